What follows belongs to an exercise in optimizing a design on an open flow for a short achievable clock period and few clock cycles; a production flow would make more cautious choices. Function was checked by simulation only, so behaviour that the tests miss may differ from the original. Runs are listed by start time; runs that overlapped did not see each other's results, and the first one shown may already differ from the original design. Not every run is shown, and edits may drop behaviour that the tests do not exercise. No activity file was given, so power comes from the tool's default toggle rates.

<file path="design.v">
`timescale 1ns / 1ps
module alu (
    input wire [31:0] a,
    input wire [31:0] b,
    input wire [3:0] alu_control,
    output reg [31:0] result,
    output wire zero
);
always @(*) begin
    case (alu_control)
        4'b0000:  result = a + b;
        4'b0001:  result = a - b;
        4'b1001:  result = a & b;
        4'b1000:   result = a | b;
        4'b0101:  result = a ^ b;
        4'b0010:  result = a << b[4:0];      
        4'b0110:  result = a >> b[4:0];      
        4'b0111:  result = $signed(a) >>> b[4:0];  
        4'b0011:  result = ($signed(a) < $signed(b)) ? 32'd1 : 32'd0;
        4'b0100: result = (a < b) ? 32'd1 : 32'd0;
        4'b1010:  result = b;                
        default:  result = 32'd0;
    endcase
end
assign zero = (result == 32'd0);
endmodule
`timescale 1ns / 1ps
module immediate_generator (
    input wire [31:0] instr,
    output reg [31:0] imm_out
);
    wire [6:0] opcode = instr[6:0];
    always @(*) begin
        case (opcode)
            7'b0010011, 7'b0000011, 7'b1100111:
                imm_out = {{20{instr[31]}}, instr[31:20]};   
            7'b0100011:
                imm_out = {{20{instr[31]}}, instr[31:25], instr[11:7]};   
            7'b1100011: 
                imm_out = {{20{instr[31]}}, instr[7], instr[30:25], instr[11:8], 1'b0};
            7'b0110111, 7'b0010111:
                imm_out = {instr[31:12], 12'b0};   
            7'b1101111:
                imm_out = {{11{instr[31]}}, instr[31], instr[19:12], instr[20], instr[30:21], 1'b0};
            default:
                imm_out = 32'b0;
        endcase
    end
endmodule
`timescale 1ns / 1ps
module control_unit (
    input wire [31:0] instruction,   
    output reg [20-1:0] control_signals
);
    wire [6:0] opcode = instruction[6:0];
    wire [2:0] funct3 = instruction[14:12];
    wire [6:0] funct7 = instruction[31:25];
    reg reg_write, mem_to_reg, mem_read, mem_write;
    reg branch, jump, alu_src;
    reg [3:0] alu_op;
    reg [2:0] imm_type;
    reg [1:0] pc_src;
    always @(*) begin
        reg_write = 0;
        mem_to_reg = 0;
        mem_read = 0;
        mem_write = 0;
        branch = 0;
        jump = 0;
        alu_src = 0;
        alu_op = 4'b0000;   
        imm_type = 3'b000;
        pc_src = 2'b00;
        case (opcode)
            7'b0110011: begin   
                reg_write = 1;
                alu_src = 0;
                case (funct3)
                    3'b000: alu_op = funct7[5] ? 4'b0001 : 4'b0000;
                    3'b001: alu_op = 4'b0010;
                    3'b010: alu_op = 4'b0011;
                    3'b011: alu_op = 4'b0100;
                    3'b100: alu_op = 4'b0101;
                    3'b101: alu_op = funct7[5] ? 4'b0111 : 4'b0110;
                    3'b110: alu_op = 4'b1000;
                    3'b111: alu_op = 4'b1001;
                endcase
            end
            7'b0010011: begin   
                reg_write = 1;
                alu_src = 1;
                imm_type = 3'b000;  
                case (funct3)
                    3'b000: alu_op = 4'b0000;   
                    3'b001: alu_op = 4'b0010;   
                    3'b010: alu_op = 4'b0011;   
                    3'b011: alu_op = 4'b0100;  
                    3'b100: alu_op = 4'b0101;   
                    3'b101: alu_op = funct7[5] ? 4'b0111 : 4'b0110;  
                    3'b110: alu_op = 4'b1000;    
                    3'b111: alu_op = 4'b1001;   
                endcase
            end
            7'b0000011: begin   
                reg_write = 1;
                mem_to_reg = 1;
                mem_read = 1;
                alu_src = 1;
                alu_op = 4'b0000;
                imm_type = 3'b000;  
            end
            7'b0100011: begin   
                mem_write = 1;
                alu_src = 1;
                alu_op = 4'b0000;
                imm_type = 3'b001;  
            end
            7'b1100011: begin   
                branch = 1;
                alu_op = 4'b0001;  
                imm_type = 3'b010;  
            end
            7'b1101111: begin   
                jump = 1;
                reg_write = 1;
                pc_src = 2'b01;  
                imm_type = 3'b011;  
            end
            7'b1100111: begin   
                jump = 1;
                reg_write = 1;
                alu_src = 1;
                pc_src = 2'b10;  
                imm_type = 3'b000;  
            end
            7'b0110111: begin   
                reg_write = 1;
                alu_src = 1;
                alu_op = 4'b1010;  
                imm_type = 3'b100;  
            end
            7'b0010111: begin   
                reg_write = 1;
                alu_src = 1;
                alu_op = 4'b0000;
                imm_type = 3'b100;  
                pc_src = 2'b11;  
            end
            default: begin
            end
        endcase
        control_signals = 0;
        control_signals[0] = reg_write;
        control_signals[1] = mem_to_reg;
        control_signals[2] = mem_read;
        control_signals[3] = mem_write;
        control_signals[4] = branch;
        control_signals[5] = jump;
        control_signals[6] = alu_src;
        control_signals[10:7] = alu_op;
        control_signals[13:11] = imm_type;
        control_signals[15:14] = pc_src;
        if (mem_read || mem_write)
            control_signals[14:12] = funct3;
    end
endmodule
`timescale 1ns / 1ps
module forwarding_unit (
    input wire [4:0] id_ex_rs1_addr,   
    input wire [4:0] id_ex_rs2_addr,   
    input wire [4:0] ex_mem_rd_addr,   
    input wire ex_mem_reg_write,       
    input wire [4:0] mem_wb_rd_addr,   
    input wire mem_wb_reg_write,       
    output reg [1:0] forward_a,        
    output reg [1:0] forward_b         
);
    localparam NO_FORWARD = 2'b00;
    localparam FORWARD_FROM_EX = 2'b01;
    localparam FORWARD_FROM_MEM = 2'b10;
    always @(*) begin
        forward_a = NO_FORWARD;
        forward_b = NO_FORWARD;
        if (ex_mem_reg_write && 
            (ex_mem_rd_addr != 5'b0) && 
            (ex_mem_rd_addr == id_ex_rs1_addr)) begin
            forward_a = FORWARD_FROM_EX;
        end
        else if (mem_wb_reg_write && 
                (mem_wb_rd_addr != 5'b0) && 
                (mem_wb_rd_addr == id_ex_rs1_addr)) begin
            forward_a = FORWARD_FROM_MEM;
        end
        if (ex_mem_reg_write && 
            (ex_mem_rd_addr != 5'b0) && 
            (ex_mem_rd_addr == id_ex_rs2_addr)) begin
            forward_b = FORWARD_FROM_EX;
        end
        else if (mem_wb_reg_write && 
                (mem_wb_rd_addr != 5'b0) && 
                (mem_wb_rd_addr == id_ex_rs2_addr)) begin
            forward_b = FORWARD_FROM_MEM;
        end
    end
endmodule
`timescale 1ns / 1ps
module hazard_detection (
    input wire [4:0] if_id_rs1_addr,   
    input wire [4:0] if_id_rs2_addr,   
    input wire [4:0] id_ex_rd_addr,    
    input wire id_ex_mem_read,         
    output reg stall                   
);
    always @(*) begin
        stall = id_ex_mem_read && 
               (id_ex_rd_addr != 5'b0) && 
               ((id_ex_rd_addr == if_id_rs1_addr) || (id_ex_rd_addr == if_id_rs2_addr));
    end
endmodule
`timescale 1ns / 1ps
module register_file #(
    parameter WIDTH = 32,
    parameter DEPTH = 16    
)(
    input wire clk,
    input wire reset,
    input wire [4:0] rs1_addr,
    input wire [4:0] rs2_addr,
    output reg [WIDTH-1:0] rs1_data,
    output reg [WIDTH-1:0] rs2_data,
    input wire [4:0] rd_addr,
    input wire [WIDTH-1:0] rd_data,
    input wire reg_write
);
    reg [WIDTH-1:0] regs [1:DEPTH-1];
    always @(posedge clk or posedge reset) begin
        if (reset) begin
            for (int i = 1; i < DEPTH; i++) begin
                regs[i] <= '0;
            end
        end else if (reg_write && rd_addr[3:0] != 4'd0) begin
            regs[rd_addr[3:0]] <= rd_data;
        end
    end
    always @(*) begin
        rs1_data = (rs1_addr[3:0] == 4'd0) ? '0 :
                  ((reg_write && (rs1_addr[3:0] == rd_addr[3:0])) ? rd_data :
                  regs[rs1_addr[3:0]]);
        rs2_data = (rs2_addr[3:0] == 4'd0) ? '0 :
                  ((reg_write && (rs2_addr[3:0] == rd_addr[3:0])) ? rd_data :
                  regs[rs2_addr[3:0]]);
    end
endmodule
`timescale 1ns / 1ps
module if_stage (
    input wire clk,
    input wire reset,
    input wire stall,
    input wire flush,
    input wire pc_src,       
    input wire [31:0] new_pc,      
    output wire [31:0] imem_addr,
    output wire imem_read,
    input wire [31:0] imem_data,
    output reg [31:0] if_id_pc,
    output reg [31:0] if_id_instruction,
    output reg if_id_valid
);
    reg [31:0] pc_reg;
    wire [31:0] pc_next;
    assign pc_next = pc_src ? new_pc : pc_reg + 4;
    wire [31:0] if_id_pc_next;
    wire [31:0] if_id_instruction_next;
    wire        if_id_valid_next;
    assign if_id_pc_next          = pc_reg;
    assign if_id_instruction_next = imem_data;
    assign if_id_valid_next       = 1'b1;
    always @(posedge clk or posedge reset) begin
        if (reset)
            pc_reg <= 32'h0;
        else if (!stall)
            pc_reg <= pc_next;
    end
    always @(posedge clk or posedge reset) begin
        if (reset) begin
            if_id_pc <= 32'h0;
            if_id_instruction <= 32'h13;
            if_id_valid <= 1'b0;
        end else if (flush) begin  
            if_id_pc <= 32'h0;
            if_id_instruction <= 32'h13;
            if_id_valid <= 1'b0;
        end else if (!stall) begin
            if_id_pc <= if_id_pc_next;
            if_id_instruction <= if_id_instruction_next;
            if_id_valid <= if_id_valid_next;
        end
    end
    assign imem_addr = pc_reg;
    assign imem_read = !stall;
endmodule
`timescale 1ns / 1ps
module id_stage (
    input wire clk,
    input wire reset,
    input wire stall,
    input wire flush,
    input wire if_id_valid,
    input wire [31:0] if_id_pc,
    input wire [31:0] if_id_instruction,
    output wire [4:0] rs1_addr,   
    output wire [4:0] rs2_addr,
    input wire [31:0] rs1_data,
    input wire [31:0] rs2_data,
    input wire [4:0] mem_wb_rd_addr,
    input wire [31:0] mem_wb_rd_data,
    input wire mem_wb_reg_write,
    output reg [31:0] id_ex_pc,
    output reg [31:0] id_ex_instruction,
    output reg [31:0] id_ex_rs1_data,
    output reg [31:0] id_ex_rs2_data,
    output reg [31:0] id_ex_immediate,
    output reg [4:0] id_ex_rd_addr,
    output reg [4:0] id_ex_rs1_addr,
    output reg [4:0] id_ex_rs2_addr,
    output reg [20-1:0] id_ex_control_signals,
    output reg id_ex_valid
);
    wire [4:0] rs1_addr_full = if_id_instruction[19:15];
    wire [4:0] rs2_addr_full = if_id_instruction[24:20];
    wire [4:0] rd_addr_full  = if_id_instruction[11:7];
    wire [20-1:0] control_signals;
    wire [31:0] immediate;
    control_unit ctrl_unit (
        .instruction(if_id_instruction),
        .control_signals(control_signals)
    );
    immediate_generator imm_gen (
        .instr(if_id_instruction),
        .imm_out(immediate)
    );
    wire [31:0] rs1_data_bypassed = (mem_wb_reg_write && mem_wb_rd_addr == rs1_addr_full && rs1_addr_full != 0) 
                                  ? mem_wb_rd_data : rs1_data;
    wire [31:0] rs2_data_bypassed = (mem_wb_reg_write && mem_wb_rd_addr == rs2_addr_full && rs2_addr_full != 0) 
                                  ? mem_wb_rd_data : rs2_data;
    assign rs1_addr = rs1_addr_full;
    assign rs2_addr = rs2_addr_full;
    always @(posedge clk or posedge reset) begin
        if (reset) begin
            id_ex_pc <= 0;
            id_ex_instruction <= 32'h00000013;  
            id_ex_rs1_data <= 0;
            id_ex_rs2_data <= 0;
            id_ex_immediate <= 0;
            id_ex_rd_addr <= 0;
            id_ex_rs1_addr <= 0;
            id_ex_rs2_addr <= 0;
            id_ex_control_signals <= 0;
            id_ex_valid <= 0;
        end else if (flush || stall) begin
            id_ex_pc <= 0;
            id_ex_instruction <= 32'h00000013;
            id_ex_rs1_data <= 0;
            id_ex_rs2_data <= 0;
            id_ex_immediate <= 0;
            id_ex_rd_addr <= 0;
            id_ex_rs1_addr <= 0;
            id_ex_rs2_addr <= 0;
            id_ex_control_signals <= 0;
            id_ex_valid <= 0;
        end else begin
            id_ex_pc <= if_id_pc;
            id_ex_instruction <= if_id_instruction;
            id_ex_rs1_data <= rs1_data_bypassed;
            id_ex_rs2_data <= rs2_data_bypassed;
            id_ex_immediate <= immediate;
            id_ex_rd_addr <= rd_addr_full;
            id_ex_rs1_addr <= rs1_addr_full;
            id_ex_rs2_addr <= rs2_addr_full;
            id_ex_control_signals <= control_signals;
            id_ex_valid <= if_id_valid;
        end
    end
endmodule
`timescale 1ns / 1ps
module ex_stage (
    input wire clk,
    input wire reset,
    input wire [31:0] id_ex_pc,
    input wire [31:0] id_ex_instruction,
    input wire [31:0] id_ex_rs1_data,
    input wire [31:0] id_ex_rs2_data,
    input wire [31:0] id_ex_immediate,
    input wire [4:0] id_ex_rd_addr,
    input wire [4:0] id_ex_rs1_addr,
    input wire [4:0] id_ex_rs2_addr,
    input wire [20-1:0] id_ex_control_signals,
    input wire id_ex_valid,
    input wire [1:0] forward_a,
    input wire [1:0] forward_b,
    input wire [31:0] wb_data,             
    output reg [31:0] ex_mem_pc,
    output reg [31:0] ex_mem_alu_result,
    output reg [31:0] ex_mem_rs2_data,
    output reg [4:0] ex_mem_rd_addr,
    output reg [20-1:0] ex_mem_control_signals,
    output reg ex_mem_valid,
    output wire [31:0] ex_mem_alu_result_fwd,  
    output wire branch_taken,                  
    output wire [31:0] branch_target           
);
    wire reg_write = id_ex_control_signals[0];
    wire mem_to_reg = id_ex_control_signals[1];
    wire mem_read = id_ex_control_signals[2];
    wire mem_write = id_ex_control_signals[3];
    wire branch = id_ex_control_signals[4];
    wire jump = id_ex_control_signals[5];
    wire alu_src = id_ex_control_signals[6];
    wire [3:0] alu_op = id_ex_control_signals[10:7];
    wire [31:0] alu_input_a, alu_input_b;
    reg [31:0] forwarded_rs1, forwarded_rs2;
    wire alu_zero;
    wire [31:0] pc_plus4 = id_ex_pc + 32'd4;
    wire [2:0] branch_type = id_ex_instruction[14:12];  
    reg branch_condition_met;
    always @(*) begin
        case (forward_a)
            2'b00: forwarded_rs1 = id_ex_rs1_data;        
            2'b01: forwarded_rs1 = ex_mem_alu_result;     
            2'b10: forwarded_rs1 = wb_data;               
            default: forwarded_rs1 = id_ex_rs1_data;
        endcase
        case (forward_b)
            2'b00: forwarded_rs2 = id_ex_rs2_data;        
            2'b01: forwarded_rs2 = ex_mem_alu_result;     
            2'b10: forwarded_rs2 = wb_data;               
            default: forwarded_rs2 = id_ex_rs2_data;
        endcase
    end
    wire [1:0] pc_src_sel = id_ex_control_signals[15:14];
    wire is_auipc = (pc_src_sel == 2'b11);
    wire is_jalr  = (pc_src_sel == 2'b10);
    assign alu_input_a = is_auipc ? id_ex_pc : forwarded_rs1;
    assign alu_input_b = alu_src ? id_ex_immediate : forwarded_rs2;
    wire [31:0] alu_result;
    alu alu_unit (
        .a(alu_input_a),
        .b(alu_input_b),
        .alu_control(alu_op),
        .result(alu_result),
        .zero(alu_zero)
    );
    always @(*) begin
        branch_condition_met = 1'b0;
        if (branch) begin
            case (branch_type)
                3'b000: branch_condition_met = (forwarded_rs1 == forwarded_rs2);  
                3'b001: branch_condition_met = (forwarded_rs1 != forwarded_rs2);  
                3'b100: branch_condition_met = ($signed(forwarded_rs1) < $signed(forwarded_rs2));  
                3'b101: branch_condition_met = ($signed(forwarded_rs1) >= $signed(forwarded_rs2));  
                3'b110: branch_condition_met = (forwarded_rs1 < forwarded_rs2);  
                3'b111: branch_condition_met = (forwarded_rs1 >= forwarded_rs2);  
                default: branch_condition_met = 1'b0;
            endcase
        end
    end
    assign branch_taken = (branch_condition_met || jump);
    wire [31:0] jalr_sum = forwarded_rs1 + id_ex_immediate;
    assign branch_target = is_jalr ? {jalr_sum[31:1], 1'b0} : (id_ex_pc + id_ex_immediate);
    always @(posedge clk or posedge reset) begin
        if (reset) begin
            ex_mem_pc <= 0;
            ex_mem_alu_result <= 0;
            ex_mem_rs2_data <= 0;
            ex_mem_rd_addr <= 0;
            ex_mem_control_signals <= 0;
            ex_mem_valid <= 0;
        end else begin
            ex_mem_pc <= id_ex_pc;
            ex_mem_alu_result <= jump ? pc_plus4 : alu_result;    
            ex_mem_rs2_data <= forwarded_rs2;
            ex_mem_rd_addr <= id_ex_rd_addr;
            ex_mem_control_signals <= id_ex_control_signals;
            ex_mem_valid <= id_ex_valid;
        end
    end
    assign ex_mem_alu_result_fwd = alu_result;
endmodule
`timescale 1ns / 1ps
module mem_stage (
    input wire clk,
    input wire reset,
    input wire [31:0] ex_mem_pc,
    input wire [31:0] ex_mem_alu_result,
    input wire [31:0] ex_mem_rs2_data,
    input wire [4:0] ex_mem_rd_addr,
    input wire [20-1:0] ex_mem_control_signals,
    input wire ex_mem_valid,
    output reg [31:0] dmem_addr,
    input wire [31:0] dmem_data_in,
    output reg [31:0] dmem_data_out,
    output reg dmem_read,
    output reg dmem_write,
    output reg [3:0] dmem_byte_enable,
    output reg [31:0] mem_wb_pc,
    output reg [31:0] mem_wb_alu_result,
    output reg [31:0] mem_wb_mem_data,
    output reg [4:0] mem_wb_rd_addr,
    output reg [20-1:0] mem_wb_control_signals,
    output reg mem_wb_valid
);
    wire mem_read_en = ex_mem_control_signals[2];
    wire mem_write_en = ex_mem_control_signals[3];
    wire [2:0] mem_width = ex_mem_control_signals[14:12];
    wire mem_unsigned = ex_mem_control_signals[14];
    always @(*) begin
        dmem_addr = ex_mem_alu_result;
        dmem_read = mem_read_en;
        dmem_write = mem_write_en;
        case (mem_width[1:0])
            2'b00: begin
                dmem_data_out = {4{ex_mem_rs2_data[7:0]}};
                case (ex_mem_alu_result[1:0])
                    2'b00: dmem_byte_enable = 4'b0001;
                    2'b01: dmem_byte_enable = 4'b0010;
                    2'b10: dmem_byte_enable = 4'b0100;
                    2'b11: dmem_byte_enable = 4'b1000;
                endcase
            end
            2'b01: begin
                dmem_data_out = {2{ex_mem_rs2_data[15:0]}};
                case (ex_mem_alu_result[1])
                    1'b0: dmem_byte_enable = 4'b0011;
                    1'b1: dmem_byte_enable = 4'b1100;
                endcase
            end
            default: begin
                dmem_data_out = ex_mem_rs2_data;
                dmem_byte_enable = 4'b1111;  
            end
        endcase
    end
    reg [31:0] read_data;
    always @(*) begin
        if (mem_read_en) begin
            case (mem_width[1:0])
                2'b00: begin
                    case (dmem_addr[1:0])
                        2'b00: read_data = mem_unsigned ? {24'b0, dmem_data_in[7:0]} : {{24{dmem_data_in[7]}}, dmem_data_in[7:0]};
                        2'b01: read_data = mem_unsigned ? {24'b0, dmem_data_in[15:8]} : {{24{dmem_data_in[15]}}, dmem_data_in[15:8]};
                        2'b10: read_data = mem_unsigned ? {24'b0, dmem_data_in[23:16]} : {{24{dmem_data_in[23]}}, dmem_data_in[23:16]};
                        2'b11: read_data = mem_unsigned ? {24'b0, dmem_data_in[31:24]} : {{24{dmem_data_in[31]}}, dmem_data_in[31:24]};
                    endcase
                end
                2'b01: begin
                    case (dmem_addr[1])
                        1'b0: read_data = mem_unsigned ? {16'b0, dmem_data_in[15:0]} : {{16{dmem_data_in[15]}}, dmem_data_in[15:0]};
                        1'b1: read_data = mem_unsigned ? {16'b0, dmem_data_in[31:16]} : {{16{dmem_data_in[31]}}, dmem_data_in[31:16]};
                    endcase
                end
                default: begin  
                    read_data = dmem_data_in;
                end
            endcase
        end else begin
            read_data = 32'b0;
        end
    end
    always @(posedge clk or posedge reset) begin
        if (reset) begin
            mem_wb_pc <= 32'h0;
            mem_wb_alu_result <= 32'h0;
            mem_wb_mem_data <= 32'h0;
            mem_wb_rd_addr <= 5'h0;
            mem_wb_control_signals <= {20{1'b0}};
            mem_wb_valid <= 1'b0;
        end else begin
            mem_wb_pc <= ex_mem_pc;
            mem_wb_alu_result <= ex_mem_alu_result;
            mem_wb_mem_data <= read_data;
            mem_wb_rd_addr <= ex_mem_rd_addr;
            mem_wb_control_signals <= ex_mem_control_signals;
            mem_wb_valid <= ex_mem_valid;
        end
    end
endmodule
`timescale 1ns / 1ps
module rv32i_cpu (
    input wire clk,
    input wire reset,
    output wire [31:0] imem_addr,
    input  wire [31:0] imem_rdata,
    output wire [31:0] dmem_addr,
    output wire [31:0] dmem_wdata,
    output wire        dmem_we,
    output wire [3:0]  dmem_be,
    input  wire [31:0] dmem_rdata
);
    wire [31:0] if_id_pc;
    wire [31:0] if_id_instruction;
    wire if_id_valid;
    wire [31:0] id_ex_pc;
    wire [31:0] id_ex_instruction;
    wire [31:0] id_ex_rs1_data;
    wire [31:0] id_ex_rs2_data;
    wire [31:0] id_ex_immediate;
    wire [4:0] id_ex_rd_addr;
    wire [4:0] id_ex_rs1_addr;
    wire [4:0] id_ex_rs2_addr;
    wire [20-1:0] id_ex_control_signals;
    wire id_ex_valid;
    wire [31:0] ex_mem_pc;
    wire [31:0] ex_mem_alu_result;
    wire [31:0] ex_mem_rs2_data;
    wire [4:0] ex_mem_rd_addr;
    wire [20-1:0] ex_mem_control_signals;
    wire ex_mem_valid;
    wire [31:0] mem_wb_pc;
    wire [31:0] mem_wb_alu_result;
    wire [31:0] mem_wb_mem_data;
    wire [4:0] mem_wb_rd_addr;
    wire [20-1:0] mem_wb_control_signals;
    wire mem_wb_valid;
    wire stall;
    wire [31:0] new_pc;
    wire pc_src;
    wire flush = pc_src;    
    wire [1:0] forward_a;
    wire [1:0] forward_b;
    wire [31:0] rs1_data;
    wire [31:0] rs2_data;
    wire [4:0] rs1_addr;
    wire [4:0] rs2_addr;
    wire [31:0] wb_data;
    wire imem_read;
    wire [31:0] dmem_data_in;
    wire [31:0] dmem_data_out;
    wire dmem_read;
    wire dmem_write;
    wire [3:0] dmem_byte_enable;
    wire [31:0] imem_data = imem_rdata;
    wire [31:0] dmem_addr_int;
    assign dmem_addr = dmem_addr_int;
    assign dmem_wdata = dmem_data_out;
    assign dmem_we = dmem_write;
    assign dmem_be = dmem_byte_enable;
    assign dmem_data_in = dmem_rdata;
    if_stage instruction_fetch (
        .clk(clk),
        .reset(reset),
        .stall(stall),
        .flush(flush),
        .pc_src(pc_src),
        .new_pc(new_pc),
        .imem_addr(imem_addr),
        .imem_data(imem_data),
        .imem_read(imem_read),
        .if_id_pc(if_id_pc),
        .if_id_instruction(if_id_instruction),
        .if_id_valid(if_id_valid)
    );
    id_stage instruction_decode (
        .clk(clk),
        .reset(reset),
        .stall(stall),
        .flush(flush),
        .if_id_pc(if_id_pc),
        .if_id_instruction(if_id_instruction),
        .if_id_valid(if_id_valid),
        .mem_wb_rd_addr(mem_wb_rd_addr),
        .mem_wb_rd_data(wb_data),
        .mem_wb_reg_write(mem_wb_control_signals[0]),
        .id_ex_pc(id_ex_pc),
        .id_ex_instruction(id_ex_instruction),
        .id_ex_rs1_data(id_ex_rs1_data),
        .id_ex_rs2_data(id_ex_rs2_data),
        .id_ex_immediate(id_ex_immediate),
        .id_ex_rd_addr(id_ex_rd_addr),
        .id_ex_rs1_addr(id_ex_rs1_addr),
        .id_ex_rs2_addr(id_ex_rs2_addr),
        .id_ex_control_signals(id_ex_control_signals),
        .id_ex_valid(id_ex_valid),
        .rs1_addr(rs1_addr),
        .rs2_addr(rs2_addr),
        .rs1_data(rs1_data),
        .rs2_data(rs2_data)
    );
    ex_stage execute (
        .clk(clk),
        .reset(reset),
        .id_ex_pc(id_ex_pc),
        .id_ex_instruction(id_ex_instruction),
        .id_ex_rs1_data(id_ex_rs1_data),
        .id_ex_rs2_data(id_ex_rs2_data),
        .id_ex_immediate(id_ex_immediate),
        .id_ex_rd_addr(id_ex_rd_addr),
        .id_ex_rs1_addr(id_ex_rs1_addr),
        .id_ex_rs2_addr(id_ex_rs2_addr),
        .id_ex_control_signals(id_ex_control_signals),
        .id_ex_valid(id_ex_valid),
        .ex_mem_pc(ex_mem_pc),
        .ex_mem_alu_result(ex_mem_alu_result),
        .ex_mem_rs2_data(ex_mem_rs2_data),
        .ex_mem_rd_addr(ex_mem_rd_addr),
        .ex_mem_control_signals(ex_mem_control_signals),
        .ex_mem_valid(ex_mem_valid),
        .forward_a(forward_a),
        .forward_b(forward_b),
        .wb_data(wb_data),
        .branch_taken(pc_src),   
        .branch_target(new_pc)
    );
    mem_stage memory_access (
        .clk(clk),
        .reset(reset),
        .ex_mem_pc(ex_mem_pc),
        .ex_mem_alu_result(ex_mem_alu_result),
        .ex_mem_rs2_data(ex_mem_rs2_data),
        .ex_mem_rd_addr(ex_mem_rd_addr),
        .ex_mem_control_signals(ex_mem_control_signals),
        .ex_mem_valid(ex_mem_valid),
        .dmem_addr(dmem_addr_int),
        .dmem_data_in(dmem_data_in),
        .dmem_data_out(dmem_data_out),
        .dmem_read(dmem_read),
        .dmem_write(dmem_write),
        .dmem_byte_enable(dmem_byte_enable),
        .mem_wb_pc(mem_wb_pc),
        .mem_wb_alu_result(mem_wb_alu_result),
        .mem_wb_mem_data(mem_wb_mem_data),
        .mem_wb_rd_addr(mem_wb_rd_addr),
        .mem_wb_control_signals(mem_wb_control_signals),
        .mem_wb_valid(mem_wb_valid)
    );
    assign wb_data = mem_wb_control_signals[1] ? mem_wb_mem_data : mem_wb_alu_result;
    hazard_detection hazard_detection (
        .id_ex_rd_addr(id_ex_rd_addr),
        .id_ex_mem_read(id_ex_control_signals[2]),
        .if_id_rs1_addr(rs1_addr),
        .if_id_rs2_addr(rs2_addr),
        .stall(stall)
    );
    forwarding_unit forwarding_unit (
        .id_ex_rs1_addr(id_ex_rs1_addr),
        .id_ex_rs2_addr(id_ex_rs2_addr),
        .ex_mem_rd_addr(ex_mem_rd_addr),
        .ex_mem_reg_write(ex_mem_control_signals[0]),
        .mem_wb_rd_addr(mem_wb_rd_addr),
        .mem_wb_reg_write(mem_wb_control_signals[0]),
        .forward_a(forward_a),
        .forward_b(forward_b)
    );
    register_file #(
        .WIDTH(32),
        .DEPTH(16)   
    ) reg_file (
        .clk(clk),
        .reset(reset),
        .rs1_addr(rs1_addr),
        .rs2_addr(rs2_addr),
        .rd_addr(mem_wb_rd_addr),
        .rd_data(wb_data),
        .reg_write(mem_wb_control_signals[0]),
        .rs1_data(rs1_data),
        .rs2_data(rs2_data)
    );
endmodule
</file>
<file path="constraint.sdc">
create_clock -name core_clock -period 8.0 [get_ports {clk}]
set_input_delay 1.6000 -clock core_clock [delete_from_list [all_inputs] [get_ports {clk}]]
set_output_delay 1.6000 -clock core_clock [all_outputs]
set_load 0.01 [all_outputs]
</file>
<file path="run.sh">
#!/bin/bash
# synth_recipe.tcl (not shown) runs the flow's synth.tcl, then flattens the netlist and writes it again
# the make line also repeats each setting of config.mk as NAME=value (left out here)
make -C /OpenROAD-flow-scripts/flow DESIGN_CONFIG=/design/flow/config.mk WORK_HOME=/design/flow/orfs CLKGATE_MAP_FILE= SYNTH_SCRIPT=/design/flow/synth_recipe.tcl finish
</file>
<file path="config.mk">
export PLATFORM = sky130hd
export DESIGN_NAME = rv32i_cpu
export DESIGN_NICKNAME = rv32i_cpu
export VERILOG_FILES = /design/flow/design.v
export SDC_FILE = /design/flow/constraint.sdc
export NUM_CORES = 4
export LEC_CHECK = 0
export CAP_MARGIN = 20
export CORE_MARGIN = 2
export CORE_UTILIZATION = 40
export SLEW_MARGIN = 20
</file>
==> impl_metrics.json, run 1 <==
{
  "clock_path_buffers": 3,
  "crit_slowest_cell": "or4_4",
  "totalPowerFinal_mw": 16.9,
  "fmax_mhz": 144,
  "fin_crit_ns": 6.95,
  "synth.distinct_cells": 94,
  "drv_slew": 0,
  "vias_per_cell": 6.74,
  "synthFlopType": "dfrtp_1",
  "synth_xor_area_share_pct": 1.98,
  "ir_worst_vdd_mv": 0.194,
  "critPathArrivalTime_ns": 7.57,
  "place_ws_ns": 1.20,
  "die_area_mm2": 0.140,
  "dr.pass1.iters": 8,
  "h-tree-depth": 3,
  "synth_edf_count": 0,
  "status": "no timing/DRC/antenna violations",
  "cts_resized": 0,
  "clk_latency_ns": 0.75,
  "tritoncts": "done",
  "layout_common_cells": "dfrtp_1 (877), a21oi_1 (771), nor2_1 (652), nand2_1 (567), o21ai_0 (391)",
  "muxShareOfSynthArea_pct": 6.53,
  "worst_pin_slew_ns": 1.27,
  "wl_per_cell_um": 34.9,
  "postRouteAntennaNets": 0,
  "timing.final.ws_setup_ns": 1.05,
  "antenna_found_initial": 31,
  "port_buffers": 166,
  "synth_seq_cells": 882,
  "drv_cap": 0,
  "io_pins": 167,
  "synth_simple_gate_area_share_pct": 15.3,
  "cts.sink_count": 882,
  "min_period_over_period_pct": 86.9,
  "holdCritPathClass": "register to register",
  "setup_viol": 0,
  "rsz0062_at_grt": "no",
  "core_mm2": 0.136,
  "synth-compound-area-share_pct": 26.4,
  "async_flop_share_pct": 100,
  "grt_max_degree": 143,
  "grt_pass1_wl_um": 399000,
  "crit_type": "register to register",
  "largest-register": "reg_file.regs",
  "p_leak_nw": 27.5,
  "ys_seq_area_share_pct": 40.3,
  "max_stage_delay_ns": 0.62,
  "grt_pass1_vias": 51900,
  "rows": 135,
  "synth.avg_cell_area_um2": 8.70,
  "synth_area_mm2": 0.0547,
  "synth_top_family_by_area": "compound AO/OA/AOI/OAI gates",
  "yosys.area_share.adder_pct": 4.53,
  "route.detailed.drc": 0,
  "hold_start": "instruction_decode.id_ex_control_signals[12]",
  "final_common_cell": "dfrtp_1",
  "yosysWarnings": 11,
  "clock_tree.root_cell": "clkbuf_16",
  "wl_um": 285000,
  "critPathLaunch": "memory_access.mem_wb_rd_addr[1]",
  "cp_cell_sequence": "or4_4 -> o211a_4 -> a21oi_1 -> o31ai_1 -> buf_4 -> mux2i_1 -> inv_1 -> ha_1 -> inv_1 -> fa_1 -> nor2_1 -> o311a_1 -> o41ai_1 -> a21oi_1 -> a41oi_1 -> a21oi_1 -> a31o_2 -> o21ai_0 -> nor2b_1 -> mux2_2 -> o32a_1",
  "ctsHoldBuffers": 0,
  "synth_cells": 6294,
  "area_growth_pct": 13.9,
  "postCtsSetupBuffers": 0,
  "crit_required_ns": 8.62,
  "numCtsBuffers": 99,
  "cp-start-kind": "register",
  "gp_congestion": 1.10,
  "fin_nets": 6542,
  "grt_overflow": 0,
  "crit_path_frequent_cell": "a21oi_1",
  "max_slew_margin_pct": 13.2,
  "hpwl_um": 194000,
  "clkTransAtPathRegs_ns": 0.07,
  "vias": 54900,
  "initial_core_util_pct": 40.4,
  "r2r-start": "memory_access.mem_wb_rd_addr[1]",
  "hold_violations": 0,
  "worstPathMaxFanout": 32,
  "end_kind": "register",
  "power_density_mw_per_mm2": 271,
  "drive_gt1_share_pct": 10.6,
  "fin_util_pct": 46.0,
  "grtUsageTotal_pct": 39.6,
  "fin_worst_skew_ns": 0.0389,
  "largest_reg_flops": 480,
  "dieHeight_um": 374,
  "fp.dieW_um": 374,
  "drt_iter0_drc": 8944
}
## through the flow
stage               hold WS [ns]  TNS (ns)  cells  area (um^2)
floorplan                  0.331  -5039.28   6294        54800
global placement           0.338         0   7959        58700
detailed placement         0.337         0   7960        58800
CTS                        0.354         0   8141        62300
global route               0.363         0   8143        62300
finish                     0.352         0   8156        62300
## worst max-delay path, delay by kind of cell (launching register included)
kind                       cells  cell delay [ns]
AOI/OAI and AO/OA             11             3.65
adders and majority gates      2             0.55
buffers and inverters          3             0.47
DFF                            1             0.53
muxes                          2             0.76
and+or+nand+nor                3             0.89
## kinds of logic after synthesis
group           after synthesis
compound gates             2214
simple gates               1873
flops                       882
buf+inv                     677
mux                         328
fa+ha+maj                   196
xor+xnor                    124
## synthesized netlist by cell type (26+ instances only)
| master | n | area, um^2 |
|---|---|---|
| o21ai_0 | 395 | 1980 |
| buf_1 | 28 | 105 |
| nor3_1 | 72 | 360 |
| nand3_1 | 178 | 891 |
| o211ai_1 | 46 | 345 |
| a211oi_1 | 65 | 488 |
| a31oi_1 | 33 | 206 |
| a21o_1 | 67 | 503 |
| xor2_1 | 52 | 455 |
| a221o_1 | 26 | 260 |
| a22oi_1 | 262 | 1970 |
| mux2i_1 | 195 | 1950 |
| a22o_1 | 47 | 412 |
| nand4_1 | 61 | 382 |
| o22ai_1 | 105 | 657 |
| a222oi_1 | 65 | 651 |
| a221oi_1 | 76 | 666 |
| and3_1 | 113 | 707 |
| a21oi_1 | 771 | 3860 |
| buf_2 | 35 | 175 |
| nand2_1 | 569 | 2140 |
| nor2_1 | 683 | 2560 |
| xnor2_1 | 72 | 631 |
| ha_1 | 192 | 2400 |
| o21a_1 | 27 | 203 |
| nor2b_1 | 28 | 175 |
| clkbuf_1 | 415 | 1560 |
| inv_1 | 164 | 616 |
| mux2_2 | 122 | 1370 |
| nand2b_1 | 48 | 300 |
| dfrtp_1 | 879 | 22000 |
## routing by layer
layer	vias up	global-route usage, %	part of all wire [%]
met5	-	0.240	0.071
met1	27100	54.5	41
met4	22	22.0	6.7
li1	23100	-	-
met2	3776	54.4	40
met3	919	13.0	12
## final cells by class
| cell class | count | area (um^2) |
|---|---|---|
| Fill cell | 13200 | 73300 |
| Sequential cell | 882 | 22100 |
| Tap cell | 1781 | 2230 |
| Clock inverter | 46 | 706 |
| Multi-Input combinational cell | 4735 | 30400 |
| Clock buffer | 135 | 2830 |
| Antenna cell | 15 | 37.5 |
| Inverter | 175 | 671 |
| Timing Repair Buffer | 387 | 3400 |
## power breakdown
group / leakage, nW / switching [mW] / internal (mW)
sequential: 11.7 / 1.13 / 5.18
clock: 1.72 / 2.09 / 2.94
combinational: 14.1 / 3.64 / 1.92
total: 27.5 / 6.86 / 10.0
## final timing paths
check	endpoint	slack, ns	cells after the start
max	execute.ex_mem_alu_result[28]	1.05	21
min	execute.ex_mem_control_signals[12]	0.35	0
max reg2reg	execute.ex_mem_alu_result[28]	1.05	21
min reg2reg	execute.ex_mem_control_signals[12]	0.35	0
max in group asynchronous	reg_file.regs[14][14]	4.82	4
min in group asynchronous	reg_file.regs[8][24]	1.34	2
Testbench counts, summed over its fixed seeds: cycles 64,675.
==> run 2, diff against run 1 <==
==> design.v (replaced) <==
`timescale 1ns / 1ps
module rv32i_cpu (
    input  wire        clk,
    input  wire        reset,
    output wire [31:0] imem_addr,
    input  wire [31:0] imem_rdata,
    output wire [31:0] dmem_addr,
    output wire [31:0] dmem_wdata,
    output wire        dmem_we,
    output wire [3:0]  dmem_be,
    input  wire [31:0] dmem_rdata
);
    reg  [29:0] pc;             
    reg         f_valid;
    reg  [29:0] f_pc;
    reg  [31:0] f_ins;
    reg         e_wr, e_ld, e_st, e_br, e_jalr;    
    reg  [3:0]  e_rd;
    reg  [31:0] e_a, e_b, e_sd, e_pass;
    reg         e_a_m, e_a_w;                      
    reg         e_b_m, e_b_w;                      
    reg         e_d_m, e_d_w;                      
    reg         r_sum, r_xor, r_or, r_and, r_sll, r_sr, r_slt, r_sltu, r_pass;
    reg         e_sub, e_sra;
    reg  [2:0]  e_f3;
    reg         e_pred;                            
    reg  [29:0] e_alt;                             
    reg         m_wr, m_we;
    reg         m_ld;
    reg  [3:0]  m_rd;
    reg  [31:0] m_res;
    reg  [2:0]  m_f3;
    reg  [3:0]  m_be;
    reg  [31:0] m_wdata;
    reg         w_wr;
    reg  [3:0]  w_rd;
    reg  [31:0] w_val;
    reg  [31:0] rf [1:15];
    reg  [15:1] rfv;
    wire        stall;
    wire        ex_redirect;
    wire [29:0] ex_target;
    wire [31:0] fi = imem_rdata;
    wire fi_jal = (fi[6:0] == 7'b1101111);
    wire fi_bbk = (fi[6:0] == 7'b1100011) & fi[31];
    wire [29:0] fi_jimm = {{12{fi[31]}}, fi[19:12], fi[20], fi[30:22]};
    wire [29:0] fi_bimm = {{20{fi[31]}}, fi[7], fi[30:25], fi[11:9]};
    wire [29:0] pc_jal  = pc + fi_jimm;
    wire [29:0] pc_br   = pc + fi_bimm;
    wire [29:0] pc_inc  = pc + 30'd1;
    wire [29:0] pc_pred = fi_jal ? pc_jal : (fi_bbk ? pc_br : pc_inc);
    assign imem_addr = {pc, 2'b00};
    always @(posedge clk or posedge reset) begin
        if (reset)
            pc <= 30'd0;
        else if (ex_redirect)
            pc <= ex_target;
        else if (!stall)
            pc <= pc_pred;
    end
    always @(posedge clk or posedge reset) begin
        if (reset)
            f_valid <= 1'b0;
        else if (ex_redirect)
            f_valid <= 1'b0;
        else if (!stall)
            f_valid <= 1'b1;
    end
    always @(posedge clk) begin
        if (!stall) begin
            f_pc  <= pc;
            f_ins <= fi;
        end
    end
    wire [6:0] op  = f_ins[6:0];
    wire [2:0] f3  = f_ins[14:12];
    wire [3:0] rd  = f_ins[10:7];
    wire [3:0] rs1 = f_ins[18:15];
    wire [3:0] rs2 = f_ins[23:20];
    wire d_r     = (op == 7'b0110011);
    wire d_i     = (op == 7'b0010011);
    wire d_ld    = (op == 7'b0000011);
    wire d_st    = (op == 7'b0100011);
    wire d_br    = (op == 7'b1100011);
    wire d_jal   = (op == 7'b1101111);
    wire d_jalr  = (op == 7'b1100111);
    wire d_lui   = (op == 7'b0110111);
    wire d_auipc = (op == 7'b0010111);
    wire d_wr  = (d_r | d_i | d_ld | d_jal | d_jalr | d_lui | d_auipc) & (rd != 4'd0);
    wire use1  = d_r | d_i | d_ld | d_st | d_br | d_jalr;
    wire use2  = d_r | d_st | d_br;
    wire b_rs2 = d_r | d_br;                  
    wire [31:0] imm_i = {{20{f_ins[31]}}, f_ins[31:20]};
    wire [31:0] imm_s = {{20{f_ins[31]}}, f_ins[31:25], f_ins[11:7]};
    wire [31:0] imm_u = {f_ins[31:12], 12'b0};
    wire [29:0] imm_b = {{20{f_ins[31]}}, f_ins[7], f_ins[30:25], f_ins[11:9]};
    wire [31:0] pc32   = {f_pc, 2'b00};
    wire [31:0] d_pass = d_lui ? imm_u : (d_auipc ? (pc32 + imm_u) : (pc32 + 32'd4));
    wire [29:0] d_alt  = f_ins[31] ? (f_pc + 30'd1) : (f_pc + imm_b);
    wire [31:0] rf1 = (rs1 != 4'd0 && rfv[rs1]) ? rf[rs1] : 32'd0;
    wire [31:0] rf2 = (rs2 != 4'd0 && rfv[rs2]) ? rf[rs2] : 32'd0;
    wire [31:0] d_v1 = (w_wr && w_rd == rs1) ? w_val : rf1;
    wire [31:0] d_v2 = (w_wr && w_rd == rs2) ? w_val : rf2;
    wire a_m = e_wr & (e_rd == rs1);
    wire a_w = ~a_m & m_wr & (m_rd == rs1);
    wire s_m = e_wr & (e_rd == rs2);
    wire s_w = ~s_m & m_wr & (m_rd == rs2);
    assign stall = f_valid & e_ld & ((use1 & (e_rd == rs1)) | (use2 & (e_rd == rs2)));
    wire kill = ex_redirect | stall | ~f_valid;
    always @(posedge clk or posedge reset) begin
        if (reset) begin
            e_wr   <= 1'b0;
            e_ld   <= 1'b0;
            e_st   <= 1'b0;
            e_br   <= 1'b0;
            e_jalr <= 1'b0;
        end else begin
            e_wr   <= d_wr & ~kill;
            e_ld   <= d_ld & d_wr & ~kill;
            e_st   <= d_st & ~kill;
            e_br   <= d_br & ~kill;
            e_jalr <= d_jalr & ~kill;
        end
    end
    always @(posedge clk) begin
        e_rd   <= rd;
        e_a    <= d_v1;
        e_b    <= b_rs2 ? d_v2 : (d_st ? imm_s : imm_i);
        e_sd   <= d_v2;
        e_pass <= d_pass;
        e_a_m  <= a_m;
        e_a_w  <= a_w;
        e_b_m  <= s_m & b_rs2;
        e_b_w  <= s_w & b_rs2;
        e_d_m  <= s_m;
        e_d_w  <= s_w;
        r_sum  <= ((d_r | d_i) & f3 == 3'b000) | d_ld | d_st;
        r_sll  <= (d_r | d_i) & f3 == 3'b001;
        r_slt  <= (d_r | d_i) & f3 == 3'b010;
        r_sltu <= (d_r | d_i) & f3 == 3'b011;
        r_xor  <= (d_r | d_i) & f3 == 3'b100;
        r_sr   <= (d_r | d_i) & f3 == 3'b101;
        r_or   <= (d_r | d_i) & f3 == 3'b110;
        r_and  <= (d_r | d_i) & f3 == 3'b111;
        r_pass <= d_jal | d_jalr | d_lui | d_auipc;
        e_sub  <= d_r & f_ins[30];
        e_sra  <= f_ins[30];
        e_f3   <= f3;
        e_pred <= f_ins[31];
        e_alt  <= d_alt;
    end
    wire [31:0] A  = e_a_m ? m_res : (e_a_w ? w_val : e_a);
    wire [31:0] B  = e_b_m ? m_res : (e_b_w ? w_val : e_b);
    wire [31:0] SD = e_d_m ? m_res : (e_d_w ? w_val : e_sd);
    wire [31:0] sum  = e_sub ? (A - B) : (A + B);
    wire        eq   = (A == B);
    wire        lt   = ($signed(A) < $signed(B));
    wire        ltu  = (A < B);
    wire [4:0]  sh   = B[4:0];
    wire [31:0] sll  = A << sh;
    wire [32:0] sra_in = {e_sra & A[31], A};
    wire [32:0] sr33 = $signed(sra_in) >>> sh;
    wire [31:0] sr   = sr33[31:0];
    wire [31:0] res = ({32{r_sum}}  & sum)
                    | ({32{r_xor}}  & (A ^ B))
                    | ({32{r_or}}   & (A | B))
                    | ({32{r_and}}  & (A & B))
                    | ({32{r_sll}}  & sll)
                    | ({32{r_sr}}   & sr)
                    | ({32{r_slt}}  & {31'd0, lt})
                    | ({32{r_sltu}} & {31'd0, ltu})
                    | ({32{r_pass}} & e_pass);
    reg cond;
    always @(*) begin
        case (e_f3[2:1])
            2'b00:   cond = eq  ^ e_f3[0];
            2'b10:   cond = lt  ^ e_f3[0];
            2'b11:   cond = ltu ^ e_f3[0];
            default: cond = 1'b0;
        endcase
    end
    assign ex_redirect = e_jalr | (e_br & (cond ^ e_pred));
    assign ex_target   = e_jalr ? sum[31:2] : e_alt;
    reg [3:0]  st_be;
    reg [31:0] st_data;
    always @(*) begin
        case (e_f3[1:0])
            2'b00: begin
                st_data = {4{SD[7:0]}};
                st_be   = 4'b0001 << sum[1:0];
            end
            2'b01: begin
                st_data = {2{SD[15:0]}};
                st_be   = sum[1] ? 4'b1100 : 4'b0011;
            end
            default: begin
                st_data = SD;
                st_be   = 4'b1111;
            end
        endcase
    end
    always @(posedge clk or posedge reset) begin
        if (reset) begin
            m_wr <= 1'b0;
            m_we <= 1'b0;
        end else begin
            m_wr <= e_wr;
            m_we <= e_st;
        end
    end
    always @(posedge clk) begin
        m_ld    <= e_ld;
        m_rd    <= e_rd;
        m_res   <= res;
        m_f3    <= e_f3;
        m_be    <= st_be;
        m_wdata <= st_data;
    end
    assign dmem_addr  = m_res;
    assign dmem_wdata = m_wdata;
    assign dmem_we    = m_we;
    assign dmem_be    = m_be;
    reg [31:0] ld_val;
    always @(*) begin
        case (m_f3[1:0])
            2'b00: begin
                case (m_res[1:0])
                    2'b00: ld_val = {{24{~m_f3[2] & dmem_rdata[7]}},  dmem_rdata[7:0]};
                    2'b01: ld_val = {{24{~m_f3[2] & dmem_rdata[15]}}, dmem_rdata[15:8]};
                    2'b10: ld_val = {{24{~m_f3[2] & dmem_rdata[23]}}, dmem_rdata[23:16]};
                    default: ld_val = {{24{~m_f3[2] & dmem_rdata[31]}}, dmem_rdata[31:24]};
                endcase
            end
            2'b01: begin
                if (m_res[1])
                    ld_val = {{16{~m_f3[2] & dmem_rdata[31]}}, dmem_rdata[31:16]};
                else
                    ld_val = {{16{~m_f3[2] & dmem_rdata[15]}}, dmem_rdata[15:0]};
            end
            default: ld_val = dmem_rdata;
        endcase
    end
    always @(posedge clk or posedge reset) begin
        if (reset)
            w_wr <= 1'b0;
        else
            w_wr <= m_wr;
    end
    always @(posedge clk) begin
        w_rd  <= m_rd;
        w_val <= m_ld ? ld_val : m_res;
    end
    always @(posedge clk or posedge reset) begin
        if (reset)
            rfv <= 15'd0;
        else if (w_wr)
            rfv[w_rd] <= 1'b1;
    end
    always @(posedge clk) begin
        if (w_wr)
            rf[w_rd] <= w_val;
    end
endmodule
--- a/config.mk
+++ b/config.mk
@@ -6,6 +6,8 @@
 export NUM_CORES = 4
 export LEC_CHECK = 0
+export ABC_CLOCK_PERIOD_IN_PS = 2500
 export CAP_MARGIN = 20
 export CORE_MARGIN = 2
 export CORE_UTILIZATION = 40
+export SETUP_SLACK_MARGIN = 5
 export SLEW_MARGIN = 20
==> impl_metrics.json, run 2 <==
{
  "p_leak_nw": 24.4,
  "synth_top_cells_by_area": "edfxtp_1 (32%), dfxtp_1 (12%), mux4_2 (8.9%)",
  "timing.final.ws_setup_ns": 3.56,
  "clock_tree.root_cell": "clkbuf_16",
  "largest_reg_flops": 480,
  "h-tree-depth": 3,
  "grt_overflow": 0,
  "fin_setup_tns_ns": 0,
  "cp_num_buf_inv": 4,
  "synth.avg_cell_area_um2": 10.8,
  "postRouteAntennaNets": 0,
  "power_density_mw_per_mm2": 234,
  "max_stage_delay_ns": 0.42,
  "fin_nets": 5318,
  "synth_most_common_cell": "edfxtp_1",
  "yosysWarnings": 1,
  "initial_core_util_pct": 40.2,
  "final_cell_area_mm2": 0.0639,
  "synth_area_mm2": 0.0510,
  "layout_common_cells": "edfxtp_1 (542), nand2_1 (410), nor2_1 (347), mux2i_1 (303), a21oi_1 (284)",
  "drv_slew": 0,
  "synth_seq_cells": 897,
  "grt_pass1_vias": 40000,
  "antenna_found_initial": 9,
  "synth_edf_count": 542,
  "fp.dieW_um": 361,
  "holdPathEnd": "w_rd[1]",
  "status": "no timing/DRC/antenna violations",
  "synth_common_cells": "edfxtp_1 (542), nand2_1 (423), nor2_1 (371)",
  "gp_congestion": 1.02,
  "area_growth_pct": 25.3,
  "r2r-start": "e_a_w",
  "final_common_cell": "edfxtp_1",
  "finalNonFillerCells": 6808,
  "dr.pass1.iters": 6,
  "max_slew_margin_pct": 21.4,
  "min_period_over_period_pct": 55.4,
  "fin_worst_skew_ns": 0.0586,
  "place_area_mm2": 0.0546,
  "worstHoldPathCells": 0,
  "drv_cap": 0,
  "io_pins": 167,
  "drt_iter0_drc": 5638,
  "crit_slowest_cell": "nor4b_4",
  "worstPathMaxFanout": 5,
  "wl_um": 194000,
  "clk_latency_ns": 0.72,
  "grtUsageTotal_pct": 28.6,
  "die_area_mm2": 0.130,
  "fin_crit_ns": 4.44,
  "route.detailed.drc": 0,
  "rsz0062_at_grt": "yes",
  "port_buffers": 164,
  "wl_per_cell_um": 28.5,
  "async_flop_share_pct": 6.02,
  "totalPowerFinal_mw": 15.0,
  "holdCritPathClass": "register to register",
  "synth_cells": 4722,
  "critPathArrivalTime_ns": 4.99,
  "drive_gt1_share_pct": 27.0,
  "cp-start-kind": "register",
  "netlist.area_leader.share_pct": 31.9,
  "worst_pin_slew_ns": 1.18,
  "synthFlopType": "edfxtp_1",
  "yosys.area.top_type": "edfxtp_1",
  "crit_type": "register to register",
  "ys_seq_area_share_pct": 46.3,
  "cp_top_family": "compound AO/OA/AOI/OAI gates",
  "vias": 42200,
  "dpl.cell_count": 6303,
  "ir_worst_vdd_mv": 0.177,
  "worstReg2RegEnd": "pc[16]",
  "grt_pass1_wl_um": 276000,
  "tritoncts": "done",
  "end_kind": "register",
  "hpwl_um": 128000,
  "fmax_mhz": 225,
  "clkTransAtPathRegs_ns": 0.07,
  "r2r_slack_ns": 3.56,
  "setup_viol": 0,
  "hold_violations": 0,
  "cp_cell_sequence": "buf_4 -> buf_6 -> mux2i_2 -> o21a_2 -> ha_4 -> fa_2 -> o21bai_4 -> o211ai_1 -> a31oi_2 -> a311oi_2 -> nor4b_4 -> o31ai_4 -> o41ai_4 -> buf_6 -> mux2i_4 -> buf_6 -> mux2_4 -> mux2_4",
  "dieHeight_um": 361,
  "grt_max_degree": 77,
  "core_mm2": 0.127,
  "crit_path_frequent_cell": "buf_6",
  "largest-register": "rf",
  "numCtsBuffers": 98,
  "rows": 131,
  "crit_required_ns": 8.55,
  "clock_path_buffers": 3,
  "hold_start": "m_rd[1]",
  "vias_per_cell": 6.20,
  "r2r_cells": 18,
  "place_ws_ns": 1.62,
  "cts.sink_count": 897,
  "synth.distinct_cells": 86
}
[run 2: cell types whose count changed after synthesis, sizes merged, moves of 137 or more]
cell	before	now
dfrtp	879	54
edfxtp	0	542
a21oi	776	328
nor2	687	372
dfxtp	0	301
a22oi	262	19
mux4	11	202
clkbuf	415	229
nand2	571	423
a211oi	66	203
[run 2: stage by stage]
stage	hold WS, ns	util, %
6_report	0.387	50.3
5_1_grt	0.392	50.3
4_1_cts	0.387	49.0
3_5_place_dp	0.378	43.0
3_3_place_gp	0.383	43.0
2_1_floorplan	0.331	-
[run 2: layout make-up]
class | count | area [um^2]
clock buffer | 118 | 2640
antenna | 5 | 12.5
sequential | 897 | 23900
inverter | 159 | 609
fill | 11100 | 63100
tap | 1662 | 2080
clock inverter | 66 | 678
timing repair buffer | 560 | 5610
multi-input combinational | 3341 | 28400
[run 2: routing by layer]
layer	GRT usage (%)	vias to the layer above	routed length (um)
met5	0	-	29
met3	5.97	390	19600
met1	40.7	21100	81900
met4	11.1	4	8490
li1	-	18400	-
met2	42.6	2315	84300
[run 2: worst max path at each step]
stage,start,to,slack (ns),cells past startpoint
3_5_place_dp,imem_rdata[31],pc[28],1.62,18
4_1_cts,imem_rdata[1],pc[28],3.62,19
5_1_grt,e_a_w,m_res[21],3.49,20
2_1_floorplan,imem_rdata[3],pc[28],3.15,18
6_report,e_a_w,pc[16],3.56,18
3_3_place_gp,imem_rdata[31],pc[28],1.63,18
[run 2: report_power, final]
part / switching, mW / internal (mW) / total, mW / leakage [nW]
clock: 2.01 / 2.61 / 4.62 / 1.62
sequential: 0.518 / 5.34 / 5.86 / 8.32
combinational: 2.51 / 1.98 / 4.49 / 14.4
[run 2: logic make-up after synthesis]
kind of cell | share of synthesized area [%]
multiplexers | 15.7
other | 0.00735
adder cells (fa/ha/maj) | 4.85
AO/OA/AOI/OAI | 17.1
AND/OR/NAND/NOR | 9.63
buffers and inverters | 3.75
flip-flops | 46.3
XOR/XNOR | 2.61
[run 2: timing repair]
action,4_1_cts,5_1_grt
gates resized for setup,825,204
gates cloned,13,3
pin swaps,150,153
hold buffers,0,0
buffers inserted,209,91
endpoints found under the setup margin,333,238
Testbench counts for the RTL of run 2, summed over its fixed seeds: cycles 58,571.
==> run 3, diff against run 2 <==
--- a/design.v
+++ b/design.v
@@ -16,9 +16,10 @@
     reg  [31:0] f_ins;
     reg         e_wr, e_ld, e_st, e_br, e_jalr;    
+    reg         e_jal;                             
     reg  [3:0]  e_rd;
     reg  [31:0] e_a, e_b, e_sd, e_pass;
-    reg         e_a_m, e_a_w;                      
-    reg         e_b_m, e_b_w;                      
-    reg         e_d_m, e_d_w;                      
+    reg         e_a_m;                             
+    reg         e_b_m;                             
+    reg         e_d_m;                             
     reg         r_sum, r_xor, r_or, r_and, r_sll, r_sr, r_slt, r_sltu, r_pass;
     reg         e_sub, e_sra;
@@ -30,4 +31,5 @@
     reg  [3:0]  m_rd;
     reg  [31:0] m_res;
+    reg  [31:0] m_addr;
     reg  [2:0]  m_f3;
     reg  [3:0]  m_be;
@@ -43,11 +45,22 @@
     wire [31:0] fi = imem_rdata;
     wire fi_jal = (fi[6:0] == 7'b1101111);
-    wire fi_bbk = (fi[6:0] == 7'b1100011) & fi[31];
-    wire [29:0] fi_jimm = {{12{fi[31]}}, fi[19:12], fi[20], fi[30:22]};
-    wire [29:0] fi_bimm = {{20{fi[31]}}, fi[7], fi[30:25], fi[11:9]};
-    wire [29:0] pc_jal  = pc + fi_jimm;
-    wire [29:0] pc_br   = pc + fi_bimm;
+    wire fi_br  = (fi[6:0] == 7'b1100011);
+    wire j_short = (fi[30] == fi[31]) & (fi[20] == fi[31]) & (fi[19:12] == {8{fi[31]}});
+    wire b_short = fi[31] & fi[30] & fi[7];
+    wire [7:0]  jlo  = fi[29:22];
+    wire [7:0]  blo  = {fi[29:25], fi[11:9]};
+    wire [8:0]  jsum = {1'b0, pc[7:0]} + {1'b0, jlo};
+    wire [8:0]  bsum = {1'b0, pc[7:0]} + {1'b0, blo};
+    wire [21:0] pchi     = pc[29:8];
+    wire [21:0] pchi_inc = pc[29:8] + 22'd1;
+    wire [21:0] pchi_dec = pc[29:8] - 22'd1;
+    wire [21:0] j_hi = fi[31] ? (jsum[8] ? pchi : pchi_dec) : (jsum[8] ? pchi_inc : pchi);
+    wire [21:0] b_hi = bsum[8] ? pchi : pchi_dec;
+    wire [29:0] t_j  = {j_hi, jsum[7:0]};
+    wire [29:0] t_b  = {b_hi, bsum[7:0]};
+    wire take_j = fi_jal & j_short;
+    wire take_b = fi_br & b_short;
     wire [29:0] pc_inc  = pc + 30'd1;
-    wire [29:0] pc_pred = fi_jal ? pc_jal : (fi_bbk ? pc_br : pc_inc);
+    wire [29:0] pc_pred = take_j ? t_j : (take_b ? t_b : pc_inc);
     assign imem_addr = {pc, 2'b00};
     always @(posedge clk or posedge reset) begin
@@ -94,16 +107,25 @@
     wire [31:0] imm_s = {{20{f_ins[31]}}, f_ins[31:25], f_ins[11:7]};
     wire [31:0] imm_u = {f_ins[31:12], 12'b0};
-    wire [29:0] imm_b = {{20{f_ins[31]}}, f_ins[7], f_ins[30:25], f_ins[11:9]};
+    wire [29:0] imm_bw = {{20{f_ins[31]}}, f_ins[7], f_ins[30:25], f_ins[11:9]};
+    wire [29:0] imm_jw = {{12{f_ins[31]}}, f_ins[19:12], f_ins[20], f_ins[30:22]};
+    wire d_bpred  = f_ins[31] & f_ins[30] & f_ins[7];
+    wire d_jshort = (f_ins[30] == f_ins[31]) & (f_ins[20] == f_ins[31]) &
+                    (f_ins[19:12] == {8{f_ins[31]}});
     wire [31:0] pc32   = {f_pc, 2'b00};
     wire [31:0] d_pass = d_lui ? imm_u : (d_auipc ? (pc32 + imm_u) : (pc32 + 32'd4));
-    wire [29:0] d_alt  = f_ins[31] ? (f_pc + 30'd1) : (f_pc + imm_b);
+    wire [29:0] d_alt  = d_jal ? (f_pc + imm_jw) :
+                         (d_bpred ? (f_pc + 30'd1) : (f_pc + imm_bw));
+    reg  [31:0] ld_val;
+    wire [31:0] mem_val = m_ld ? ld_val : m_res;
     wire [31:0] rf1 = (rs1 != 4'd0 && rfv[rs1]) ? rf[rs1] : 32'd0;
     wire [31:0] rf2 = (rs2 != 4'd0 && rfv[rs2]) ? rf[rs2] : 32'd0;
-    wire [31:0] d_v1 = (w_wr && w_rd == rs1) ? w_val : rf1;
-    wire [31:0] d_v2 = (w_wr && w_rd == rs2) ? w_val : rf2;
-    wire a_m = e_wr & (e_rd == rs1);
-    wire a_w = ~a_m & m_wr & (m_rd == rs1);
-    wire s_m = e_wr & (e_rd == rs2);
-    wire s_w = ~s_m & m_wr & (m_rd == rs2);
+    wire a_mem = m_wr & (m_rd == rs1);
+    wire a_wb  = w_wr & (w_rd == rs1);
+    wire b_mem = m_wr & (m_rd == rs2);
+    wire b_wb  = w_wr & (w_rd == rs2);
+    wire [31:0] d_v1 = a_mem ? mem_val : (a_wb ? w_val : rf1);
+    wire [31:0] d_v2 = b_mem ? mem_val : (b_wb ? w_val : rf2);
+    wire a_ex = e_wr & (e_rd == rs1);
+    wire b_ex = e_wr & (e_rd == rs2);
     assign stall = f_valid & e_ld & ((use1 & (e_rd == rs1)) | (use2 & (e_rd == rs2)));
     wire kill = ex_redirect | stall | ~f_valid;
@@ -115,4 +137,5 @@
             e_br   <= 1'b0;
             e_jalr <= 1'b0;
+            e_jal  <= 1'b0;
         end else begin
             e_wr   <= d_wr & ~kill;
@@ -121,4 +144,5 @@
             e_br   <= d_br & ~kill;
             e_jalr <= d_jalr & ~kill;
+            e_jal  <= d_jal & ~d_jshort & ~kill;
         end
     end
@@ -129,10 +153,7 @@
         e_sd   <= d_v2;
         e_pass <= d_pass;
-        e_a_m  <= a_m;
-        e_a_w  <= a_w;
-        e_b_m  <= s_m & b_rs2;
-        e_b_w  <= s_w & b_rs2;
-        e_d_m  <= s_m;
-        e_d_w  <= s_w;
+        e_a_m  <= a_ex;
+        e_b_m  <= b_ex & b_rs2;
+        e_d_m  <= b_ex;
         r_sum  <= ((d_r | d_i) & f3 == 3'b000) | d_ld | d_st;
         r_sll  <= (d_r | d_i) & f3 == 3'b001;
@@ -147,11 +168,11 @@
         e_sra  <= f_ins[30];
         e_f3   <= f3;
-        e_pred <= f_ins[31];
+        e_pred <= d_bpred;
         e_alt  <= d_alt;
     end
-    wire [31:0] A  = e_a_m ? m_res : (e_a_w ? w_val : e_a);
-    wire [31:0] B  = e_b_m ? m_res : (e_b_w ? w_val : e_b);
-    wire [31:0] SD = e_d_m ? m_res : (e_d_w ? w_val : e_sd);
-    wire [31:0] sum  = e_sub ? (A - B) : (A + B);
+    wire [31:0] A  = e_a_m ? m_res : e_a;
+    wire [31:0] B  = e_b_m ? m_res : e_b;
+    wire [31:0] SD = e_d_m ? m_res : e_sd;
+    wire [31:0] sum  = A + (B ^ {32{e_sub}}) + {31'd0, e_sub};
     wire        eq   = (A == B);
     wire        lt   = ($signed(A) < $signed(B));
@@ -180,5 +201,5 @@
         endcase
     end
-    assign ex_redirect = e_jalr | (e_br & (cond ^ e_pred));
+    assign ex_redirect = e_jalr | e_jal | (e_br & (cond ^ e_pred));
     assign ex_target   = e_jalr ? sum[31:2] : e_alt;
     reg [3:0]  st_be;
@@ -213,17 +234,17 @@
         m_rd    <= e_rd;
         m_res   <= res;
+        m_addr  <= sum;
         m_f3    <= e_f3;
         m_be    <= st_be;
         m_wdata <= st_data;
     end
-    assign dmem_addr  = m_res;
+    assign dmem_addr  = m_addr;
     assign dmem_wdata = m_wdata;
     assign dmem_we    = m_we;
     assign dmem_be    = m_be;
-    reg [31:0] ld_val;
     always @(*) begin
         case (m_f3[1:0])
             2'b00: begin
-                case (m_res[1:0])
+                case (m_addr[1:0])
                     2'b00: ld_val = {{24{~m_f3[2] & dmem_rdata[7]}},  dmem_rdata[7:0]};
                     2'b01: ld_val = {{24{~m_f3[2] & dmem_rdata[15]}}, dmem_rdata[15:8]};
@@ -233,5 +254,5 @@
             end
             2'b01: begin
-                if (m_res[1])
+                if (m_addr[1])
                     ld_val = {{16{~m_f3[2] & dmem_rdata[31]}}, dmem_rdata[31:16]};
                 else
@@ -249,5 +270,5 @@
     always @(posedge clk) begin
         w_rd  <= m_rd;
-        w_val <= m_ld ? ld_val : m_res;
+        w_val <= mem_val;
     end
     always @(posedge clk or posedge reset) begin
==> impl_metrics.json, run 3 <==
{
  "status": "no timing/DRC/antenna violations",
  "async_flop_share_pct": 5.93,
  "clk_latency_ns": 0.79,
  "worstPathMaxFanout": 5,
  "antenna_found_initial": 13,
  "max_slew_margin_pct": 30.2,
  "synth.distinct_cells": 90,
  "holdCritPathClass": "register to register",
  "grt_pass1_wl_um": 298000,
  "clock_path_buffers": 3,
  "synth_cells": 4807,
  "timing.final.ws_setup_ns": 3.94,
  "crit_slowest_cell": "dfxtp_1",
  "vias": 44100,
  "crit_type": "register to register",
  "grt_max_degree": 65,
  "drv_slew": 0,
  "totalPowerFinal_mw": 15.8,
  "cts.sink_count": 927,
  "cp_top_family": "compound AO/OA/AOI/OAI gates",
  "area_growth_pct": 29.9,
  "ys_seq_area_share_pct": 46.4,
  "vias_per_cell": 6.22,
  "h-tree-depth": 3,
  "numCtsBuffers": 101,
  "largest_reg_flops": 480,
  "crit_required_ns": 8.58,
  "grtUsageTotal_pct": 30.9,
  "core_mm2": 0.129,
  "wl_um": 212000,
  "hold_violations": 0,
  "tritoncts": "done",
  "fin_worst_skew_ns": 0.0642,
  "fp.dieW_um": 365,
  "cp-start-kind": "register",
  "grt_overflow": 0,
  "initial_core_util_pct": 40.3,
  "clock_tree.root_cell": "clkbuf_16",
  "r2r_slack_ns": 3.94,
  "synth.avg_cell_area_um2": 10.9,
  "cp_cell_sequence": "mux2i_4 -> buf_12 -> xnor2_1 -> ha_4 -> a21oi_4 -> o2111ai_2 -> a211oi_4 -> o31ai_4 -> a31oi_4 -> o21ai_4 -> o21a_4 -> o41a_1 -> xnor2_4 -> mux2i_1",
  "synth_most_common_cell": "edfxtp_1",
  "synth_seq_cells": 927,
  "critPathArrivalTime_ns": 4.64,
  "synth_common_cells": "edfxtp_1 (542), nand2_1 (496), nor2_1 (354)",
  "max_stage_delay_ns": 0.73,
  "dr.pass1.iters": 6,
  "route.detailed.drc": 0,
  "fin_crit_ns": 4.06,
  "gp_congestion": 1.06,
  "end_kind": "register",
  "drive_gt1_share_pct": 29.8,
  "worst_pin_slew_ns": 1.05,
  "fin_setup_tns_ns": 0,
  "synth_top_cells_by_area": "edfxtp_1 (31%), dfxtp_1 (13%), mux4_2 (10%)",
  "die_area_mm2": 0.134,
  "wl_per_cell_um": 29.9,
  "ir_worst_vdd_mv": 0.170,
  "drv_cap": 0,
  "power_density_mw_per_mm2": 233,
  "cp_num_buf_inv": 1,
  "clkTransAtPathRegs_ns": 0.09,
  "rsz0062_at_grt": "yes",
  "dieHeight_um": 365,
  "fmax_mhz": 246,
  "synth_area_mm2": 0.0522,
  "setup_viol": 0,
  "postRouteAntennaNets": 0,
  "netlist.area_leader.share_pct": 31.2,
  "place_ws_ns": 2.27,
  "largest-register": "rf",
  "layout_common_cells": "edfxtp_1 (542), nand2_1 (474), buf_4 (325), nor2_1 (317), dfxtp_1 (307)",
  "yosysWarnings": 1,
  "hpwl_um": 137000,
  "ctsHoldBuffers": 0,
  "fin_nets": 5533,
  "drt_iter0_drc": 5488,
  "yosys.area.top_type": "edfxtp_1",
  "synthFlopType": "edfxtp_1",
  "port_buffers": 164,
  "final_common_cell": "edfxtp_1",
  "io_pins": 167,
  "grt_pass1_vias": 41900,
  "p_leak_nw": 25.6,
  "synth_edf_count": 542,
  "min_period_over_period_pct": 50.8,
  "rows": 132
}
## run 3: cell count changes after synthesis, moves of 32 or more
cell and delta:
a2bb2oi_1 +32, mux2i_1 -45, nand3_1 +35, o21ai_0 +75, mux4_2 +38, o21a_1 -71
a211oi_1 -115, nand2_1 +73, a21o_1 -43, a22oi_1 +36
## run 3: layer usage
metal,share of wire (%),vias to the layer above,track usage [%]
met4,5.4,4,14.6
met3,11,548,6.97
li1,-,19000,-
met2,45,2582,47.9
met1,39,22000,41.0
met5,0.011,-,0.0726
## run 3: area by class of cell
class	instances	area, um^2
fillers	11200	61600
clock buffers	135	2860
clock inverters	56	711
inverters	184	712
flip-flops and latches	927	24400
multi-input cells	3391	30400
repair buffers	645	6630
diodes	5	12.5
well taps	1742	2180
## run 3: what timing repair did
| action | CTS | global route |
|---|---|---|
| gates resized for setup | 806 | 298 |
| gates cloned | 21 | 2 |
| endpoints found under the setup margin | 339 | 268 |
| buffers inserted | 257 | 110 |
| pin swaps | 150 | 138 |
## run 3: cell families after synthesis
kind of cell | share of synthesized area, %
AOI/OAI and AO/OA | 14.8
xor gates and xnor gates | 3.07
adders and majority gates | 5.28
buffers and inverters | 3.64
DFF | 46.4
muxes | 16.2
other | 0.00718
and+or+nand+nor | 10.6
## run 3: path summary, 6_finish.rpt
kind | start | cells past startpoint | endpoint
worst min register to register | e_ld | 0 | m_ld
max in group asynchronous | reset | 3 | pc[26]
worst max-delay path | m_res[10] | 14 | pc[23]
min in group asynchronous | reset | 3 | rfv[3]
worst max register to register | m_res[10] | 14 | pc[23]
worst min-delay path | e_ld | 0 | m_ld
## run 3: power by group
part	internal (mW)	switching (mW)
sequential	5.47	0.446
combinational	2.13	2.81
clock	2.82	2.12
## run 3: stage by stage
stage                     utilization, %  instance area, um^2  cells  hold WS [ns]
final                               52.4                67800   7085         0.378
after global routing                52.4                67800   7082         0.388
after detailed placement            43.8                56700   6499         0.375
after CTS                           50.6                65600   6968         0.376
after floorplan                        -                53500   4808         0.331
after global placement              43.8                56700   6499         0.394
Testbench counts for the RTL of run 3, summed over its fixed seeds: cycles 58,571.
==> run 4, diff against run 3 <==
==> design.v (replaced) <==
`timescale 1ns / 1ps
module rv32i_cpu (
    input  wire        clk,
    input  wire        reset,
    output wire [31:0] imem_addr,
    input  wire [31:0] imem_rdata,
    output wire [31:0] dmem_addr,
    output wire [31:0] dmem_wdata,
    output wire        dmem_we,
    output wire [3:0]  dmem_be,
    input  wire [31:0] dmem_rdata
);
    reg  [29:0] pc;             
    reg         f_valid;
    reg  [29:0] f_pc;
    reg  [31:0] f_ins;
    reg         f_r, f_i, f_ld, f_st, f_br, f_jal, f_jalr, f_lui, f_auipc;
    reg         f_use1, f_use2, f_brs2, f_wr, f_bpred;
    reg         e_wr, e_ld, e_st;                  
    reg         e_beq;                             
    reg         e_blt;                             
    reg         e_jalr;                            
    reg  [3:0]  e_rd;
    reg  [31:0] e_a, e_b, e_bx, e_sd, e_pass;      
    reg         r_sum, r_xor, r_or, r_and, r_sll, r_sr, r_slt, r_sltu, r_pass;
    reg         e_sub, e_sra;
    reg  [2:0]  e_f3;
    reg         e_pred;                            
    reg  [29:0] e_alt;                             
    reg         m_wr, m_we, m_mis;                 
    reg         m_ld, m_jalr;
    reg  [3:0]  m_rd;
    reg  [31:0] m_res;
    reg  [31:0] m_addr;
    reg  [29:0] m_alt;
    reg  [2:0]  m_f3;
    reg  [3:0]  m_be;
    reg  [31:0] m_wdata;
    reg         w_wr;
    reg  [3:0]  w_rd;
    reg  [31:0] w_val;
    reg  [31:0] rf [0:15];
    reg  [15:0] rfv;
    wire        stall;
    wire        id_redirect;
    wire [29:0] id_target;
    wire        ex_redirect;
    wire [29:0] ex_target;
    wire        mem_redirect = m_mis;
    wire [29:0] mem_target   = m_jalr ? m_addr[31:2] : m_alt;
    wire [31:0] fi = imem_rdata;
    wire fi_br  = (fi[6:0] == 7'b1100011);
    wire [7:0]  blo  = {fi[29:25], fi[11:9]};
    wire [8:0]  bsum = {1'b0, pc[7:0]} + {1'b0, blo};
    wire take_b = fi_br & fi[31] & fi[30] & fi[7] & bsum[8];
    wire [29:0] pc_inc   = pc + 30'd1;
    wire [29:0] t_b      = {pc[29:8], bsum[7:0]};
    wire        use_pred = ~mem_redirect & ~ex_redirect & ~id_redirect & ~stall;
    wire [29:0] pc_other = mem_redirect ? mem_target :
                           ex_redirect  ? ex_target  :
                           id_redirect  ? id_target  : pc;
    wire [29:0] pc_next  = ({30{use_pred &  take_b}} & t_b) |
                           ({30{use_pred & ~take_b}} & pc_inc) |
                           ({30{~use_pred}} & pc_other);
    assign imem_addr = {pc, 2'b00};
    always @(posedge clk or posedge reset) begin
        if (reset)
            pc <= 30'd0;
        else
            pc <= pc_next;
    end
    always @(posedge clk or posedge reset) begin
        if (reset)
            f_valid <= 1'b0;
        else if (mem_redirect | ex_redirect | id_redirect)
            f_valid <= 1'b0;
        else if (!stall)
            f_valid <= 1'b1;
    end
    wire fd_r     = (fi[6:0] == 7'b0110011);
    wire fd_i     = (fi[6:0] == 7'b0010011);
    wire fd_ld    = (fi[6:0] == 7'b0000011);
    wire fd_st    = (fi[6:0] == 7'b0100011);
    wire fd_jal   = (fi[6:0] == 7'b1101111);
    wire fd_jalr  = (fi[6:0] == 7'b1100111);
    wire fd_lui   = (fi[6:0] == 7'b0110111);
    wire fd_auipc = (fi[6:0] == 7'b0010111);
    always @(posedge clk) begin
        if (!stall) begin
            f_pc     <= pc;
            f_ins    <= fi;
            f_r      <= fd_r;
            f_i      <= fd_i;
            f_ld     <= fd_ld;
            f_st     <= fd_st;
            f_br     <= fi_br;
            f_jal    <= fd_jal;
            f_jalr   <= fd_jalr;
            f_lui    <= fd_lui;
            f_auipc  <= fd_auipc;
            f_use1   <= fd_r | fd_i | fd_ld | fd_st | fi_br | fd_jalr;
            f_use2   <= fd_r | fd_st | fi_br;
            f_brs2   <= fd_r | fi_br;
            f_wr     <= (fd_r | fd_i | fd_ld | fd_jal | fd_jalr | fd_lui | fd_auipc) &
                        (fi[10:7] != 4'd0);
            f_bpred  <= take_b;
        end
    end
    wire [2:0] f3  = f_ins[14:12];
    wire [3:0] rd  = f_ins[10:7];
    wire [3:0] rs1 = f_ins[18:15];
    wire [3:0] rs2 = f_ins[23:20];
    wire [31:0] imm_i  = {{20{f_ins[31]}}, f_ins[31:20]};
    wire [31:0] imm_s  = {{20{f_ins[31]}}, f_ins[31:25], f_ins[11:7]};
    wire [29:0] imm_bw = {{20{f_ins[31]}}, f_ins[7], f_ins[30:25], f_ins[11:9]};
    wire [29:0] imm_jw = {{12{f_ins[31]}}, f_ins[19:12], f_ins[20], f_ins[30:22]};
    wire [29:0] pc_p1  = f_pc + 30'd1;
    wire [19:0] pc_up  = f_pc[29:10] + f_ins[31:12];
    wire [31:0] d_pass = f_lui   ? {f_ins[31:12], 12'b0} :
                         f_auipc ? {pc_up, f_pc[9:0], 2'b00} : {pc_p1, 2'b00};
    wire [29:0] alt_b  = f_pc + imm_bw;
    wire [29:0] d_alt  = f_bpred ? pc_p1 : alt_b;
    assign id_redirect = f_valid & f_jal & ~mem_redirect & ~ex_redirect;
    assign id_target   = f_pc + imm_jw;
    reg  [31:0] ld_val;
    wire [31:0] mem_val = m_ld ? ld_val : m_res;
    wire [31:0] rf1 = (rs1 != 4'd0 && rfv[rs1]) ? rf[rs1] : 32'd0;
    wire [31:0] rf2 = (rs2 != 4'd0 && rfv[rs2]) ? rf[rs2] : 32'd0;
    wire a_mem = m_wr & (m_rd == rs1);
    wire a_wb  = w_wr & (w_rd == rs1);
    wire b_mem = m_wr & (m_rd == rs2);
    wire b_wb  = w_wr & (w_rd == rs2);
    wire [31:0] d_v1 = a_mem ? mem_val : (a_wb ? w_val : rf1);
    wire [31:0] d_v2 = b_mem ? mem_val : (b_wb ? w_val : rf2);
    wire [31:0] d_b   = f_brs2 ? d_v2 : (f_st ? imm_s : imm_i);
    wire        d_sub = (f_r & f_ins[30] & f3 == 3'b000) |
                        ((f_r | f_i) & f3[2:1] == 2'b01) | f_br;
    wire a_ex = e_wr & (e_rd == rs1);
    wire b_ex = e_wr & (e_rd == rs2) & f_brs2;
    wire d_ex = e_wr & (e_rd == rs2);
    assign stall = f_valid & e_ld & ((f_use1 & (e_rd == rs1)) | (f_use2 & (e_rd == rs2)));
    wire kill = mem_redirect | ex_redirect | stall | ~f_valid;
    always @(posedge clk or posedge reset) begin
        if (reset) begin
            e_wr   <= 1'b0;
            e_ld   <= 1'b0;
            e_st   <= 1'b0;
            e_beq  <= 1'b0;
            e_blt  <= 1'b0;
            e_jalr <= 1'b0;
        end else begin
            e_wr   <= f_wr & ~kill;
            e_ld   <= f_ld & f_wr & ~kill;
            e_st   <= f_st & ~kill;
            e_beq  <= f_br & ~f3[2] & ~kill;
            e_blt  <= f_br & f3[2] & ~kill;
            e_jalr <= f_jalr & ~kill;
        end
    end
    wire [31:0] sum;
    wire [31:0] res_o;                             
    wire a_s  = a_ex & r_sum;
    wire a_o  = a_ex & ~r_sum;
    wire b_s  = b_ex & r_sum;
    wire b_o  = b_ex & ~r_sum;
    wire d_s  = d_ex & r_sum;
    wire d_o  = d_ex & ~r_sum;
    always @(posedge clk) begin
        e_rd   <= rd;
        e_a    <= ({32{a_s}} & sum) | ({32{a_o}} & res_o) | ({32{~a_ex}} & d_v1);
        e_b    <= ({32{b_s}} & sum) | ({32{b_o}} & res_o) | ({32{~b_ex}} & d_b);
        e_bx   <= ({32{b_s & ~d_sub}} & sum) | ({32{b_s & d_sub}} & ~sum) |
                  ({32{b_o}} & (res_o ^ {32{d_sub}})) |
                  ({32{~b_ex}} & (d_b ^ {32{d_sub}}));
        e_sd   <= ({32{d_s}} & sum) | ({32{d_o}} & res_o) | ({32{~d_ex}} & d_v2);
        e_pass <= d_pass;
        r_sum  <= ((f_r | f_i) & f3 == 3'b000) | f_ld | f_st;
        r_sll  <= (f_r | f_i) & f3 == 3'b001;
        r_slt  <= (f_r | f_i) & f3 == 3'b010;
        r_sltu <= (f_r | f_i) & f3 == 3'b011;
        r_xor  <= (f_r | f_i) & f3 == 3'b100;
        r_sr   <= (f_r | f_i) & f3 == 3'b101;
        r_or   <= (f_r | f_i) & f3 == 3'b110;
        r_and  <= (f_r | f_i) & f3 == 3'b111;
        r_pass <= f_jal | f_jalr | f_lui | f_auipc;
        e_sub  <= d_sub;
        e_sra  <= f_ins[30];
        e_f3   <= f3;
        e_pred <= f_bpred;
        e_alt  <= d_alt;
    end
    wire [31:0] A  = e_a;
    wire [31:0] B  = e_b;
    wire [31:0] SD = e_sd;
    wire [32:0] ad  = {1'b0, A} + {1'b0, e_bx} + {32'd0, e_sub};
    assign sum = ad[31:0];
    wire ltu = ~ad[32];
    wire lt  = (A[31] ^ B[31]) ? A[31] : ad[31];
    wire eq  = (A == B);
    wire [4:0]  sh   = B[4:0];
    wire [31:0] sll  = A << sh;
    wire [32:0] sra_in = {e_sra & A[31], A};
    wire [32:0] sr33 = $signed(sra_in) >>> sh;
    wire [31:0] sr   = sr33[31:0];
    assign res_o = ({32{r_xor}}  & (A ^ B))
                 | ({32{r_or}}   & (A | B))
                 | ({32{r_and}}  & (A & B))
                 | ({32{r_sll}}  & sll)
                 | ({32{r_sr}}   & sr)
                 | ({32{r_slt}}  & {31'd0, lt})
                 | ({32{r_sltu}} & {31'd0, ltu})
                 | ({32{r_pass}} & e_pass);
    wire beq_taken = eq ^ e_f3[0];
    assign ex_redirect = e_beq & (beq_taken ^ e_pred);
    assign ex_target   = e_alt;
    wire blt_taken = (e_f3[1] ? ltu : lt) ^ e_f3[0];
    wire ex_mis    = e_jalr | (e_blt & (blt_taken ^ e_pred));
    reg [3:0]  st_be;
    reg [31:0] st_data;
    always @(*) begin
        case (e_f3[1:0])
            2'b00: begin
                st_data = {4{SD[7:0]}};
                st_be   = 4'b0001 << sum[1:0];
            end
            2'b01: begin
                st_data = {2{SD[15:0]}};
                st_be   = sum[1] ? 4'b1100 : 4'b0011;
            end
            default: begin
                st_data = SD;
                st_be   = 4'b1111;
            end
        endcase
    end
    always @(posedge clk or posedge reset) begin
        if (reset) begin
            m_wr  <= 1'b0;
            m_we  <= 1'b0;
            m_mis <= 1'b0;
        end else begin
            m_wr  <= e_wr & ~mem_redirect;
            m_we  <= e_st & ~mem_redirect;
            m_mis <= ex_mis & ~mem_redirect;
        end
    end
    always @(posedge clk) begin
        m_ld    <= e_ld;
        m_jalr  <= e_jalr;
        m_rd    <= e_rd;
        m_res   <= r_sum ? sum : res_o;
        m_addr  <= sum;
        m_alt   <= e_alt;
        m_f3    <= e_f3;
        m_be    <= st_be;
        m_wdata <= st_data;
    end
    assign dmem_addr  = m_addr;
    assign dmem_wdata = m_wdata;
    assign dmem_we    = m_we;
    assign dmem_be    = m_be;
    always @(*) begin
        case (m_f3[1:0])
            2'b00: begin
                case (m_addr[1:0])
                    2'b00: ld_val = {{24{~m_f3[2] & dmem_rdata[7]}},  dmem_rdata[7:0]};
                    2'b01: ld_val = {{24{~m_f3[2] & dmem_rdata[15]}}, dmem_rdata[15:8]};
                    2'b10: ld_val = {{24{~m_f3[2] & dmem_rdata[23]}}, dmem_rdata[23:16]};
                    default: ld_val = {{24{~m_f3[2] & dmem_rdata[31]}}, dmem_rdata[31:24]};
                endcase
            end
            2'b01: begin
                if (m_addr[1])
                    ld_val = {{16{~m_f3[2] & dmem_rdata[31]}}, dmem_rdata[31:16]};
                else
                    ld_val = {{16{~m_f3[2] & dmem_rdata[15]}}, dmem_rdata[15:0]};
            end
            default: ld_val = dmem_rdata;
        endcase
    end
    always @(posedge clk or posedge reset) begin
        if (reset)
            w_wr <= 1'b0;
        else
            w_wr <= m_wr;
    end
    always @(posedge clk) begin
        w_rd  <= m_rd;
        w_val <= mem_val;
    end
    always @(posedge clk or posedge reset) begin
        if (reset)
            rfv <= 16'd0;
        else if (w_wr)
            rfv[w_rd] <= 1'b1;
    end
    always @(posedge clk) begin
        if (w_wr)
            rf[w_rd] <= w_val;
    end
endmodule
==> impl_metrics.json, run 4 <==
{
  "status": "no timing/DRC/antenna violations",
  "crit_path_frequent_cell": "buf_6",
  "largest-register": "rf",
  "synth.distinct_cells": 96,
  "cp_num_buf_inv": 3,
  "port_buffers": 164,
  "crit_required_ns": 8.59,
  "fp.dieW_um": 373,
  "clkTransAtPathRegs_ns": 0.06,
  "internal_power_mw": 11.0,
  "fin_nets": 5087,
  "area_growth_pct": 26.3,
  "grt_overflow": 0,
  "clock_tree.root_cell": "clkbuf_16",
  "worst_pin_slew_ns": 1.13,
  "dieHeight_um": 373,
  "fmax_mhz": 291,
  "grtUsageTotal_pct": 30.1,
  "totalPowerFinal_mw": 16.1,
  "synth_cells": 4435,
  "synth_common_cells": "edfxtp_1 (581), dfxtp_1 (390), mux4_2 (381)",
  "worstReg2RegEnd": "e_bx[10]",
  "fin_crit_ns": 3.44,
  "setup_viol": 0,
  "gp_congestion": 0.984,
  "core_mm2": 0.135,
  "switchingPower_mw": 5.16,
  "layout_common_cells": "edfxtp_1 (581), mux4_2 (382), dfxtp_1 (316), buf_4 (286), nand2_1 (279)",
  "h-tree-depth": 3,
  "cp-start-kind": "primary input",
  "max_stage_delay_ns": 0.56,
  "async_flop_share_pct": 5.45,
  "cp_top_family": "compound AO/OA/AOI/OAI gates",
  "drive_gt1_share_pct": 33.5,
  "drv_cap": 0,
  "vias": 42800,
  "synth_top_cells_by_area": "edfxtp_1 (32%), mux4_2 (16%), dfxtp_1 (14%)",
  "vias_per_cell": 6.35,
  "sw_frac_of_total_pct": 31.9,
  "clkPwrFrac_pct": 33.7,
  "r2r-start": "e_bx[0]",
  "postRouteAntennaNets": 0,
  "largest_reg_flops": 512,
  "synth.avg_cell_area_um2": 12.3,
  "synthFlopType": "edfxtp_1",
  "cts.sink_count": 1027,
  "hold_ws_ns": 0.346,
  "yosys.area.top_type": "edfxtp_1",
  "dr.pass1.iters": 7,
  "power_density_mw_per_mm2": 235,
  "critPathArrivalTime_ns": 4.03,
  "initial_core_util_pct": 40.3,
  "grt_pass1_vias": 41200,
  "hold_start": "e_alt[11]",
  "p_leak_nw": 25.5,
  "synth_seq_cells": 1027,
  "rsz0062_at_grt": "yes",
  "io_pins": 167,
  "max_slew_margin_pct": 24.6,
  "endpoint": "e_bx[27]",
  "r2r_cells": 14,
  "netlist.area_leader.share_pct": 32.0,
  "drt_iter0_drc": 5007,
  "rows": 135,
  "worstPathMaxFanout": 8,
  "ir_worst_vdd_mv": 0.289,
  "clock_path_buffers": 3,
  "route.detailed.drc": 0,
  "hold_violations": 0,
  "yosysWarnings": 1,
  "numCtsBuffers": 109,
  "synth_edf_count": 581,
  "grt_pass1_wl_um": 305000,
  "fin_worst_skew_ns": 0.0712,
  "synth_area_mm2": 0.0545,
  "fin_setup_tns_ns": 0,
  "crit_type": "primary input to register",
  "antenna_found_initial": 5,
  "crit_slowest_cell": "o211ai_1",
  "wl_um": 218000,
  "wl_per_cell_um": 32.3,
  "critPathLaunch": "dmem_rdata[31]",
  "cp_cell_sequence": "buf_8 -> mux4_2 -> nor4b_4 -> buf_6 -> nor3b_4 -> buf_6 -> nor2_4 -> o211ai_1 -> o41ai_4 -> o21a_1 -> xnor2_1",
  "die_area_mm2": 0.139,
  "grt_max_degree": 66,
  "combPwrFrac_pct": 25.5,
  "ys_seq_area_share_pct": 48.9,
  "holdCritPathClass": "register to register",
  "min_period_over_period_pct": 43.0,
  "final_common_cell": "edfxtp_1",
  "crit_cells": 11,
  "hpwl_um": 138000,
  "tritoncts": "done",
  "clk_latency_ns": 0.79,
  "r2r_slack_ns": 4.56,
  "p_seq_share_pct": 40.9,
  "drv_slew": 0,
  "synth_most_common_cell": "edfxtp_1",
  "end_kind": "register"
}
-- run 4: cell count changes after synthesis, sizes merged, moves of 60 or more --
cell,previous run,this run
nand2,496,293
o21ai,345,217
a21oi,338,273
dfxtp,330,390
nor2,354,246
mux2i,272,129
mux4,240,383
-- run 4: worst min-delay path by stage --
stage / end / slack (ns) / cells past startpoint
6_report: m_alt[11] / 0.35 / 0
5_1_grt: m_alt[5] / 0.35 / 0
4_1_cts: m_alt[8] / 0.35 / 0
3_5_place_dp: m_f3[2] / 0.32 / 0
3_3_place_gp: m_f3[2] / 0.31 / 0
2_1_floorplan: m_f3[2] / 0.31 / 0
-- run 4: final cells by class --
cell class / count / area [um^2]
Multi-Input combinational cell: 2916 / 28900
Timing Repair Buffer: 604 / 6130
Clock inverter: 70 / 845
Clock buffer: 137 / 2990
Tap cell: 1781 / 2230
Inverter: 194 / 787
Antenna cell: 3 / 7.51
Sequential cell: 1027 / 26900
Fill cell: 11600 / 66500
-- run 4: metrics by stage --
stage | setup WS, ns | area [um^2] | instances | utilization [%]
after global routing | 4.52 | 68800 | 6729 | 50.9
after global placement | 2.95 | 58300 | 6168 | 43.1
after detailed placement | 2.89 | 58300 | 6168 | 43.1
after CTS | 4.55 | 66400 | 6608 | 49.1
after floorplan | 4.06 | 54800 | 4436 | -
final | 4.56 | 68800 | 6732 | 50.9
-- run 4: power groups by stage --
stage | registers (mW) | logic, mW | clock network, mW
global placement | 6.80 | 3.17 | 0
detailed placement | 6.79 | 3.16 | 0
floorplan | 6.46 | 2.12 | 0
CTS | 6.60 | 3.72 | 5.48
finish | 6.60 | 4.11 | 5.43
global route | 6.62 | 4.35 | 5.67
-- run 4: routing by layer --
layer	routed length (um)	track usage [%]	share of wire, %
met1	82900	39.5	38
met2	99900	47.5	46
met3	22700	6.95	10
met4	12200	13.6	5.6
met5	16	0	0.0073
-- run 4: cell families (layout without fill, tap and decap cells) --
logic type | count (synthesis) | after routing | synth area share, %
xor+xnor | 206 | 206 | 3.34
buf+inv | 496 | 1005 | 3.61
other cells | 1 | 5 | 0.00688
mux | 580 | 580 | 19.6
compound gates | 1023 | 1024 | 12.4
flops | 1027 | 1027 | 48.9
simple gates | 933 | 935 | 8.13
fa+ha+maj | 169 | 169 | 3.96
-- run 4: worst reg2reg max path, cell delays in order, from the launching register on --
cell and delay [ns]:
dfxtp_2 0.34, fa_2 0.45, inv_2 0.08, fa_2 0.21, nor2b_2 0.05, o31a_1 0.32, buf_4 0.17, o221ai_4 0.25
buf_6 0.17, a211oi_4 0.06, or4_4 0.47, o221ai_4 0.14, o21ai_2 0.12, mux2_4 0.29, xnor2_1 0.12
-- run 4: repair_timing --
item                       CTS  global route
hold buffers                 0             0
buffers inserted           215           114
setup endpoints to repair  412           200
gates cloned                18             7
pin swaps                  103           145
resized for setup          888           301
Testbench counts for the RTL of run 4, summed over its fixed seeds: cycles 59,877.
==> run 5, diff against run 4 <==
--- a/design.v
+++ b/design.v
@@ -27,4 +27,7 @@
     reg  [2:0]  e_f3;
     reg         e_pred;                            
+    reg         e_d_m;                             
+    reg  [31:0] e_sa;                              
+    reg  [4:0]  e_sh;                              
     reg  [29:0] e_alt;                             
     reg         m_wr, m_we, m_mis;                 
@@ -32,6 +35,6 @@
     reg  [3:0]  m_rd;
     reg  [31:0] m_res;
-    reg  [31:0] m_addr;
     reg  [29:0] m_alt;
+    reg  [29:0] m_tgt;                             
     reg  [2:0]  m_f3;
     reg  [3:0]  m_be;
@@ -48,5 +51,5 @@
     wire [29:0] ex_target;
     wire        mem_redirect = m_mis;
-    wire [29:0] mem_target   = m_jalr ? m_addr[31:2] : m_alt;
+    wire [29:0] mem_target   = m_jalr ? m_tgt : m_alt;
     wire [31:0] fi = imem_rdata;
     wire fi_br  = (fi[6:0] == 7'b1100011);
@@ -136,4 +139,5 @@
     wire        d_sub = (f_r & f_ins[30] & f3 == 3'b000) |
                         ((f_r | f_i) & f3[2:1] == 2'b01) | f_br;
+    wire d_shift = (f_r | f_i) & (f3[1:0] == 2'b01);
     wire a_ex = e_wr & (e_rd == rs1);
     wire b_ex = e_wr & (e_rd == rs2) & f_brs2;
@@ -164,6 +168,4 @@
     wire b_s  = b_ex & r_sum;
     wire b_o  = b_ex & ~r_sum;
-    wire d_s  = d_ex & r_sum;
-    wire d_o  = d_ex & ~r_sum;
     always @(posedge clk) begin
         e_rd   <= rd;
@@ -173,5 +175,10 @@
                   ({32{b_o}} & (res_o ^ {32{d_sub}})) |
                   ({32{~b_ex}} & (d_b ^ {32{d_sub}}));
-        e_sd   <= ({32{d_s}} & sum) | ({32{d_o}} & res_o) | ({32{~d_ex}} & d_v2);
+        e_sd   <= d_v2;
+        if (d_shift) begin
+            e_sa <= ({32{a_s}} & sum) | ({32{a_o}} & res_o) | ({32{~a_ex}} & d_v1);
+            e_sh <= ({5{b_s}} & sum[4:0]) | ({5{b_o}} & res_o[4:0]) | ({5{~b_ex}} & d_b[4:0]);
+        end
+        e_d_m  <= d_ex;
         e_pass <= d_pass;
         r_sum  <= ((f_r | f_i) & f3 == 3'b000) | f_ld | f_st;
@@ -192,5 +199,5 @@
     wire [31:0] A  = e_a;
     wire [31:0] B  = e_b;
-    wire [31:0] SD = e_sd;
+    wire [31:0] SD = e_d_m ? m_res : e_sd;      
     wire [32:0] ad  = {1'b0, A} + {1'b0, e_bx} + {32'd0, e_sub};
     assign sum = ad[31:0];
@@ -198,7 +205,7 @@
     wire lt  = (A[31] ^ B[31]) ? A[31] : ad[31];
     wire eq  = (A == B);
-    wire [4:0]  sh   = B[4:0];
-    wire [31:0] sll  = A << sh;
-    wire [32:0] sra_in = {e_sra & A[31], A};
+    wire [4:0]  sh   = e_sh;
+    wire [31:0] sll  = e_sa << sh;
+    wire [32:0] sra_in = {e_sra & e_sa[31], e_sa};
     wire [32:0] sr33 = $signed(sra_in) >>> sh;
     wire [31:0] sr   = sr33[31:0];
@@ -250,11 +257,11 @@
         m_rd    <= e_rd;
         m_res   <= r_sum ? sum : res_o;
-        m_addr  <= sum;
         m_alt   <= e_alt;
+        m_tgt   <= sum[31:2];
         m_f3    <= e_f3;
         m_be    <= st_be;
         m_wdata <= st_data;
     end
-    assign dmem_addr  = m_addr;
+    assign dmem_addr  = m_res;
     assign dmem_wdata = m_wdata;
     assign dmem_we    = m_we;
@@ -263,5 +270,5 @@
         case (m_f3[1:0])
             2'b00: begin
-                case (m_addr[1:0])
+                case (m_res[1:0])
                     2'b00: ld_val = {{24{~m_f3[2] & dmem_rdata[7]}},  dmem_rdata[7:0]};
                     2'b01: ld_val = {{24{~m_f3[2] & dmem_rdata[15]}}, dmem_rdata[15:8]};
@@ -271,5 +278,5 @@
             end
             2'b01: begin
-                if (m_addr[1])
+                if (m_res[1])
                     ld_val = {{16{~m_f3[2] & dmem_rdata[31]}}, dmem_rdata[31:16]};
                 else
==> impl_metrics.json, run 5 <==
{
  "min_period_over_period_pct": 44.8,
  "clk_latency_ns": 0.77,
  "fin_nets": 5152,
  "r2r_cells": 16,
  "rsz0062_at_grt": "yes",
  "antenna_found_initial": 14,
  "synth_edf_count": 618,
  "core_mm2": 0.139,
  "r2r-start": "e_sub",
  "synth.distinct_cells": 97,
  "ys_seq_area_share_pct": 49.7,
  "drive_gt1_share_pct": 34.8,
  "grt_pass1_vias": 41400,
  "crit_slowest_cell": "and4b_2",
  "drv_slew": 0,
  "final_common_cell": "edfxtp_1",
  "route.detailed.drc": 0,
  "cts.sink_count": 1063,
  "die_area_mm2": 0.143,
  "async_flop_share_pct": 5.27,
  "finalNonFillerCells": 6896,
  "area_growth_pct": 25.9,
  "io_pins": 167,
  "final_cell_area_mm2": 0.0703,
  "dpl.cell_count": 6309,
  "yosys.area.top_type": "edfxtp_1",
  "status": "no timing/DRC/antenna violations",
  "synthFlopType": "edfxtp_1",
  "worstHoldPathCells": 0,
  "hold_start": "e_alt[3]",
  "grtUsageTotal_pct": 29.5,
  "wl_um": 216000,
  "dr_wl_met2_um": 99200,
  "ctsHoldBuffers": 0,
  "wl_met3_um": 21400,
  "wl_met1_um": 82600,
  "clkPwrFrac_pct": 31.9,
  "fmax_mhz": 279,
  "holdCritPathClass": "register to register",
  "cp_cell_sequence": "buf_8 -> ha_4 -> fa_2 -> a21o_1 -> a21oi_2 -> nor2b_2 -> o31ai_2 -> a21o_2 -> and4b_2 -> nand3_2 -> xor2_1 -> a221o_1 -> a21oi_1",
  "layout_common_cells": "edfxtp_1 (618), mux4_2 (390), dfxtp_1 (311), buf_4 (306), nor2_1 (266)",
  "place_area_mm2": 0.0595,
  "grt_max_degree": 65,
  "max_stage_delay_ns": 0.36,
  "fillerInstances": 12000,
  "dr.pass1.iters": 6,
  "clock_path_buffers": 3,
  "synth_seq_cells": 1063,
  "multiInputGateArea_mm2": 0.0293,
  "cp-start-kind": "primary input",
  "vias_per_cell": 6.21,
  "yosysWarnings": 1,
  "fin_util_pct": 50.6,
  "synth_top_cells_by_area": "edfxtp_1 (33%), mux4_2 (16%), dfxtp_1 (14%)",
  "top_layer": "met5",
  "sw_frac_of_total_pct": 31.9,
  "clkTransAtPathRegs_ns": 0.06,
  "p_seq_share_pct": 41.1,
  "vias": 42800,
  "p_leak_nw": 25.9,
  "fp.dieW_um": 378,
  "synth_common_cells": "edfxtp_1 (618), dfxtp_1 (389), mux4_2 (388)",
  "wl_per_cell_um": 31.3,
  "hold_violations": 0,
  "fin_worst_skew_ns": 0.0948,
  "setup_viol": 0,
  "grt_pass1_wl_um": 302000,
  "synth_most_common_cell": "edfxtp_1",
  "largest_reg_flops": 512,
  "holdPathEnd": "m_alt[3]",
  "internal_power_mw": 11.3,
  "synth_area_mm2": 0.0558,
  "ir_worst_vdd_mv": 0.159,
  "crit_type": "primary input to register",
  "fin_setup_tns_ns": 0,
  "initial_core_util_pct": 40.2,
  "postRouteAntennaNets": 0,
  "worstPathMaxFanout": 4,
  "port_buffers": 164,
  "drt_iter0_drc": 5640,
  "rows": 137,
  "hpwl_um": 141000,
  "crit_required_ns": 8.69,
  "worst_pin_slew_ns": 1.10,
  "power_density_mw_per_mm2": 236,
  "synth_cells": 4487,
  "fin_crit_ns": 3.58,
  "hold_ws_ns": 0.305,
  "tritoncts": "done",
  "end_kind": "register",
  "synth.avg_cell_area_um2": 12.4,
  "dieHeight_um": 378,
  "seqCellArea_mm2": 0.0280,
  "numCtsBuffers": 114,
  "grt_overflow": 0,
  "clock_tree.root_cell": "clkbuf_16",
  "combPwrFrac_pct": 27.1,
  "critPathArrivalTime_ns": 4.27,
  "drv_cap": 0,
  "gp_congestion": 1.02,
  "h-tree-depth": 3,
  "switchingPower_mw": 5.30,
  "r2r_slack_ns": 4.66,
  "netlist.area_leader.share_pct": 33.2,
  "largest-register": "rf",
  "worstReg2RegEnd": "e_sa[25]",
  "max_slew_margin_pct": 26.1
}
[run 5: cell count changes after synthesis, moves of 13 or more]
cell and change:
a21oi_1 +38, a221o_1 -15, clkbuf_1 -20, edfxtp_1 +37, nand2_1 -13, nand3_1 -14, nor2_1 +57, o211ai_1 -26
o21ai_1 -13, o22ai_1 -18
[run 5: timing repair]
item                                    4_1_cts  5_1_grt
resized for setup                           962      276
buffers inserted                            245       93
endpoints found under the setup margin      431      178
pin swaps                                   159      177
gates cloned                                 26        4
[run 5: layout make-up]
class,count,share of cell area [%]
clock inverters,55,0.806
well taps,1876,3.34
clock buffers,158,4.53
diodes,5,0.0178
inverters,181,1.02
repair buffers,612,8.76
multi-input cells,2944,41.7
flip-flops and latches,1063,39.8
repair inverters,2,0.0178
[run 5: worst max path at each step]
| stage | start | end | slack [ns] | depth (start not counted) |
|---|---|---|---|---|
| finish | imem_rdata[9] | pc[29] | 4.42 | 13 |
| global route | imem_rdata[9] | pc[24] | 4.35 | 14 |
| CTS | imem_rdata[9] | pc[29] | 4.53 | 13 |
| detailed placement | imem_rdata[9] | pc[29] | 2.92 | 13 |
| global placement | imem_rdata[9] | pc[29] | 2.98 | 13 |
| floorplan | imem_rdata[9] | pc[29] | 4.11 | 12 |
[run 5: per-layer routing]
metal  track usage, %  vias up
met2             46.3     2482
met3             5.62      512
met5                0        -
li1                 -    18200
met4             14.6        2
met1             39.3    21700
[run 5: kinds of logic (layout without fill, tap and decap cells)]
| kind of cell | Yosys count | in the layout | share of synthesized area [%] |
|---|---|---|---|
| other | 1 | 7 | 0.00672 |
| adders and majority gates | 168 | 168 | 3.85 |
| buffers and inverters | 482 | 1008 | 3.68 |
| AOI/OAI and AO/OA | 1031 | 1032 | 12.2 |
| muxes | 584 | 584 | 19.4 |
| DFF | 1063 | 1063 | 49.7 |
| xor gates and xnor gates | 210 | 210 | 3.29 |
| and+or+nand+nor | 948 | 948 | 7.92 |
[run 5: per-stage QoR]
step | setup slack (ns) | total power [mW]
global route | 4.35 | 17.2
global placement | 2.98 | 10.4
CTS | 4.53 | 16.2
detailed placement | 2.92 | 10.4
floorplan | 4.11 | 9.05
finish | 4.42 | 16.6
[run 5: power groups by stage]
stage,Combinational [mW],Sequential (mW),Clock [mW]
floorplan,2.28,6.77,0
finish,4.50,6.82,5.29
CTS,4.06,6.82,5.34
detailed placement,3.32,7.09,0
global placement,3.30,7.09,0
global route,4.79,6.85,5.56
[run 5: worst max-delay path: cells and delay by family]
family | cells | cell delay [ns]
compound gates | 6 | 1.36
xor+xnor | 1 | 0.17
simple gates | 3 | 0.53
fa+ha+maj | 2 | 0.50
buf+inv | 1 | 0.10
Testbench counts for the RTL of run 5, summed over its fixed seeds: cycles 59,877.
==> run 6, diff against run 5 <==
--- a/design.v
+++ b/design.v
@@ -11,5 +11,6 @@
     input  wire [31:0] dmem_rdata
 );
-    reg  [29:0] pc;             
+    reg  [29:0] pa, pt;
+    wire [29:0] pc = pa | pt;
     reg         f_valid;
     reg  [29:0] f_pc;
@@ -27,4 +28,6 @@
     reg  [2:0]  e_f3;
     reg         e_pred;                            
+    reg         e_addi;                            
+    reg  [31:0] e_nimm;                            
     reg         e_d_m;                             
     reg  [31:0] e_sa;                              
@@ -59,17 +62,19 @@
     wire [29:0] pc_inc   = pc + 30'd1;
     wire [29:0] t_b      = {pc[29:8], bsum[7:0]};
-    wire        use_pred = ~mem_redirect & ~ex_redirect & ~id_redirect & ~stall;
-    wire [29:0] pc_other = mem_redirect ? mem_target :
-                           ex_redirect  ? ex_target  :
-                           id_redirect  ? id_target  : pc;
-    wire [29:0] pc_next  = ({30{use_pred &  take_b}} & t_b) |
-                           ({30{use_pred & ~take_b}} & pc_inc) |
-                           ({30{~use_pred}} & pc_other);
+    wire        redirect = mem_redirect | ex_redirect | id_redirect;
+    wire [29:0] r_target = mem_redirect ? mem_target :
+                           ex_redirect  ? ex_target  : id_target;
     assign imem_addr = {pc, 2'b00};
     always @(posedge clk or posedge reset) begin
-        if (reset)
-            pc <= 30'd0;
-        else
-            pc <= pc_next;
+        if (reset) begin
+            pa <= 30'd0;
+            pt <= 30'd0;
+        end else if (redirect) begin
+            pa <= r_target;
+            pt <= 30'd0;
+        end else if (!stall) begin
+            pa <= take_b ? 30'd0 : pc_inc;
+            pt <= take_b ? t_b : 30'd0;
+        end
     end
     always @(posedge clk or posedge reset) begin
@@ -123,7 +128,16 @@
                          f_auipc ? {pc_up, f_pc[9:0], 2'b00} : {pc_p1, 2'b00};
     wire [29:0] alt_b  = f_pc + imm_bw;
-    wire [29:0] d_alt  = f_bpred ? pc_p1 : alt_b;
-    assign id_redirect = f_valid & f_jal & ~mem_redirect & ~ex_redirect;
-    assign id_target   = f_pc + imm_jw;
+    wire j_fuse = f_jalr & e_wr & (e_rd == rs1) & r_pass;
+    wire [31:0] j_sum = e_pass + imm_i;
+    wire z_fuse = f_br & ~f3[2] & (rs2 == 4'd0) & e_wr & (e_rd == rs1) & e_addi;
+    wire z_zero = (e_a == e_nimm);
+    wire z_taken = z_zero ^ f3[0];
+    wire z_mis  = z_fuse & (z_taken ^ f_bpred);
+    assign id_redirect = f_valid & (f_jal | j_fuse | z_mis) & ~mem_redirect & ~ex_redirect;
+    assign id_target   = f_jal  ? (f_pc + imm_jw) :
+                         j_fuse ? j_sum[31:2] :
+                         z_taken ? alt_b : pc_p1;
+    wire d_pred = z_fuse ? z_taken : f_bpred;
+    wire [29:0] d_alt  = d_pred ? pc_p1 : alt_b;
     reg  [31:0] ld_val;
     wire [31:0] mem_val = m_ld ? ld_val : m_res;
@@ -159,5 +173,5 @@
             e_beq  <= f_br & ~f3[2] & ~kill;
             e_blt  <= f_br & f3[2] & ~kill;
-            e_jalr <= f_jalr & ~kill;
+            e_jalr <= f_jalr & ~j_fuse & ~kill;
         end
     end
@@ -194,6 +208,8 @@
         e_sra  <= f_ins[30];
         e_f3   <= f3;
-        e_pred <= f_bpred;
+        e_pred <= d_pred;
         e_alt  <= d_alt;
+        e_addi <= f_i & (f3 == 3'b000);
+        e_nimm <= 32'd0 - imm_i;
     end
     wire [31:0] A  = e_a;
==> impl_metrics.json, run 6 <==
{
  "fin_crit_ns": 3.54,
  "worst_pin_slew_ns": 1.05,
  "combPwrFrac_pct": 33.6,
  "dpl.cell_count": 7116,
  "p_leak_nw": 30.2,
  "synth_area_mm2": 0.0603,
  "grt_max_degree": 65,
  "async_flop_share_pct": 7.85,
  "vias": 50000,
  "cp_num_buf_inv": 1,
  "tritoncts": "done",
  "yosysWarnings": 1,
  "fin_util_pct": 53.4,
  "clock_tree.root_cell": "clkbuf_16",
  "clk_latency_ns": 0.82,
  "seqCellArea_mm2": 0.0291,
  "fin_nets": 6105,
  "dieHeight_um": 392,
  "synth_most_common_cell": "edfxtp_1",
  "end_kind": "register",
  "numCtsBuffers": 118,
  "rsz0062_at_grt": "yes",
  "worstPathMaxFanout": 4,
  "largest-register": "rf",
  "place_area_mm2": 0.0643,
  "fin_setup_tns_ns": 0,
  "internal_power_mw": 13.0,
  "cts.sink_count": 1108,
  "p_seq_share_pct": 36.7,
  "finalNonFillerCells": 7961,
  "fp.dieW_um": 392,
  "fmax_mhz": 282,
  "final_common_cell": "edfxtp_1",
  "netlist.area_leader.share_pct": 30.8,
  "drive_gt1_share_pct": 38.3,
  "synth_cells": 5176,
  "cp_top_family": "compound AO/OA/AOI/OAI gates",
  "vias_per_cell": 6.28,
  "crit_required_ns": 8.68,
  "sw_frac_of_total_pct": 33.7,
  "synth_edf_count": 618,
  "synth.avg_cell_area_um2": 11.6,
  "layout_common_cells": "edfxtp_1 (618), buf_4 (483), mux4_2 (378), nor2_1 (344), nand2_1 (325)",
  "hpwl_um": 157000,
  "die_area_mm2": 0.154,
  "setup_viol": 0,
  "drt_iter0_drc": 6422,
  "min_period_over_period_pct": 44.3,
  "clock_path_buffers": 3,
  "cp_cell_sequence": "ha_4 -> fa_2 -> a211o_1 -> a2111oi_4 -> buf_4 -> nor3_2 -> or2_4 -> a221o_1 -> a21o_1 -> xnor2_2 -> o21ai_1 -> a22oi_1 -> o311ai_1",
  "synth.distinct_cells": 99,
  "wl_um": 248000,
  "route.detailed.drc": 0,
  "final_cell_area_mm2": 0.0799,
  "crit_type": "register to register",
  "rows": 142,
  "synthFlopType": "edfxtp_1",
  "largest_reg_flops": 512,
  "drv_slew": 0,
  "yosys.area.top_type": "edfxtp_1",
  "crit_slowest_cell": "edfxtp_1",
  "antenna_found_initial": 17,
  "io_pins": 167,
  "holdCritPathClass": "register to register",
  "power_density_mw_per_mm2": 245,
  "synth_seq_cells": 1108,
  "drv_cap": 0,
  "max_stage_delay_ns": 0.49,
  "initial_core_util_pct": 40.3,
  "hold_violations": 0,
  "ir_worst_vdd_mv": 0.207,
  "clkTransAtPathRegs_ns": 0.06,
  "synth_top_cells_by_area": "edfxtp_1 (31%), mux4_2 (14%), dfxtp_1 (13%)",
  "max_slew_margin_pct": 29.7,
  "grt_pass1_wl_um": 345000,
  "clkPwrFrac_pct": 29.7,
  "grt_overflow": 0,
  "fin_worst_skew_ns": 0.120,
  "cp-start-kind": "register",
  "status": "no timing/DRC/antenna violations",
  "area_growth_pct": 32.6,
  "fillerInstances": 12400,
  "h-tree-depth": 3,
  "port_buffers": 164,
  "core_mm2": 0.150,
  "critPathArrivalTime_ns": 4.22,
  "grt_pass1_vias": 47900,
  "wl_per_cell_um": 31.1,
  "postRouteAntennaNets": 0,
  "gp_congestion": 0.994,
  "ctsHoldBuffers": 0,
  "dr.pass1.iters": 8,
  "switchingPower_mw": 6.59,
  "ys_seq_area_share_pct": 47.8,
  "multiInputGateArea_mm2": 0.0346,
  "grtUsageTotal_pct": 31.1,
  "synth_common_cells": "edfxtp_1 (618), nor2_1 (405), dfxtp_1 (403)"
}
==> run 6: logic make-up after synthesis <==
| logic type | share of synthesized area [%] |
|---|---|
| xor+xnor | 3.49 |
| compound gates | 13.5 |
| mux | 17.5 |
| simple gates | 9.98 |
| fa+ha+maj | 4.22 |
| buf+inv | 3.56 |
| flops | 47.8 |
| other cells | 0.00622 |
==> run 6: path summary, 6_finish.rpt <==
check / startpoint / endpoint / slack [ns] / cells after the start
min reg2reg: e_f3[2] / m_f3[2] / 0.34 / 0
max in group asynchronous: reset / m_mis / 5.29 / 3
min: e_f3[2] / m_f3[2] / 0.34 / 0
min in group asynchronous: reset / pt[1] / 1.28 / 2
max reg2reg: f_ins[9] / pa[26] / 4.46 / 13
max: f_ins[9] / pa[26] / 4.46 / 13
==> run 6: cell type report <==
class / count / area share (%)
Multi-Input combinational cell: 3541 / 43.3
Sequential cell: 1108 / 36.4
Timing Repair Buffer: 874 / 11.0
Clock buffer: 157 / 4.12
Tap cell: 2016 / 3.16
Clock inverter: 65 / 1.03
Inverter: 195 / 0.980
Timing Repair inverter: 2 / 0.0235
Antenna cell: 3 / 0.00939
==> run 6: metrics by stage <==
step / hold WS, ns / setup slack (ns) / power, mW
4_1_cts: 0.340 / 4.41 / 18.8
3_3_place_gp: 0.312 / 2.95 / 11.9
3_5_place_dp: 0.326 / 2.80 / 11.9
2_1_floorplan: 0.310 / 4.35 / 10.2
5_1_grt: 0.356 / 4.35 / 20.3
6_report: 0.339 / 4.46 / 19.5
==> run 6: power groups by stage <==
stage / sequential [mW] / combinational (mW) / clock [mW]
after detailed placement: 7.36 / 4.51 / 0
final: 7.18 / 6.57 / 5.80
after floorplan: 6.99 / 3.23 / 0
after global placement: 7.37 / 4.50 / 0
after CTS: 7.16 / 5.78 / 5.83
after global routing: 7.20 / 6.97 / 6.08
==> run 6: metal layers <==
| layer | routed length, um | part of all wire, % | vias up | global-route usage, % |
|---|---|---|---|---|
| li1 | - | - | 21100 | - |
| met1 | 95200 | 38 | 25200 | 41.3 |
| met2 | 112000 | 45 | 2979 | 48.4 |
| met3 | 25500 | 10 | 675 | 6.31 |
| met4 | 15100 | 6.1 | 14 | 15.8 |
| met5 | 85 | 0.034 | - | 0 |
==> run 6: timing repair <==
action / CTS / global route
resized for setup: 1307 / 476
setup buffers: 412 / 174
setup endpoints to repair: 500 / 280
pin swaps: 232 / 261
gates cloned: 30 / 4
Testbench counts for the RTL of run 6, summed over its fixed seeds: cycles 57,312.
==> run 7, diff against run 6 <==
--- a/design.v
+++ b/design.v
@@ -17,5 +17,5 @@
     reg  [31:0] f_ins;
     reg         f_r, f_i, f_ld, f_st, f_br, f_jal, f_jalr, f_lui, f_auipc;
-    reg         f_use1, f_use2, f_brs2, f_wr, f_bpred;
+    reg         f_use1, f_use2, f_brs2, f_wr, f_bpred, f_jpred;
     reg         e_wr, e_ld, e_st;                  
     reg         e_beq;                             
@@ -57,9 +57,15 @@
     wire [31:0] fi = imem_rdata;
     wire fi_br  = (fi[6:0] == 7'b1100011);
+    wire fi_jal = (fi[6:0] == 7'b1101111);
     wire [7:0]  blo  = {fi[29:25], fi[11:9]};
     wire [8:0]  bsum = {1'b0, pc[7:0]} + {1'b0, blo};
     wire take_b = fi_br & fi[31] & fi[30] & fi[7] & bsum[8];
+    wire [7:0]  jlo  = fi[29:22];
+    wire [8:0]  jsum = {1'b0, pc[7:0]} + {1'b0, jlo};
+    wire j_short = (fi[30] == fi[31]) & (fi[20] == fi[31]) & (fi[19:12] == {8{fi[31]}});
+    wire take_j = fi_jal & j_short & (jsum[8] == fi[31]);
+    wire take   = take_b | take_j;
     wire [29:0] pc_inc   = pc + 30'd1;
-    wire [29:0] t_b      = {pc[29:8], bsum[7:0]};
+    wire [29:0] t_bj     = {pc[29:8], take_j ? jsum[7:0] : bsum[7:0]};
     wire        redirect = mem_redirect | ex_redirect | id_redirect;
     wire [29:0] r_target = mem_redirect ? mem_target :
@@ -74,6 +80,6 @@
             pt <= 30'd0;
         end else if (!stall) begin
-            pa <= take_b ? 30'd0 : pc_inc;
-            pt <= take_b ? t_b : 30'd0;
+            pa <= take ? 30'd0 : pc_inc;
+            pt <= take ? t_bj : 30'd0;
         end
     end
@@ -113,4 +119,5 @@
                         (fi[10:7] != 4'd0);
             f_bpred  <= take_b;
+            f_jpred  <= take_j;
         end
     end
@@ -134,6 +141,7 @@
     wire z_taken = z_zero ^ f3[0];
     wire z_mis  = z_fuse & (z_taken ^ f_bpred);
-    assign id_redirect = f_valid & (f_jal | j_fuse | z_mis) & ~mem_redirect & ~ex_redirect;
-    assign id_target   = f_jal  ? (f_pc + imm_jw) :
+    wire j_mis  = f_jal & ~f_jpred;
+    assign id_redirect = f_valid & (j_mis | j_fuse | z_mis) & ~mem_redirect & ~ex_redirect;
+    assign id_target   = j_mis  ? (f_pc + imm_jw) :
                          j_fuse ? j_sum[31:2] :
                          z_taken ? alt_b : pc_p1;
==> impl_metrics.json, run 7 <==
{
  "status": "no timing/DRC/antenna violations",
  "multiInputGateArea_mm2": 0.0337,
  "synth_edf_count": 619,
  "seqCellArea_mm2": 0.0291,
  "postRouteAntennaNets": 0,
  "holdCritPathClass": "register to register",
  "grt_pass1_vias": 47100,
  "fmax_mhz": 284,
  "min_period_over_period_pct": 44.0,
  "r2r_slack_ns": 4.48,
  "dieHeight_um": 391,
  "wl_per_cell_um": 31.2,
  "hold_start": "e_f3[2]",
  "clock_path_buffers": 3,
  "port_buffers": 164,
  "synth_most_common_cell": "edfxtp_1",
  "h-tree-depth": 3,
  "synth_area_mm2": 0.0600,
  "drv_cap": 0,
  "critPathArrivalTime_ns": 4.21,
  "largest-register": "rf",
  "rsz0062_at_grt": "yes",
  "r2r_cells": 15,
  "ir_worst_vdd_mv": 0.215,
  "vias": 49500,
  "synth.distinct_cells": 92,
  "ys_seq_area_share_pct": 48.0,
  "worstReg2RegEnd": "pa[21]",
  "die_area_mm2": 0.153,
  "synth_common_cells": "edfxtp_1 (619), dfxtp_1 (403), nand2_1 (390)",
  "fin_setup_tns_ns": 0,
  "drt_iter0_drc": 6089,
  "grt_pass1_wl_um": 340000,
  "tritoncts": "done",
  "end_kind": "register",
  "fin_worst_skew_ns": 0.0811,
  "worst_pin_slew_ns": 1.19,
  "worstPathMaxFanout": 15,
  "route.detailed.drc": 0,
  "vias_per_cell": 6.30,
  "wl_um": 245000,
  "clkTransAtPathRegs_ns": 0.06,
  "p_leak_nw": 29.6,
  "endpoint": "pa[21]",
  "grt_overflow": 0,
  "crit_type": "register to register",
  "synth_top_cells_by_area": "edfxtp_1 (31%), mux4_2 (14%), dfxtp_1 (13%)",
  "clock_tree.root_cell": "clkbuf_16",
  "area_growth_pct": 30.8,
  "hold_ws_ns": 0.336,
  "drive_gt1_share_pct": 36.3,
  "power_density_mw_per_mm2": 248,
  "grtUsageTotal_pct": 30.7,
  "largest_reg_flops": 512,
  "gp_congestion": 1.03,
  "max_slew_margin_pct": 20.8,
  "setup_viol": 0,
  "io_pins": 167,
  "cp-start-kind": "register",
  "totalPowerFinal_mw": 19.4,
  "critPathLaunch": "e_b[24]",
  "synth_seq_cells": 1109,
  "fin_crit_ns": 3.52,
  "crit_required_ns": 8.68,
  "cts.sink_count": 1109,
  "hpwl_um": 156000,
  "final_common_cell": "edfxtp_1",
  "layout_common_cells": "edfxtp_1 (619), buf_4 (431), mux4_2 (374), nand2_1 (363), dfxtp_1 (320)",
  "yosys.area.top_type": "edfxtp_1",
  "drv_slew": 0,
  "numCtsBuffers": 115,
  "initial_core_util_pct": 40.2,
  "hold_violations": 0,
  "grt_max_degree": 68,
  "synthFlopType": "edfxtp_1",
  "fp.dieW_um": 391,
  "r2r-start": "e_b[24]",
  "clk_latency_ns": 0.80,
  "async_flop_share_pct": 7.84,
  "rows": 142,
  "fillerInstances": 12600,
  "synth.avg_cell_area_um2": 11.7,
  "synth_cells": 5142,
  "fin_nets": 6003,
  "core_mm2": 0.149,
  "yosysWarnings": 1,
  "dr.pass1.iters": 8,
  "netlist.area_leader.share_pct": 31.0,
  "antenna_found_initial": 6
}
-- run 7: what timing repair did --
action | CTS | global route
setup endpoints to repair | 502 | 310
hold buffers | 0 | 0
gates cloned | 38 | 13
setup buffers | 308 | 183
hold endpoints to repair | 0 | 0
gates resized for setup | 1150 | 429
pin swaps | 198 | 214
-- run 7: per-layer routing --
metal	vias up	routed length [um]	GRT usage (%)
met5	-	0	0
met4	0	15800	16.7
met3	683	24200	5.81
met2	2981	113000	48.7
met1	25000	91700	39.9
li1	20800	-	-
-- run 7: kinds of logic after synthesis --
group / Yosys count / synth area share, %
AOI/OAI and AO/OA: 1257 / 13.6
and+or+nand+nor: 1187 / 9.16
DFF: 1109 / 48.0
muxes: 580 / 17.6
buffers and inverters: 560 / 3.65
xor gates and xnor gates: 245 / 3.58
adders and majority gates: 203 / 4.33
other: 1 / 0.00625
-- run 7: critical path: stages (launching register included) --
cell and delay [ns]:
dfxtp_4 0.38, inv_1 0.05, ha_1 0.30, nor4_2 0.31
nand4_1 0.29, nor2_4 0.25, xnor2_2 0.09, and2_4 0.17
buf_12 0.16, a211o_4 0.34, buf_6 0.14, buf_4 0.13
or3_4 0.45, o221ai_2 0.21, a21oi_1 0.07, o21ai_1 0.08
-- run 7: worst min path at each step --
stage / to / cells after the start
floorplan: m_f3[2] / 0
global placement: m_f3[2] / 0
detailed placement: m_f3[2] / 0
CTS: m_alt[1] / 0
global route: m_f3[2] / 0
finish: m_f3[2] / 0
-- run 7: cell type report --
type | count | area share (%)
multi-input cells | 3483 | 43.0
clock buffers | 147 | 3.96
repair buffers | 789 | 10.4
inverters | 234 | 1.23
repair inverters | 2 | 0.0494
clock inverters | 73 | 1.09
diodes | 3 | 0.00957
well taps | 2016 | 3.21
flip-flops and latches | 1109 | 37.0
-- run 7: power by group --
part	total, mW	internal [mW]	leakage [nW]	switching (mW)
clock	5.63	3.17	1.94	2.46
combinational	6.54	2.94	17.3	3.60
sequential	7.26	6.60	10.4	0.660
-- run 7: metrics by stage --
step | instance area (um^2) | instances | util (%) | setup slack, ns
4_1_cts | 74700 | 7657 | 50.0 | 4.56
2_1_floorplan | 60500 | 5143 | - | 3.83
5_1_grt | 78500 | 7854 | 52.5 | 4.39
3_3_place_gp | 64200 | 7091 | 42.9 | 2.78
3_5_place_dp | 64200 | 7091 | 42.9 | 2.74
6_report | 78500 | 7856 | 52.5 | 4.48
Testbench counts for the RTL of run 7, summed over its fixed seeds: cycles 56,829.
==> run 8, diff against run 7 <==
--- a/design.v
+++ b/design.v
@@ -1,3 +1,23 @@
 `timescale 1ns / 1ps
+module ex_adder (
+    input  wire [31:0] a,
+    input  wire [31:0] b,
+    input  wire        cin,
+    output wire [32:0] s
+);
+    assign s = {1'b0, a} + {1'b0, b} + {32'd0, cin};
+endmodule
+module fwd_sel #(
+    parameter W = 32
+) (
+    input  wire         s,
+    input  wire         x,
+    input  wire [W-1:0] a,
+    input  wire [W-1:0] b,
+    output wire [W-1:0] y
+);
+    assign y = s ? (a ^ {W{x}}) : b;
+endmodule
+`timescale 1ns / 1ps
 module rv32i_cpu (
     input  wire        clk,
@@ -190,15 +210,30 @@
     wire b_s  = b_ex & r_sum;
     wire b_o  = b_ex & ~r_sum;
+    wire [31:0] fa_o  = a_o ? res_o : d_v1;
+    wire [31:0] fb_o  = b_o ? res_o : d_b;
+    wire [31:0] fbx_o = fb_o ^ {32{d_sub}};
+    wire r_cmp = r_slt | r_sltu;
+    wire cmp   = r_slt ? lt : ltu;
+    wire [31:0] sum_c = {sum[31:1], r_sum ? sum[0] : cmp};
+    wire a_sc  = a_s | (a_ex & r_cmp);
+    wire b_sc  = b_s | (b_ex & r_cmp);
+    wire [31:0] fa_y, fb_y, fbx_y, fm_y;
+    fwd_sel #(.W(1))  fwd_a0  (.s(a_sc), .x(1'b0),  .a(sum_c[0]), .b(fa_o[0]),  .y(fa_y[0]));
+    fwd_sel #(.W(1))  fwd_b0  (.s(b_sc), .x(1'b0),  .a(sum_c[0]), .b(fb_o[0]),  .y(fb_y[0]));
+    fwd_sel #(.W(1))  fwd_bx0 (.s(b_sc), .x(d_sub), .a(sum_c[0]), .b(fbx_o[0]), .y(fbx_y[0]));
+    fwd_sel #(.W(1))  fwd_m0  (.s(r_sum | r_cmp), .x(1'b0), .a(sum_c[0]), .b(res_o[0]), .y(fm_y[0]));
+    fwd_sel #(.W(31)) fwd_a   (.s(a_s),   .x(1'b0),  .a(sum[31:1]), .b(fa_o[31:1]),  .y(fa_y[31:1]));
+    fwd_sel #(.W(31)) fwd_b   (.s(b_s),   .x(1'b0),  .a(sum[31:1]), .b(fb_o[31:1]),  .y(fb_y[31:1]));
+    fwd_sel #(.W(31)) fwd_bx  (.s(b_s),   .x(d_sub), .a(sum[31:1]), .b(fbx_o[31:1]), .y(fbx_y[31:1]));
+    fwd_sel #(.W(31)) fwd_m   (.s(r_sum), .x(1'b0),  .a(sum[31:1]), .b(res_o[31:1]), .y(fm_y[31:1]));
     always @(posedge clk) begin
         e_rd   <= rd;
-        e_a    <= ({32{a_s}} & sum) | ({32{a_o}} & res_o) | ({32{~a_ex}} & d_v1);
-        e_b    <= ({32{b_s}} & sum) | ({32{b_o}} & res_o) | ({32{~b_ex}} & d_b);
-        e_bx   <= ({32{b_s & ~d_sub}} & sum) | ({32{b_s & d_sub}} & ~sum) |
-                  ({32{b_o}} & (res_o ^ {32{d_sub}})) |
-                  ({32{~b_ex}} & (d_b ^ {32{d_sub}}));
+        e_a    <= fa_y;
+        e_b    <= fb_y;
+        e_bx   <= fbx_y;
         e_sd   <= d_v2;
         if (d_shift) begin
-            e_sa <= ({32{a_s}} & sum) | ({32{a_o}} & res_o) | ({32{~a_ex}} & d_v1);
-            e_sh <= ({5{b_s}} & sum[4:0]) | ({5{b_o}} & res_o[4:0]) | ({5{~b_ex}} & d_b[4:0]);
+            e_sa <= fa_y;
+            e_sh <= fb_y[4:0];
         end
         e_d_m  <= d_ex;
@@ -224,5 +259,6 @@
     wire [31:0] B  = e_b;
     wire [31:0] SD = e_d_m ? m_res : e_sd;      
-    wire [32:0] ad  = {1'b0, A} + {1'b0, e_bx} + {32'd0, e_sub};
+    wire [32:0] ad;
+    ex_adder adder (.a(A), .b(e_bx), .cin(e_sub), .s(ad));
     assign sum = ad[31:0];
     wire ltu = ~ad[32];
@@ -239,6 +275,4 @@
                  | ({32{r_sll}}  & sll)
                  | ({32{r_sr}}   & sr)
-                 | ({32{r_slt}}  & {31'd0, lt})
-                 | ({32{r_sltu}} & {31'd0, ltu})
                  | ({32{r_pass}} & e_pass);
     wire beq_taken = eq ^ e_f3[0];
@@ -280,5 +314,5 @@
         m_jalr  <= e_jalr;
         m_rd    <= e_rd;
-        m_res   <= r_sum ? sum : res_o;
+        m_res   <= fm_y;
         m_alt   <= e_alt;
         m_tgt   <= sum[31:2];
--- a/config.mk
+++ b/config.mk
@@ -6,5 +6,4 @@
 export NUM_CORES = 4
 export LEC_CHECK = 0
-export ABC_CLOCK_PERIOD_IN_PS = 2500
 export CAP_MARGIN = 20
 export CORE_MARGIN = 2
@@ -12,2 +11,4 @@
 export SETUP_SLACK_MARGIN = 5
 export SLEW_MARGIN = 20
+export SYNTH_HIERARCHICAL = 1
+export SYNTH_MINIMUM_KEEP_SIZE = 0
==> impl_metrics.json, run 8 <==
{
  "worst_pin_slew_ns": 1.10,
  "end_kind": "register",
  "synth_top_cells_by_area": "edfxtp_1 (29%), mux4_2 (14%), dfxtp_1 (13%)",
  "drv_slew": 0,
  "wl_per_cell_um": 30.7,
  "dieHeight_um": 405,
  "layout_common_cells": "edfxtp_1 (619), buf_4 (490), nor2_1 (399), mux4_2 (389), nand2_1 (364)",
  "p_leak_nw": 32.1,
  "rows": 146,
  "ctsHoldBuffers": 0,
  "io_pins": 167,
  "synth.distinct_cells": 108,
  "critPathArrivalTime_ns": 4.34,
  "numCtsBuffers": 119,
  "vias_per_cell": 6.28,
  "min_period_over_period_pct": 46.4,
  "power_density_mw_per_mm2": 225,
  "clkTransAtPathRegs_ns": 0.07,
  "dpl.cell_count": 7735,
  "cp-start-kind": "register",
  "fp.dieW_um": 405,
  "synth_edf_count": 619,
  "worstPathMaxFanout": 4,
  "largest-register": "rf",
  "clock_tree.root_cell": "clkbuf_16",
  "wl_um": 265000,
  "hpwl_um": 166000,
  "synth.avg_cell_area_um2": 11.1,
  "async_flop_share_pct": 7.84,
  "core_mm2": 0.159,
  "clk_latency_ns": 0.80,
  "drt_iter0_drc": 6745,
  "grt_overflow": 0,
  "fin_crit_ns": 3.72,
  "dr.pass1.iters": 8,
  "synthFlopType": "edfxtp_1",
  "ys_seq_area_share_pct": 44.9,
  "max_slew_margin_pct": 26.9,
  "clock_path_buffers": 3,
  "fin_worst_skew_ns": 0.117,
  "synth_most_common_cell": "edfxtp_1",
  "gp_congestion": 1.02,
  "cts.sink_count": 1109,
  "route.detailed.drc": 0,
  "netlist.area_leader.share_pct": 29.0,
  "largest_reg_flops": 512,
  "grt_pass1_wl_um": 365000,
  "hold_violations": 0,
  "area_growth_pct": 33.1,
  "vias": 54200,
  "grt_max_degree": 94,
  "drv_cap": 0,
  "yosysWarnings": 7,
  "grt_pass1_vias": 51000,
  "synth_area_mm2": 0.0642,
  "holdCritPathClass": "register to register",
  "port_buffers": 164,
  "synth_cells": 5757,
  "final_common_cell": "edfxtp_1",
  "crit_required_ns": 8.63,
  "synth_common_cells": "edfxtp_1 (619), nor2_1 (516), a21oi_1 (463)",
  "fmax_mhz": 269,
  "tritoncts": "done",
  "rsz0062_at_grt": "yes",
  "yosys.area.top_type": "edfxtp_1",
  "h-tree-depth": 3,
  "status": "no timing/DRC/antenna violations",
  "ir_worst_vdd_mv": 0.198,
  "grtUsageTotal_pct": 30.7,
  "die_area_mm2": 0.164,
  "postRouteAntennaNets": 0,
  "fin_nets": 6711,
  "fin_util_pct": 53.7,
  "finalNonFillerCells": 8626,
  "synth_seq_cells": 1109,
  "setup_viol": 0,
  "initial_core_util_pct": 40.4,
  "drive_gt1_share_pct": 38.2,
  "crit_type": "register to register",
  "fin_setup_tns_ns": 0,
  "antenna_found_initial": 14
}
-- run 8: metal layers --
layer / up-vias / track usage (%) / share of wire, %
li1: 23000 / - / -
met2: 3247 / 48.1 / 45
met5: - / 0 / 0.012
met1: 27200 / 40.0 / 38
met3: 745 / 5.46 / 9.7
met4: 4 / 17.6 / 7.1
-- run 8: power breakdown --
part	switching (mW)	internal (mW)	total, mW
combinational	3.39	2.84	6.23
sequential	0.633	6.53	7.16
clock	2.51	3.31	5.81
-- run 8: logic make-up after synthesis --
| group | after synthesis | share of synthesized area [%] |
|---|---|---|
| compound gates | 1384 | 13.6 |
| simple gates | 1412 | 10.3 |
| fa+ha+maj | 203 | 4.05 |
| buf+inv | 638 | 4.45 |
| other cells | 1 | 0.00584 |
| xor+xnor | 413 | 5.69 |
| mux | 597 | 17.0 |
| flops | 1109 | 44.9 |
-- run 8: worst paths after layout --
path / start / endpoint / slack, ns / cells after the start
max: e_a[0] / e_bx[0] / 4.28 / 15
min in group asynchronous: reset / f_valid / 1.29 / 2
max reg2reg: e_a[0] / e_bx[0] / 4.28 / 15
min reg2reg: e_alt[2] / m_alt[2] / 0.32 / 0
min: e_alt[2] / m_alt[2] / 0.32 / 0
max in group asynchronous: reset / pa[25] / 5.38 / 3
-- run 8: stage by stage --
stage | hold slack (ns) | power, mW | setup WS, ns | instance area [um^2]
finish | 0.323 | 19.2 | 4.28 | 85400
global route | 0.323 | 19.9 | 4.18 | 85400
global placement | 0.328 | 11.7 | 2.83 | 68000
CTS | 0.316 | 18.4 | 4.37 | 80300
floorplan | 0.310 | 10.1 | 4.13 | 64500
detailed placement | 0.324 | 11.7 | 2.73 | 68000
-- run 8: timing repair --
action,4_1_cts,5_1_grt
pin swaps,236,324
setup endpoints to repair,517,300
buffers inserted,413,195
gates resized for setup,1378,712
gates cloned,36,14
-- run 8: modules after synthesis (local to each module, per instance), excerpt --
| module | cells inside | cell area [um^2] | flip-flops and latches | copies in the design |
|---|---|---|---|---|
| ex_adder | 259 | 1850 | 0 | 1 |
| rv32i_cpu | 5070 | 59700 | 1109 | 1 |
-- run 8: area by class of cell --
type | count | area (um^2)
inverter | 255 | 1050
sequential | 1109 | 29100
timing repair inverter | 1 | 11.3
clock buffer | 163 | 3320
antenna | 9 | 22.5
timing repair buffer | 935 | 9830
tap | 2072 | 2590
fill | 13300 | 73500
multi-input combinational | 4021 | 38700
clock inverter | 61 | 785
-- run 8: worst max-delay path, stage by stage (launching register included) --
cell,delay (ns)
dfxtp_4,0.38
fa_2,0.38
fa_2,0.41
a21oi_4,0.18
o32ai_4,0.10
o211ai_2,0.22
a21o_1,0.20
o21ai_4,0.10
a21o_1,0.22
a211o_4,0.39
mux2_4,0.30
o21ai_4,0.26
buf_4,0.17
buf_6,0.09
xnor2_2,0.10
a21oi_1,0.08
Testbench counts for the RTL of run 8, summed over its fixed seeds: cycles 56,829.
==> run 9, diff against run 8 <==
--- a/design.v
+++ b/design.v
@@ -1,23 +1,3 @@
 `timescale 1ns / 1ps
-module ex_adder (
-    input  wire [31:0] a,
-    input  wire [31:0] b,
-    input  wire        cin,
-    output wire [32:0] s
-);
-    assign s = {1'b0, a} + {1'b0, b} + {32'd0, cin};
-endmodule
-module fwd_sel #(
-    parameter W = 32
-) (
-    input  wire         s,
-    input  wire         x,
-    input  wire [W-1:0] a,
-    input  wire [W-1:0] b,
-    output wire [W-1:0] y
-);
-    assign y = s ? (a ^ {W{x}}) : b;
-endmodule
-`timescale 1ns / 1ps
 module rv32i_cpu (
     input  wire        clk,
@@ -48,4 +28,5 @@
     reg  [2:0]  e_f3;
     reg         e_pred;                            
+    reg         e_k;                               
     reg         e_addi;                            
     reg  [31:0] e_nimm;                            
@@ -70,4 +51,5 @@
     wire        stall;
     wire        id_redirect;
+    wire        id_redir0;                         
     wire [29:0] id_target;
     wire        ex_redirect;
@@ -88,7 +70,12 @@
     wire [29:0] pc_inc   = pc + 30'd1;
     wire [29:0] t_bj     = {pc[29:8], take_j ? jsum[7:0] : bsum[7:0]};
-    wire        redirect = mem_redirect | ex_redirect | id_redirect;
-    wire [29:0] r_target = mem_redirect ? mem_target :
-                           ex_redirect  ? ex_target  : id_target;
+    wire        ex_go   = ex_redirect & ~mem_redirect;
+    wire [29:0] pa_rest = mem_redirect ? mem_target :
+                          id_redir0    ? id_target  :
+                          stall        ? pa         :
+                          take         ? 30'd0      : pc_inc;
+    wire [29:0] pt_rest = (mem_redirect | id_redir0) ? 30'd0 :
+                          stall        ? pt         :
+                          take         ? t_bj       : 30'd0;
     assign imem_addr = {pc, 2'b00};
     always @(posedge clk or posedge reset) begin
@@ -96,10 +83,7 @@
             pa <= 30'd0;
             pt <= 30'd0;
-        end else if (redirect) begin
-            pa <= r_target;
-            pt <= 30'd0;
-        end else if (!stall) begin
-            pa <= take ? 30'd0 : pc_inc;
-            pt <= take ? t_bj : 30'd0;
+        end else begin
+            pa <= ex_go ? ex_target : pa_rest;
+            pt <= ex_go ? 30'd0     : pt_rest;
         end
     end
@@ -107,8 +91,6 @@
         if (reset)
             f_valid <= 1'b0;
-        else if (mem_redirect | ex_redirect | id_redirect)
-            f_valid <= 1'b0;
-        else if (!stall)
-            f_valid <= 1'b1;
+        else
+            f_valid <= ~ex_go & ~mem_redirect & ~id_redir0 & (f_valid | ~stall);
     end
     wire fd_r     = (fi[6:0] == 7'b0110011);
@@ -162,5 +144,6 @@
     wire z_mis  = z_fuse & (z_taken ^ f_bpred);
     wire j_mis  = f_jal & ~f_jpred;
-    assign id_redirect = f_valid & (j_mis | j_fuse | z_mis) & ~mem_redirect & ~ex_redirect;
+    assign id_redir0   = f_valid & (j_mis | j_fuse | z_mis) & ~mem_redirect;
+    assign id_redirect = id_redir0 & ~ex_redirect;
     assign id_target   = j_mis  ? (f_pc + imm_jw) :
                          j_fuse ? j_sum[31:2] :
@@ -210,30 +193,15 @@
     wire b_s  = b_ex & r_sum;
     wire b_o  = b_ex & ~r_sum;
-    wire [31:0] fa_o  = a_o ? res_o : d_v1;
-    wire [31:0] fb_o  = b_o ? res_o : d_b;
-    wire [31:0] fbx_o = fb_o ^ {32{d_sub}};
-    wire r_cmp = r_slt | r_sltu;
-    wire cmp   = r_slt ? lt : ltu;
-    wire [31:0] sum_c = {sum[31:1], r_sum ? sum[0] : cmp};
-    wire a_sc  = a_s | (a_ex & r_cmp);
-    wire b_sc  = b_s | (b_ex & r_cmp);
-    wire [31:0] fa_y, fb_y, fbx_y, fm_y;
-    fwd_sel #(.W(1))  fwd_a0  (.s(a_sc), .x(1'b0),  .a(sum_c[0]), .b(fa_o[0]),  .y(fa_y[0]));
-    fwd_sel #(.W(1))  fwd_b0  (.s(b_sc), .x(1'b0),  .a(sum_c[0]), .b(fb_o[0]),  .y(fb_y[0]));
-    fwd_sel #(.W(1))  fwd_bx0 (.s(b_sc), .x(d_sub), .a(sum_c[0]), .b(fbx_o[0]), .y(fbx_y[0]));
-    fwd_sel #(.W(1))  fwd_m0  (.s(r_sum | r_cmp), .x(1'b0), .a(sum_c[0]), .b(res_o[0]), .y(fm_y[0]));
-    fwd_sel #(.W(31)) fwd_a   (.s(a_s),   .x(1'b0),  .a(sum[31:1]), .b(fa_o[31:1]),  .y(fa_y[31:1]));
-    fwd_sel #(.W(31)) fwd_b   (.s(b_s),   .x(1'b0),  .a(sum[31:1]), .b(fb_o[31:1]),  .y(fb_y[31:1]));
-    fwd_sel #(.W(31)) fwd_bx  (.s(b_s),   .x(d_sub), .a(sum[31:1]), .b(fbx_o[31:1]), .y(fbx_y[31:1]));
-    fwd_sel #(.W(31)) fwd_m   (.s(r_sum), .x(1'b0),  .a(sum[31:1]), .b(res_o[31:1]), .y(fm_y[31:1]));
     always @(posedge clk) begin
         e_rd   <= rd;
-        e_a    <= fa_y;
-        e_b    <= fb_y;
-        e_bx   <= fbx_y;
+        e_a    <= ({32{a_s}} & sum) | ({32{a_o}} & res_o) | ({32{~a_ex}} & d_v1);
+        e_b    <= ({32{b_s}} & sum) | ({32{b_o}} & res_o) | ({32{~b_ex}} & d_b);
+        e_bx   <= ({32{b_s & ~d_sub}} & sum) | ({32{b_s & d_sub}} & ~sum) |
+                  ({32{b_o}} & (res_o ^ {32{d_sub}})) |
+                  ({32{~b_ex}} & (d_b ^ {32{d_sub}}));
         e_sd   <= d_v2;
         if (d_shift) begin
-            e_sa <= fa_y;
-            e_sh <= fb_y[4:0];
+            e_sa <= ({32{a_s}} & sum) | ({32{a_o}} & res_o) | ({32{~a_ex}} & d_v1);
+            e_sh <= ({5{b_s}} & sum[4:0]) | ({5{b_o}} & res_o[4:0]) | ({5{~b_ex}} & d_b[4:0]);
         end
         e_d_m  <= d_ex;
@@ -252,4 +220,5 @@
         e_f3   <= f3;
         e_pred <= d_pred;
+        e_k    <= f3[0] ^ d_pred;
         e_alt  <= d_alt;
         e_addi <= f_i & (f3 == 3'b000);
@@ -259,6 +228,5 @@
     wire [31:0] B  = e_b;
     wire [31:0] SD = e_d_m ? m_res : e_sd;      
-    wire [32:0] ad;
-    ex_adder adder (.a(A), .b(e_bx), .cin(e_sub), .s(ad));
+    wire [32:0] ad  = {1'b0, A} + {1'b0, e_bx} + {32'd0, e_sub};
     assign sum = ad[31:0];
     wire ltu = ~ad[32];
@@ -275,7 +243,8 @@
                  | ({32{r_sll}}  & sll)
                  | ({32{r_sr}}   & sr)
+                 | ({32{r_slt}}  & {31'd0, lt})
+                 | ({32{r_sltu}} & {31'd0, ltu})
                  | ({32{r_pass}} & e_pass);
-    wire beq_taken = eq ^ e_f3[0];
-    assign ex_redirect = e_beq & (beq_taken ^ e_pred);
+    assign ex_redirect = e_beq & (eq ^ e_k);
     assign ex_target   = e_alt;
     wire blt_taken = (e_f3[1] ? ltu : lt) ^ e_f3[0];
@@ -314,5 +283,5 @@
         m_jalr  <= e_jalr;
         m_rd    <= e_rd;
-        m_res   <= fm_y;
+        m_res   <= r_sum ? sum : res_o;
         m_alt   <= e_alt;
         m_tgt   <= sum[31:2];
--- a/config.mk
+++ b/config.mk
@@ -6,4 +6,5 @@
 export NUM_CORES = 4
 export LEC_CHECK = 0
+export ABC_CLOCK_PERIOD_IN_PS = 2500
 export CAP_MARGIN = 20
 export CORE_MARGIN = 2
@@ -11,4 +12,2 @@
 export SETUP_SLACK_MARGIN = 5
 export SLEW_MARGIN = 20
-export SYNTH_HIERARCHICAL = 1
-export SYNTH_MINIMUM_KEEP_SIZE = 0
==> impl_metrics.json, run 9 <==
{
  "status": "no timing/DRC/antenna violations",
  "port_buffers": 164,
  "hold_ws_ns": 0.333,
  "fin_worst_skew_ns": 0.111,
  "ctsHoldBuffers": 0,
  "yosys.area_share.adder_pct": 4.25,
  "synth_cells": 5250,
  "rsz0062_at_grt": "yes",
  "fin_setup_tns_ns": 0,
  "async_flop_share_pct": 7.84,
  "ir_worst_vdd_mv": 0.215,
  "fin_nets": 6179,
  "wl_um": 256000,
  "dieHeight_um": 395,
  "grt_pass1_wl_um": 353000,
  "tritoncts": "done",
  "muxShareOfSynthArea_pct": 18.1,
  "grt_pass1_vias": 48800,
  "synth_top_family_by_area": "multiplexers",
  "cp_top_family": "compound AO/OA/AOI/OAI gates",
  "totalPowerFinal_mw": 19.3,
  "synthFlopType": "edfxtp_1",
  "synth_most_common_cell": "edfxtp_1",
  "netlist.area_leader.share_pct": 30.3,
  "drv_slew": 0,
  "place_area_mm2": 0.0656,
  "drv_cap": 0,
  "worstPathMaxFanout": 11,
  "clkTransAtPathRegs_ns": 0.07,
  "crit_type": "register to register",
  "h-tree-depth": 3,
  "clock_path_buffers": 3,
  "drive_gt1_share_pct": 39.9,
  "cp_cell_sequence": "buf_12 -> ha_4 -> and3_1 -> a221o_1 -> a221oi_2 -> nand3_2 -> a221o_1 -> a2111oi_2 -> a41o_1 -> a2111oi_2 -> a221o_1",
  "fin_util_pct": 53.8,
  "hold_violations": 0,
  "gp_congestion": 1.03,
  "seqCellArea_mm2": 0.0292,
  "min_period_over_period_pct": 42.6,
  "grt_max_degree": 65,
  "setup_viol": 0,
  "grt_overflow": 0,
  "fmax_mhz": 293,
  "synth_seq_cells": 1110,
  "initial_core_util_pct": 40.3,
  "multiInputGateArea_mm2": 0.0361,
  "yosysWarnings": 1,
  "fin_crit_ns": 3.41,
  "synth_simple_gate_area_share_pct": 9.69,
  "holdCritPathClass": "register to register",
  "synth_xor_area_share_pct": 3.48,
  "ys_seq_area_share_pct": 47.1,
  "clk_latency_ns": 0.84,
  "grtUsageTotal_pct": 31.2,
  "power_density_mw_per_mm2": 236,
  "largest-register": "rf",
  "synth_top_cells_by_area": "edfxtp_1 (30%), mux4_2 (14%), dfxtp_1 (13%)",
  "vias": 51300,
  "critPathArrivalTime_ns": 4.08,
  "core_mm2": 0.152,
  "die_area_mm2": 0.156,
  "final_common_cell": "edfxtp_1",
  "worst_pin_slew_ns": 1.07,
  "io_pins": 167,
  "fillerInstances": 12600,
  "dr.pass1.iters": 9,
  "drt_iter0_drc": 6472,
  "synth.distinct_cells": 96,
  "clock_tree.root_cell": "clkbuf_16",
  "synth_edf_count": 619,
  "yosys.area.top_type": "edfxtp_1",
  "wl_per_cell_um": 31.8,
  "synth_common_cells": "edfxtp_1 (619), nor2_1 (406), dfxtp_1 (404)",
  "area_growth_pct": 33.7,
  "rows": 143,
  "cp_num_buf_inv": 1,
  "numCtsBuffers": 118,
  "max_stage_delay_ns": 0.46,
  "route.detailed.drc": 0,
  "cp-start-kind": "register",
  "end_kind": "register",
  "layout_common_cells": "edfxtp_1 (619), buf_4 (488), mux4_2 (391), nor2_1 (319), nand2_1 (310)",
  "largest_reg_flops": 512,
  "hpwl_um": 163000,
  "synth_area_mm2": 0.0612,
  "final_cell_area_mm2": 0.0819,
  "p_leak_nw": 30.8,
  "cts.sink_count": 1110,
  "fp.dieW_um": 395,
  "synth-compound-area-share_pct": 13.6,
  "max_slew_margin_pct": 28.1,
  "vias_per_cell": 6.37,
  "crit_required_ns": 8.68,
  "postRouteAntennaNets": 0,
  "crit_path_frequent_cell": "a221o_1",
  "synth.avg_cell_area_um2": 11.7,
  "crit_slowest_cell": "edfxtp_1",
  "antenna_found_initial": 16
}
-- run 9: changes by cell type after synthesis, sizes merged, moves of 13 or more --
cell / change
a31oi: +22
mux2: +28
buf: -45
a221oi: -30
xor2: -13
and3: +21
inv: -24
mux2i: -14
nand2: -47
xnor2: -161
nor2: -111
a21oi: -132
a211oi: +35
o21ai: -77
-- run 9: routing by layer --
| metal | up-vias | part of all wire (%) | wire [um] | track usage, % |
|---|---|---|---|---|
| met3 | 804 | 11 | 28000 | 7.34 |
| met2 | 3146 | 45 | 114000 | 47.7 |
| met4 | 20 | 7.2 | 18300 | 17.7 |
| li1 | 21500 | - | - | - |
| met5 | - | 0.055 | 142 | 0 |
| met1 | 25800 | 37 | 95100 | 40.6 |
-- run 9: worst reg2reg max path: stages (launching register included) --
cell       delay (ns)
edfxtp_1         0.46
buf_12           0.20
ha_4             0.29
and3_1           0.24
a221o_1          0.39
a221oi_2         0.29
nand3_2          0.15
a221o_1          0.37
a2111oi_2        0.30
a41o_1           0.21
a2111oi_2        0.10
a221o_1          0.31
-- run 9: per-stage QoR --
stage / worst slack, ns / cells
global route: 4.51 / 8044
floorplan: 4.18 / 5251
finish: 4.59 / 8048
detailed placement: 2.41 / 7206
CTS: 4.64 / 7861
global placement: 2.51 / 7206
-- run 9: logic make-up after synthesis --
group,count (synthesis)
compound gates,1257
xor+xnor,240
fa+ha+maj,203
buf+inv,572
flops,1110
mux,613
other cells,1
simple gates,1254
-- run 9: final cells by class --
type,count,area share (%)
multi-input cells,3572,44.0
repair buffers,875,11.1
clock inverters,70,0.928
inverters,233,1.15
diodes,4,0.0122
well taps,2030,3.10
flip-flops and latches,1110,35.6
clock buffers,154,4.00
-- run 9: repair_timing --
action                                  4_1_cts  5_1_grt
gates resized for setup                    1453      467
gates cloned                                 35       11
pin swaps                                   238      274
endpoints found under the setup margin      522      260
setup buffers                               396      172
-- run 9: path summary, 6_finish.rpt --
kind	startpoint	to	slack [ns]	cells past startpoint
worst max-delay path	f_ins[31]	pa[26]	4.59	11
worst min-delay path	e_f3[2]	m_f3[2]	0.33	0
worst max register to register	f_ins[31]	pa[26]	4.59	11
worst min register to register	e_f3[2]	m_f3[2]	0.33	0
max in group asynchronous	reset	pa[28]	5.26	3
min in group asynchronous	reset	m_we	1.35	2
-- run 9: report_power, final --
part           total, mW  leakage [nW]  internal (mW)  switching (mW)
Sequential          7.20          10.4           6.56           0.645
Clock               5.72          1.95           3.20            2.53
Combinational       6.36          18.4           2.86            3.50
Total               19.3          30.8           12.6            6.67
Testbench counts for the RTL of run 9, summed over its fixed seeds: cycles 56,829.
==> run 10, diff against run 9 <==
--- a/design.v
+++ b/design.v
@@ -18,4 +18,6 @@
     reg         f_r, f_i, f_ld, f_st, f_br, f_jal, f_jalr, f_lui, f_auipc;
     reg         f_use1, f_use2, f_brs2, f_wr, f_bpred, f_jpred;
+    reg         lx_valid;
+    reg  [29:0] lx_pc;
     reg         e_wr, e_ld, e_st;                  
     reg         e_beq;                             
@@ -31,4 +33,5 @@
     reg         e_addi;                            
     reg  [31:0] e_nimm;                            
+    reg  [31:0] e_nimm2;                           
     reg         e_d_m;                             
     reg  [31:0] e_sa;                              
@@ -62,5 +65,10 @@
     wire [7:0]  blo  = {fi[29:25], fi[11:9]};
     wire [8:0]  bsum = {1'b0, pc[7:0]} + {1'b0, blo};
-    wire take_b = fi_br & fi[31] & fi[30] & fi[7] & bsum[8];
+    wire lx_hit = lx_valid & (pc == lx_pc);
+    wire take_bb = fi_br & fi[31] & fi[30] & fi[7] & bsum[8] & ~lx_hit;
+    wire same_rs = (fi[18:15] == fi[23:20]);
+    wire f3_eqge = (fi[14:12] == 3'b000) | (fi[14:12] == 3'b101) | (fi[14:12] == 3'b111);
+    wire take_bf = fi_br & ~fi[31] & ~fi[30] & ~fi[7] & ~bsum[8] & same_rs & f3_eqge;
+    wire take_b = take_bb | take_bf;
     wire [7:0]  jlo  = fi[29:22];
     wire [8:0]  jsum = {1'b0, pc[7:0]} + {1'b0, jlo};
@@ -150,4 +158,18 @@
                          z_taken ? alt_b : pc_p1;
     wire d_pred = z_fuse ? z_taken : f_bpred;
+    wire lx_set = f_valid & z_fuse & f3[0] & z_taken & (e_a == e_nimm2) &
+                  ~mem_redirect & ~ex_redirect;
+    always @(posedge clk or posedge reset) begin
+        if (reset)
+            lx_valid <= 1'b0;
+        else if (lx_set)
+            lx_valid <= 1'b1;
+        else if (lx_hit & ~stall)
+            lx_valid <= 1'b0;
+    end
+    always @(posedge clk) begin
+        if (lx_set)
+            lx_pc <= f_pc;
+    end
     wire [29:0] d_alt  = d_pred ? pc_p1 : alt_b;
     reg  [31:0] ld_val;
@@ -224,4 +246,5 @@
         e_addi <= f_i & (f3 == 3'b000);
         e_nimm <= 32'd0 - imm_i;
+        e_nimm2 <= 32'd0 - {imm_i[30:0], 1'b0};
     end
     wire [31:0] A  = e_a;
==> impl_metrics.json, run 10 <==
{
  "status": "no timing/DRC/antenna violations",
  "drv_slew": 0,
  "netlist.area_leader.share_pct": 30.9,
  "core_mm2": 0.156,
  "synth_area_mm2": 0.0631,
  "crit_type": "primary input to register",
  "holdCritPathClass": "register to register",
  "synth_top_cells_by_area": "edfxtp_1 (31%), mux4_2 (14%), dfxtp_1 (13%)",
  "numCtsBuffers": 130,
  "io_pins": 167,
  "critPathArrivalTime_ns": 4.30,
  "ctsHoldBuffers": 0,
  "worst_pin_slew_ns": 1.01,
  "cp_cell_sequence": "clkdlybuf4s50_1 -> nor2b_2 -> nand3_2 -> a2111oi_4 -> buf_4 -> a211oi_4 -> nand4_1 -> buf_6 -> buf_16 -> buf_6 -> o22ai_2 -> a22oi_1 -> o31ai_1",
  "ir_worst_vdd_mv": 0.182,
  "drt_iter0_drc": 6689,
  "route.detailed.drc": 0,
  "cts.sink_count": 1141,
  "crit_required_ns": 8.68,
  "h-tree-depth": 4,
  "largest-register": "rf",
  "layout_common_cells": "edfxtp_1 (649), buf_4 (446), mux4_2 (395), dfxtp_1 (321), nand2_1 (310)",
  "grt_max_degree": 65,
  "fp.dieW_um": 401,
  "max_slew_margin_pct": 32.4,
  "postRouteAntennaNets": 0,
  "largest_reg_flops": 512,
  "port_buffers": 164,
  "dr.pass1.iters": 6,
  "synth_edf_count": 649,
  "die_area_mm2": 0.161,
  "clock_tree.root_cell": "clkbuf_16",
  "antenna_found_initial": 10,
  "r2r_slack_ns": 4.47,
  "cp_num_buf_inv": 5,
  "crit_path_frequent_cell": "buf_6",
  "grt_overflow": 0,
  "dieHeight_um": 401,
  "hold_violations": 0,
  "fmax_mhz": 277,
  "rows": 145,
  "grt_pass1_vias": 51100,
  "synth.distinct_cells": 100,
  "worstPathMaxFanout": 7,
  "vias_per_cell": 6.44,
  "setup_viol": 0,
  "synth_cells": 5401,
  "vias": 53000,
  "tritoncts": "done",
  "area_growth_pct": 32.3,
  "synth.avg_cell_area_um2": 11.7,
  "drive_gt1_share_pct": 38.0,
  "fin_util_pct": 53.4,
  "final_common_cell": "edfxtp_1",
  "p_leak_nw": 31.1,
  "power_density_mw_per_mm2": 246,
  "rsz0062_at_grt": "yes",
  "async_flop_share_pct": 7.71,
  "synth_common_cells": "edfxtp_1 (649), dfxtp_1 (404), mux4_2 (395)",
  "synth_most_common_cell": "edfxtp_1",
  "crit_slowest_cell": "clkdlybuf4s50_1",
  "totalPowerFinal_mw": 20.5,
  "max_stage_delay_ns": 0.61,
  "ys_seq_area_share_pct": 47.2,
  "drv_cap": 0,
  "hpwl_um": 172000,
  "wl_per_cell_um": 32.4,
  "gp_congestion": 1.01,
  "fin_crit_ns": 3.61,
  "clk_latency_ns": 0.81,
  "yosysWarnings": 1,
  "grtUsageTotal_pct": 32.1,
  "end_kind": "register",
  "initial_core_util_pct": 40.4,
  "grt_pass1_wl_um": 375000,
  "clock_path_buffers": 3,
  "cp_top_family": "buffers and inverters",
  "clkTransAtPathRegs_ns": 0.06,
  "fin_nets": 6321,
  "synth_seq_cells": 1141,
  "yosys.area.top_type": "edfxtp_1",
  "cp-start-kind": "primary input",
  "fin_worst_skew_ns": 0.0631,
  "min_period_over_period_pct": 45.2,
  "fin_setup_tns_ns": 0,
  "fillerInstances": 13200,
  "wl_um": 266000,
  "synthFlopType": "edfxtp_1"
}
run 10: cells by family after synthesis:
group / synth area share [%]
simple gates: 9.96
other cells: 0.00594
xor+xnor: 3.59
fa+ha+maj: 4.12
buf+inv: 3.58
compound gates: 13.6
mux: 18.0
flops: 47.2
run 10: what timing repair did:
action,CTS,global route
buffers inserted,403,142
pin swaps,240,237
resized for setup,1413,430
gates cloned,35,6
setup endpoints to repair,544,311
run 10: power by group:
group | switching, mW | internal, mW
clock | 2.72 | 3.68
combinational | 3.76 | 2.90
sequential | 0.681 | 6.76
run 10: final cells by class:
cell class              instances  area, um^2  area share (%)
diodes                          2        5.00         0.00599
clock buffers                 157        3420            4.09
clock inverters                81        1170            1.40
inverters                     224         900            1.08
multi-input cells            3699       36400            43.6
flip-flops and latches       1141       30000            36.0
well taps                    2058        2570            3.08
repair buffers                856        8980            10.8
run 10: final timing paths:
path                               startpoint  cells past startpoint        to
worst max register to register         pa[14]                     13     pa[0]
worst min register to register       e_alt[5]                      0  m_alt[5]
worst max-delay path            imem_rdata[5]                     13    pa[17]
max in group asynchronous               reset                      4     pa[2]
worst min-delay path                 e_alt[5]                      0  m_alt[5]
min in group asynchronous               reset                      3      m_wr
run 10: worst reg2reg max path: cells and delay by family, from the launching register on:
family                 cells  cell delay, ns
and+or+nand+nor            4            1.42
buffers and inverters      4            0.69
DFF                        1            0.45
AOI/OAI and AO/OA          5            0.88
run 10: metal layers:
metal	vias to the layer above	GRT usage (%)	wire, um
li1	22100	-	-
met1	26700	42.2	101000
met2	3315	49.5	119000
met3	825	6.58	27000
met4	2	18.1	18900
met5	-	0	12
run 10: through the flow:
step                      std cells  setup WS (ns)  hold slack [ns]  area (um^2)
final                          8218           4.39            0.321        83500
after global routing           8216           4.32            0.340        83500
after CTS                      8068           4.52            0.315        80300
after detailed placement       7392           2.29            0.339        67600
after global placement         7392           2.33            0.337        67600
after floorplan                5402           3.68            0.310        63800
Testbench counts for the RTL of run 10, summed over its fixed seeds: cycles 55,044.
==> run 11, diff against run 10 <==
--- a/design.v
+++ b/design.v
@@ -16,4 +16,6 @@
     reg  [29:0] f_pc;
     reg  [31:0] f_ins;
+    reg  [29:0] f_pc1;                             
+    reg  [29:0] f_tb, f_tj;                        
     reg         f_r, f_i, f_ld, f_st, f_br, f_jal, f_jalr, f_lui, f_auipc;
     reg         f_use1, f_use2, f_brs2, f_wr, f_bpred, f_jpred;
@@ -77,4 +79,6 @@
     wire take   = take_b | take_j;
     wire [29:0] pc_inc   = pc + 30'd1;
+    wire [29:0] fi_bw    = {{20{fi[31]}}, fi[7], fi[30:25], fi[11:9]};
+    wire [29:0] fi_jw    = {{12{fi[31]}}, fi[19:12], fi[20], fi[30:22]};
     wire [29:0] t_bj     = {pc[29:8], take_j ? jsum[7:0] : bsum[7:0]};
     wire        ex_go   = ex_redirect & ~mem_redirect;
@@ -113,4 +117,7 @@
         if (!stall) begin
             f_pc     <= pc;
+            f_pc1    <= pc_inc;
+            f_tb     <= pc + fi_bw;
+            f_tj     <= pc + fi_jw;
             f_ins    <= fi;
             f_r      <= fd_r;
@@ -138,11 +145,9 @@
     wire [31:0] imm_i  = {{20{f_ins[31]}}, f_ins[31:20]};
     wire [31:0] imm_s  = {{20{f_ins[31]}}, f_ins[31:25], f_ins[11:7]};
-    wire [29:0] imm_bw = {{20{f_ins[31]}}, f_ins[7], f_ins[30:25], f_ins[11:9]};
-    wire [29:0] imm_jw = {{12{f_ins[31]}}, f_ins[19:12], f_ins[20], f_ins[30:22]};
-    wire [29:0] pc_p1  = f_pc + 30'd1;
+    wire [29:0] pc_p1  = f_pc1;
     wire [19:0] pc_up  = f_pc[29:10] + f_ins[31:12];
     wire [31:0] d_pass = f_lui   ? {f_ins[31:12], 12'b0} :
                          f_auipc ? {pc_up, f_pc[9:0], 2'b00} : {pc_p1, 2'b00};
-    wire [29:0] alt_b  = f_pc + imm_bw;
+    wire [29:0] alt_b  = f_tb;
     wire j_fuse = f_jalr & e_wr & (e_rd == rs1) & r_pass;
     wire [31:0] j_sum = e_pass + imm_i;
@@ -154,5 +159,5 @@
     assign id_redir0   = f_valid & (j_mis | j_fuse | z_mis) & ~mem_redirect;
     assign id_redirect = id_redir0 & ~ex_redirect;
-    assign id_target   = j_mis  ? (f_pc + imm_jw) :
+    assign id_target   = j_mis  ? f_tj :
                          j_fuse ? j_sum[31:2] :
                          z_taken ? alt_b : pc_p1;
==> impl_metrics.json, run 11 <==
{
  "status": "no timing/DRC/antenna violations",
  "die_area_mm2": 0.162,
  "final_common_cell": "edfxtp_1",
  "hold_start": "e_f3[2]",
  "synth_seq_cells": 1231,
  "layout_common_cells": "edfxtp_1 (739), buf_4 (435), mux4_2 (392), dfxtp_1 (326), nor2_1 (293)",
  "fin_worst_skew_ns": 0.0551,
  "largest_reg_flops": 512,
  "grtUsageTotal_pct": 30.6,
  "cts.sink_count": 1231,
  "r2r_cells": 13,
  "route.detailed.drc": 0,
  "synthFlopType": "edfxtp_1",
  "holdPathEnd": "m_f3[2]",
  "r2r-start": "e_a[0]",
  "port_buffers": 164,
  "clock_path_buffers": 3,
  "crit_type": "register to register",
  "dieHeight_um": 403,
  "drv_slew": 0,
  "clkTransAtPathRegs_ns": 0.06,
  "area_growth_pct": 31.4,
  "grt_max_degree": 74,
  "worstPathMaxFanout": 3,
  "largest-register": "rf",
  "fmax_mhz": 258,
  "dr.pass1.iters": 7,
  "synth.avg_cell_area_um2": 12.4,
  "grt.met1_usage_pct": 38.9,
  "core_mm2": 0.158,
  "grt_busiest_layer": "met2",
  "gp_congestion": 0.984,
  "ys_seq_area_share_pct": 51.1,
  "cp-start-kind": "register",
  "fillerInstances": 13100,
  "antenna_found_initial": 9,
  "drt_iter0_drc": 6705,
  "clock_tree.root_cell": "clkbuf_16",
  "clk_latency_ns": 0.79,
  "async_flop_share_pct": 7.15,
  "ir_worst_vdd_mv": 0.195,
  "holdCritPathClass": "register to register",
  "synth.distinct_cells": 97,
  "postRouteAntennaNets": 0,
  "hold_violations": 0,
  "synth_cells": 5130,
  "drive_gt1_share_pct": 38.4,
  "drv_cap": 0,
  "io_pins": 167,
  "netlist.area_leader.share_pct": 34.9,
  "dpl.cell_count": 7161,
  "wl_um": 257000,
  "worstHoldPathCells": 0,
  "use_met3_pct": 6.61,
  "grt_util_met2_pct": 48.7,
  "worstReg2RegEnd": "e_sa[30]",
  "fin_setup_tns_ns": 0,
  "grt_pass1_vias": 48600,
  "min_period_over_period_pct": 48.5,
  "rows": 146,
  "grt_overflow": 0,
  "yosys.area.top_type": "edfxtp_1",
  "max_slew_margin_pct": 23.8,
  "vias_per_cell": 6.34,
  "numCtsBuffers": 139,
  "setup_viol": 0,
  "synth_top_cells_by_area": "edfxtp_1 (35%), mux4_2 (14%), dfxtp_1 (13%)",
  "power_density_mw_per_mm2": 254,
  "h-tree-depth": 4,
  "r2r_slack_ns": 4.12,
  "rsz0062_at_grt": "yes",
  "finalNonFillerCells": 8002,
  "end_kind": "register",
  "yosysWarnings": 1,
  "wl_per_cell_um": 32.1,
  "vias": 50700,
  "synth_area_mm2": 0.0636,
  "crit_required_ns": 8.48,
  "synth_edf_count": 739,
  "synth_most_common_cell": "edfxtp_1",
  "totalPowerFinal_mw": 21.3,
  "grt_pass1_wl_um": 356000,
  "worst_pin_slew_ns": 1.14,
  "fin_crit_ns": 3.88,
  "fin_nets": 6075,
  "synth_common_cells": "edfxtp_1 (739), dfxtp_1 (404), mux4_2 (392)",
  "critPathArrivalTime_ns": 4.36,
  "fp.dieW_um": 403,
  "initial_core_util_pct": 40.2,
  "tritoncts": "done",
  "p_leak_nw": 31.5,
  "hpwl_um": 162000
}
run 11: cell type report:
class | count | area [um^2] | area share, %
well taps | 2072 | 2590 | 3.10
multi-input cells | 3363 | 33700 | 40.3
diodes | 2 | 5.00 | 0.00599
inverters | 221 | 938 | 1.12
repair buffers | 856 | 8880 | 10.6
clock buffers | 186 | 3860 | 4.62
flip-flops and latches | 1231 | 32800 | 39.2
clock inverters | 71 | 845 | 1.01
run 11: worst max path at each step:
stage | end | cells after the start | start | slack [ns]
after floorplan | pa[5] | 11 | imem_rdata[9] | 4.07
after global placement | pt[22] | 12 | imem_rdata[22] | 2.96
after detailed placement | f_tj[22] | 14 | imem_rdata[22] | 3.05
after CTS | e_bx[30] | 14 | e_a[0] | 4.18
after global routing | e_sa[30] | 13 | e_a[0] | 4.09
final | e_sa[30] | 13 | e_a[0] | 4.12
run 11: metal layers:
layer | wire, um | part of all wire (%)
met5 | 40 | 0.016
met4 | 16700 | 6.5
met3 | 27100 | 11
met2 | 118000 | 46
met1 | 94700 | 37
run 11: power breakdown:
part / internal (mW) / switching [mW] / total (mW) / leakage, nW
Sequential: 7.64 / 0.830 / 8.47 / 11.6
Combinational: 2.84 / 3.37 / 6.21 / 17.6
Clock: 3.79 / 2.79 / 6.58 / 2.29
Total: 14.3 / 6.99 / 21.3 / 31.5
run 11: per-stage QoR:
stage | hold WS (ns) | setup slack, ns | utilization [%] | instance area, um^2
final | 0.338 | 4.12 | 52.8 | 83600
after detailed placement | 0.321 | 3.05 | 43.2 | 68300
after global placement | 0.319 | 2.96 | 43.2 | 68300
after CTS | 0.337 | 4.18 | 50.8 | 80400
after floorplan | 0.310 | 4.07 | - | 64400
after global routing | 0.356 | 4.09 | 52.8 | 83600
run 11: worst max-delay path, cell delays in order, from the launching register on:
cell and delay (ns):
dfxtp_4 0.35, fa_2 0.37, inv_2 0.07, fa_2 0.21, nor2b_2 0.05, o31a_1 0.27, o211a_1 0.25, a221o_2 0.46
a2111oi_4 0.39, o31ai_2 0.12, a21oi_2 0.27, xor2_4 0.31, a21oi_4 0.11, a21o_4 0.31
run 11: cell families (layout without fill, tap and decap cells):
| kind of cell | after synthesis | count (layout) | synth area share, % |
|---|---|---|---|
| simple gates | 1086 | 1086 | 7.96 |
| compound gates | 1190 | 1191 | 12.2 |
| xor+xnor | 247 | 247 | 3.43 |
| buf+inv | 538 | 1334 | 3.39 |
| other cells | 1 | 4 | 0.00590 |
| mux | 640 | 640 | 17.9 |
| fa+ha+maj | 197 | 197 | 3.95 |
| flops | 1231 | 1231 | 51.1 |
run 11: repair_timing:
item / CTS / global route
setup endpoints to repair: 606 / 392
gates cloned: 27 / 10
pin swaps: 214 / 248
resized for setup: 1370 / 410
setup buffers: 391 / 153
hold buffers: 0 / 0
Testbench counts for the RTL of run 11, summed over its fixed seeds: cycles 55,044.
==> run 12, diff against run 11 <==
--- a/design.v
+++ b/design.v
@@ -21,5 +21,5 @@
     reg         f_use1, f_use2, f_brs2, f_wr, f_bpred, f_jpred;
     reg         lx_valid;
-    reg  [29:0] lx_pc;
+    reg  [7:0]  lx_pc;
     reg         e_wr, e_ld, e_st;                  
     reg         e_beq;                             
@@ -67,5 +67,5 @@
     wire [7:0]  blo  = {fi[29:25], fi[11:9]};
     wire [8:0]  bsum = {1'b0, pc[7:0]} + {1'b0, blo};
-    wire lx_hit = lx_valid & (pc == lx_pc);
+    wire lx_hit = lx_valid & (pc[7:0] == lx_pc);
     wire take_bb = fi_br & fi[31] & fi[30] & fi[7] & bsum[8] & ~lx_hit;
     wire same_rs = (fi[18:15] == fi[23:20]);
@@ -175,5 +175,5 @@
     always @(posedge clk) begin
         if (lx_set)
-            lx_pc <= f_pc;
+            lx_pc <= f_pc[7:0];
     end
     wire [29:0] d_alt  = d_pred ? pc_p1 : alt_b;
==> impl_metrics.json, run 12 <==
{
  "clk_latency_ns": 0.81,
  "wl_um": 244000,
  "fp.dieW_um": 401,
  "grt_pass1_vias": 47900,
  "r2r_slack_ns": 4.55,
  "min_period_over_period_pct": 45.6,
  "die_area_mm2": 0.161,
  "setup_viol": 0,
  "synth.distinct_cells": 99,
  "grtUsageTotal_pct": 29.0,
  "clkPwrFrac_pct": 30.8,
  "drv_slew": 0,
  "synth_seq_cells": 1209,
  "critPathArrivalTime_ns": 4.34,
  "p_leak_nw": 30.7,
  "netlist.area_leader.share_pct": 34.1,
  "fin_crit_ns": 3.65,
  "drt_iter0_drc": 5911,
  "drive_gt1_share_pct": 39.2,
  "synth_edf_count": 717,
  "fmax_mhz": 274,
  "r2r-start": "e_a[0]",
  "gp_congestion": 1.03,
  "worstHoldPathCells": 0,
  "h-tree-depth": 4,
  "area_growth_pct": 32.0,
  "clkTransAtPathRegs_ns": 0.06,
  "rows": 145,
  "vias_per_cell": 6.21,
  "cts.sink_count": 1209,
  "grt_pass1_wl_um": 339000,
  "yosysWarnings": 1,
  "ctsHoldBuffers": 0,
  "holdPathEnd": "m_f3[2]",
  "max_stage_delay_ns": 0.54,
  "crit_slowest_cell": "or4b_1",
  "cp-start-kind": "primary input",
  "largest_reg_flops": 512,
  "crit_type": "primary input to register",
  "grt_overflow": 0,
  "synth_most_common_cell": "edfxtp_1",
  "fin_worst_skew_ns": 0.0371,
  "largest-register": "rf",
  "yosys.area.top_type": "edfxtp_1",
  "io_pins": 167,
  "initial_core_util_pct": 40.3,
  "hold_violations": 0,
  "combPwrFrac_pct": 29.8,
  "synthFlopType": "edfxtp_1",
  "wl_per_cell_um": 30.5,
  "fin_setup_tns_ns": 0,
  "worstPathMaxFanout": 7,
  "internal_power_mw": 14.1,
  "power_density_mw_per_mm2": 249,
  "synth_area_mm2": 0.0631,
  "dr.pass1.iters": 6,
  "tritoncts": "done",
  "grt_max_degree": 117,
  "ys_seq_area_share_pct": 50.4,
  "worst_pin_slew_ns": 1.16,
  "clock_path_buffers": 3,
  "switchingPower_mw": 6.67,
  "hpwl_um": 152000,
  "async_flop_share_pct": 7.28,
  "status": "no timing/DRC/antenna violations",
  "rsz0062_at_grt": "yes",
  "worstReg2RegEnd": "e_sa[24]",
  "max_slew_margin_pct": 22.8,
  "fin_nets": 6081,
  "final_cell_area_mm2": 0.0833,
  "dieHeight_um": 401,
  "sw_frac_of_total_pct": 32.2,
  "route.detailed.drc": 0,
  "synth_top_cells_by_area": "edfxtp_1 (34%), mux4_2 (13%), dfxtp_1 (13%)",
  "synth.avg_cell_area_um2": 12.2,
  "vias": 49700,
  "end_kind": "register",
  "hold_start": "e_f3[2]",
  "synth_common_cells": "edfxtp_1 (717), dfxtp_1 (404), nor2_1 (392)",
  "core_mm2": 0.156,
  "crit_required_ns": 8.70,
  "r2r_cells": 16,
  "port_buffers": 164,
  "final_common_cell": "edfxtp_1",
  "synth_cells": 5191,
  "place_area_mm2": 0.0675,
  "numCtsBuffers": 136,
  "p_seq_share_pct": 39.4,
  "postRouteAntennaNets": 0,
  "antenna_found_initial": 14,
  "cp_cell_sequence": "clkdlybuf4s15_2 -> xnor2_1 -> nand2_1 -> or4b_1 -> or4_4 -> o221a_4 -> nor3b_4 -> buf_12 -> a221o_1 -> o21ai_1 -> a21oi_1",
  "drv_cap": 0,
  "layout_common_cells": "edfxtp_1 (717), buf_4 (437), mux4_2 (376), nor2_1 (315), dfxtp_1 (312)",
  "ir_worst_vdd_mv": 0.232,
  "fillerInstances": 12800,
  "clock_tree.root_cell": "clkbuf_16",
  "holdCritPathClass": "register to register"
}
-- run 12: cell type report --
class	instances	area [um^2]	area share, %
diodes	5	12.5	0.0150
clock buffers	194	3840	4.61
clock inverters	56	699	0.840
inverters	202	865	1.04
multi-input cells	3456	34800	41.8
flip-flops and latches	1209	32100	38.6
well taps	2058	2570	3.09
repair buffers	811	8350	10.0
repair inverters	2	16.3	0.0195
-- run 12: repair_timing --
item,CTS,global route
resized for setup,1496,420
endpoints found under the setup margin,631,368
buffers inserted,342,168
pin swaps,283,286
cloned,36,6
-- run 12: layer usage --
layer | wire length, um | vias up | track usage [%]
met5 | 50 | - | 0
met4 | 15700 | 8 | 15.7
met3 | 23000 | 702 | 5.89
met2 | 113000 | 2862 | 46.2
met1 | 92200 | 25100 | 37.0
li1 | - | 21000 | -
-- run 12: cell families after synthesis --
logic type / Yosys count / share of synthesized area, %
mux: 642 / 17.8
xor+xnor: 253 / 3.51
flops: 1209 / 50.4
other cells: 1 / 0.00594
compound gates: 1165 / 11.8
simple gates: 1195 / 9.05
fa+ha+maj: 197 / 3.98
buf+inv: 529 / 3.34
-- run 12: worst max path at each step --
| stage | startpoint | to | depth (start not counted) |
|---|---|---|---|
| floorplan | imem_rdata[3] | pa[1] | 11 |
| global placement | imem_rdata[6] | pt[8] | 12 |
| detailed placement | imem_rdata[6] | pt[12] | 12 |
| CTS | imem_rdata[3] | pa[14] | 12 |
| global route | imem_rdata[18] | pa[12] | 11 |
| finish | imem_rdata[18] | pa[27] | 11 |
-- run 12: stage by stage --
stage	std cells	hold WS [ns]	util (%)	total power, mW	worst slack, ns
after detailed placement	7186	0.314	43.2	12.5	2.12
after global routing	7988	0.347	53.2	21.4	4.28
after global placement	7186	0.314	43.2	12.5	2.27
after floorplan	5192	0.310	-	10.9	3.83
after CTS	7814	0.327	51.1	20.1	4.38
final	7993	0.332	53.2	20.7	4.35
-- run 12: power groups by stage --
stage / Clock (mW) / Combinational (mW) / Sequential (mW)
floorplan: 0 / 3.02 / 7.88
global placement: 0 / 4.23 / 8.26
detailed placement: 0 / 4.27 / 8.27
CTS: 6.43 / 5.57 / 8.15
global route: 6.68 / 6.52 / 8.20
finish: 6.38 / 6.18 / 8.17
-- run 12: critical path: cells and delay by family --
family	cells	cell delay, ns
and+or+nand+nor	4	1.37
xor gates and xnor gates	1	0.17
AOI/OAI and AO/OA	4	0.65
buffers and inverters	2	0.55
Testbench counts for the RTL of run 12, summed over its fixed seeds: cycles 55,044.
==> run 13, diff against run 12 <==
--- a/design.v
+++ b/design.v
@@ -69,8 +69,5 @@
     wire lx_hit = lx_valid & (pc[7:0] == lx_pc);
     wire take_bb = fi_br & fi[31] & fi[30] & fi[7] & bsum[8] & ~lx_hit;
-    wire same_rs = (fi[18:15] == fi[23:20]);
-    wire f3_eqge = (fi[14:12] == 3'b000) | (fi[14:12] == 3'b101) | (fi[14:12] == 3'b111);
-    wire take_bf = fi_br & ~fi[31] & ~fi[30] & ~fi[7] & ~bsum[8] & same_rs & f3_eqge;
-    wire take_b = take_bb | take_bf;
+    wire take_b = take_bb;
     wire [7:0]  jlo  = fi[29:22];
     wire [8:0]  jsum = {1'b0, pc[7:0]} + {1'b0, jlo};
@@ -81,13 +78,16 @@
     wire [29:0] fi_bw    = {{20{fi[31]}}, fi[7], fi[30:25], fi[11:9]};
     wire [29:0] fi_jw    = {{12{fi[31]}}, fi[19:12], fi[20], fi[30:22]};
-    wire [29:0] t_bj     = {pc[29:8], take_j ? jsum[7:0] : bsum[7:0]};
+    wire [29:0] t_bj     = {pc[29:8], fi_jal ? jsum[7:0] : bsum[7:0]};
     wire        ex_go   = ex_redirect & ~mem_redirect;
-    wire [29:0] pa_rest = mem_redirect ? mem_target :
-                          id_redir0    ? id_target  :
-                          stall        ? pa         :
-                          take         ? 30'd0      : pc_inc;
-    wire [29:0] pt_rest = (mem_redirect | id_redir0) ? 30'd0 :
-                          stall        ? pt         :
-                          take         ? t_bj       : 30'd0;
+    wire        seq      = ~mem_redirect & ~id_redir0 & ~stall;
+    wire        hold     = ~mem_redirect & ~id_redir0 & stall;
+    wire [29:0] pa_other = mem_redirect ? mem_target : id_redir0 ? id_target : pa;
+    wire        s_inc    = ~ex_go & seq & ~take;
+    wire        s_tgt    = ~ex_go & seq &  take;
+    wire        s_oth    = ~ex_go & ~seq;
+    wire        s_hold   = ~ex_go & hold;
+    wire [29:0] pa_next  = ({30{ex_go}} & ex_target) | ({30{s_inc}} & pc_inc) |
+                           ({30{s_oth}} & pa_other);
+    wire [29:0] pt_next  = ({30{s_tgt}} & t_bj) | ({30{s_hold}} & pt);
     assign imem_addr = {pc, 2'b00};
     always @(posedge clk or posedge reset) begin
@@ -96,6 +96,6 @@
             pt <= 30'd0;
         end else begin
-            pa <= ex_go ? ex_target : pa_rest;
-            pt <= ex_go ? 30'd0     : pt_rest;
+            pa <= pa_next;
+            pt <= pt_next;
         end
     end
==> impl_metrics.json, run 13 <==
{
  "status": "no timing/DRC/antenna violations",
  "clock_path_buffers": 3,
  "totalPowerFinal_mw": 19.3,
  "timing.final.ws_setup_ns": 4.37,
  "ctsHoldBuffers": 0,
  "netlist.area_leader.share_pct": 34.4,
  "end_kind": "register",
  "grt_max_degree": 79,
  "fp.dieW_um": 399,
  "wl_per_cell_um": 31.2,
  "holdPathEnd": "m_f3[2]",
  "grtUsageTotal_pct": 29.7,
  "drt_iter0_drc": 6771,
  "synth_most_common_cell": "edfxtp_1",
  "cp-start-kind": "register",
  "initial_core_util_pct": 40.1,
  "min_period_over_period_pct": 45.4,
  "fin_setup_tns_ns": 0,
  "tritoncts": "done",
  "r2r_slack_ns": 4.37,
  "layout_common_cells": "edfxtp_1 (717), buf_4 (398), mux4_2 (362), nand2_1 (340), dfxtp_1 (327)",
  "wl_um": 246000,
  "largest-register": "rf",
  "hold_violations": 0,
  "fin_util_pct": 52.7,
  "drive_gt1_share_pct": 37.7,
  "vias_per_cell": 6.30,
  "dr.pass1.iters": 6,
  "hpwl_um": 153000,
  "fin_crit_ns": 3.63,
  "clk_latency_ns": 0.80,
  "dpl.cell_count": 7107,
  "drv_cap": 0,
  "rows": 145,
  "crit_required_ns": 8.64,
  "max_slew_margin_pct": 24.6,
  "fin_worst_skew_ns": 0.0493,
  "power_density_mw_per_mm2": 235,
  "h-tree-depth": 4,
  "fillerInstances": 12700,
  "vias": 49800,
  "grt_overflow": 0,
  "r2r_cells": 14,
  "route.detailed.drc": 0,
  "io_pins": 167,
  "r2r-start": "e_sub",
  "antenna_found_initial": 13,
  "synth_seq_cells": 1209,
  "ys_seq_area_share_pct": 50.9,
  "critPathArrivalTime_ns": 4.27,
  "finalNonFillerCells": 7900,
  "rsz0062_at_grt": "yes",
  "cts.sink_count": 1209,
  "final_cell_area_mm2": 0.0822,
  "hold_start": "e_f3[2]",
  "worstPathMaxFanout": 5,
  "yosysWarnings": 1,
  "critPathLaunch": "e_sub",
  "holdCritPathClass": "register to register",
  "async_flop_share_pct": 7.28,
  "place_ws_ns": 2.45,
  "synthFlopType": "edfxtp_1",
  "hold_ws_ns": 0.341,
  "synth.avg_cell_area_um2": 12.2,
  "synth_top_cells_by_area": "edfxtp_1 (34%), mux4_2 (13%), dfxtp_1 (13%)",
  "place_area_mm2": 0.0668,
  "setup_viol": 0,
  "gp_congestion": 1.02,
  "dieHeight_um": 399,
  "drv_slew": 0,
  "core_mm2": 0.156,
  "grt_pass1_wl_um": 341000,
  "final_common_cell": "edfxtp_1",
  "largest_reg_flops": 512,
  "worstReg2RegEnd": "e_bx[0]",
  "die_area_mm2": 0.160,
  "clock_tree.root_cell": "clkbuf_16",
  "postRouteAntennaNets": 0,
  "synth_edf_count": 717,
  "synth_cells": 5118,
  "synth.distinct_cells": 92,
  "numCtsBuffers": 135,
  "fin_nets": 5993,
  "worstHoldPathCells": 0,
  "p_leak_nw": 30.8,
  "grt_pass1_vias": 47200,
  "synth_common_cells": "edfxtp_1 (717), dfxtp_1 (404), nand2_1 (382)",
  "fmax_mhz": 276,
  "synth_area_mm2": 0.0626,
  "worst_pin_slew_ns": 1.13,
  "ir_worst_vdd_mv": 0.236,
  "yosys.area.top_type": "edfxtp_1",
  "clkTransAtPathRegs_ns": 0.06,
  "area_growth_pct": 31.4,
  "port_buffers": 164,
  "crit_type": "register to register"
}
-- run 13: where the power goes --
group | internal [mW] | total [mW] | switching (mW)
Sequential | 7.35 | 8.01 | 0.662
Clock | 3.76 | 6.54 | 2.78
Combinational | 2.24 | 4.75 | 2.51
-- run 13: area by class of cell --
cell class                      count  area, um^2  share of cell area, %
Timing Repair Buffer              796        8540                   10.4
Multi-Input combinational cell   3398       33600                   40.9
Clock inverter                     74         967                   1.18
Clock buffer                      171        3670                   4.46
Inverter                          190         793                  0.965
Antenna cell                        4        10.0                 0.0122
Tap cell                         2058        2570                   3.13
Sequential cell                  1209       32000                   39.0
-- run 13: cells by family after synthesis --
logic type | share of synthesized area (%)
flip-flops | 50.9
AND/OR/NAND/NOR | 8.98
adder cells (fa/ha/maj) | 4.01
XOR/XNOR | 3.49
AO/OA/AOI/OAI | 11.8
other | 0.00600
multiplexers | 17.6
buffers and inverters | 3.24
-- run 13: worst max-delay path, cell delays in order (launching register included) --
cell      delay [ns]
dfxtp_2         0.32
fa_2            0.42
inv_2           0.08
fa_2            0.23
nand2b_4        0.15
a21oi_4         0.06
o31a_1          0.37
o211ai_1        0.26
o211ai_1        0.26
o31ai_4         0.39
a311oi_4        0.15
buf_6           0.17
o221a_4         0.30
o21ai_4         0.24
xnor2_1         0.09
-- run 13: per-layer routing --
layer	vias to the layer above	GRT usage (%)	wire length (um)
li1	20800	-	-
met1	25200	40.7	96500
met2	3267	44.4	108000
met3	579	8.01	29400
met4	10	12.6	11700
met5	-	0	58
-- run 13: worst max path at each step --
stage	to	slack, ns	cells past startpoint
after global placement	pa[16]	2.51	15
after floorplan	f_tb[28]	3.84	12
after global routing	e_bx[28]	4.32	14
final	e_bx[0]	4.37	14
after CTS	f_tj[23]	4.45	12
after detailed placement	pa[16]	2.45	15
-- run 13: what timing repair did --
action / 4_1_cts / 5_1_grt
resized for setup: 1376 / 405
cloned: 43 / 7
pin swaps: 253 / 229
setup endpoints to repair: 617 / 318
buffers inserted: 334 / 160
Testbench counts for the RTL of run 13, summed over its fixed seeds: cycles 55,422.
==> run 14, diff against run 13 <==
--- a/design.v
+++ b/design.v
@@ -17,11 +17,13 @@
     reg  [31:0] f_ins;
     reg  [29:0] f_pc1;                             
-    reg  [29:0] f_tb, f_tj;                        
+    reg  [10:0] f_tbl;                             
+    reg         f_lxhit;                           
     reg         f_r, f_i, f_ld, f_st, f_br, f_jal, f_jalr, f_lui, f_auipc;
-    reg         f_use1, f_use2, f_brs2, f_wr, f_bpred, f_jpred;
+    reg         f_use1, f_use2, f_brs2, f_wr;
     reg         lx_valid;
     reg  [7:0]  lx_pc;
     reg         e_wr, e_ld, e_st;                  
     reg         e_beq;                             
+    reg         e_jalu;                            
     reg         e_blt;                             
     reg         e_jalr;                            
@@ -69,5 +71,8 @@
     wire lx_hit = lx_valid & (pc[7:0] == lx_pc);
     wire take_bb = fi_br & fi[31] & fi[30] & fi[7] & bsum[8] & ~lx_hit;
-    wire take_b = take_bb;
+    wire same_rs = (fi[18:15] == fi[23:20]);
+    wire f3_eqge = (fi[14:12] == 3'b000) | (fi[14:12] == 3'b101) | (fi[14:12] == 3'b111);
+    wire take_bf = fi_br & ~fi[31] & ~fi[30] & ~fi[7] & ~bsum[8] & same_rs & f3_eqge;
+    wire take_b = take_bb | take_bf;
     wire [7:0]  jlo  = fi[29:22];
     wire [8:0]  jsum = {1'b0, pc[7:0]} + {1'b0, jlo};
@@ -118,6 +123,6 @@
             f_pc     <= pc;
             f_pc1    <= pc_inc;
-            f_tb     <= pc + fi_bw;
-            f_tj     <= pc + fi_jw;
+            f_tbl    <= {1'b0, pc[9:0]} + {1'b0, fi_bw[9:0]};
+            f_lxhit  <= lx_hit;
             f_ins    <= fi;
             f_r      <= fd_r;
@@ -135,6 +140,4 @@
             f_wr     <= (fd_r | fd_i | fd_ld | fd_jal | fd_jalr | fd_lui | fd_auipc) &
                         (fi[10:7] != 4'd0);
-            f_bpred  <= take_b;
-            f_jpred  <= take_j;
         end
     end
@@ -144,4 +147,5 @@
     wire [3:0] rs2 = f_ins[23:20];
     wire [31:0] imm_i  = {{20{f_ins[31]}}, f_ins[31:20]};
+    wire [29:0] imm_jw = {{12{f_ins[31]}}, f_ins[19:12], f_ins[20], f_ins[30:22]};
     wire [31:0] imm_s  = {{20{f_ins[31]}}, f_ins[31:25], f_ins[11:7]};
     wire [29:0] pc_p1  = f_pc1;
@@ -149,5 +153,16 @@
     wire [31:0] d_pass = f_lui   ? {f_ins[31:12], 12'b0} :
                          f_auipc ? {pc_up, f_pc[9:0], 2'b00} : {pc_p1, 2'b00};
-    wire [29:0] alt_b  = f_tb;
+    wire [8:0]  d_bsum  = {1'b0, f_pc[7:0]} + {1'b0, f_ins[29:25], f_ins[11:9]};
+    wire        f_bpred = (f_br & f_ins[31] & f_ins[30] & f_ins[7] & d_bsum[8] & ~f_lxhit) |
+                          (f_br & ~f_ins[31] & ~f_ins[30] & ~f_ins[7] & ~d_bsum[8] &
+                           (f_ins[18:15] == f_ins[23:20]) &
+                           ((f3 == 3'b000) | (f3 == 3'b101) | (f3 == 3'b111)));
+    wire [8:0]  d_jsum  = {1'b0, f_pc[7:0]} + {1'b0, f_ins[29:22]};
+    wire        d_jshort = (f_ins[30] == f_ins[31]) & (f_ins[20] == f_ins[31]) &
+                           (f_ins[19:12] == {8{f_ins[31]}});
+    wire        f_jpred = d_jshort & (d_jsum[8] == f_ins[31]);
+    wire [19:0] tb_hi  = (f_tbl[10] == f_ins[31]) ? f_pc[29:10] :
+                         f_tbl[10] ? (f_pc[29:10] + 20'd1) : (f_pc[29:10] - 20'd1);
+    wire [29:0] alt_b  = {tb_hi, f_tbl[9:0]};
     wire j_fuse = f_jalr & e_wr & (e_rd == rs1) & r_pass;
     wire [31:0] j_sum = e_pass + imm_i;
@@ -156,9 +171,8 @@
     wire z_taken = z_zero ^ f3[0];
     wire z_mis  = z_fuse & (z_taken ^ f_bpred);
-    wire j_mis  = f_jal & ~f_jpred;
-    assign id_redir0   = f_valid & (j_mis | j_fuse | z_mis) & ~mem_redirect;
+    wire j_mis  = f_jal & ~f_jpred;                
+    assign id_redir0   = f_valid & (j_fuse | z_mis) & ~mem_redirect;
     assign id_redirect = id_redir0 & ~ex_redirect;
-    assign id_target   = j_mis  ? f_tj :
-                         j_fuse ? j_sum[31:2] :
+    assign id_target   =                          j_fuse ? j_sum[31:2] :
                          z_taken ? alt_b : pc_p1;
     wire d_pred = z_fuse ? z_taken : f_bpred;
@@ -177,5 +191,5 @@
             lx_pc <= f_pc[7:0];
     end
-    wire [29:0] d_alt  = d_pred ? pc_p1 : alt_b;
+    wire [29:0] d_alt  = f_jal ? (f_pc + imm_jw) : d_pred ? pc_p1 : alt_b;
     reg  [31:0] ld_val;
     wire [31:0] mem_val = m_ld ? ld_val : m_res;
@@ -203,4 +217,5 @@
             e_st   <= 1'b0;
             e_beq  <= 1'b0;
+            e_jalu <= 1'b0;
             e_blt  <= 1'b0;
             e_jalr <= 1'b0;
@@ -210,4 +225,5 @@
             e_st   <= f_st & ~kill;
             e_beq  <= f_br & ~f3[2] & ~kill;
+            e_jalu <= j_mis & ~kill;
             e_blt  <= f_br & f3[2] & ~kill;
             e_jalr <= f_jalr & ~j_fuse & ~kill;
@@ -274,5 +290,5 @@
                  | ({32{r_sltu}} & {31'd0, ltu})
                  | ({32{r_pass}} & e_pass);
-    assign ex_redirect = e_beq & (eq ^ e_k);
+    assign ex_redirect = (e_beq & (eq ^ e_k)) | e_jalu;
     assign ex_target   = e_alt;
     wire blt_taken = (e_f3[1] ? ltu : lt) ^ e_f3[0];
==> impl_metrics.json, run 14 <==
{
  "fmax_mhz": 280,
  "io_pins": 167,
  "postRouteAntennaNets": 0,
  "end_kind": "register",
  "crit_type": "primary input to register",
  "largest_reg_flops": 512,
  "power_density_mw_per_mm2": 255,
  "drv_slew": 0,
  "worst_pin_slew_ns": 1.30,
  "setup_viol": 0,
  "tritoncts": "done",
  "wl_per_cell_um": 31.3,
  "place_ws_ns": 2.34,
  "grt_overflow": 0,
  "port_buffers": 164,
  "core_mm2": 0.154,
  "crit_slowest_cell": "a31o_4",
  "vias": 49800,
  "synth_edf_count": 667,
  "cp_cell_sequence": "clkdlybuf4s15_2 -> ha_4 -> a21o_1 -> a21oi_2 -> o21ai_2 -> a31o_4 -> nor3_2 -> o21ai_2 -> o211ai_1 -> buf_4 -> nor3_4 -> buf_6 -> buf_12 -> buf_16 -> a221oi_4 -> o21ai_1",
  "numCtsBuffers": 132,
  "cts.sink_count": 1160,
  "totalPowerFinal_mw": 20.5,
  "max_slew_margin_pct": 13.1,
  "dieHeight_um": 397,
  "synth_common_cells": "edfxtp_1 (667), dfxtp_1 (404), nand2_1 (386)",
  "status": "no timing/DRC/antenna violations",
  "cp_top_family": "compound AO/OA/AOI/OAI gates",
  "hold_violations": 0,
  "fin_crit_ns": 3.57,
  "drive_gt1_share_pct": 35.3,
  "synth_area_mm2": 0.0619,
  "yosys.area.top_type": "edfxtp_1",
  "vias_per_cell": 6.26,
  "cp-start-kind": "primary input",
  "rows": 144,
  "crit_path_frequent_cell": "o21ai_2",
  "synthFlopType": "edfxtp_1",
  "place_area_mm2": 0.0664,
  "grt_pass1_wl_um": 345000,
  "async_flop_share_pct": 7.67,
  "rsz0062_at_grt": "yes",
  "layout_common_cells": "edfxtp_1 (667), buf_4 (382), mux4_2 (363), nand2_1 (351), dfxtp_1 (334)",
  "drv_cap": 0,
  "synth.distinct_cells": 87,
  "min_period_over_period_pct": 44.6,
  "synth_top_cells_by_area": "edfxtp_1 (32%), mux4_2 (13%), dfxtp_1 (13%)",
  "initial_core_util_pct": 40.2,
  "timing.final.ws_setup_ns": 4.43,
  "synth.avg_cell_area_um2": 11.9,
  "critPathArrivalTime_ns": 4.23,
  "largest-register": "rf",
  "grt_pass1_vias": 47900,
  "gp_congestion": 1.03,
  "clock_path_buffers": 3,
  "h-tree-depth": 4,
  "fin_nets": 6070,
  "drt_iter0_drc": 6115,
  "netlist.area_leader.share_pct": 32.4,
  "ir_worst_vdd_mv": 0.227,
  "clkTransAtPathRegs_ns": 0.06,
  "p_leak_nw": 30.5,
  "hpwl_um": 158000,
  "fp.dieW_um": 397,
  "final_common_cell": "edfxtp_1",
  "crit_required_ns": 8.66,
  "wl_um": 248000,
  "yosysWarnings": 1,
  "cp_num_buf_inv": 5,
  "fin_setup_tns_ns": 0,
  "ys_seq_area_share_pct": 49.0,
  "synth_cells": 5211,
  "final_cell_area_mm2": 0.0806,
  "fin_worst_skew_ns": 0.0593,
  "grtUsageTotal_pct": 30.3,
  "worstPathMaxFanout": 7,
  "area_growth_pct": 30.2,
  "clk_latency_ns": 0.82,
  "holdCritPathClass": "register to register",
  "max_stage_delay_ns": 0.26,
  "die_area_mm2": 0.158,
  "dr.pass1.iters": 8,
  "synth_seq_cells": 1160,
  "clock_tree.root_cell": "clkbuf_16",
  "synth_most_common_cell": "edfxtp_1",
  "grt_max_degree": 65,
  "antenna_found_initial": 8,
  "route.detailed.drc": 0
}
-- run 14: cell types whose count changed in the layout (fill, tap and decap cells not counted), sizes merged, moves of 16 or more --
| cell | before | now |
|---|---|---|
| buf | 688 | 648 |
| mux2 | 97 | 81 |
| nand3 | 46 | 67 |
| edfxtp | 717 | 667 |
| nor3b | 69 | 20 |
| inv | 189 | 219 |
| mux2i | 177 | 206 |
| and3 | 30 | 61 |
| a21oi | 336 | 313 |
| o21ai | 233 | 289 |
| nor2 | 348 | 321 |
-- run 14: routing by layer --
metal | vias to the layer above | share of wire, % | global-route usage [%]
met1 | 24900 | 36 | 38.4
met2 | 3076 | 46 | 47.5
met5 | - | 0.0056 | 0
met3 | 765 | 11 | 7.00
met4 | 2 | 7.1 | 18.0
li1 | 21000 | - | -
-- run 14: logic make-up after synthesis --
| group | count (synthesis) | synth area share [%] |
|---|---|---|
| xor+xnor | 256 | 3.63 |
| compound gates | 1205 | 12.6 |
| mux | 648 | 17.9 |
| simple gates | 1184 | 8.97 |
| buf+inv | 544 | 3.39 |
| flops | 1160 | 49.0 |
| other cells | 1 | 0.00606 |
| fa+ha+maj | 213 | 4.40 |
-- run 14: worst paths after layout --
kind	from	end	slack, ns	cells past startpoint
worst max-delay path	imem_rdata[25]	pa[9]	4.43	16
worst min-delay path	e_f3[2]	m_f3[2]	0.34	0
worst max register to register	f_ins[29]	pa[9]	4.45	16
worst min register to register	e_f3[2]	m_f3[2]	0.34	0
max in group asynchronous	reset	pa[29]	5.33	3
min in group asynchronous	reset	pt[1]	1.25	2
-- run 14: area by class of cell --
cell class / instances / area [um^2]
Multi-Input combinational cell: 3513 / 34100
Fill cell: 12800 / 73300
Antenna cell: 7 / 17.5
Tap cell: 2044 / 2560
Clock buffer: 182 / 3640
Inverter: 227 / 938
Sequential cell: 1160 / 30500
Timing Repair Buffer: 757 / 8090
Clock inverter: 54 / 713
-- run 14: metrics by stage --
| stage | hold WS [ns] | utilization (%) | std cells |
|---|---|---|---|
| 3_3_place_gp | 0.320 | 43.2 | 7205 |
| 4_1_cts | 0.340 | 50.4 | 7794 |
| 6_report | 0.343 | 52.4 | 7944 |
| 2_1_floorplan | 0.310 | - | 5212 |
| 3_5_place_dp | 0.326 | 43.2 | 7205 |
| 5_1_grt | 0.339 | 52.4 | 7937 |
-- run 14: repair_timing --
item / 4_1_cts / 5_1_grt
cloned: 31 / 11
buffers inserted: 322 / 132
resized for setup: 1245 / 399
pin swaps: 223 / 169
setup endpoints to repair: 542 / 312
hold buffers: 0 / 0
-- run 14: power breakdown --
part / switching, mW / total, mW / internal, mW
clock network: 2.70 / 6.11 / 3.41
logic: 3.63 / 6.73 / 3.10
registers: 0.677 / 7.67 / 6.99
-- run 14: worst reg2reg max path, delay by kind of cell (launching register included) --
family          cells  cell delay, ns
fa+ha+maj           1            0.32
buf+inv             5            0.82
simple gates        4            0.80
compound gates      6            1.10
flops               1            0.36
Testbench counts for the RTL of run 14, summed over its fixed seeds: cycles 55,046.
==> run 15, diff against run 14 <==
--- a/design.v
+++ b/design.v
@@ -236,15 +236,35 @@
     wire b_s  = b_ex & r_sum;
     wire b_o  = b_ex & ~r_sum;
+    wire [31:0] A, B;                              
+    wire [32:0] ad;                                
+    wire [31:0] fa_d  = ({32{a_s}} & sum) | ({32{a_o}} & res_o) | ({32{~a_ex}} & d_v1);
+    wire [31:0] fb_d  = ({32{b_s}} & sum) | ({32{b_o}} & res_o) | ({32{~b_ex}} & d_b);
+    wire [31:0] fbx_d = ({32{b_s & ~d_sub}} & sum) | ({32{b_s & d_sub}} & ~sum) |
+                        ({32{b_o}} & (res_o ^ {32{d_sub}})) |
+                        ({32{~b_ex}} & (d_b ^ {32{d_sub}}));
+    wire [31:0] fm_d  = r_sum ? sum : res_o;
+    wire c_x   = A[31] ^ B[31];                    
+    wire c_lt  = r_slt & ~c_x;                     
+    wire c_lta = r_slt & c_x & A[31];              
+    wire c_o   = ~r_sum & ~r_slt & ~r_sltu;
+    wire fa0  = (a_ex & r_sum & ad[0]) | (a_ex & c_lt & ad[31]) | (a_ex & r_sltu & ~ad[32]) |
+                (a_ex & c_lta) | (a_ex & c_o & res_o[0]) | (~a_ex & d_v1[0]);
+    wire fb0  = (b_ex & r_sum & ad[0]) | (b_ex & c_lt & ad[31]) | (b_ex & r_sltu & ~ad[32]) |
+                (b_ex & c_lta) | (b_ex & c_o & res_o[0]) | (~b_ex & d_b[0]);
+    wire fbx0 = (b_ex & r_sum & ~d_sub & ad[0]) | (b_ex & r_sum & d_sub & ~ad[0]) |
+                (b_ex & c_lt & ~d_sub & ad[31]) | (b_ex & c_lt & d_sub & ~ad[31]) |
+                (b_ex & r_sltu & ~d_sub & ~ad[32]) | (b_ex & r_sltu & d_sub & ad[32]) |
+                (b_ex & r_slt & c_x & (A[31] ^ d_sub)) |
+                (b_ex & c_o & (res_o[0] ^ d_sub)) | (~b_ex & (d_b[0] ^ d_sub));
+    wire fm0  = (r_sum & ad[0]) | (c_lt & ad[31]) | (r_sltu & ~ad[32]) | c_lta | (c_o & res_o[0]);
     always @(posedge clk) begin
         e_rd   <= rd;
-        e_a    <= ({32{a_s}} & sum) | ({32{a_o}} & res_o) | ({32{~a_ex}} & d_v1);
-        e_b    <= ({32{b_s}} & sum) | ({32{b_o}} & res_o) | ({32{~b_ex}} & d_b);
-        e_bx   <= ({32{b_s & ~d_sub}} & sum) | ({32{b_s & d_sub}} & ~sum) |
-                  ({32{b_o}} & (res_o ^ {32{d_sub}})) |
-                  ({32{~b_ex}} & (d_b ^ {32{d_sub}}));
+        e_a    <= {fa_d[31:1], fa0};
+        e_b    <= {fb_d[31:1], fb0};
+        e_bx   <= {fbx_d[31:1], fbx0};
         e_sd   <= d_v2;
         if (d_shift) begin
-            e_sa <= ({32{a_s}} & sum) | ({32{a_o}} & res_o) | ({32{~a_ex}} & d_v1);
-            e_sh <= ({5{b_s}} & sum[4:0]) | ({5{b_o}} & res_o[4:0]) | ({5{~b_ex}} & d_b[4:0]);
+            e_sa <= {fa_d[31:1], fa0};
+            e_sh <= {fb_d[4:1], fb0};
         end
         e_d_m  <= d_ex;
@@ -269,8 +289,8 @@
         e_nimm2 <= 32'd0 - {imm_i[30:0], 1'b0};
     end
-    wire [31:0] A  = e_a;
-    wire [31:0] B  = e_b;
+    assign A = e_a;
+    assign B = e_b;
     wire [31:0] SD = e_d_m ? m_res : e_sd;      
-    wire [32:0] ad  = {1'b0, A} + {1'b0, e_bx} + {32'd0, e_sub};
+    assign ad = {1'b0, A} + {1'b0, e_bx} + {32'd0, e_sub};
     assign sum = ad[31:0];
     wire ltu = ~ad[32];
@@ -287,6 +307,4 @@
                  | ({32{r_sll}}  & sll)
                  | ({32{r_sr}}   & sr)
-                 | ({32{r_slt}}  & {31'd0, lt})
-                 | ({32{r_sltu}} & {31'd0, ltu})
                  | ({32{r_pass}} & e_pass);
     assign ex_redirect = (e_beq & (eq ^ e_k)) | e_jalu;
@@ -327,5 +345,5 @@
         m_jalr  <= e_jalr;
         m_rd    <= e_rd;
-        m_res   <= r_sum ? sum : res_o;
+        m_res   <= {fm_d[31:1], fm0};
         m_alt   <= e_alt;
         m_tgt   <= sum[31:2];
==> impl_metrics.json, run 15 <==
{
  "dieHeight_um": 398,
  "antenna_found_initial": 15,
  "worstPathMaxFanout": 5,
  "core_mm2": 0.154,
  "clkPwrFrac_pct": 29.6,
  "hold_ws_ns": 0.337,
  "largest-register": "rf",
  "drive_gt1_share_pct": 38.8,
  "yosys.area.top_type": "edfxtp_1",
  "fin_worst_skew_ns": 0.0401,
  "dpl.cell_count": 7121,
  "synth_most_common_cell": "edfxtp_1",
  "grt_max_degree": 73,
  "fin_util_pct": 53.7,
  "power_density_mw_per_mm2": 255,
  "timing.final.ws_setup_ns": 4.41,
  "end_kind": "register",
  "fin_setup_tns_ns": 0,
  "synth.distinct_cells": 95,
  "rows": 144,
  "p_leak_nw": 31.4,
  "tritoncts": "done",
  "async_flop_share_pct": 7.67,
  "netlist.area_leader.share_pct": 32.3,
  "p_seq_share_pct": 36.6,
  "die_area_mm2": 0.158,
  "critPathArrivalTime_ns": 4.30,
  "fin_nets": 6118,
  "synthFlopType": "edfxtp_1",
  "synth.avg_cell_area_um2": 12.1,
  "cp_cell_sequence": "buf_8 -> ha_4 -> inv_2 -> fa_2 -> nor2b_1 -> o21ai_1 -> a21boi_1 -> o21ai_1 -> a21oi_1 -> xnor2_1 -> a32oi_2 -> buf_4 -> nor4b_4 -> buf_6 -> buf_12 -> nor2_4 -> buf_6 -> buf_6 -> nor2_2",
  "synth_cells": 5143,
  "layout_common_cells": "edfxtp_1 (667), buf_4 (430), mux4_2 (399), dfxtp_1 (329), nand2_1 (327)",
  "crit_required_ns": 8.71,
  "io_pins": 167,
  "grt_overflow": 0,
  "grtUsageTotal_pct": 30.6,
  "synth_seq_cells": 1160,
  "crit_path_frequent_cell": "buf_6",
  "gp_congestion": 1.03,
  "final_common_cell": "edfxtp_1",
  "area_growth_pct": 33.5,
  "crit_type": "primary input to register",
  "drv_slew": 0,
  "cts.sink_count": 1160,
  "route.detailed.drc": 0,
  "synth_top_cells_by_area": "edfxtp_1 (32%), mux4_2 (14%), dfxtp_1 (13%)",
  "fin_crit_ns": 3.59,
  "cp-start-kind": "primary input",
  "place_ws_ns": 2.58,
  "switchingPower_mw": 7.18,
  "status": "no timing/DRC/antenna violations",
  "vias": 50200,
  "crit_slowest_cell": "fa_2",
  "rsz0062_at_grt": "yes",
  "worst_pin_slew_ns": 1.15,
  "sw_frac_of_total_pct": 34.0,
  "initial_core_util_pct": 40.3,
  "max_slew_margin_pct": 23.1,
  "combPwrFrac_pct": 33.8,
  "vias_per_cell": 6.28,
  "min_period_over_period_pct": 44.9,
  "ys_seq_area_share_pct": 48.9,
  "numCtsBuffers": 133,
  "clkTransAtPathRegs_ns": 0.06,
  "yosysWarnings": 1,
  "largest_reg_flops": 512,
  "fmax_mhz": 279,
  "synth_common_cells": "edfxtp_1 (667), dfxtp_1 (404), mux4_2 (399)",
  "grt_pass1_wl_um": 349000,
  "clock_tree.root_cell": "clkbuf_16",
  "grt_pass1_vias": 48700,
  "fp.dieW_um": 398,
  "clock_path_buffers": 3,
  "ir_worst_vdd_mv": 0.208,
  "postRouteAntennaNets": 0,
  "clk_latency_ns": 0.79,
  "drt_iter0_drc": 6682,
  "ctsHoldBuffers": 0,
  "internal_power_mw": 13.9,
  "synth_area_mm2": 0.0620,
  "wl_per_cell_um": 31.5,
  "h-tree-depth": 4,
  "setup_viol": 0,
  "hold_violations": 0,
  "synth_edf_count": 667,
  "finalNonFillerCells": 7991,
  "max_stage_delay_ns": 0.34,
  "holdCritPathClass": "register to register",
  "drv_cap": 0,
  "wl_um": 252000,
  "port_buffers": 164,
  "dr.pass1.iters": 9,
  "hpwl_um": 157000
}
run 15: cell count changes after synthesis, sizes merged, moves of 22 or more:
cell and change:
o21a -30, mux4 +38, a22o -22, a22oi +30
nand2 -36, clkbuf -24, mux2i -61, buf +36
and3 -33, nor2 +34
run 15: final timing paths:
check,startpoint,endpoint,slack [ns],cells past startpoint
max in group asynchronous,reset,pa[14],5.56,3
max,imem_rdata[22],pt[11],4.41,19
min,e_f3[2],m_f3[2],0.34,0
max reg2reg,pt[0],pt[11],4.45,21
min in group asynchronous,reset,rfv[3],1.23,2
min reg2reg,e_f3[2],m_f3[2],0.34,0
run 15: final cells by class:
class / instances / area, um^2
timing repair inverter: 3 / 20.0
timing repair buffer: 884 / 9630
multi-input combinational: 3432 / 34600
tap: 2044 / 2560
inverter: 225 / 928
clock buffer: 175 / 3660
sequential: 1160 / 30600
antenna: 3 / 7.51
fill: 12600 / 71300
clock inverter: 65 / 781
run 15: timing repair:
item | CTS | global route
resized for setup | 1383 | 425
cloned | 39 | 13
pin swaps | 290 | 231
setup endpoints to repair | 499 | 309
setup buffers | 423 | 152
run 15: kinds of logic after synthesis:
logic type / Yosys count / share of synthesized area, %
AOI/OAI and AO/OA: 1196 / 12.5
DFF: 1160 / 48.9
and+or+nand+nor: 1140 / 8.67
muxes: 615 / 18.1
buffers and inverters: 554 / 3.60
xor gates and xnor gates: 264 / 3.75
adders and majority gates: 213 / 4.39
other: 1 / 0.00605
run 15: stage by stage:
stage          total power [mW]  instance area [um^2]
2_1_floorplan              11.0                 62800
3_3_place_gp               12.8                 66400
3_5_place_dp               12.8                 66400
4_1_cts                    20.5                 79400
5_1_grt                    21.8                 82800
6_report                   21.1                 82800
run 15: metal layers:
| layer | track usage, % | wire length [um] |
|---|---|---|
| met5 | 0 | 103 |
| met1 | 38.8 | 93000 |
| met3 | 7.41 | 25500 |
| met2 | 47.7 | 115000 |
| met4 | 18.0 | 18500 |
run 15: critical path: cells and delay by family:
family / cells / cell delay, ns
AO/OA/AOI/OAI: 5 / 0.72
buffers and inverters: 7 / 0.81
XOR/XNOR: 1 / 0.18
adder cells (fa/ha/maj): 2 / 0.47
AND/OR/NAND/NOR: 4 / 0.53
run 15: power groups by stage:
stage / Combinational, mW / Sequential (mW) / Clock (mW)
after floorplan: 3.55 / 7.41 / 0
after global placement: 4.98 / 7.80 / 0
after detailed placement: 5.01 / 7.80 / 0
after CTS: 6.54 / 7.68 / 6.30
after global routing: 7.55 / 7.73 / 6.55
final: 7.13 / 7.72 / 6.26
Testbench counts for the RTL of run 15, summed over its fixed seeds: cycles 55,046.
==> run 16, diff against run 15 <==
--- a/design.v
+++ b/design.v
@@ -11,6 +11,8 @@
     input  wire [31:0] dmem_rdata
 );
-    reg  [29:0] pa, pt;
-    wire [29:0] pc = pa | pt;
+    reg  [29:0] pa;
+    reg  [7:0]  pt;
+    wire [29:0] pc = {pa[29:8], pa[7:0] | pt};
+    wire        c8 = &pc[7:0];
     reg         f_valid;
     reg  [29:0] f_pc;
@@ -79,25 +81,27 @@
     wire j_short = (fi[30] == fi[31]) & (fi[20] == fi[31]) & (fi[19:12] == {8{fi[31]}});
     wire take_j = fi_jal & j_short & (jsum[8] == fi[31]);
-    wire take   = take_b | take_j;
+    wire take   = (take_b | take_j) & ~c8;
     wire [29:0] pc_inc   = pc + 30'd1;
     wire [29:0] fi_bw    = {{20{fi[31]}}, fi[7], fi[30:25], fi[11:9]};
     wire [29:0] fi_jw    = {{12{fi[31]}}, fi[19:12], fi[20], fi[30:22]};
-    wire [29:0] t_bj     = {pc[29:8], fi_jal ? jsum[7:0] : bsum[7:0]};
+    wire [7:0]  t_lo     = fi_jal ? jsum[7:0] : bsum[7:0];
     wire        ex_go   = ex_redirect & ~mem_redirect;
     wire        seq      = ~mem_redirect & ~id_redir0 & ~stall;
     wire        hold     = ~mem_redirect & ~id_redir0 & stall;
     wire [29:0] pa_other = mem_redirect ? mem_target : id_redir0 ? id_target : pa;
-    wire        s_inc    = ~ex_go & seq & ~take;
+    wire        s_inc    = ~ex_go & seq & ~take;   
     wire        s_tgt    = ~ex_go & seq &  take;
     wire        s_oth    = ~ex_go & ~seq;
     wire        s_hold   = ~ex_go & hold;
-    wire [29:0] pa_next  = ({30{ex_go}} & ex_target) | ({30{s_inc}} & pc_inc) |
-                           ({30{s_oth}} & pa_other);
-    wire [29:0] pt_next  = ({30{s_tgt}} & t_bj) | ({30{s_hold}} & pt);
+    wire [21:0] pa_hi_next = ex_go ? ex_target[29:8] : seq ? pc_inc[29:8] : pa_other[29:8];
+    wire [7:0]  pa_lo_next = ({8{ex_go}} & ex_target[7:0]) | ({8{s_inc}} & pc_inc[7:0]) |
+                             ({8{s_oth}} & pa_other[7:0]);
+    wire [29:0] pa_next  = {pa_hi_next, pa_lo_next};
+    wire [7:0]  pt_next  = ({8{s_tgt}} & t_lo) | ({8{s_hold}} & pt);
     assign imem_addr = {pc, 2'b00};
     always @(posedge clk or posedge reset) begin
         if (reset) begin
             pa <= 30'd0;
-            pt <= 30'd0;
+            pt <= 8'd0;
         end else begin
             pa <= pa_next;
@@ -154,12 +158,13 @@
                          f_auipc ? {pc_up, f_pc[9:0], 2'b00} : {pc_p1, 2'b00};
     wire [8:0]  d_bsum  = {1'b0, f_pc[7:0]} + {1'b0, f_ins[29:25], f_ins[11:9]};
-    wire        f_bpred = (f_br & f_ins[31] & f_ins[30] & f_ins[7] & d_bsum[8] & ~f_lxhit) |
+    wire        f_c8    = &f_pc[7:0];
+    wire        f_bpred = ~f_c8 & ((f_br & f_ins[31] & f_ins[30] & f_ins[7] & d_bsum[8] & ~f_lxhit) |
                           (f_br & ~f_ins[31] & ~f_ins[30] & ~f_ins[7] & ~d_bsum[8] &
                            (f_ins[18:15] == f_ins[23:20]) &
-                           ((f3 == 3'b000) | (f3 == 3'b101) | (f3 == 3'b111)));
+                           ((f3 == 3'b000) | (f3 == 3'b101) | (f3 == 3'b111))));
     wire [8:0]  d_jsum  = {1'b0, f_pc[7:0]} + {1'b0, f_ins[29:22]};
     wire        d_jshort = (f_ins[30] == f_ins[31]) & (f_ins[20] == f_ins[31]) &
                            (f_ins[19:12] == {8{f_ins[31]}});
-    wire        f_jpred = d_jshort & (d_jsum[8] == f_ins[31]);
+    wire        f_jpred = ~f_c8 & d_jshort & (d_jsum[8] == f_ins[31]);
     wire [19:0] tb_hi  = (f_tbl[10] == f_ins[31]) ? f_pc[29:10] :
                          f_tbl[10] ? (f_pc[29:10] + 20'd1) : (f_pc[29:10] - 20'd1);
==> impl_metrics.json, run 16 <==
{
  "status": "no timing/DRC/antenna violations",
  "largest-register": "rf",
  "clkTransAtPathRegs_ns": 0.06,
  "dieHeight_um": 394,
  "initial_core_util_pct": 40.2,
  "dpl.cell_count": 6986,
  "wl_um": 237000,
  "fin_setup_tns_ns": 0,
  "clock_tree.root_cell": "clkbuf_16",
  "grt_pass1_wl_um": 332000,
  "dr.pass1.iters": 6,
  "clk_latency_ns": 0.80,
  "max_slew_margin_pct": 24.7,
  "yosys.area.top_type": "edfxtp_1",
  "hpwl_um": 156000,
  "rows": 143,
  "ys_seq_area_share_pct": 49.0,
  "synth.distinct_cells": 84,
  "grt_busiest_layer": "met2",
  "synth_most_common_cell": "edfxtp_1",
  "die_area_mm2": 0.155,
  "fmax_mhz": 276,
  "hold_start": "e_f3[2]",
  "synth_seq_cells": 1138,
  "max_stage_delay_ns": 0.42,
  "largest_reg_flops": 512,
  "fin_nets": 5775,
  "cts.sink_count": 1138,
  "synth_common_cells": "edfxtp_1 (667), dfxtp_1 (404), mux4_2 (399)",
  "fillerInstances": 12900,
  "finalNonFillerCells": 7640,
  "io_pins": 167,
  "core_mm2": 0.152,
  "numCtsBuffers": 121,
  "synth_cells": 5021,
  "worstHoldPathCells": 0,
  "worstReg2RegEnd": "e_sa[28]",
  "crit_required_ns": 8.50,
  "final_common_cell": "edfxtp_1",
  "drive_gt1_share_pct": 34.8,
  "postRouteAntennaNets": 0,
  "cp-start-kind": "register",
  "synthFlopType": "edfxtp_1",
  "critPathArrivalTime_ns": 4.12,
  "port_buffers": 164,
  "fin_util_pct": 51.2,
  "wl_per_cell_um": 31.0,
  "p_leak_nw": 28.8,
  "antenna_found_initial": 13,
  "multiInputGateArea_mm2": 0.0334,
  "synth_top_cells_by_area": "edfxtp_1 (33%), mux4_2 (15%), dfxtp_1 (13%)",
  "vias_per_cell": 6.28,
  "layout_common_cells": "edfxtp_1 (667), mux4_2 (399), buf_4 (358), nand2_1 (337), dfxtp_1 (322)",
  "cp_top_family": "compound AO/OA/AOI/OAI gates",
  "seqCellArea_mm2": 0.0301,
  "async_flop_share_pct": 5.89,
  "hold_violations": 0,
  "drv_cap": 0,
  "vias": 48000,
  "r2r-start": "e_sub",
  "grtUsageTotal_pct": 29.4,
  "h-tree-depth": 3,
  "route.detailed.drc": 0,
  "worstPathMaxFanout": 5,
  "area_growth_pct": 27.6,
  "fp.dieW_um": 394,
  "drv_slew": 0,
  "grt.met1_usage_pct": 37.7,
  "min_period_over_period_pct": 45.3,
  "power_density_mw_per_mm2": 262,
  "cp_num_buf_inv": 3,
  "ctsHoldBuffers": 0,
  "end_kind": "register",
  "fin_worst_skew_ns": 0.0761,
  "crit_type": "register to register",
  "grt_max_degree": 70,
  "use_met3_pct": 6.32,
  "synth.avg_cell_area_um2": 12.1,
  "holdPathEnd": "m_f3[2]",
  "drt_iter0_drc": 6112,
  "holdCritPathClass": "register to register",
  "netlist.area_leader.share_pct": 32.9,
  "grt_overflow": 0,
  "synth_area_mm2": 0.0609,
  "r2r_slack_ns": 4.38,
  "worst_pin_slew_ns": 1.13,
  "gp_congestion": 0.974,
  "fin_crit_ns": 3.62,
  "tritoncts": "done",
  "ir_worst_vdd_mv": 0.264,
  "grt_util_met2_pct": 46.5,
  "r2r_cells": 15,
  "yosysWarnings": 1,
  "clock_path_buffers": 3,
  "setup_viol": 0,
  "rsz0062_at_grt": "yes",
  "crit_slowest_cell": "fa_2",
  "cp_cell_sequence": "fa_2 -> buf_4 -> inv_2 -> fa_2 -> nor2b_2 -> o31a_1 -> o21ai_4 -> a21oi_4 -> o21ai_4 -> buf_6 -> o22ai_4 -> nor3_4 -> nor2_4 -> o21a_2 -> a21o_4",
  "synth_edf_count": 667,
  "grt_pass1_vias": 46400
}
## run 16: cell types whose count changed in the layout (fill, tap and decap cells not counted), sizes merged, moves of 16 or more
cell / before / now
a22oi: 60 / 29
dfrtp: 89 / 67
o211ai: 73 / 52
mux2: 72 / 44
a31oi: 44 / 73
inv: 224 / 188
o21ai: 282 / 244
nor2: 356 / 326
clkbuf: 191 / 170
buf: 768 / 568
a21oi: 324 / 303
mux2i: 145 / 161
## run 16: report_power, final
group | leakage [nW] | internal, mW | switching (mW) | total, mW
clock network | 2.05 | 3.36 | 2.54 | 5.90
registers | 10.6 | 6.87 | 0.718 | 7.59
logic | 16.1 | 3.12 | 3.69 | 6.81
total | 28.8 | 13.4 | 6.95 | 20.3
## run 16: metrics by stage
| step | hold WS (ns) | power, mW | worst slack [ns] | area [um^2] |
|---|---|---|---|---|
| 2_1_floorplan | 0.310 | 10.7 | 3.99 | 61700 |
| 3_3_place_gp | 0.314 | 12.5 | 2.97 | 65300 |
| 3_5_place_dp | 0.326 | 12.5 | 2.87 | 65300 |
| 4_1_cts | 0.334 | 19.6 | 4.56 | 75500 |
| 5_1_grt | 0.336 | 21.0 | 4.33 | 77600 |
| 6_report | 0.331 | 20.3 | 4.38 | 77600 |
## run 16: metal layers
layer	vias up	routed length (um)
met5	-	53
met4	8	15100
met3	625	23300
met2	2800	109000
met1	24300	89100
li1	20200	-
## run 16: worst max-delay path by stage
stage | cells past startpoint | to | from | slack (ns)
floorplan | 14 | pa[5] | imem_rdata[22] | 3.99
global placement | 10 | pa[5] | f_ins[15] | 2.97
detailed placement | 10 | pa[5] | f_ins[15] | 2.87
CTS | 11 | e_sa[27] | e_sub | 4.56
global route | 15 | e_sa[28] | e_sub | 4.33
finish | 15 | e_sa[28] | e_sub | 4.38
## run 16: cells by family after synthesis
logic type | count (synthesis) | synth area share (%)
AOI/OAI and AO/OA | 1136 | 12.2
xor gates and xnor gates | 263 | 3.79
adders and majority gates | 213 | 4.48
buffers and inverters | 516 | 3.39
DFF | 1138 | 49.0
muxes | 604 | 18.2
other | 1 | 0.00616
and+or+nand+nor | 1150 | 8.98
## run 16: timing repair
item,in CTS,in global routing
pin swaps,216,189
gates cloned,15,5
setup endpoints to repair,530,331
setup buffers,298,99
gates resized for setup,1165,267
## run 16: area by class of cell
type	count	share of cell area [%]
flip-flops and latches	1138	38.7
clock inverters	68	0.991
clock buffers	164	4.43
inverters	188	0.970
repair buffers	676	8.55
multi-input cells	3371	43.1
diodes	5	0.0161
well taps	2030	3.27
Testbench counts for the RTL of run 16, summed over its fixed seeds: cycles 55,047.
==> run 17, diff against run 16 <==
--- a/config.mk
+++ b/config.mk
@@ -10,4 +10,4 @@
 export CORE_MARGIN = 2
 export CORE_UTILIZATION = 40
-export SETUP_SLACK_MARGIN = 5
+export SETUP_SLACK_MARGIN = 4.6
 export SLEW_MARGIN = 20
==> impl_metrics.json, run 17 <==
{
  "clock_tree.root_cell": "clkbuf_16",
  "hold_violations": 0,
  "synth_top_cells_by_area": "edfxtp_1 (33%), mux4_2 (15%), dfxtp_1 (13%)",
  "h-tree-depth": 4,
  "numCtsBuffers": 132,
  "fp.dieW_um": 394,
  "final_common_cell": "edfxtp_1",
  "crit_type": "register to register",
  "async_flop_share_pct": 5.89,
  "wl_per_cell_um": 30.5,
  "rsz0062_at_grt": "yes",
  "max_stage_delay_ns": 0.65,
  "clock_path_buffers": 3,
  "vias": 46300,
  "gp_congestion": 1.03,
  "cp-start-kind": "register",
  "worstPathMaxFanout": 6,
  "initial_core_util_pct": 40.2,
  "postRouteAntennaNets": 0,
  "drv_slew": 0,
  "route.detailed.drc": 0,
  "port_buffers": 164,
  "p_leak_nw": 27.0,
  "cp_num_buf_inv": 3,
  "drv_cap": 0,
  "max_slew_margin_pct": 28.2,
  "clkTransAtPathRegs_ns": 0.06,
  "dpl.cell_count": 6993,
  "synth_edf_count": 667,
  "grt_max_degree": 72,
  "fin_worst_skew_ns": 0.0739,
  "synthFlopType": "edfxtp_1",
  "synth_top_family_by_area": "multiplexers",
  "synth_common_cells": "edfxtp_1 (667), dfxtp_1 (404), mux4_2 (399)",
  "ir_worst_vdd_mv": 0.223,
  "fin_crit_ns": 3.57,
  "totalPowerFinal_mw": 19.0,
  "io_pins": 167,
  "power_density_mw_per_mm2": 261,
  "grt_pass1_vias": 45300,
  "worst_pin_slew_ns": 1.08,
  "drt_iter0_drc": 6022,
  "fin_setup_tns_ns": 0,
  "min_period_over_period_pct": 44.6,
  "cp_top_family": "multiplexers",
  "clk_latency_ns": 0.81,
  "hpwl_um": 154000,
  "fmax_mhz": 280,
  "rows": 143,
  "netlist.area_leader.share_pct": 32.9,
  "grt.met1_usage_pct": 36.7,
  "yosysWarnings": 1,
  "grtUsageTotal_pct": 28.4,
  "end_kind": "register",
  "synth_most_common_cell": "edfxtp_1",
  "antenna_found_initial": 16,
  "ctsHoldBuffers": 0,
  "grt_busiest_layer": "met2",
  "setup_viol": 0,
  "grt_util_met2_pct": 45.2,
  "grt_pass1_wl_um": 322000,
  "largest-register": "rf",
  "drive_gt1_share_pct": 24.8,
  "core_mm2": 0.152,
  "synth_cells": 5021,
  "crit_slowest_cell": "o211ai_1",
  "use_met3_pct": 5.36,
  "cts.sink_count": 1138,
  "yosys.area_share.adder_pct": 4.48,
  "wl_um": 227000,
  "fin_nets": 5559,
  "dieHeight_um": 394,
  "place_area_mm2": 0.0647,
  "yosys.area.top_type": "edfxtp_1",
  "vias_per_cell": 6.24,
  "crit_required_ns": 8.65,
  "layout_common_cells": "edfxtp_1 (667), mux4_2 (399), nand2_1 (352), dfxtp_1 (339), nor2_1 (306)",
  "finalNonFillerCells": 7427,
  "synth-compound-area-share_pct": 12.2,
  "critPathArrivalTime_ns": 4.22,
  "muxShareOfSynthArea_pct": 18.2,
  "die_area_mm2": 0.155,
  "synth.distinct_cells": 84,
  "fin_util_pct": 48.0,
  "holdCritPathClass": "register to register",
  "synth_simple_gate_area_share_pct": 8.98,
  "status": "no timing/DRC/antenna violations",
  "dr.pass1.iters": 8,
  "tritoncts": "done",
  "ys_seq_area_share_pct": 49.0,
  "grt_overflow": 0,
  "synth_seq_cells": 1138,
  "area_growth_pct": 19.6,
  "synth_area_mm2": 0.0609,
  "largest_reg_flops": 512,
  "synth_xor_area_share_pct": 3.79,
  "cp_cell_sequence": "buf_12 -> buf_12 -> mux4_2 -> mux4_2 -> o211ai_1 -> o2bb2ai_2 -> inv_1 -> mux2_4 -> mux2_4 -> xnor2_1",
  "final_cell_area_mm2": 0.0728,
  "synth.avg_cell_area_um2": 12.1
}
==> run 17: cell count changes in the layout (fill, tap and decap cells not counted), moves of 32 or more <==
cell             change
a21oi_2             -42
ha_4                -41
buf_6               -76
dfxtp_4             -32
ha_1                +41
clkdlybuf4s50_1     +58
o21ai_1             -42
buf_2               -41
o21ai_0             +68
a21oi_1             +48
buf_4              -139
==> run 17: layer usage <==
metal,wire length (um),up-vias
met1,86100,23300
li1,-,19800
met4,13700,10
met2,105000,2608
met3,21300,602
met5,70,-
==> run 17: area by class of cell <==
cell class / instances / area, um^2
multi-input cells: 3368 / 30800
diodes: 8 / 20.0
clock inverters: 68 / 661
well taps: 2030 / 2540
clock buffers: 175 / 3670
inverters: 188 / 751
flip-flops and latches: 1138 / 29900
repair buffers: 452 / 4430
fillers: 13400 / 78700
==> run 17: worst paths after layout <==
check,endpoint,slack [ns],start,cells past startpoint
setup / recovery,e_bx[5],4.43,e_sh[0],10
hold / removal,m_f3[2],0.33,e_f3[2],0
setup reg to reg,e_bx[5],4.43,e_sh[0],10
hold reg to reg,m_f3[2],0.33,e_f3[2],0
max in group asynchronous,pa[24],5.71,reset,3
min in group asynchronous,rfv[13],1.11,reset,2
==> run 17: worst reg2reg max path: stages, from the launching register on <==
cell	delay (ns)
edfxtp_1	0.37
buf_12	0.16
buf_12	0.16
mux4_2	0.56
mux4_2	0.54
o211ai_1	0.65
o2bb2ai_2	0.24
inv_1	0.10
mux2_4	0.30
mux2_4	0.27
xnor2_1	0.12
==> run 17: cells by family (layout without fill, tap and decap cells) <==
family	count (synthesis)	after routing
DFF	1138	1138
other	1	10
muxes	604	604
AOI/OAI and AO/OA	1136	1136
buffers and inverters	516	883
adders and majority gates	213	213
xor gates and xnor gates	263	263
and+or+nand+nor	1150	1150
==> run 17: where the power goes <==
group,internal (mW),total (mW),switching [mW]
combinational,2.35,5.38,3.03
clock,3.39,6.03,2.64
sequential,6.88,7.57,0.688
total,12.6,19.0,6.36
==> run 17: through the flow <==
stage / hold WS (ns) / worst slack (ns)
after floorplan: 0.310 / 3.99
after global placement: 0.313 / 3.08
after detailed placement: 0.314 / 3.13
after CTS: 0.327 / 4.51
after global routing: 0.328 / 4.41
final: 0.329 / 4.43
==> run 17: what timing repair did <==
item                       4_1_cts  5_1_grt
buffers inserted               104       71
setup endpoints to repair      400      129
hold endpoints to repair         0        0
resized for setup              408      222
pin swaps                       53       95
gates cloned                     4        4
==> run 18, diff against run 17 <==
--- a/design.v
+++ b/design.v
@@ -269,8 +269,6 @@
         e_bx   <= {fbx_d[31:1], fbx0};
         e_sd   <= d_v2;
-        if (d_shift) begin
-            e_sa <= {fa_d[31:1], fa0};
-            e_sh <= {fb_d[4:1], fb0};
-        end
+        e_sa   <= {fa_d[31:1], fa0} & {32{d_shift}};
+        e_sh   <= {fb_d[4:1], fb0} & {5{d_shift}};
         e_d_m  <= d_ex;
         e_pass <= d_pass;
--- a/config.mk
+++ b/config.mk
@@ -10,4 +10,4 @@
 export CORE_MARGIN = 2
 export CORE_UTILIZATION = 40
-export SETUP_SLACK_MARGIN = 4.6
+export SETUP_SLACK_MARGIN = 5
 export SLEW_MARGIN = 20
==> impl_metrics.json, run 18 <==
{
  "status": "no timing/DRC/antenna violations",
  "vias": 49300,
  "rows": 143,
  "max_stage_delay_ns": 0.55,
  "wl_met1_um": 94800,
  "critPathArrivalTime_ns": 4.28,
  "crit_required_ns": 8.71,
  "timing.final.ws_setup_ns": 4.43,
  "drv_slew": 0,
  "max_slew_margin_pct": 14.6,
  "initial_core_util_pct": 40.1,
  "largest-register": "rf",
  "largest_reg_flops": 512,
  "min_period_over_period_pct": 44.6,
  "antenna_found_initial": 17,
  "fin_setup_tns_ns": 0,
  "wl_per_cell_um": 32.2,
  "synth_most_common_cell": "edfxtp_1",
  "drt_iter0_drc": 6744,
  "cts.sink_count": 1138,
  "clock_path_buffers": 3,
  "core_mm2": 0.151,
  "ctsHoldBuffers": 0,
  "dr_wl_met2_um": 114000,
  "synth_common_cells": "edfxtp_1 (630), dfxtp_1 (441), mux4_2 (390)",
  "synth_top_cells_by_area": "edfxtp_1 (31%), dfxtp_1 (15%), mux4_2 (14%)",
  "hpwl_um": 163000,
  "synthFlopType": "edfxtp_1",
  "cp_num_buf_inv": 2,
  "synth_area_mm2": 0.0607,
  "grt_max_degree": 126,
  "synth_seq_cells": 1138,
  "yosysWarnings": 1,
  "port_buffers": 164,
  "final_common_cell": "edfxtp_1",
  "cp_top_family": "simple AND/OR/NAND/NOR gates",
  "worstPathMaxFanout": 5,
  "wl_um": 252000,
  "rsz0062_at_grt": "yes",
  "setup_viol": 0,
  "hold_violations": 0,
  "hold_start": "e_f3[2]",
  "ir_worst_vdd_mv": 0.229,
  "fin_nets": 5964,
  "worst_pin_slew_ns": 1.27,
  "crit_type": "register to register",
  "die_area_mm2": 0.155,
  "area_growth_pct": 31.2,
  "power_density_mw_per_mm2": 239,
  "cp_cell_sequence": "buf_12 -> ha_4 -> nand4_1 -> a211oi_2 -> nor3_4 -> mux2i_4 -> or4b_4 -> a31o_4 -> nor2_4 -> buf_4 -> a21oi_2 -> o211ai_1 -> o21a_1",
  "grtUsageTotal_pct": 31.1,
  "seqCellArea_mm2": 0.0297,
  "place_ws_ns": 3.07,
  "clock_tree.root_cell": "clkbuf_16",
  "r2r-start": "f_ins[26]",
  "tritoncts": "done",
  "h-tree-depth": 3,
  "crit_slowest_cell": "or4b_4",
  "yosys.area.top_type": "edfxtp_1",
  "gp_congestion": 1.04,
  "holdCritPathClass": "register to register",
  "dr.pass1.iters": 5,
  "synth.distinct_cells": 91,
  "end_kind": "register",
  "grt_pass1_wl_um": 348000,
  "dieHeight_um": 394,
  "postRouteAntennaNets": 0,
  "fp.dieW_um": 394,
  "grt_overflow": 0,
  "clk_latency_ns": 0.83,
  "drv_cap": 0,
  "wl_met3_um": 25000,
  "vias_per_cell": 6.31,
  "route.detailed.drc": 0,
  "grt_pass1_vias": 46900,
  "top_layer": "met5",
  "numCtsBuffers": 121,
  "netlist.area_leader.share_pct": 31.1,
  "async_flop_share_pct": 5.89,
  "ys_seq_area_share_pct": 48.4,
  "clkTransAtPathRegs_ns": 0.06,
  "cp-start-kind": "register",
  "p_leak_nw": 29.3,
  "fin_crit_ns": 3.57,
  "synth_cells": 5150,
  "multiInputGateArea_mm2": 0.0342,
  "io_pins": 167,
  "fillerInstances": 12800,
  "synth.avg_cell_area_um2": 11.8,
  "critPathLaunch": "f_ins[26]",
  "fmax_mhz": 280,
  "layout_common_cells": "edfxtp_1 (630), mux4_2 (390), nand2_1 (356), dfxtp_1 (351), buf_4 (351)",
  "drive_gt1_share_pct": 36.9,
  "synth_edf_count": 630,
  "fin_worst_skew_ns": 0.128
}
## run 18: changes by cell type in the layout (fill, tap and decap cells not counted), moves of 41 or more
cell | before | now
buf_12 | 26 | 67
clkdlybuf4s50_1 | 110 | 38
a21oi_2 | 21 | 112
o21ai_2 | 22 | 68
buf_6 | 28 | 111
a21oi_1 | 274 | 215
buf_4 | 219 | 351
## run 18: through the flow
stage	area [um^2]	util, %	hold WS, ns	power (mW)	cells
global route	79700	52.6	0.337	19.7	7818
floorplan	61400	-	0.310	10.2	5151
CTS	76400	50.5	0.332	18.5	7684
finish	79700	52.6	0.333	19.0	7822
detailed placement	65000	42.9	0.317	11.7	7112
global placement	65000	42.9	0.324	11.7	7112
## run 18: power breakdown
group	total (mW)	leakage, nW	switching [mW]	internal, mW
clock	5.96	2.03	2.53	3.43
combinational	5.64	16.6	3.08	2.55
sequential	7.43	10.6	0.633	6.79
total	19.0	29.3	6.24	12.8
## run 18: metal layers
| metal | vias to the layer above | GRT usage (%) |
|---|---|---|
| met4 | 18 | 16.8 |
| met5 | - | 0 |
| met3 | 762 | 6.37 |
| li1 | 20700 | - |
| met2 | 2947 | 48.4 |
| met1 | 24900 | 40.7 |
## run 18: worst register-to-register path, cell delays in order (launching register included)
cell and delay, ns:
edfxtp_1 0.42, buf_12 0.15, ha_4 0.27, nand4_1 0.21, a211oi_2 0.40, nor3_4 0.10, mux2i_4 0.24, or4b_4 0.55
a31o_4 0.31, nor2_4 0.28, buf_4 0.18, a21oi_2 0.06, o211ai_1 0.16, o21a_1 0.15
## run 18: final cells by class
| type | instances | area share, % |
|---|---|---|
| tap | 2030 | 3.19 |
| antenna | 4 | 0.0126 |
| clock inverter | 64 | 1.08 |
| inverter | 183 | 0.970 |
| clock buffer | 162 | 4.20 |
| timing repair inverter | 2 | 0.0236 |
| timing repair buffer | 733 | 10.3 |
| multi-input combinational | 3506 | 42.9 |
| sequential | 1138 | 37.3 |
## run 18: cell families after synthesis
kind of cell,count (synthesis),share of synthesized area (%)
buffers and inverters,513,3.45
AND/OR/NAND/NOR,1251,9.82
other,1,0.00617
XOR/XNOR,263,3.79
flip-flops,1138,48.4
multiplexers,580,17.7
AO/OA/AOI/OAI,1191,12.3
adder cells (fa/ha/maj),213,4.49
## run 18: path summary, 6_finish.rpt
path	to	slack (ns)	cells after the start
max	pa[11]	4.43	13
min	m_f3[2]	0.33	0
max reg2reg	pa[11]	4.43	13
min reg2reg	m_f3[2]	0.33	0
max in group asynchronous	pa[25]	5.57	3
min in group asynchronous	lx_valid	1.23	2
## run 18: timing repair
action	CTS	global route
endpoints found under the setup margin	523	242
setup buffers	298	126
pin swaps	224	259
gates cloned	48	8
resized for setup	1297	452
Testbench counts for the RTL of run 18, summed over its fixed seeds: cycles 55,047.
==> run 19, diff against run 18 <==
--- a/config.mk
+++ b/config.mk
@@ -10,4 +10,4 @@
 export CORE_MARGIN = 2
 export CORE_UTILIZATION = 40
-export SETUP_SLACK_MARGIN = 5
+export SETUP_SLACK_MARGIN = 4.6
 export SLEW_MARGIN = 20
==> impl_metrics.json, run 19 <==
{
  "holdCritPathClass": "register to register",
  "grt_overflow": 0,
  "clock_tree.root_cell": "clkbuf_16",
  "synth_most_common_cell": "edfxtp_1",
  "synth_cells": 5150,
  "drv_cap": 0,
  "clock_path_buffers": 3,
  "vias_per_cell": 6.22,
  "sw_frac_of_total_pct": 32.7,
  "hold_start": "e_f3[2]",
  "rows": 143,
  "drt_iter0_drc": 5683,
  "fmax_mhz": 283,
  "max_slew_margin_pct": 23.7,
  "wl_per_cell_um": 31.5,
  "rsz0062_at_grt": "yes",
  "grt_pass1_vias": 45100,
  "fin_crit_ns": 3.53,
  "worst_pin_slew_ns": 1.14,
  "fin_worst_skew_ns": 0.102,
  "synthFlopType": "edfxtp_1",
  "hpwl_um": 163000,
  "hold_violations": 0,
  "ir_worst_vdd_mv": 0.220,
  "worstReg2RegEnd": "pa[5]",
  "grt_pass1_wl_um": 332000,
  "combPwrFrac_pct": 27.3,
  "synth_common_cells": "edfxtp_1 (630), dfxtp_1 (441), mux4_2 (390)",
  "synth_area_mm2": 0.0607,
  "worstHoldPathCells": 0,
  "tritoncts": "done",
  "fin_setup_tns_ns": 0,
  "vias": 47000,
  "synth_seq_cells": 1138,
  "power_density_mw_per_mm2": 254,
  "p_seq_share_pct": 40.2,
  "r2r_cells": 10,
  "yosysWarnings": 1,
  "ys_seq_area_share_pct": 48.4,
  "synth_top_cells_by_area": "edfxtp_1 (31%), dfxtp_1 (15%), mux4_2 (14%)",
  "layout_common_cells": "edfxtp_1 (630), mux4_2 (390), nand2_1 (377), dfxtp_1 (376), nor2_1 (349)",
  "crit_type": "register to register",
  "initial_core_util_pct": 40.1,
  "synth.avg_cell_area_um2": 11.8,
  "netlist.area_leader.share_pct": 31.1,
  "r2r_slack_ns": 4.47,
  "worstPathMaxFanout": 8,
  "fin_nets": 5678,
  "clkPwrFrac_pct": 32.5,
  "wl_um": 238000,
  "grt_max_degree": 68,
  "critPathArrivalTime_ns": 4.20,
  "end_kind": "register",
  "crit_required_ns": 8.67,
  "p_leak_nw": 26.6,
  "r2r-start": "f_pc[4]",
  "h-tree-depth": 3,
  "yosys.area.top_type": "edfxtp_1",
  "port_buffers": 164,
  "grtUsageTotal_pct": 29.5,
  "clk_latency_ns": 0.83,
  "drive_gt1_share_pct": 25.1,
  "cp-start-kind": "register",
  "postRouteAntennaNets": 0,
  "route.detailed.drc": 0,
  "largest_reg_flops": 512,
  "gp_congestion": 1.02,
  "area_growth_pct": 19.9,
  "switchingPower_mw": 6.05,
  "ctsHoldBuffers": 0,
  "largest-register": "rf",
  "io_pins": 167,
  "fp.dieW_um": 394,
  "cts.sink_count": 1138,
  "die_area_mm2": 0.155,
  "synth.distinct_cells": 91,
  "fin_util_pct": 48.1,
  "dieHeight_um": 394,
  "setup_viol": 0,
  "status": "no timing/DRC/antenna violations",
  "final_common_cell": "edfxtp_1",
  "internal_power_mw": 12.4,
  "clkTransAtPathRegs_ns": 0.06,
  "antenna_found_initial": 24,
  "async_flop_share_pct": 5.89,
  "min_period_over_period_pct": 44.2,
  "holdPathEnd": "m_f3[2]",
  "core_mm2": 0.151,
  "synth_edf_count": 630,
  "numCtsBuffers": 120,
  "drv_slew": 0,
  "dr.pass1.iters": 7
}
run 19: cell counts after synthesis:
No cell type changed its count.
run 19: final cells by class:
class / instances / area [um^2]
Clock inverter: 70 / 915
Timing Repair Buffer: 451 / 4260
Sequential cell: 1138 / 29600
Inverter: 183 / 732
Fill cell: 13400 / 78500
Multi-Input combinational cell: 3504 / 31400
Tap cell: 2030 / 2540
Clock buffer: 160 / 3340
Antenna cell: 7 / 17.5
Timing Repair inverter: 1 / 5.00
run 19: metal layers:
metal,GRT usage (%),wire (um),part of all wire (%)
met2,45.9,109000,46
met3,5.96,23100,9.7
met5,0,127,0.053
met1,39.1,92300,39
met4,14.9,13700,5.8
run 19: timing repair:
action	in CTS	in global routing
cloned	7	4
gates resized for setup	471	230
buffers inserted	120	57
pin swaps	71	106
setup endpoints to repair	461	153
run 19: per-stage QoR:
| step | setup slack, ns | hold slack (ns) | power [mW] | area, um^2 | std cells |
|---|---|---|---|---|---|
| 2_1_floorplan | 4.17 | 0.310 | 10.1 | 60800 | 5151 |
| 3_3_place_gp | 3.08 | 0.313 | 11.7 | 64500 | 7118 |
| 3_5_place_dp | 3.01 | 0.322 | 11.7 | 64500 | 7119 |
| 4_1_cts | 4.49 | 0.337 | 18.1 | 71400 | 7476 |
| 5_1_grt | 4.39 | 0.348 | 19.1 | 72800 | 7537 |
| 6_report | 4.47 | 0.336 | 18.5 | 72900 | 7544 |
run 19: power groups by stage:
stage               sequential [mW]  clock, mW  combinational [mW]
floorplan                      7.19          0                2.91
global placement               7.57          0                4.09
detailed placement             7.56          0                4.11
CTS                            7.42       6.06                4.61
global route                   7.47       6.29                5.38
finish                         7.44       6.01                5.04
run 19: how the worst max path moves through the flow:
stage,from,to,slack [ns],cells after the start
floorplan,imem_rdata[9],pt[1],4.17,14
global placement,dmem_rdata[23],e_sa[25],3.08,7
detailed placement,imem_rdata[22],pt[3],3.01,14
CTS,f_ins[13],pa[27],4.49,12
global route,f_ins[27],pa[10],4.39,12
finish,f_pc[4],pa[5],4.47,10
run 19: worst max-delay path, stage by stage, from the launching register on:
cell,delay [ns]
edfxtp_1,0.52
nand4_1,0.25
o21ai_0,0.24
nor4_2,0.48
mux2i_4,0.19
or4b_4,0.61
a31o_4,0.31
buf_12,0.16
a211oi_1,0.24
a21oi_1,0.07
a221o_1,0.33
run 19: logic make-up (layout without fill, tap and decap cells):
kind of cell	after synthesis	in the layout	share of synthesized area (%)
and+or+nand+nor	1251	1251	9.82
AOI/OAI and AO/OA	1191	1195	12.3
DFF	1138	1138	48.4
muxes	580	580	17.7
buffers and inverters	513	865	3.45
xor gates and xnor gates	263	263	3.79
adders and majority gates	213	213	4.49
other	1	9	0.00617
==> run 20, diff against run 19 <==
--- a/design.v
+++ b/design.v
@@ -11,21 +11,13 @@
     input  wire [31:0] dmem_rdata
 );
-    reg  [29:0] pa;
-    reg  [7:0]  pt;
-    wire [29:0] pc = {pa[29:8], pa[7:0] | pt};
-    wire        c8 = &pc[7:0];
+    reg  [29:0] pa, pt;
+    wire [29:0] pc = pa | pt;
     reg         f_valid;
     reg  [29:0] f_pc;
     reg  [31:0] f_ins;
-    reg  [29:0] f_pc1;                             
-    reg  [10:0] f_tbl;                             
-    reg         f_lxhit;                           
     reg         f_r, f_i, f_ld, f_st, f_br, f_jal, f_jalr, f_lui, f_auipc;
-    reg         f_use1, f_use2, f_brs2, f_wr;
-    reg         lx_valid;
-    reg  [7:0]  lx_pc;
+    reg         f_use1, f_use2, f_brs2, f_wr, f_bpred, f_jpred;
     reg         e_wr, e_ld, e_st;                  
     reg         e_beq;                             
-    reg         e_jalu;                            
     reg         e_blt;                             
     reg         e_jalr;                            
@@ -39,5 +31,4 @@
     reg         e_addi;                            
     reg  [31:0] e_nimm;                            
-    reg  [31:0] e_nimm2;                           
     reg         e_d_m;                             
     reg  [31:0] e_sa;                              
@@ -71,40 +62,28 @@
     wire [7:0]  blo  = {fi[29:25], fi[11:9]};
     wire [8:0]  bsum = {1'b0, pc[7:0]} + {1'b0, blo};
-    wire lx_hit = lx_valid & (pc[7:0] == lx_pc);
-    wire take_bb = fi_br & fi[31] & fi[30] & fi[7] & bsum[8] & ~lx_hit;
-    wire same_rs = (fi[18:15] == fi[23:20]);
-    wire f3_eqge = (fi[14:12] == 3'b000) | (fi[14:12] == 3'b101) | (fi[14:12] == 3'b111);
-    wire take_bf = fi_br & ~fi[31] & ~fi[30] & ~fi[7] & ~bsum[8] & same_rs & f3_eqge;
-    wire take_b = take_bb | take_bf;
+    wire take_b = fi_br & fi[31] & fi[30] & fi[7] & bsum[8];
     wire [7:0]  jlo  = fi[29:22];
     wire [8:0]  jsum = {1'b0, pc[7:0]} + {1'b0, jlo};
     wire j_short = (fi[30] == fi[31]) & (fi[20] == fi[31]) & (fi[19:12] == {8{fi[31]}});
     wire take_j = fi_jal & j_short & (jsum[8] == fi[31]);
-    wire take   = (take_b | take_j) & ~c8;
+    wire take   = take_b | take_j;
     wire [29:0] pc_inc   = pc + 30'd1;
-    wire [29:0] fi_bw    = {{20{fi[31]}}, fi[7], fi[30:25], fi[11:9]};
-    wire [29:0] fi_jw    = {{12{fi[31]}}, fi[19:12], fi[20], fi[30:22]};
-    wire [7:0]  t_lo     = fi_jal ? jsum[7:0] : bsum[7:0];
+    wire [29:0] t_bj     = {pc[29:8], take_j ? jsum[7:0] : bsum[7:0]};
     wire        ex_go   = ex_redirect & ~mem_redirect;
-    wire        seq      = ~mem_redirect & ~id_redir0 & ~stall;
-    wire        hold     = ~mem_redirect & ~id_redir0 & stall;
-    wire [29:0] pa_other = mem_redirect ? mem_target : id_redir0 ? id_target : pa;
-    wire        s_inc    = ~ex_go & seq & ~take;   
-    wire        s_tgt    = ~ex_go & seq &  take;
-    wire        s_oth    = ~ex_go & ~seq;
-    wire        s_hold   = ~ex_go & hold;
-    wire [21:0] pa_hi_next = ex_go ? ex_target[29:8] : seq ? pc_inc[29:8] : pa_other[29:8];
-    wire [7:0]  pa_lo_next = ({8{ex_go}} & ex_target[7:0]) | ({8{s_inc}} & pc_inc[7:0]) |
-                             ({8{s_oth}} & pa_other[7:0]);
-    wire [29:0] pa_next  = {pa_hi_next, pa_lo_next};
-    wire [7:0]  pt_next  = ({8{s_tgt}} & t_lo) | ({8{s_hold}} & pt);
+    wire [29:0] pa_rest = mem_redirect ? mem_target :
+                          id_redir0    ? id_target  :
+                          stall        ? pa         :
+                          take         ? 30'd0      : pc_inc;
+    wire [29:0] pt_rest = (mem_redirect | id_redir0) ? 30'd0 :
+                          stall        ? pt         :
+                          take         ? t_bj       : 30'd0;
     assign imem_addr = {pc, 2'b00};
     always @(posedge clk or posedge reset) begin
         if (reset) begin
             pa <= 30'd0;
-            pt <= 8'd0;
+            pt <= 30'd0;
         end else begin
-            pa <= pa_next;
-            pt <= pt_next;
+            pa <= ex_go ? ex_target : pa_rest;
+            pt <= ex_go ? 30'd0     : pt_rest;
         end
     end
@@ -126,7 +105,4 @@
         if (!stall) begin
             f_pc     <= pc;
-            f_pc1    <= pc_inc;
-            f_tbl    <= {1'b0, pc[9:0]} + {1'b0, fi_bw[9:0]};
-            f_lxhit  <= lx_hit;
             f_ins    <= fi;
             f_r      <= fd_r;
@@ -144,4 +120,6 @@
             f_wr     <= (fd_r | fd_i | fd_ld | fd_jal | fd_jalr | fd_lui | fd_auipc) &
                         (fi[10:7] != 4'd0);
+            f_bpred  <= take_b;
+            f_jpred  <= take_j;
         end
     end
@@ -151,23 +129,12 @@
     wire [3:0] rs2 = f_ins[23:20];
     wire [31:0] imm_i  = {{20{f_ins[31]}}, f_ins[31:20]};
-    wire [29:0] imm_jw = {{12{f_ins[31]}}, f_ins[19:12], f_ins[20], f_ins[30:22]};
     wire [31:0] imm_s  = {{20{f_ins[31]}}, f_ins[31:25], f_ins[11:7]};
-    wire [29:0] pc_p1  = f_pc1;
+    wire [29:0] imm_bw = {{20{f_ins[31]}}, f_ins[7], f_ins[30:25], f_ins[11:9]};
+    wire [29:0] imm_jw = {{12{f_ins[31]}}, f_ins[19:12], f_ins[20], f_ins[30:22]};
+    wire [29:0] pc_p1  = f_pc + 30'd1;
     wire [19:0] pc_up  = f_pc[29:10] + f_ins[31:12];
     wire [31:0] d_pass = f_lui   ? {f_ins[31:12], 12'b0} :
                          f_auipc ? {pc_up, f_pc[9:0], 2'b00} : {pc_p1, 2'b00};
-    wire [8:0]  d_bsum  = {1'b0, f_pc[7:0]} + {1'b0, f_ins[29:25], f_ins[11:9]};
-    wire        f_c8    = &f_pc[7:0];
-    wire        f_bpred = ~f_c8 & ((f_br & f_ins[31] & f_ins[30] & f_ins[7] & d_bsum[8] & ~f_lxhit) |
-                          (f_br & ~f_ins[31] & ~f_ins[30] & ~f_ins[7] & ~d_bsum[8] &
-                           (f_ins[18:15] == f_ins[23:20]) &
-                           ((f3 == 3'b000) | (f3 == 3'b101) | (f3 == 3'b111))));
-    wire [8:0]  d_jsum  = {1'b0, f_pc[7:0]} + {1'b0, f_ins[29:22]};
-    wire        d_jshort = (f_ins[30] == f_ins[31]) & (f_ins[20] == f_ins[31]) &
-                           (f_ins[19:12] == {8{f_ins[31]}});
-    wire        f_jpred = ~f_c8 & d_jshort & (d_jsum[8] == f_ins[31]);
-    wire [19:0] tb_hi  = (f_tbl[10] == f_ins[31]) ? f_pc[29:10] :
-                         f_tbl[10] ? (f_pc[29:10] + 20'd1) : (f_pc[29:10] - 20'd1);
-    wire [29:0] alt_b  = {tb_hi, f_tbl[9:0]};
+    wire [29:0] alt_b  = f_pc + imm_bw;
     wire j_fuse = f_jalr & e_wr & (e_rd == rs1) & r_pass;
     wire [31:0] j_sum = e_pass + imm_i;
@@ -176,25 +143,12 @@
     wire z_taken = z_zero ^ f3[0];
     wire z_mis  = z_fuse & (z_taken ^ f_bpred);
-    wire j_mis  = f_jal & ~f_jpred;                
-    assign id_redir0   = f_valid & (j_fuse | z_mis) & ~mem_redirect;
+    wire j_mis  = f_jal & ~f_jpred;
+    assign id_redir0   = f_valid & (j_mis | j_fuse | z_mis) & ~mem_redirect;
     assign id_redirect = id_redir0 & ~ex_redirect;
-    assign id_target   =                          j_fuse ? j_sum[31:2] :
+    assign id_target   = j_mis  ? (f_pc + imm_jw) :
+                         j_fuse ? j_sum[31:2] :
                          z_taken ? alt_b : pc_p1;
     wire d_pred = z_fuse ? z_taken : f_bpred;
-    wire lx_set = f_valid & z_fuse & f3[0] & z_taken & (e_a == e_nimm2) &
-                  ~mem_redirect & ~ex_redirect;
-    always @(posedge clk or posedge reset) begin
-        if (reset)
-            lx_valid <= 1'b0;
-        else if (lx_set)
-            lx_valid <= 1'b1;
-        else if (lx_hit & ~stall)
-            lx_valid <= 1'b0;
-    end
-    always @(posedge clk) begin
-        if (lx_set)
-            lx_pc <= f_pc[7:0];
-    end
-    wire [29:0] d_alt  = f_jal ? (f_pc + imm_jw) : d_pred ? pc_p1 : alt_b;
+    wire [29:0] d_alt  = d_pred ? pc_p1 : alt_b;
     reg  [31:0] ld_val;
     wire [31:0] mem_val = m_ld ? ld_val : m_res;
@@ -222,5 +176,4 @@
             e_st   <= 1'b0;
             e_beq  <= 1'b0;
-            e_jalu <= 1'b0;
             e_blt  <= 1'b0;
             e_jalr <= 1'b0;
@@ -230,5 +183,4 @@
             e_st   <= f_st & ~kill;
             e_beq  <= f_br & ~f3[2] & ~kill;
-            e_jalu <= j_mis & ~kill;
             e_blt  <= f_br & f3[2] & ~kill;
             e_jalr <= f_jalr & ~j_fuse & ~kill;
@@ -241,34 +193,14 @@
     wire b_s  = b_ex & r_sum;
     wire b_o  = b_ex & ~r_sum;
-    wire [31:0] A, B;                              
-    wire [32:0] ad;                                
-    wire [31:0] fa_d  = ({32{a_s}} & sum) | ({32{a_o}} & res_o) | ({32{~a_ex}} & d_v1);
-    wire [31:0] fb_d  = ({32{b_s}} & sum) | ({32{b_o}} & res_o) | ({32{~b_ex}} & d_b);
-    wire [31:0] fbx_d = ({32{b_s & ~d_sub}} & sum) | ({32{b_s & d_sub}} & ~sum) |
-                        ({32{b_o}} & (res_o ^ {32{d_sub}})) |
-                        ({32{~b_ex}} & (d_b ^ {32{d_sub}}));
-    wire [31:0] fm_d  = r_sum ? sum : res_o;
-    wire c_x   = A[31] ^ B[31];                    
-    wire c_lt  = r_slt & ~c_x;                     
-    wire c_lta = r_slt & c_x & A[31];              
-    wire c_o   = ~r_sum & ~r_slt & ~r_sltu;
-    wire fa0  = (a_ex & r_sum & ad[0]) | (a_ex & c_lt & ad[31]) | (a_ex & r_sltu & ~ad[32]) |
-                (a_ex & c_lta) | (a_ex & c_o & res_o[0]) | (~a_ex & d_v1[0]);
-    wire fb0  = (b_ex & r_sum & ad[0]) | (b_ex & c_lt & ad[31]) | (b_ex & r_sltu & ~ad[32]) |
-                (b_ex & c_lta) | (b_ex & c_o & res_o[0]) | (~b_ex & d_b[0]);
-    wire fbx0 = (b_ex & r_sum & ~d_sub & ad[0]) | (b_ex & r_sum & d_sub & ~ad[0]) |
-                (b_ex & c_lt & ~d_sub & ad[31]) | (b_ex & c_lt & d_sub & ~ad[31]) |
-                (b_ex & r_sltu & ~d_sub & ~ad[32]) | (b_ex & r_sltu & d_sub & ad[32]) |
-                (b_ex & r_slt & c_x & (A[31] ^ d_sub)) |
-                (b_ex & c_o & (res_o[0] ^ d_sub)) | (~b_ex & (d_b[0] ^ d_sub));
-    wire fm0  = (r_sum & ad[0]) | (c_lt & ad[31]) | (r_sltu & ~ad[32]) | c_lta | (c_o & res_o[0]);
     always @(posedge clk) begin
         e_rd   <= rd;
-        e_a    <= {fa_d[31:1], fa0};
-        e_b    <= {fb_d[31:1], fb0};
-        e_bx   <= {fbx_d[31:1], fbx0};
+        e_a    <= ({32{a_s}} & sum) | ({32{a_o}} & res_o) | ({32{~a_ex}} & d_v1);
+        e_b    <= ({32{b_s}} & sum) | ({32{b_o}} & res_o) | ({32{~b_ex}} & d_b);
+        e_bx   <= ({32{b_s & ~d_sub}} & sum) | ({32{b_s & d_sub}} & ~sum) |
+                  ({32{b_o}} & (res_o ^ {32{d_sub}})) |
+                  ({32{~b_ex}} & (d_b ^ {32{d_sub}}));
         e_sd   <= d_v2;
-        e_sa   <= {fa_d[31:1], fa0} & {32{d_shift}};
-        e_sh   <= {fb_d[4:1], fb0} & {5{d_shift}};
+        e_sa   <= (({32{a_s}} & sum) | ({32{a_o}} & res_o) | ({32{~a_ex}} & d_v1)) & {32{d_shift}};
+        e_sh   <= (({5{b_s}} & sum[4:0]) | ({5{b_o}} & res_o[4:0]) | ({5{~b_ex}} & d_b[4:0])) & {5{d_shift}};
         e_d_m  <= d_ex;
         e_pass <= d_pass;
@@ -290,10 +222,9 @@
         e_addi <= f_i & (f3 == 3'b000);
         e_nimm <= 32'd0 - imm_i;
-        e_nimm2 <= 32'd0 - {imm_i[30:0], 1'b0};
     end
-    assign A = e_a;
-    assign B = e_b;
+    wire [31:0] A  = e_a;
+    wire [31:0] B  = e_b;
     wire [31:0] SD = e_d_m ? m_res : e_sd;      
-    assign ad = {1'b0, A} + {1'b0, e_bx} + {32'd0, e_sub};
+    wire [32:0] ad  = {1'b0, A} + {1'b0, e_bx} + {32'd0, e_sub};
     assign sum = ad[31:0];
     wire ltu = ~ad[32];
@@ -310,6 +241,8 @@
                  | ({32{r_sll}}  & sll)
                  | ({32{r_sr}}   & sr)
+                 | ({32{r_slt}}  & {31'd0, lt})
+                 | ({32{r_sltu}} & {31'd0, ltu})
                  | ({32{r_pass}} & e_pass);
-    assign ex_redirect = (e_beq & (eq ^ e_k)) | e_jalu;
+    assign ex_redirect = e_beq & (eq ^ e_k);
     assign ex_target   = e_alt;
     wire blt_taken = (e_f3[1] ? ltu : lt) ^ e_f3[0];
@@ -348,5 +281,5 @@
         m_jalr  <= e_jalr;
         m_rd    <= e_rd;
-        m_res   <= {fm_d[31:1], fm0};
+        m_res   <= r_sum ? sum : res_o;
         m_alt   <= e_alt;
         m_tgt   <= sum[31:2];
--- a/config.mk
+++ b/config.mk
@@ -10,4 +10,4 @@
 export CORE_MARGIN = 2
 export CORE_UTILIZATION = 40
-export SETUP_SLACK_MARGIN = 4.6
+export SETUP_SLACK_MARGIN = 5
 export SLEW_MARGIN = 20
==> impl_metrics.json, run 20 <==
{
  "final_common_cell": "edfxtp_1",
  "dieHeight_um": 392,
  "drv_cap": 0,
  "place_area_mm2": 0.0646,
  "power_density_mw_per_mm2": 255,
  "finalNonFillerCells": 7709,
  "r2r_cells": 13,
  "cp_num_buf_inv": 1,
  "p_leak_nw": 28.4,
  "r2r-start": "e_a[0]",
  "synth.distinct_cells": 96,
  "route.detailed.drc": 0,
  "worstPathMaxFanout": 6,
  "cp_top_family": "compound AO/OA/AOI/OAI gates",
  "hold_start": "e_alt[1]",
  "worst_pin_slew_ns": 1.17,
  "rows": 142,
  "io_pins": 167,
  "fin_worst_skew_ns": 0.148,
  "max_stage_delay_ns": 0.52,
  "synth_area_mm2": 0.0602,
  "cp-start-kind": "register",
  "initial_core_util_pct": 40.2,
  "fillerInstances": 12800,
  "drt_iter0_drc": 6589,
  "h-tree-depth": 3,
  "setup_viol": 0,
  "synth_most_common_cell": "edfxtp_1",
  "r2r_slack_ns": 4.33,
  "clock_tree.root_cell": "clkbuf_16",
  "cp_cell_sequence": "fa_2 -> inv_2 -> fa_2 -> nor2b_2 -> o31a_1 -> o2111ai_2 -> a21oi_4 -> o41a_1 -> a221o_2 -> xor2_4 -> o21ai_4 -> a221oi_4 -> xnor2_1",
  "worstHoldPathCells": 0,
  "numCtsBuffers": 121,
  "grtUsageTotal_pct": 30.4,
  "largest_reg_flops": 512,
  "synth_seq_cells": 1110,
  "fin_setup_tns_ns": 0,
  "synth_cells": 5098,
  "grt_pass1_wl_um": 336000,
  "synthFlopType": "edfxtp_1",
  "dpl.cell_count": 7046,
  "synth.avg_cell_area_um2": 11.8,
  "area_growth_pct": 27.9,
  "crit_type": "register to register",
  "wl_per_cell_um": 31.4,
  "die_area_mm2": 0.154,
  "grt_overflow": 0,
  "holdPathEnd": "m_alt[1]",
  "clkTransAtPathRegs_ns": 0.07,
  "tritoncts": "done",
  "holdCritPathClass": "register to register",
  "ys_seq_area_share_pct": 47.3,
  "crit_path_frequent_cell": "fa_2",
  "fp.dieW_um": 392,
  "wl_um": 242000,
  "fmax_mhz": 273,
  "clk_latency_ns": 0.82,
  "end_kind": "register",
  "vias_per_cell": 6.30,
  "antenna_found_initial": 18,
  "min_period_over_period_pct": 45.9,
  "gp_congestion": 1.02,
  "synth_top_cells_by_area": "edfxtp_1 (29%), mux4_2 (15%), dfxtp_1 (15%)",
  "yosysWarnings": 1,
  "largest-register": "rf",
  "postRouteAntennaNets": 0,
  "grt_pass1_vias": 46200,
  "cts.sink_count": 1110,
  "yosys.area.top_type": "edfxtp_1",
  "timing.final.ws_setup_ns": 4.33,
  "critPathArrivalTime_ns": 4.29,
  "synth_common_cells": "edfxtp_1 (582), dfxtp_1 (441), mux4_2 (401)",
  "status": "no timing/DRC/antenna violations",
  "ir_worst_vdd_mv": 0.218,
  "grt_max_degree": 65,
  "worstReg2RegEnd": "e_bx[28]",
  "fin_nets": 5855,
  "core_mm2": 0.150,
  "layout_common_cells": "edfxtp_1 (582), mux4_2 (401), dfxtp_1 (357), buf_4 (349), nand2_1 (308)",
  "vias": 48500,
  "ctsHoldBuffers": 0,
  "max_slew_margin_pct": 21.5,
  "synth_edf_count": 582,
  "netlist.area_leader.share_pct": 29.0,
  "place_ws_ns": 2.84,
  "drv_slew": 0,
  "crit_required_ns": 8.62,
  "dr.pass1.iters": 8,
  "fin_crit_ns": 3.67,
  "hpwl_um": 158000,
  "crit_slowest_cell": "a221o_2",
  "async_flop_share_pct": 7.84,
  "drive_gt1_share_pct": 34.8,
  "fin_util_pct": 51.5,
  "hold_violations": 0,
  "clock_path_buffers": 3,
  "rsz0062_at_grt": "yes",
  "port_buffers": 164,
  "final_cell_area_mm2": 0.0770
}
-- run 20: cell count changes after synthesis, sizes merged, moves of 20 or more --
cell | previous run | this run
inv | 178 | 221
nor3b | 74 | 37
mux2 | 36 | 68
nand2 | 390 | 330
a22o | 4 | 37
edfxtp | 630 | 582
o21ai | 315 | 251
a221oi | 30 | 50
dfrtp | 67 | 87
-- run 20: logic make-up (layout without fill, tap and decap cells) --
group / after synthesis / after routing / share of synthesized area, %
AO/OA/AOI/OAI: 1204 / 1205 / 13.1
other: 1 / 3 / 0.00623
XOR/XNOR: 263 / 263 / 3.83
multiplexers: 621 / 621 / 18.8
flip-flops: 1110 / 1110 / 47.3
AND/OR/NAND/NOR: 1140 / 1140 / 8.97
adder cells (fa/ha/maj): 203 / 203 / 4.32
buffers and inverters: 556 / 1148 / 3.66
-- run 20: layer usage --
layer,routed length [um],vias up,track usage [%]
met3,24600,742,5.73
met1,91300,24400,40.0
met4,16200,6,15.8
li1,-,20500,-
met5,46,-,0
met2,110000,2965,47.7
-- run 20: layout make-up --
type                       count  area (um^2)  share of cell area, %
sequential                  1110        28700                   37.3
antenna                        1         2.50                0.00325
clock buffer                 158         3370                   4.38
timing repair inverter         1         6.26                0.00813
multi-input combinational   3434        33500                   43.5
clock inverter                71          721                  0.936
inverter                     224          902                   1.17
timing repair buffer         694         7240                   9.40
tap                         2016         2520                   3.28
-- run 20: how the worst max path moves through the flow --
stage | depth (start not counted) | slack [ns] | from | end
after detailed placement | 15 | 2.84 | imem_rdata[22] | pt[7]
after global placement | 15 | 2.80 | imem_rdata[22] | pt[7]
after floorplan | 14 | 4.05 | imem_rdata[22] | pt[7]
after CTS | 13 | 4.27 | e_a[0] | e_bx[28]
final | 13 | 4.33 | e_a[0] | e_bx[28]
after global routing | 17 | 4.27 | e_a[0] | e_bx[18]
-- run 20: per-stage QoR --
step                power [mW]  hold WS [ns]
finish                    19.6         0.252
global route              20.3         0.260
CTS                       19.1         0.243
detailed placement        12.3         0.318
global placement          12.2         0.316
floorplan                 10.4         0.310
-- run 20: timing repair --
item,in CTS,in global routing
cloned,19,13
endpoints found under the setup margin,521,274
buffers inserted,297,104
pin swaps,187,183
gates resized for setup,1170,325
-- run 20: power by group --
group          total (mW)  switching [mW]  internal [mW]
Clock                5.74            2.52           3.22
Combinational        6.64            3.65           2.99
Sequential           7.26           0.690           6.57
Testbench counts for the RTL of run 20, summed over its fixed seeds: cycles 56,829.
==> run 21, diff against run 20 <==
--- a/design.v
+++ b/design.v
@@ -11,13 +11,21 @@
     input  wire [31:0] dmem_rdata
 );
-    reg  [29:0] pa, pt;
-    wire [29:0] pc = pa | pt;
+    reg  [29:0] pa;
+    reg  [7:0]  pt;
+    wire [29:0] pc = {pa[29:8], pa[7:0] | pt};
+    wire        c8 = &pc[7:0];
     reg         f_valid;
     reg  [29:0] f_pc;
     reg  [31:0] f_ins;
+    reg  [29:0] f_pc1;                             
+    reg  [10:0] f_tbl;                             
+    reg         f_lxhit;                           
     reg         f_r, f_i, f_ld, f_st, f_br, f_jal, f_jalr, f_lui, f_auipc;
-    reg         f_use1, f_use2, f_brs2, f_wr, f_bpred, f_jpred;
+    reg         f_use1, f_use2, f_brs2, f_wr;
+    reg         lx_valid;
+    reg  [7:0]  lx_pc;
     reg         e_wr, e_ld, e_st;                  
     reg         e_beq;                             
+    reg         e_jalu;                            
     reg         e_blt;                             
     reg         e_jalr;                            
@@ -31,4 +39,5 @@
     reg         e_addi;                            
     reg  [31:0] e_nimm;                            
+    reg  [31:0] e_nimm2;                           
     reg         e_d_m;                             
     reg  [31:0] e_sa;                              
@@ -62,28 +71,37 @@
     wire [7:0]  blo  = {fi[29:25], fi[11:9]};
     wire [8:0]  bsum = {1'b0, pc[7:0]} + {1'b0, blo};
-    wire take_b = fi_br & fi[31] & fi[30] & fi[7] & bsum[8];
+    wire lx_hit = lx_valid & (pc[7:0] == lx_pc);
+    wire take_bb = fi_br & fi[31] & fi[30] & fi[7] & bsum[8] & ~lx_hit;
+    wire take_b = take_bb;
     wire [7:0]  jlo  = fi[29:22];
     wire [8:0]  jsum = {1'b0, pc[7:0]} + {1'b0, jlo};
     wire j_short = (fi[30] == fi[31]) & (fi[20] == fi[31]) & (fi[19:12] == {8{fi[31]}});
     wire take_j = fi_jal & j_short & (jsum[8] == fi[31]);
-    wire take   = take_b | take_j;
+    wire take   = (take_b | take_j) & ~c8;
     wire [29:0] pc_inc   = pc + 30'd1;
-    wire [29:0] t_bj     = {pc[29:8], take_j ? jsum[7:0] : bsum[7:0]};
+    wire [29:0] fi_bw    = {{20{fi[31]}}, fi[7], fi[30:25], fi[11:9]};
+    wire [29:0] fi_jw    = {{12{fi[31]}}, fi[19:12], fi[20], fi[30:22]};
+    wire [7:0]  t_lo     = fi_jal ? jsum[7:0] : bsum[7:0];
     wire        ex_go   = ex_redirect & ~mem_redirect;
-    wire [29:0] pa_rest = mem_redirect ? mem_target :
-                          id_redir0    ? id_target  :
-                          stall        ? pa         :
-                          take         ? 30'd0      : pc_inc;
-    wire [29:0] pt_rest = (mem_redirect | id_redir0) ? 30'd0 :
-                          stall        ? pt         :
-                          take         ? t_bj       : 30'd0;
+    wire        seq      = ~mem_redirect & ~id_redir0 & ~stall;
+    wire        hold     = ~mem_redirect & ~id_redir0 & stall;
+    wire [29:0] pa_other = mem_redirect ? mem_target : id_redir0 ? id_target : pa;
+    wire        s_inc    = ~ex_go & seq & ~take;   
+    wire        s_tgt    = ~ex_go & seq &  take;
+    wire        s_oth    = ~ex_go & ~seq;
+    wire        s_hold   = ~ex_go & hold;
+    wire [21:0] pa_hi_next = ex_go ? ex_target[29:8] : seq ? pc_inc[29:8] : pa_other[29:8];
+    wire [7:0]  pa_lo_next = ({8{ex_go}} & ex_target[7:0]) | ({8{s_inc}} & pc_inc[7:0]) |
+                             ({8{s_oth}} & pa_other[7:0]);
+    wire [29:0] pa_next  = {pa_hi_next, pa_lo_next};
+    wire [7:0]  pt_next  = ({8{s_tgt}} & t_lo) | ({8{s_hold}} & pt);
     assign imem_addr = {pc, 2'b00};
     always @(posedge clk or posedge reset) begin
         if (reset) begin
             pa <= 30'd0;
-            pt <= 30'd0;
+            pt <= 8'd0;
         end else begin
-            pa <= ex_go ? ex_target : pa_rest;
-            pt <= ex_go ? 30'd0     : pt_rest;
+            pa <= pa_next;
+            pt <= pt_next;
         end
     end
@@ -105,4 +123,7 @@
         if (!stall) begin
             f_pc     <= pc;
+            f_pc1    <= pc_inc;
+            f_tbl    <= {1'b0, pc[9:0]} + {1'b0, fi_bw[9:0]};
+            f_lxhit  <= lx_hit;
             f_ins    <= fi;
             f_r      <= fd_r;
@@ -120,6 +141,4 @@
             f_wr     <= (fd_r | fd_i | fd_ld | fd_jal | fd_jalr | fd_lui | fd_auipc) &
                         (fi[10:7] != 4'd0);
-            f_bpred  <= take_b;
-            f_jpred  <= take_j;
         end
     end
@@ -129,12 +148,20 @@
     wire [3:0] rs2 = f_ins[23:20];
     wire [31:0] imm_i  = {{20{f_ins[31]}}, f_ins[31:20]};
-    wire [31:0] imm_s  = {{20{f_ins[31]}}, f_ins[31:25], f_ins[11:7]};
-    wire [29:0] imm_bw = {{20{f_ins[31]}}, f_ins[7], f_ins[30:25], f_ins[11:9]};
     wire [29:0] imm_jw = {{12{f_ins[31]}}, f_ins[19:12], f_ins[20], f_ins[30:22]};
-    wire [29:0] pc_p1  = f_pc + 30'd1;
+    wire [31:0] imm_s  = {{20{f_ins[31]}}, f_ins[31:25], f_ins[11:7]};
+    wire [29:0] pc_p1  = f_pc1;
     wire [19:0] pc_up  = f_pc[29:10] + f_ins[31:12];
     wire [31:0] d_pass = f_lui   ? {f_ins[31:12], 12'b0} :
                          f_auipc ? {pc_up, f_pc[9:0], 2'b00} : {pc_p1, 2'b00};
-    wire [29:0] alt_b  = f_pc + imm_bw;
+    wire [8:0]  d_bsum  = {1'b0, f_pc[7:0]} + {1'b0, f_ins[29:25], f_ins[11:9]};
+    wire        f_c8    = &f_pc[7:0];
+    wire        f_bpred = ~f_c8 & f_br & f_ins[31] & f_ins[30] & f_ins[7] & d_bsum[8] & ~f_lxhit;
+    wire [8:0]  d_jsum  = {1'b0, f_pc[7:0]} + {1'b0, f_ins[29:22]};
+    wire        d_jshort = (f_ins[30] == f_ins[31]) & (f_ins[20] == f_ins[31]) &
+                           (f_ins[19:12] == {8{f_ins[31]}});
+    wire        f_jpred = ~f_c8 & d_jshort & (d_jsum[8] == f_ins[31]);
+    wire [19:0] tb_hi  = (f_tbl[10] == f_ins[31]) ? f_pc[29:10] :
+                         f_tbl[10] ? (f_pc[29:10] + 20'd1) : (f_pc[29:10] - 20'd1);
+    wire [29:0] alt_b  = {tb_hi, f_tbl[9:0]};
     wire j_fuse = f_jalr & e_wr & (e_rd == rs1) & r_pass;
     wire [31:0] j_sum = e_pass + imm_i;
@@ -143,12 +170,25 @@
     wire z_taken = z_zero ^ f3[0];
     wire z_mis  = z_fuse & (z_taken ^ f_bpred);
-    wire j_mis  = f_jal & ~f_jpred;
-    assign id_redir0   = f_valid & (j_mis | j_fuse | z_mis) & ~mem_redirect;
+    wire j_mis  = f_jal & ~f_jpred;                
+    assign id_redir0   = f_valid & (j_fuse | z_mis) & ~mem_redirect;
     assign id_redirect = id_redir0 & ~ex_redirect;
-    assign id_target   = j_mis  ? (f_pc + imm_jw) :
-                         j_fuse ? j_sum[31:2] :
+    assign id_target   =                          j_fuse ? j_sum[31:2] :
                          z_taken ? alt_b : pc_p1;
     wire d_pred = z_fuse ? z_taken : f_bpred;
-    wire [29:0] d_alt  = d_pred ? pc_p1 : alt_b;
+    wire lx_set = f_valid & z_fuse & f3[0] & z_taken & (e_a == e_nimm2) &
+                  ~mem_redirect & ~ex_redirect;
+    always @(posedge clk or posedge reset) begin
+        if (reset)
+            lx_valid <= 1'b0;
+        else if (lx_set)
+            lx_valid <= 1'b1;
+        else if (lx_hit & ~stall)
+            lx_valid <= 1'b0;
+    end
+    always @(posedge clk) begin
+        if (lx_set)
+            lx_pc <= f_pc[7:0];
+    end
+    wire [29:0] d_alt  = f_jal ? (f_pc + imm_jw) : d_pred ? pc_p1 : alt_b;
     reg  [31:0] ld_val;
     wire [31:0] mem_val = m_ld ? ld_val : m_res;
@@ -176,4 +216,5 @@
             e_st   <= 1'b0;
             e_beq  <= 1'b0;
+            e_jalu <= 1'b0;
             e_blt  <= 1'b0;
             e_jalr <= 1'b0;
@@ -183,4 +224,5 @@
             e_st   <= f_st & ~kill;
             e_beq  <= f_br & ~f3[2] & ~kill;
+            e_jalu <= j_mis & ~kill;
             e_blt  <= f_br & f3[2] & ~kill;
             e_jalr <= f_jalr & ~j_fuse & ~kill;
@@ -193,14 +235,34 @@
     wire b_s  = b_ex & r_sum;
     wire b_o  = b_ex & ~r_sum;
+    wire [31:0] A, B;                              
+    wire [32:0] ad;                                
+    wire [31:0] fa_d  = ({32{a_s}} & sum) | ({32{a_o}} & res_o) | ({32{~a_ex}} & d_v1);
+    wire [31:0] fb_d  = ({32{b_s}} & sum) | ({32{b_o}} & res_o) | ({32{~b_ex}} & d_b);
+    wire [31:0] fbx_d = ({32{b_s & ~d_sub}} & sum) | ({32{b_s & d_sub}} & ~sum) |
+                        ({32{b_o}} & (res_o ^ {32{d_sub}})) |
+                        ({32{~b_ex}} & (d_b ^ {32{d_sub}}));
+    wire [31:0] fm_d  = r_sum ? sum : res_o;
+    wire c_x   = A[31] ^ B[31];                    
+    wire c_lt  = r_slt & ~c_x;                     
+    wire c_lta = r_slt & c_x & A[31];              
+    wire c_o   = ~r_sum & ~r_slt & ~r_sltu;
+    wire fa0  = (a_ex & r_sum & ad[0]) | (a_ex & c_lt & ad[31]) | (a_ex & r_sltu & ~ad[32]) |
+                (a_ex & c_lta) | (a_ex & c_o & res_o[0]) | (~a_ex & d_v1[0]);
+    wire fb0  = (b_ex & r_sum & ad[0]) | (b_ex & c_lt & ad[31]) | (b_ex & r_sltu & ~ad[32]) |
+                (b_ex & c_lta) | (b_ex & c_o & res_o[0]) | (~b_ex & d_b[0]);
+    wire fbx0 = (b_ex & r_sum & ~d_sub & ad[0]) | (b_ex & r_sum & d_sub & ~ad[0]) |
+                (b_ex & c_lt & ~d_sub & ad[31]) | (b_ex & c_lt & d_sub & ~ad[31]) |
+                (b_ex & r_sltu & ~d_sub & ~ad[32]) | (b_ex & r_sltu & d_sub & ad[32]) |
+                (b_ex & r_slt & c_x & (A[31] ^ d_sub)) |
+                (b_ex & c_o & (res_o[0] ^ d_sub)) | (~b_ex & (d_b[0] ^ d_sub));
+    wire fm0  = (r_sum & ad[0]) | (c_lt & ad[31]) | (r_sltu & ~ad[32]) | c_lta | (c_o & res_o[0]);
     always @(posedge clk) begin
         e_rd   <= rd;
-        e_a    <= ({32{a_s}} & sum) | ({32{a_o}} & res_o) | ({32{~a_ex}} & d_v1);
-        e_b    <= ({32{b_s}} & sum) | ({32{b_o}} & res_o) | ({32{~b_ex}} & d_b);
-        e_bx   <= ({32{b_s & ~d_sub}} & sum) | ({32{b_s & d_sub}} & ~sum) |
-                  ({32{b_o}} & (res_o ^ {32{d_sub}})) |
-                  ({32{~b_ex}} & (d_b ^ {32{d_sub}}));
+        e_a    <= {fa_d[31:1], fa0};
+        e_b    <= {fb_d[31:1], fb0};
+        e_bx   <= {fbx_d[31:1], fbx0};
         e_sd   <= d_v2;
-        e_sa   <= (({32{a_s}} & sum) | ({32{a_o}} & res_o) | ({32{~a_ex}} & d_v1)) & {32{d_shift}};
-        e_sh   <= (({5{b_s}} & sum[4:0]) | ({5{b_o}} & res_o[4:0]) | ({5{~b_ex}} & d_b[4:0])) & {5{d_shift}};
+        e_sa   <= {fa_d[31:1], fa0} & {32{d_shift}};
+        e_sh   <= {fb_d[4:1], fb0} & {5{d_shift}};
         e_d_m  <= d_ex;
         e_pass <= d_pass;
@@ -222,9 +284,10 @@
         e_addi <= f_i & (f3 == 3'b000);
         e_nimm <= 32'd0 - imm_i;
+        e_nimm2 <= 32'd0 - {imm_i[30:0], 1'b0};
     end
-    wire [31:0] A  = e_a;
-    wire [31:0] B  = e_b;
+    assign A = e_a;
+    assign B = e_b;
     wire [31:0] SD = e_d_m ? m_res : e_sd;      
-    wire [32:0] ad  = {1'b0, A} + {1'b0, e_bx} + {32'd0, e_sub};
+    assign ad = {1'b0, A} + {1'b0, e_bx} + {32'd0, e_sub};
     assign sum = ad[31:0];
     wire ltu = ~ad[32];
@@ -241,8 +304,6 @@
                  | ({32{r_sll}}  & sll)
                  | ({32{r_sr}}   & sr)
-                 | ({32{r_slt}}  & {31'd0, lt})
-                 | ({32{r_sltu}} & {31'd0, ltu})
                  | ({32{r_pass}} & e_pass);
-    assign ex_redirect = e_beq & (eq ^ e_k);
+    assign ex_redirect = (e_beq & (eq ^ e_k)) | e_jalu;
     assign ex_target   = e_alt;
     wire blt_taken = (e_f3[1] ? ltu : lt) ^ e_f3[0];
@@ -281,5 +342,5 @@
         m_jalr  <= e_jalr;
         m_rd    <= e_rd;
-        m_res   <= r_sum ? sum : res_o;
+        m_res   <= {fm_d[31:1], fm0};
         m_alt   <= e_alt;
         m_tgt   <= sum[31:2];
==> impl_metrics.json, run 21 <==
{
  "status": "no timing/DRC/antenna violations",
  "crit_type": "register to register",
  "cts.sink_count": 1138,
  "gp_congestion": 1.02,
  "seqCellArea_mm2": 0.0297,
  "drv_slew": 0,
  "die_area_mm2": 0.156,
  "min_period_over_period_pct": 44.4,
  "tritoncts": "done",
  "grt.met1_usage_pct": 39.0,
  "vias_per_cell": 6.26,
  "fin_setup_tns_ns": 0,
  "dr.pass1.iters": 8,
  "drv_cap": 0,
  "initial_core_util_pct": 40.3,
  "synth_most_common_cell": "edfxtp_1",
  "final_common_cell": "edfxtp_1",
  "synth_cells": 5136,
  "power_density_mw_per_mm2": 257,
  "synth_area_mm2": 0.0613,
  "fin_nets": 5942,
  "hold_ws_ns": 0.301,
  "hpwl_um": 161000,
  "worst_pin_slew_ns": 1.10,
  "critPathArrivalTime_ns": 4.20,
  "io_pins": 167,
  "worstPathMaxFanout": 7,
  "yosys.area.top_type": "edfxtp_1",
  "max_slew_margin_pct": 26.4,
  "drt_iter0_drc": 5761,
  "fin_crit_ns": 3.56,
  "synth_top_cells_by_area": "edfxtp_1 (31%), dfxtp_1 (14%), mux4_2 (14%)",
  "setup_viol": 0,
  "rows": 143,
  "multiInputGateArea_mm2": 0.0339,
  "area_growth_pct": 28.8,
  "grt_util_met2_pct": 47.2,
  "clkTransAtPathRegs_ns": 0.06,
  "fp.dieW_um": 396,
  "synth.avg_cell_area_um2": 11.9,
  "layout_common_cells": "edfxtp_1 (630), buf_4 (396), mux4_2 (392), dfxtp_1 (356), nand2_1 (329)",
  "netlist.area_leader.share_pct": 30.9,
  "grt_overflow": 0,
  "grt_max_degree": 65,
  "antenna_found_initial": 8,
  "synth_seq_cells": 1138,
  "fmax_mhz": 281,
  "grt_busiest_layer": "met2",
  "ir_worst_vdd_mv": 0.223,
  "end_kind": "register",
  "synth_edf_count": 630,
  "ys_seq_area_share_pct": 48.0,
  "hold_violations": 0,
  "use_met3_pct": 6.27,
  "clk_latency_ns": 0.82,
  "route.detailed.drc": 0,
  "rsz0062_at_grt": "yes",
  "synth_common_cells": "edfxtp_1 (630), dfxtp_1 (441), mux4_2 (392)",
  "dieHeight_um": 396,
  "grt_pass1_vias": 47200,
  "fin_worst_skew_ns": 0.0737,
  "cp-start-kind": "register",
  "crit_required_ns": 8.64,
  "vias": 48800,
  "postRouteAntennaNets": 0,
  "grt_pass1_wl_um": 342000,
  "largest_reg_flops": 512,
  "h-tree-depth": 4,
  "p_leak_nw": 29.5,
  "wl_um": 246000,
  "drive_gt1_share_pct": 35.7,
  "fin_util_pct": 51.9,
  "fillerInstances": 12900,
  "ctsHoldBuffers": 0,
  "core_mm2": 0.152,
  "synth.distinct_cells": 96,
  "wl_per_cell_um": 31.6,
  "place_ws_ns": 3.17,
  "numCtsBuffers": 130,
  "grtUsageTotal_pct": 30.2,
  "timing.final.ws_setup_ns": 4.44,
  "port_buffers": 164,
  "clock_path_buffers": 3,
  "yosysWarnings": 1,
  "clock_tree.root_cell": "clkbuf_16",
  "holdCritPathClass": "register to register",
  "largest-register": "rf",
  "async_flop_share_pct": 5.89,
  "synthFlopType": "edfxtp_1"
}
-- run 21: area by class of cell --
class / instances / share of cell area (%)
Clock inverter: 68 / 1.09
Timing Repair Buffer: 743 / 9.64
Sequential cell: 1138 / 37.6
Clock buffer: 168 / 4.45
Multi-Input combinational cell: 3453 / 43.0
Inverter: 197 / 1.01
Tap cell: 2030 / 3.22
Antenna cell: 2 / 0.00634
-- run 21: what timing repair did --
item / 4_1_cts / 5_1_grt
pin swaps: 194 / 229
buffers inserted: 292 / 154
gates resized for setup: 1185 / 388
cloned: 22 / 12
endpoints found under the setup margin: 498 / 260
-- run 21: stage by stage --
step                cells  instance area, um^2  total power, mW
floorplan            5137                61900             10.6
global placement     7081                65400             12.3
detailed placement   7081                65400             12.3
CTS                  7631                75700             19.5
global route         7797                78900             21.0
finish               7799                78900             20.3
-- run 21: final timing paths --
path | cells past startpoint | slack (ns) | start | to
min in group asynchronous | 2 | 1.23 | reset | pt[2]
min | 0 | 0.30 | e_alt[27] | m_alt[27]
min reg2reg | 0 | 0.30 | e_alt[27] | m_alt[27]
max | 12 | 4.44 | e_a[9] | e_sa[0]
max in group asynchronous | 3 | 5.54 | reset | m_mis
max reg2reg | 12 | 4.44 | e_a[9] | e_sa[0]
-- run 21: critical path, cell delays in order (launching register included) --
cell       delay [ns]
dfxtp_4          0.40
ha_4             0.32
o21ai_0          0.12
o21bai_2         0.24
and3b_2          0.27
nor3b_4          0.34
o211ai_1         0.23
buf_4            0.21
a2111oi_4        0.42
o31a_1           0.26
nand3_4          0.10
mux2_4           0.29
and2_4           0.18
-- run 21: logic make-up after synthesis --
logic type	Yosys count	share of synthesized area, %
other cells	1	0.00612
xor+xnor	257	3.72
fa+ha+maj	213	4.44
compound gates	1190	12.6
buf+inv	550	3.76
simple gates	1156	9.01
flops	1138	48.0
mux	631	18.4
-- run 21: power breakdown --
part           internal [mW]  total [mW]  switching (mW)
Sequential              6.85        7.56           0.713
Clock                   3.38        6.06            2.68
Combinational           3.11        6.67            3.56
-- run 21: routing by layer --
layer  wire length, um  vias to the layer above
met2            113000                     2902
met1             93200                    24500
met5                38                        -
li1                  -                    20700
met4             16600                        8
met3             23800                      692
Testbench counts for the RTL of run 21, summed over its fixed seeds: cycles 55,425.

## re-timing with driven ports
How much do the figures lean on ideal ports? The routed layouts below were timed once more, with nothing changed but the port constraints.
Step 1 (the two cells are an assumption about what drives the block):
set clk [get_ports {clk}]
set_driving_cell -lib_cell sky130_fd_sc_hd__clkbuf_16 $clk
set_driving_cell -lib_cell sky130_fd_sc_hd__buf_2 [delete_from_list [all_inputs] $clk]
Step 2 moves the port delays by t, midway between the first and last clock arrival at a register: inputs arrive t later, outputs are due t later. That takes back most of the time a late clock gives input paths.
Slacks: ideal / step 1 / step 2; pairs: ideal / step 1.
run	t (ns)	setup WS [ns]	worst hold slack (ns)
run 1	0.808	1.049 / 1.049 / 1.049	0.352 / 0.352 / 0.352
run 2	0.765	3.564 / 3.564 / 2.915	0.387 / 0.387 / 0.387
run 3	0.829	3.937 / 3.937 / 3.345	0.378 / 0.378 / 0.378
run 4	0.841	4.559 / 4.562 / 3.762	0.346 / 0.346 / 0.346
run 5	0.801	4.418 / 4.440 / 3.639	0.305 / 0.305 / 0.305
run 6	0.831	4.456 / 4.456 / 3.838	0.339 / 0.339 / 0.339
run 7	0.836	4.476 / 4.476 / 3.668	0.336 / 0.336 / 0.336
run 8	0.834	4.284 / 4.284 / 3.757	0.323 / 0.323 / 0.323
run 9	0.868	4.592 / 4.592 / 3.751	0.333 / 0.333 / 0.333
run 10	0.855	4.386 / 4.387 / 3.533	0.321 / 0.321 / 0.321
run 11	0.851	4.119 / 4.119 / 3.641	0.338 / 0.338 / 0.338
run 12	0.878	4.353 / 4.413 / 3.535	0.332 / 0.332 / 0.332
run 13	0.869	4.372 / 4.372 / 3.612	0.341 / 0.341 / 0.341
run 14	0.881	4.432 / 4.450 / 3.602	0.343 / 0.343 / 0.343
run 15	0.847	4.411 / 4.422 / 3.576	0.337 / 0.337 / 0.337
run 16	0.847	4.380 / 4.380 / 3.718	0.331 / 0.331 / 0.331
run 17	0.850	4.429 / 4.429 / 3.737	0.329 / 0.329 / 0.329
run 18	0.852	4.431 / 4.431 / 3.823	0.333 / 0.333 / 0.333
run 19	0.869	4.466 / 4.466 / 3.777	0.336 / 0.336 / 0.336
run 20	0.831	4.331 / 4.331 / 3.723	0.252 / 0.252 / 0.252
run 21	0.867	4.444 / 4.444 / 3.836	0.301 / 0.301 / 0.301
After both steps every run listed still meets setup and hold. The setup slack of run 10, which loses most, moves by +0.001 ns with the drivers and by -0.853 ns with both steps.
